Background: an optimization exercise with open tools, aiming at small area and a short achievable clock period. Do not read the settings as production practice. Where RTL was checked, it was by simulation tests only, not by an equivalence proof against the original. The runs stand in the order in which they began. Some may have run side by side, so a run need not build on the results above it, and the first need not be the original design. Some runs may be left out. An edit can pass the tests and still lose a function that they never use. Function not checked in run 2: the RTL went through the layout flow alone. Power and IR drop assume default switching activity.

==> flow/design.v <==
module temp_converter(
input clk,
input reset,
input [7:0] upper,
input [7:0] lower,
input toggle,
output reg [11:0] BCD_celsius,
output reg [11:0] BCD_fahrenheit,
output reg [11:0] BCD_kelvin,
output reg [7:0] bcd_tenth_hundreth_c,
output reg [7:0] bcd_tenth_hundreth_f,
output reg [7:0] bcd_tenth_hundreth_k,
output reg [7:0] sign);
integer celsius;			 
reg [11:0] temp_bcd_celsius;	 
integer bcd_hundreth_c;		 
integer bcd_tenth_c;		 
integer fahrenheit;			 
reg [11:0] temp_bcd_fahrenheit; 
integer bcd_hundreth_f;		 
integer bcd_tenth_f;		 
integer kelvin;			 
reg [11:0] temp_bcd_kelvin;	 
integer bcd_hundreth_k;		 
integer bcd_tenth_k;		 
integer f_offset;			 
integer i;
reg [2:0] STATE;
parameter binary_temps = 0;	 
parameter shift = 1;		 
parameter shift_check = 2;	 
parameter add3 = 3;		 
parameter fractional_bcd = 5;	 
parameter set = 6;		 
always @(posedge clk) begin
if (!reset) begin	 
	STATE <= fractional_bcd;
	i <= 0;
	celsius <= 0;
	fahrenheit <= 0;
	kelvin <= 0;
	temp_bcd_celsius <= 12'h000;
	temp_bcd_fahrenheit <= 12'h000;
	temp_bcd_kelvin <= 12'h000;
	bcd_hundreth_c <= 0;
	bcd_tenth_c <= 0;
	bcd_hundreth_f <= 0;
	bcd_tenth_f <= 0;
	bcd_hundreth_k <= 0;
	bcd_tenth_k <= 0;
	f_offset <= 0;
	BCD_celsius <= 12'h000;
	BCD_fahrenheit <= 12'h000;
	BCD_kelvin <= 12'h000;
	bcd_tenth_hundreth_c <= 8'h00;
	bcd_tenth_hundreth_f <= 8'h00;
	bcd_tenth_hundreth_k <= 8'h00;
	sign <= 8'h00;
end
else begin
case (STATE) 
	fractional_bcd : begin	 
		bcd_tenth_c <= ((lower % 16) * 10) / 16;	 
		bcd_hundreth_c <= ((((lower % 16) * 10) % 16) * 10) / 16;  
		if ((((((lower % 16) * 10) % 16) * 10) / 16) + 4'b0101 >= 4'b1010) begin  
			bcd_hundreth_k <= (((((lower % 16) * 10) % 16) * 10) / 16) - 4'b0101; 
			if ((((lower % 16) * 10) / 16) + 4'b0010 >= 4'b1010) begin	 
				bcd_tenth_k <= (((lower % 16) * 10) / 16) - 4'b1000;	 
			end								 
			else begin							 
				bcd_tenth_k <= (((lower % 16) * 10) / 16) + 4'b0010;
			end
		end
		else if ((((((lower % 16) * 10) % 16) * 10) / 16) + 4'b0101 < 4'b1010) begin  
			bcd_hundreth_k[3:0] <= (((((lower % 16) * 10) % 16) * 10) / 16) + 4'b0101; 
			if((((lower % 16) * 10) / 16) + 4'b0001 >= 4'b1010) begin	 
				bcd_tenth_k <= (((lower % 16) * 10) / 16) - 4'b1001;	 
			end
			else begin							 
				bcd_tenth_k <= (((lower % 16) * 10) / 16) + 4'b0001;	 
			end
		end
		if (((((upper * 144) % 5) * 10) / 5) + ((((lower * 9) % 80) * 10) / 80) >= 4'b1010) begin  
			bcd_tenth_f <= ((((upper * 144) % 5) * 10) / 5) + ((((lower * 9) % 80) * 10) / 80) - 4'b1010; 
		end
		else if (((((upper * 144) % 5) * 10) / 5) + ((((lower * 9) % 80) * 10) / 80) < 4'b1010) begin
			bcd_tenth_f <= ((((upper * 144) % 5) * 10) / 5) + ((((lower * 9) % 80) * 10) / 80);
		end
		if (((((((upper * 144) % 5) * 10) % 5) * 10) / 5) + ((((((lower * 9) % 80) * 10) % 80) * 10) / 80) >= 4'b1010) begin 
			bcd_hundreth_f <= ((((((upper * 144) % 5) * 10) % 5) * 10) / 5) + ((((((lower * 9) % 80) * 10) % 80) * 10) / 80) - 4'b1010; 
		end
		else if (((((((upper * 144) % 5) * 10) % 5) * 10) / 5) + ((((((lower * 9) % 80) * 10) % 80) * 10) / 80) < 4'b1010) begin
			bcd_hundreth_f <= ((((((upper * 144) % 5) * 10) % 5) * 10) / 5) + ((((((lower * 9) % 80) * 10) % 80) * 10) / 80);
		end
		if ({bcd_tenth_c[3:0],bcd_hundreth_c[3:0]} <= 8'h11)
			f_offset <= 0;
		else if ({bcd_tenth_c[3:0],bcd_hundreth_c[3:0]} <= 8'h22)
			f_offset <= 1;
		else if ({bcd_tenth_c[3:0],bcd_hundreth_c[3:0]} <= 8'h33)
			f_offset <= 2;
		else if ({bcd_tenth_c[3:0],bcd_hundreth_c[3:0]} <= 8'h44)
			f_offset <= 3;
		else if ({bcd_tenth_c[3:0],bcd_hundreth_c[3:0]} <= 8'h55)
			f_offset <= 4;
		else if ({bcd_tenth_c[3:0],bcd_hundreth_c[3:0]} <= 8'h66)
			f_offset <= 5;
		else if ({bcd_tenth_c[3:0],bcd_hundreth_c[3:0]} <= 8'h77)
			f_offset <= 6;
		else if ({bcd_tenth_c[3:0],bcd_hundreth_c[3:0]} <= 8'h88)
			f_offset <= 7;
		else if ({bcd_tenth_c[3:0],bcd_hundreth_c[3:0]} <= 8'h99)
			f_offset <= 8;
		STATE <= binary_temps;
	end
	binary_temps : begin 
		temp_bcd_celsius <= 12'h000;  
		temp_bcd_fahrenheit <= 12'h000;
		temp_bcd_kelvin <= 12'h000;
		if (upper[4] == 1'b0) begin 
			celsius <= (upper * 16) + (lower / 16);
			fahrenheit <= ((((((upper * 16) + (lower / 16))) * 9) + f_offset) / 5) + 32; 
			if ({bcd_tenth_c[3:0],bcd_hundreth_c[3:0]} >= 8'h85) 
				kelvin <= ((upper * 16) + (lower / 16)) + 274;
			else
				kelvin <= ((upper * 16) + (lower / 16)) + 273;
			sign <= 8'hFE;	 
		end
		else begin 
			celsius <= (256 - (((upper * 8'h0F) * 16) + (lower / 16)));
			fahrenheit <= (((((256 - (((upper* 8'h0F) * 16) + (lower / 16)))) * 9) + f_offset) / 5) - 32; 
			sign <= 8'h2D;	 
			if (bcd_tenth_c >= 4'h1 && bcd_hundreth_c > 4'h5) 
				kelvin <= 272 - (256 - (((upper* 8'h0F) * 16) + (lower / 16)));
			else
				kelvin <= 273 - (256 - (((upper* 8'h0F) * 16) + (lower / 16)));
		end
		STATE <= shift;
	end
	shift : begin  
		if (i <= 7) begin 
			temp_bcd_celsius <= temp_bcd_celsius << 1;
			temp_bcd_celsius[0] <= celsius[7-i];
			temp_bcd_fahrenheit <= temp_bcd_fahrenheit << 1;
			temp_bcd_fahrenheit[0] <= fahrenheit[7-i];
		end 
		temp_bcd_kelvin <= temp_bcd_kelvin << 1;
		temp_bcd_kelvin[0] <= kelvin[8-i];
		STATE <= shift_check;
	end
	shift_check : begin 
		if (i <= 7) begin	 
			STATE <= add3;
			i <= i + 1;
		end
		else begin 
			STATE <= set;
			i <= 0;
		end
	end
	add3 : begin  
		if (i <= 7) begin 
			if (temp_bcd_celsius[3:0] > 4) begin  
				temp_bcd_celsius[3:0] <= temp_bcd_celsius[3:0] + 4'h3;
			end
			if (temp_bcd_celsius[7:4] > 4) begin
				temp_bcd_celsius[7:4] <= temp_bcd_celsius[7:4] + 4'h3; 
			end
			if (temp_bcd_celsius[11:8] > 4) begin
				temp_bcd_celsius[11:8] <= temp_bcd_celsius[11:8] + 4'h3; 
			end
			if (temp_bcd_fahrenheit[3:0] > 4) begin  
				temp_bcd_fahrenheit[3:0] <= temp_bcd_fahrenheit[3:0] + 4'h3;
			end
			if (temp_bcd_fahrenheit[7:4] > 4) begin
				temp_bcd_fahrenheit[7:4] <= temp_bcd_fahrenheit[7:4] + 4'h3;
			end
			if (temp_bcd_fahrenheit[11:8] > 4) begin
				temp_bcd_fahrenheit[11:8] <= temp_bcd_fahrenheit[11:8] + 4'h3;
			end
		end 
		if (temp_bcd_kelvin[3:0] > 4) begin  
			temp_bcd_kelvin[3:0] <= temp_bcd_kelvin[3:0] + 4'h3;
		end
		if (temp_bcd_kelvin[7:4] > 4) begin
			temp_bcd_kelvin[7:4] <= temp_bcd_kelvin[7:4] + 4'h3;
		end
		if (temp_bcd_kelvin[11:8] > 4) begin
			temp_bcd_kelvin[11:8] <= temp_bcd_kelvin[11:8] + 4'h3;
		end
		STATE <= shift;
	end
	set : begin 
		if (toggle == 1'b1) begin 
			bcd_tenth_hundreth_c [7:4] <= bcd_tenth_c;
			bcd_tenth_hundreth_c [3:0] <= bcd_hundreth_c;
			bcd_tenth_hundreth_f [7:4] <= bcd_tenth_f;
			bcd_tenth_hundreth_f [3:0] <= bcd_hundreth_f;
			bcd_tenth_hundreth_k [7:4] <= bcd_tenth_k;
			bcd_tenth_hundreth_k [3:0] <= bcd_hundreth_k;
			BCD_celsius <= temp_bcd_celsius;
			BCD_fahrenheit <= temp_bcd_fahrenheit;
			BCD_kelvin <= temp_bcd_kelvin;
		end
		STATE <= fractional_bcd;
	end
endcase
end
end
endmodule 
==> flow/run.sh <==
#!/bin/bash
# synth_recipe.tcl (not shown) runs the flow's synth.tcl, then flattens the netlist and writes it again
# the make line also repeats each setting of config.mk as NAME=value (left out here)
make -C /OpenROAD-flow-scripts/flow DESIGN_CONFIG=/design/flow/config.mk WORK_HOME=/design/flow/orfs CLKGATE_MAP_FILE= SYNTH_SCRIPT=/design/flow/synth_recipe.tcl finish
==> flow/config.mk <==
export PLATFORM = sky130hd
export DESIGN_NAME = temp_converter
export DESIGN_NICKNAME = temp_converter
export VERILOG_FILES = /design/flow/design.v
export SDC_FILE = /design/flow/constraint.sdc
export NUM_CORES = 4
export LEC_CHECK = 0
export CAP_MARGIN = 20
export CORE_MARGIN = 2
export CORE_UTILIZATION = 40
export SLEW_MARGIN = 20
==> flow/constraint.sdc <==
create_clock -name core_clock -period 150.0 [get_ports {clk}]
set_input_delay 30.0000 -clock core_clock [delete_from_list [all_inputs] [get_ports {clk}]]
set_output_delay 30.0000 -clock core_clock [all_outputs]
set_load 0.01 [all_outputs]
==> impl_metrics.tcl, run 1 <==
set metrics [dict create \
    regToRegStartpoint "f_offset[2]$_SDFFE_PN0P_" \
    hpwl_mm 276 \
    grt_usage_pct 25.4 \
    grt_antenna_before_repair 5 \
    grt_pass1_wl_mm 543 \
    crit_slowest_cell "nor4_1" \
    die_y_um 504 \
    yosys.area.top_type "xnor2_1" \
    grt_max_degree 112 \
    cts_root_buf "clkbuf_16" \
    utilization_pct 42.2 \
    gp_congestion 0.971 \
    synth_top_area_share_pct 8.30 \
    setup.worst_path.class "in2reg" \
    syn_inst 13400 \
    seq_area_frac_synth_pct 4.89 \
    synth_area_um2 99900 \
    r2r-end "fahrenheit[0]$_SDFFE_PN0P_" \
    clockBufferDepth 3 \
    clk_latency_ns 0.55 \
    drc 0 \
    hold_path.class "reg2reg" \
    async_reset_ff_share_pct 0 \
    io_buffers 86 \
    clk_pin_slew_worst_paths_ns 0.06 \
    cts_hold_buffers 0 \
    rows 183 \
    max_stage_delay_ns 0.80 \
    finalMaxSlewViolations 0 \
    yosys_register_bits 244 \
    worstPathArrival_ns 144.08 \
    cts_max_level 1 \
    die-area_um2 254000 \
    fin_skew_ns 0.0141 \
    drt-total-wl_mm 347 \
    num-nets-final 13900 \
    start_kind "input pin" \
    avgSynthCellArea_um2 7.47 \
    first_pass_iters 9 \
    place_ws_ns -1.70 \
    wl_met2_mm 158 \
    setup_violations 0 \
    syn_to_final_growth_pct 5.02 \
    io_pins 87 \
    vias_per_cell 6.29 \
    maxSlewHeadroom_pct 21.5 \
    initial_core_util_pct 40.2 \
    cts_tree "built" \
    setup_slack_ns 6.39 \
    reg2reg_depth 74 \
    hp-start "BCD_celsius[11]$_SDFFE_PN0P_" \
    min_path_cells 2 \
    tightest_slew_ns 1.17 \
    period_minus_slack_ns 143.61 \
    ant_nets 0 \
    drtIter0Drc 9550 \
    cts_buffers 25 \
    crit_top_cell "a21oi_1" \
    finalHoldViolCount 0 \
    yosys_warnings 1 \
    filler_cell_count 25700 \
    post_synth_num_cell_types 241 \
    fin_crit_sh_pct 95.7 \
    worstPathMaxFanout 35 \
    drv_cap 0 \
    synthTopCellsByArea "xnor2_1 (8.3%), ha_1 (6.0%), dfxtp_1 (4.9%)" \
    m1WireLength_mm 154 \
    top_layer "met4" \
    die_w_um 504 \
    min_to "BCD_celsius[11]$_SDFFE_PN0P_" \
    synth_edf_count 0 \
    coreArea_um2 248000 \
    grt_pass1_vias 95500 \
    ys.flop_type "dfxtp_1" \
    fmax_mhz 6.96 \
    drive_gt1_share_pct 17.4 \
    wl_met3_mm 20.2 \
    wire_per_inst_um 20.8 \
    grt_overflow 0 \
    hold_slack_ns 0.463 \
    vias 105000 \
    end_kind "register" \
    cts.sinks 244 \
    status "complete, no violations" \
    critical_path_required_ns 150.46 \
    timing.reg2reg.setup_slack_ns 132.11 \
]
==> worst max path at each step <==
stage                   from                        endpoint  slack, ns  cells after the start
floorplan           upper[1]  bcd_hundreth_f[3]$_SDFFE_PN0P_      19.78                    413
global placement    upper[5]  bcd_hundreth_f[2]$_SDFFE_PN0P_      -0.05                    389
detailed placement  upper[7]  bcd_hundreth_f[3]$_SDFFE_PN0P_      -1.70                    392
CTS                 upper[5]  bcd_hundreth_f[3]$_SDFFE_PN0P_       0.19                    393
global route        upper[1]  bcd_hundreth_f[3]$_SDFFE_PN0P_      -0.07                    401
finish              upper[1]  bcd_hundreth_f[3]$_SDFFE_PN0P_       6.39                    397
==> cells in the final DEF (no fill, tap or decap), drive strengths merged, types with 104 or more instances in the layout <==
| cell type | count |
|---|---|
| xor2 | 413 |
| nand2 | 1321 |
| or3 | 213 |
| a31oi | 177 |
| xnor2 | 1021 |
| ha | 479 |
| a21oi | 920 |
| o21ai | 675 |
| mux2i | 154 |
| a2111oi | 119 |
| nand4 | 231 |
| nor4 | 250 |
| nor2 | 1207 |
| buf | 378 |
| o31ai | 110 |
| o21bai | 186 |
| and3 | 171 |
| nand3 | 521 |
| inv | 489 |
| a21o | 126 |
| and2 | 239 |
| nor3 | 523 |
| o211ai | 174 |
| dfxtp | 244 |
| or2 | 152 |
| a211oi | 240 |
| nor2b | 104 |
| o21a | 116 |
| a21boi | 175 |
==> synthesized netlist by cell type (148+ instances only) <==
library cell / n
o21bai_1: 178
nor2_1: 1152
nand2_1: 1293
a21oi_1: 822
or3_1: 155
inv_1: 442
a21boi_0: 148
nor3_1: 451
nand3_1: 483
clkbuf_1: 160
a31oi_1: 157
dfxtp_1: 244
ha_1: 479
xnor2_1: 947
nor4_1: 205
xor2_1: 383
o21ai_0: 531
nand4_1: 212
a211oi_1: 188
==> per-layer routing <==
| metal | up-vias | track usage (%) |
|---|---|---|
| li1 | 50600 | - |
| met1 | 49800 | 34.4 |
| met2 | 3930 | 41.7 |
| met3 | 628 | 1.83 |
| met4 | 0 | 9.63 |
| met5 | - | 0 |
==> registers in the layout, summed over array words and instances (netlist names), 18 cells and up <==
register and count:
i 32, kelvin 32, celsius 18, fahrenheit 32
==> through the flow <==
step / setup TNS [ns] / instances / cell area [µm²]
final: 0 / 16700 / 105000
after global routing: -0.0709 / 16700 / 105000
after CTS: 0 / 16600 / 103000
after detailed placement: -5.04 / 16500 / 102000
after global placement: -0.135 / 16500 / 102000
after floorplan: 0 / 13400 / 100000
==> final cells by class <==
class                      count  area (µm²)  share of cell area (%)
multi-input combinational  12100       89100                    84.9
clock inverter                 8         169                   0.161
clock buffer                  33         716                   0.682
inverter                     500        2090                    1.99
sequential                   244        4890                    4.66
timing repair buffer         463        3760                    3.58
antenna                        5        12.5                  0.0119
tap                         3330        4170                    3.97
==> timing repair <==
action                                  in CTS  in global routing
resized for setup                            5                164
endpoints found under the setup margin       3                  4
pin swaps                                    5                 40
buffers inserted                             7                 76
gates cloned                                 2                  9
==> critical path, delay by kind of cell <==
kind / cells / cell delay [ns]
fa+ha+maj: 18 / 5.65
mux: 6 / 2.14
compound gates: 172 / 45.51
simple gates: 143 / 48.58
xor+xnor: 11 / 2.60
buf+inv: 47 / 9.16
==> cells by family after synthesis <==
| group | after synthesis | synth area share (%) |
|---|---|---|
| simple gates | 5594 | 31.2 |
| compound gates | 4228 | 33.3 |
| xor+xnor | 1435 | 13.5 |
| buf+inv | 1083 | 7.38 |
| fa+ha+maj | 540 | 6.89 |
| flops | 244 | 4.89 |
| mux | 241 | 2.85 |
| other cells | 1 | 0.00375 |
Power of run 1 is left out: the tool's default activity adds up to more than one toggle a clock period on the data nets, which glitch-free logic cannot reach.
==> run 2: changes to the inputs <==
==> flow/design.v (replaced) <==
module temp_converter(
input clk,
input reset,
input [7:0] upper,
input [7:0] lower,
input toggle,
output [11:0] BCD_celsius,
output [11:0] BCD_fahrenheit,
output [11:0] BCD_kelvin,
output [7:0] bcd_tenth_hundreth_c,
output [7:0] bcd_tenth_hundreth_f,
output [7:0] bcd_tenth_hundreth_k,
output [7:0] sign);
reg [11:0] r;       
reg valid;          
reg sign_pre, sign_on;
always @(posedge clk) begin
	if (!reset) begin
		r <= 12'd0;
		valid <= 1'b0;
		sign_pre <= 1'b0;
		sign_on <= 1'b0;
	end else begin
		if (toggle) begin
			r <= {upper[3:0], lower};
			valid <= 1'b1;
		end
		sign_pre <= 1'b1;
		sign_on <= sign_pre;
	end
end
assign sign = {{7{sign_on}}, 1'b0};
function [3:0] add3;
	input [3:0] d;
	begin
		add3[3] = d[3] | (d[2] & (d[1] | d[0]));
		add3[2] = (d[3] & d[0]) | (d[2] & ~d[1] & ~d[0]);
		add3[1] = (d[3] & ~d[0]) | (~d[2] & d[1]) | (d[1] & d[0]);
		add3[0] = (~d[3] & ~d[2] & d[0]) | (d[2] & d[1] & ~d[0]) | (d[3] & ~d[0]);
	end
endfunction
function [9:0] bcd8;
	input [7:0] b;
	reg [3:0] t0, t1, t2, t3, t4, o0, o1;
	begin
		t0 = add3({1'b0, b[7:5]});
		t1 = add3({t0[2:0], b[4]});
		t2 = add3({t1[2:0], b[3]});
		o0 = add3({1'b0, t0[3], t1[3], t2[3]});
		t3 = add3({t2[2:0], b[2]});
		o1 = add3({o0[2:0], t3[3]});
		t4 = add3({t3[2:0], b[1]});
		bcd8 = {o0[3], o1[3], o1[2:0], t4[3], t4[2:0], b[0]};
	end
endfunction
function [10:0] bcd9;
	input [8:0] b;
	reg [3:0] t0, t1, t2, t3, t4, t5, o0, o1, o2;
	begin
		t0 = add3({1'b0, b[8:6]});
		t1 = add3({t0[2:0], b[5]});
		t2 = add3({t1[2:0], b[4]});
		o0 = add3({1'b0, t0[3], t1[3], t2[3]});
		t3 = add3({t2[2:0], b[3]});
		o1 = add3({o0[2:0], t3[3]});
		t4 = add3({t3[2:0], b[2]});
		o2 = add3({o1[2:0], t4[3]});
		t5 = add3({t4[2:0], b[1]});
		bcd9 = {o0[3], o1[3], o2[3], o2[2:0], t5[3], t5[2:0], b[0]};
	end
endfunction
wire [7:0] c = r[11:4];    
wire [3:0] x = r[3:0];     
wire [3:0] u = r[11:8];
wire [7:0] l = r[7:0];
wire [7:0] x10 = {x, 3'b000} + {x, 1'b0};
wire [7:0] h10 = {x10[3:0], 3'b000} + {x10[3:0], 1'b0};
wire [3:0] tc = x10[7:4];
wire [3:0] hc = h10[7:4];
wire hcar = hc >= 4'd5;
wire [4:0] tk0 = tc + {3'd0, valid} + {3'd0, hcar};
wire [3:0] tk = (tk0 >= 5'd10) ? tk0 - 5'd10 : tk0;
wire [3:0] hk = valid ? (hcar ? hc - 4'd5 : hc + 4'd5) : 4'd0;
wire [3:0] d0 = add3({1'b0, c[7:5]});
wire [3:0] d1 = add3({d0[2:0], c[4]});
wire [3:0] d2 = add3({d1[2:0], c[3]});
wire [3:0] d3 = add3({d2[2:0], c[2]});
wire [3:0] d4 = add3({d3[2:0], c[1]});
wire [3:0] d5 = add3({d4[2:0], c[0]});
wire [5:0] a = {d0[3], d1[3], d2[3], d3[3], d4[3], d5[3]};
wire [2:0] b = d5[2:0];
wire [7:0] x9 = {x, 3'b000} + x;
wire [4:0] w = {b, 2'b00} + x9[7:4];
wire [2:0] e = (w >= 5'd20) ? 3'd4 : (w >= 5'd15) ? 3'd3 : (w >= 5'd10) ? 3'd2 : (w >= 5'd5) ? 3'd1 : 3'd0;
wire [7:0] fahr = {a, 3'b000} + a + b + e + {2'b00, valid, 5'd0};
wire [8:0] kel = {1'b0, c} + (valid ? 9'd273 : 9'd0) + (x[3] & x[2] & x[1]);
wire [2:0] m5 = (u == 4'd1 || u == 4'd6 || u == 4'd11) ? 3'd4 :
                (u == 4'd2 || u == 4'd7 || u == 4'd12) ? 3'd3 :
                (u == 4'd3 || u == 4'd8 || u == 4'd13) ? 3'd2 :
                (u == 4'd4 || u == 4'd9 || u == 4'd14) ? 3'd1 : 3'd0;
wire [8:0] tsum = l + l[7:3] + {m5, 1'b0};
wire [3:0] s0 = add3({1'b0, tsum[8:6]});
wire [3:0] s1 = add3({s0[2:0], tsum[5]});
wire [3:0] s2 = add3({s1[2:0], tsum[4]});
wire [3:0] s3 = add3({s2[2:0], tsum[3]});
wire [3:0] s4 = add3({s3[2:0], tsum[2]});
wire [3:0] s5 = add3({s4[2:0], tsum[1]});
wire [3:0] tf = {s5[2:0], tsum[0]};
wire [3:0] hf = {l[2] & l[1] & l[0], l[2] & ~(l[1] & l[0]),
                 (~l[2] & l[1]) | (l[2] & (l[1] ^ l[0])), l[2] ^ l[0]};
assign BCD_celsius = {2'b00, bcd8(c)};
assign BCD_fahrenheit = {2'b00, bcd8(fahr)};
assign BCD_kelvin = {1'b0, bcd9(kel)};
assign bcd_tenth_hundreth_c = {tc, hc};
assign bcd_tenth_hundreth_k = {tk, hk};
assign bcd_tenth_hundreth_f = {tf, hf};
endmodule
--- a/flow/config.mk
+++ b/flow/config.mk
@@ -6,4 +6,5 @@
 export NUM_CORES = 4
 export LEC_CHECK = 0
+export ABC_AREA = 1
 export CAP_MARGIN = 20
 export CORE_MARGIN = 2
==> run 2 against run 1 <==
Final cell count is 94% lower; design area decreased by 95%; critical path depth down 358; hold slack got worse by 0.036 ns; register-to-register slack gained 17 ns; critical path type is now reg2out; clock-buffer cell count shrank 30; wire length is 97% lower; synthesized cell count shrank 95%; highest routed layer unchanged; flip-flop and latch count is 229 lower; still clean; non-clock buffer count fell by 387; global-route usage fell by 6.6 points.
==> impl_metrics.tcl, run 2 <==
set metrics [dict create \
    status "complete, no violations" \
    yosys.area.top_type "nand2_1" \
    cts_tree "built" \
    die_w_um 107 \
    timing.reg2reg.setup_slack_ns 148.75 \
    initial_core_util_pct 41.2 \
    avgSynthCellArea_um2 5.90 \
    rsz0062_at_grt "no" \
    tightest_slew_ns 0.595 \
    vdd_ir_drop_max_mv 0.0458 \
    drc 0 \
    grt_antenna_before_repair 0 \
    grt_max_degree 24 \
    vias 4607 \
    grt_overflow 0 \
    yosys_register_bits 15 \
    reg2reg_depth 2 \
    coreArea_um2 10400 \
    drv_cap 0 \
    drtIter0Drc 192 \
    synth_area_um2 4270 \
    rows 37 \
    drive_gt1_share_pct 12.5 \
    ant_nets 0 \
    start_kind "register" \
    leakagePower_nw 2.68 \
    post_synth_num_cell_types 47 \
    grt_pass1_wl_mm 18.7 \
    end_kind "output port" \
    seq_area_frac_synth_pct 7.03 \
    n_antenna_cell 0 \
    synth_edf_count 0 \
    cts_root_buf "clkbuf_8" \
    period_minus_slack_ns 37.29 \
    largest-register "r" \
    first_pass_iters 5 \
    post-synth-top-count-cell "nand2_1" \
    yosys_warnings 1 \
    worstPathMaxFanout 10 \
    cts_max_level 1 \
    cts.sinks 15 \
    setup_violations 0 \
    p_per_area_nw_per_um2 21.3 \
    mostFrequentLayoutCells "nand2_1 (183), inv_1 (98), clkdlybuf4s50_1 (76)" \
    clk_latency_ns 0.25 \
    hpwl_mm 8.79 \
    clockBufferDepth 2 \
    finalHoldViolCount 0 \
    final_common_cell "nand2_1" \
    setup.worst_path.class "reg2out" \
    r2r-end "r[6]$_SDFFE_PN0P_" \
    worstPathArrival_ns 7.29 \
    crit_start "r[9]$_SDFFE_PN0P_" \
    fin_skew_ns 0.000127 \
    gp_congestion 0.857 \
    synth_top_area_share_pct 16.1 \
    clk_pin_slew_worst_paths_ns 0.07 \
    fin_crit_sh_pct 24.9 \
    grt_usage_pct 18.8 \
    max_stage_delay_ns 0.57 \
    syn_to_final_growth_pct 19.2 \
    maxSlewHeadroom_pct 59.9 \
    die_y_um 107 \
    wire_per_inst_um 11.3 \
    hold_path.class "reg2reg" \
    fmax_mhz 26.8 \
    postCtsSetupRepairBufs 0 \
    io_pins 87 \
    drt-total-wl_mm 10.4 \
    cts_hold_buffers 0 \
    synthTopCellsByArea "nand2_1 (16%), inv_1 (8.6%), nand3_1 (8.2%)" \
    critical_path_required_ns 120.00 \
    cp-endpoint "BCD_fahrenheit[6]" \
    largest_register_ffs 12 \
    synthTopCellsByCount "nand2_1 (183), inv_1 (98), nand3_1 (70)" \
    regToRegStartpoint "r[6]$_SDFFE_PN0P_" \
    vias_per_cell 5.01 \
    finalMaxSlewViolations 0 \
    hold_slack_ns 0.427 \
    finalSetupTns_ns 0 \
    num-nets-final 843 \
    ys.flop_type "dfxtp_1" \
    syn_inst 724 \
    crit_slowest_cell "dfxtp_1" \
    cts_resized 0 \
    die-area_um2 11500 \
    io_buffers 76 \
    cts_buffers 3 \
    grt_pass1_vias 4383 \
    async_reset_ff_share_pct 0 \
]
-- run 2: cell types whose count changed after synthesis, moves of 188 or more --
cell	previous run	this run
nand2_1	1293	183
nor2_1	1152	55
xnor2_1	947	3
a21oi_1	822	28
o21ai_0	531	29
ha_1	479	27
nor3_1	451	3
nand3_1	483	70
xor2_1	383	16
inv_1	442	98
dfxtp_1	244	15
nor4_1	205	0
a211oi_1	188	0
-- run 2: logic make-up after synthesis --
group                      synth area share (%)
adders and majority gates                  14.0
xor gates and xnor gates                   3.89
and+or+nand+nor                            45.0
other                                    0.0878
muxes                                     0.234
DFF                                        7.03
AOI/OAI and AO/OA                          15.1
buffers and inverters                      14.6
-- run 2: layout make-up --
class	instances	area, µm²
fillers	1076	5280
multi-input cells	570	3370
repair buffers	76	761
inverters	118	445
flip-flops and latches	15	300
well taps	136	170
clock buffers	3	41.3
clock inverters	1	7.51
-- run 2: critical path: cells and delay by family, from the launching register on --
family	cells	cell delay, ns
buffers and inverters	8	1.14
AOI/OAI and AO/OA	7	1.33
xor gates and xnor gates	1	0.19
adders and majority gates	5	1.65
DFF	1	0.57
and+or+nand+nor	18	2.15
-- run 2: worst min-delay path by stage --
stage | slack (ns) | cells past startpoint | start | endpoint
floorplan | 0.39 | 2 | sign_pre$_DFF_P_ | sign_on$_SDFF_PN0_
global placement | 0.40 | 2 | sign_pre$_DFF_P_ | sign_on$_SDFF_PN0_
detailed placement | 0.41 | 2 | sign_pre$_DFF_P_ | sign_on$_SDFF_PN0_
CTS | 0.42 | 2 | sign_pre$_DFF_P_ | sign_on$_SDFF_PN0_
global route | 0.43 | 2 | sign_pre$_DFF_P_ | sign_on$_SDFF_PN0_
finish | 0.43 | 2 | sign_pre$_DFF_P_ | sign_on$_SDFF_PN0_
-- run 2: per-layer routing --
| layer | global-route usage [%] | vias up | wire length (µm) |
|---|---|---|---|
| li1 | - | 2447 | - |
| met1 | 24.0 | 2081 | 4960 |
| met2 | 34.8 | 73 | 5010 |
| met3 | 1.27 | 6 | 387 |
| met4 | 3.39 | 0 | 73 |
| met5 | 0 | - | 0 |
-- run 2: through the flow --
step	worst slack (ns)	utilization [%]	std cells	total power, mW	area (µm²)
finish	112.71	49.1	919	0.108	5090
global route	111.87	49.1	919	0.121	5090
CTS	112.68	49.1	919	0.109	5090
detailed placement	113.00	48.6	915	0.105	5040
global placement	113.07	48.6	915	0.103	5040
floorplan	114.28	-	729	0.0723	4290
-- run 2: report_power, final --
part | internal (mW) | total (mW) | switching (mW)
clock | 0.00187 | 0.00349 | 0.00162
combinational | 0.0429 | 0.0998 | 0.0569
sequential | 0.00426 | 0.00498 | 0.000726
==> run 3: changes to the inputs <==
==> flow/design.v (replaced) <==
module temp_converter(
input clk,
input reset,
input [7:0] upper,
input [7:0] lower,
input toggle,
output [11:0] BCD_celsius,
output [11:0] BCD_fahrenheit,
output [11:0] BCD_kelvin,
output [7:0] bcd_tenth_hundreth_c,
output [7:0] bcd_tenth_hundreth_f,
output [7:0] bcd_tenth_hundreth_k,
output [7:0] sign);
reg [11:0] r;       
reg valid;          
reg sign_pre, sign_on;
always @(posedge clk) begin
	if (!reset) begin
		r <= 12'd0;
		valid <= 1'b0;
		sign_pre <= 1'b0;
		sign_on <= 1'b0;
	end else begin
		if (toggle) begin
			r <= {upper[3:0], lower};
			valid <= 1'b1;
		end
		sign_pre <= 1'b1;
		sign_on <= sign_pre;
	end
end
assign sign = {{7{sign_on}}, 1'b0};
function [3:0] div5;
	input [3:0] d;
	begin
		div5[3] = d[3] | (d[2] & (d[1] | d[0]));
		div5[2] = (d[3] & d[0]) | (d[2] & ~d[1] & ~d[0]);
		div5[1] = (d[3] & ~d[0]) | (~d[2] & d[1]) | (d[1] & d[0]);
		div5[0] = (~d[3] & ~d[2] & d[0]) | (d[2] & d[1] & ~d[0]) | (d[3] & ~d[0]);
	end
endfunction
function [9:0] bcd8;
	input [7:0] b;
	reg [3:0] t0, t1, t2, t3, t4, o0, o1;
	begin
		t0 = div5({1'b0, b[7:5]});
		t1 = div5({t0[2:0], b[4]});
		t2 = div5({t1[2:0], b[3]});
		o0 = div5({1'b0, t0[3], t1[3], t2[3]});
		t3 = div5({t2[2:0], b[2]});
		o1 = div5({o0[2:0], t3[3]});
		t4 = div5({t3[2:0], b[1]});
		bcd8 = {o0[3], o1[3], o1[2:0], t4[3], t4[2:0], b[0]};
	end
endfunction
wire [7:0] c = r[11:4];    
wire [3:0] x = r[3:0];     
wire [3:0] d0 = div5({1'b0, c[7:5]});
wire [3:0] d1 = div5({d0[2:0], c[4]});
wire [3:0] d2 = div5({d1[2:0], c[3]});
wire [3:0] d3 = div5({d2[2:0], c[2]});
wire [3:0] d4 = div5({d3[2:0], c[1]});
wire [4:0] q = {d0[3], d1[3], d2[3], d3[3], d4[3]};   
wire [3:0] o = {d4[2:0], c[0]};                       
wire [3:0] e0 = div5({1'b0, q[4:2]});
wire [3:0] e1 = div5({e0[2:0], q[1]});
wire [1:0] ch = {e0[3], e1[3]};                       
wire [3:0] ct = {e1[2:0], q[0]};                      
wire [7:0] x10 = x * 4'd10;
wire [7:0] h10 = x10[3:0] * 4'd10;
wire [3:0] tc = x10[7:4];
wire [3:0] hc = h10[7:4];
wire k1 = x[3] & x[2] & x[1];
wire [4:0] ko0 = o + {2'b00, valid, valid} + k1;
wire kc0 = ko0 >= 5'd10;
wire [3:0] ko = kc0 ? ko0 - 5'd10 : ko0;
wire [4:0] kt0 = ct + {2'b00, valid, valid, valid} + kc0;
wire kc1 = kt0 >= 5'd10;
wire [3:0] kt = kc1 ? kt0 - 5'd10 : kt0;
wire [2:0] kh = ch + {valid, 1'b0} + kc1;
wire kwrap = (kh == 3'd5) && (kt[1] || (kt[0] && ko >= 4'd2));
wire [3:0] kom2 = ko >= 4'd2 ? ko - 4'd2 : ko + 4'd8;
wire [11:0] kelvin = kwrap ? {8'h00, 3'b000, kt[1] & (ko >= 4'd2), kom2} : {1'b0, kh, kt, ko};
wire hcar = hc >= 4'd5;
wire [4:0] tk0 = tc + {3'd0, valid} + {3'd0, hcar};
wire [3:0] tk = (tk0 >= 5'd10) ? tk0 - 5'd10 : tk0;
wire [3:0] hk = valid ? (hcar ? hc - 4'd5 : hc + 4'd5) : 4'd0;
wire g = o >= 4'd5;
wire [2:0] om5 = g ? o - 4'd5 : o;
wire [7:0] x9 = x * 4'd9;
wire [4:0] w = {om5, 2'b00} + x9[7:4];
wire [2:0] e = (w >= 5'd20) ? 3'd4 : (w >= 5'd15) ? 3'd3 : (w >= 5'd10) ? 3'd2 : (w >= 5'd5) ? 3'd1 : 3'd0;
wire [4:0] s = o + {g, 2'b00} + e;
wire [7:0] fahr = {q[3:0], 4'b0000} + {q, 1'b0} + s + {2'b00, valid, 5'd0};
wire [3:0] u = r[11:8];
wire [7:0] l = r[7:0];
wire [2:0] m5 = ({2'b00, u, 2'b00} % 8'd5);
wire [8:0] tsum = l + l[7:3] + {m5, 1'b0};
wire [3:0] tf = tsum % 9'd10;
wire [6:0] hf10 = l[2:0] * 4'd10;
wire [3:0] hf = hf10[6:3];
assign BCD_celsius = {2'b00, ch, ct, o};
assign BCD_fahrenheit = {2'b00, bcd8(fahr)};
assign BCD_kelvin = kelvin;
assign bcd_tenth_hundreth_c = {tc, hc};
assign bcd_tenth_hundreth_k = {tk, hk};
assign bcd_tenth_hundreth_f = {tf, hf};
endmodule
==> run 3 against run 2 <==
Still clean on timing, DRC and antenna; flip-flop and latch count is the same; core utilization down 0.080 points; die area decreased by 2.0%; worst setup slack lost 1.0 ns; area after synthesis down 2.1%; sequential share of layout area increased by 0.090 points; critical path depth rose by 7; maximum frequency down 2.7%; design area decreased by 1.5%; synthesized cell count shrank 7.9%; final cell count shrank 6.0%; register-to-register slack improved by 0.28 ns; highest routed layer unchanged.
==> impl_metrics.tcl, run 3 <==
set metrics [dict create \
    grt_pass1_vias 3917 \
    end_kind "output port" \
    clk_latency_ns 0.26 \
    drc 0 \
    syn_to_final_growth_pct 19.9 \
    period_minus_slack_ns 38.32 \
    finalSetupTns_ns 0 \
    grt_antenna_before_repair 0 \
    ys.flop_type "dfxtp_1" \
    num-nets-final 816 \
    ant_nets 0 \
    vias 4211 \
    n_antenna_cell 0 \
    grt_overflow 0 \
    rsz0062_at_grt "no" \
    grt_max_degree 21 \
    vias_per_cell 4.87 \
    cts_buffers 3 \
    hp-start "sign_pre$_DFF_P_" \
    met2_usage_pct 32.5 \
    setup_slack_ns 111.69 \
    filler_cell_count 1021 \
    syn_inst 667 \
    clockBufferDepth 2 \
    synthTopCellsByCount "nand2_1 (154), inv_1 (110), nand3_1 (53)" \
    grt.met1_usage_pct 21.0 \
    seq_area_frac_synth_pct 7.18 \
    clk_pin_slew_worst_paths_ns 0.07 \
    worstPathMaxFanout 6 \
    first_pass_iters 4 \
    timing.reg2reg.setup_slack_ns 149.03 \
    critical_path_required_ns 120.00 \
    synthTopCellsByArea "ha_1 (15%), nand2_1 (14%), inv_1 (9.9%)" \
    reg2reg_depth 2 \
    place_ws_ns 111.98 \
    synth_top_area_share_pct 15.0 \
    avgSynthCellArea_um2 6.27 \
    grt_pass1_wl_mm 16.5 \
    post-synth-top-count-cell "nand2_1" \
    finalMaxSlewViolations 0 \
    drv_cap 0 \
    drtIter0Drc 171 \
    largest_register_ffs 12 \
    hpwl_mm 8.43 \
    initial_core_util_pct 40.9 \
    setup.worst_path.class "reg2out" \
    gp_congestion 0.817 \
    largest-register "r" \
    final_common_cell "nand2_1" \
    synth_area_um2 4180 \
    use_met3_pct 0.797 \
    die_w_um 106 \
    mostFrequentLayoutCells "nand2_1 (154), inv_1 (110), clkdlybuf4s50_1 (76)" \
    fin_skew_ns 0.0000228 \
    rows 37 \
    coreArea_um2 10200 \
    drive_gt1_share_pct 11.7 \
    hold_path.class "reg2reg" \
    finalHoldViolCount 0 \
    setup_violations 0 \
    max_stage_delay_ns 0.56 \
    yosys_warnings 1 \
    die-area_um2 11300 \
    yosys.area.top_type "ha_1" \
    min_path_cells 2 \
    regToRegStartpoint "r[2]$_SDFFE_PN0P_" \
    postCtsSetupRepairBufs 0 \
    crit_slowest_cell "fa_1" \
    synth_edf_count 0 \
    async_reset_ff_share_pct 0 \
    cts_resized 0 \
    cts_max_level 1 \
    busiest_layer "met2" \
    start_kind "register" \
    cts_hold_buffers 0 \
    fmax_mhz 26.1 \
    yosys_register_bits 15 \
    min_to "sign_on$_SDFF_PN0_" \
    io_buffers 76 \
    status "complete, no violations" \
    crit_top_cell "inv_1" \
    worstPathArrival_ns 8.32 \
    io_pins 87 \
    wire_per_inst_um 11.2 \
    cts_tree "built" \
    grt_usage_pct 17.0 \
    tightest_slew_ns 0.702 \
    post_synth_num_cell_types 47 \
    fin_crit_sh_pct 25.5 \
    r2r-end "r[2]$_SDFFE_PN0P_" \
    cts.sinks 15 \
    drt-total-wl_mm 9.64 \
    maxSlewHeadroom_pct 52.7 \
    die_y_um 106 \
    cts_root_buf "clkbuf_8" \
]
## run 3: per-stage QoR
stage	util [%]	hold slack (ns)	instances	instance area (µm²)
6_report	49.0	0.416	864	5010
5_1_grt	49.0	0.446	864	5010
4_1_cts	49.0	0.422	864	5010
3_5_place_dp	48.6	0.405	860	4970
3_3_place_gp	48.6	0.397	860	4970
2_1_floorplan	-	0.390	672	4200
## run 3: worst max-delay path by stage
stage / startpoint / end / slack, ns
floorplan: r[9]$_SDFFE_PN0P_ / BCD_fahrenheit[4] / 113.24
global placement: r[9]$_SDFFE_PN0P_ / BCD_fahrenheit[5] / 112.09
detailed placement: r[9]$_SDFFE_PN0P_ / BCD_fahrenheit[7] / 111.98
CTS: r[9]$_SDFFE_PN0P_ / BCD_fahrenheit[5] / 111.69
global route: r[10]$_SDFFE_PN0P_ / BCD_fahrenheit[5] / 110.88
finish: r[9]$_SDFFE_PN0P_ / BCD_fahrenheit[5] / 111.69
## run 3: layer usage
layer	wire [µm]	vias to the layer above	share of wire, %
met5	0	-	0
met4	97	0	1.0
met3	281	10	2.9
met2	4820	63	50
met1	4440	1923	46
li1	-	2215	-
## run 3: critical path: cells and delay by family (launching register included)
family / cells / cell delay [ns]
AO/OA/AOI/OAI: 6 / 1.31
flip-flops: 1 / 0.35
XOR/XNOR: 2 / 0.37
adder cells (fa/ha/maj): 7 / 2.40
AND/OR/NAND/NOR: 20 / 2.34
buffers and inverters: 11 / 1.28
## run 3: kinds of logic (layout without fill, tap and decap cells)
group	count (synthesis)	after routing	synth area share [%]
adders and majority gates	68	68	23.6
DFF	15	15	7.18
xor gates and xnor gates	20	20	4.37
AOI/OAI and AO/OA	91	91	12.9
and+or+nand+nor	319	319	36.0
buffers and inverters	151	207	15.4
muxes	2	2	0.478
other	1	6	0.0896
## run 3: area by class of cell
class	instances	area [µm²]	share of cell area (%)
Timing Repair Buffer	76	761	15.2
Clock buffer	3	41.3	0.823
Inverter	127	479	9.56
Tap cell	136	170	3.39
Clock inverter	1	5.00	0.0998
Multi-Input combinational cell	506	3260	65.0
Sequential cell	15	300	5.99
Power of run 3 is not shown: the default activity estimate is doubtful for this run.
==> run 4: changes to the inputs <==
--- a/flow/design.v
+++ b/flow/design.v
@@ -31,4 +31,18 @@
 end
 assign sign = {{7{sign_on}}, 1'b0};
+tc_decode dec(.r(r), .valid(valid),
+	.BCD_celsius(BCD_celsius), .BCD_fahrenheit(BCD_fahrenheit), .BCD_kelvin(BCD_kelvin),
+	.bcd_tenth_hundreth_c(bcd_tenth_hundreth_c), .bcd_tenth_hundreth_f(bcd_tenth_hundreth_f),
+	.bcd_tenth_hundreth_k(bcd_tenth_hundreth_k));
+endmodule
+module tc_decode(
+input [11:0] r,
+input valid,
+output [11:0] BCD_celsius,
+output [11:0] BCD_fahrenheit,
+output [11:0] BCD_kelvin,
+output [7:0] bcd_tenth_hundreth_c,
+output [7:0] bcd_tenth_hundreth_f,
+output [7:0] bcd_tenth_hundreth_k);
 function [3:0] div5;
 	input [3:0] d;
@@ -56,4 +70,6 @@
 wire [7:0] c = r[11:4];    
 wire [3:0] x = r[3:0];     
+wire [3:0] u = r[11:8];
+wire [7:0] l = r[7:0];
 wire [3:0] d0 = div5({1'b0, c[7:5]});
 wire [3:0] d1 = div5({d0[2:0], c[4]});
@@ -72,18 +88,18 @@
 wire [3:0] hc = h10[7:4];
 wire k1 = x[3] & x[2] & x[1];
-wire [4:0] ko0 = o + {2'b00, valid, valid} + k1;
-wire kc0 = ko0 >= 5'd10;
-wire [3:0] ko = kc0 ? ko0 - 5'd10 : ko0;
-wire [4:0] kt0 = ct + {2'b00, valid, valid, valid} + kc0;
-wire kc1 = kt0 >= 5'd10;
-wire [3:0] kt = kc1 ? kt0 - 5'd10 : kt0;
-wire [2:0] kh = ch + {valid, 1'b0} + kc1;
-wire kwrap = (kh == 3'd5) && (kt[1] || (kt[0] && ko >= 4'd2));
+wire c0 = (o >= 4'd7) | ((o == 4'd6) & k1);           
+wire [3:0] ko = c0 ? o - 4'd7 + k1 : o + 4'd3 + k1;
+wire c1 = (ct >= 4'd3) | ((ct == 4'd2) & c0);         
+wire [3:0] kt = c1 ? ct - 4'd3 + c0 : ct + 4'd7 + c0;
+wire [2:0] kh = ch + 3'd2 + c1;
+wire o9 = (o == 4'd9) | ((o == 4'd8) & k1);
+wire kwrap = ch[1] & ((ct >= 4'd4) | ((ct == 4'd3) & o9));
+wire [3:0] wt = (ct == 4'd5 || (ct == 4'd4 && o9)) ? 4'd1 : 4'd0;
 wire [3:0] kom2 = ko >= 4'd2 ? ko - 4'd2 : ko + 4'd8;
-wire [11:0] kelvin = kwrap ? {8'h00, 3'b000, kt[1] & (ko >= 4'd2), kom2} : {1'b0, kh, kt, ko};
+wire [11:0] kel = kwrap ? {4'h0, wt, kom2} : {1'b0, kh, kt, ko};
 wire hcar = hc >= 4'd5;
-wire [4:0] tk0 = tc + {3'd0, valid} + {3'd0, hcar};
+wire [4:0] tk0 = tc + 4'd1 + {3'd0, hcar};
 wire [3:0] tk = (tk0 >= 5'd10) ? tk0 - 5'd10 : tk0;
-wire [3:0] hk = valid ? (hcar ? hc - 4'd5 : hc + 4'd5) : 4'd0;
+wire [3:0] hk = hcar ? hc - 4'd5 : hc + 4'd5;
 wire g = o >= 4'd5;
 wire [2:0] om5 = g ? o - 4'd5 : o;
@@ -92,17 +108,18 @@
 wire [2:0] e = (w >= 5'd20) ? 3'd4 : (w >= 5'd15) ? 3'd3 : (w >= 5'd10) ? 3'd2 : (w >= 5'd5) ? 3'd1 : 3'd0;
 wire [4:0] s = o + {g, 2'b00} + e;
-wire [7:0] fahr = {q[3:0], 4'b0000} + {q, 1'b0} + s + {2'b00, valid, 5'd0};
-wire [3:0] u = r[11:8];
-wire [7:0] l = r[7:0];
-wire [2:0] m5 = ({2'b00, u, 2'b00} % 8'd5);
-wire [8:0] tsum = l + l[7:3] + {m5, 1'b0};
-wire [3:0] tf = tsum % 9'd10;
+wire [7:0] fahr = {q[3:0], 4'b0000} + {q, 1'b0} + s + 8'd32;
+wire [1:0] f4 = {1'b0, l[3]} + {1'b0, l[7]} + {1'b0, u[3]};   
+wire [1:0] f3 = {1'b0, l[4]} + {1'b0, u[0]};                  
+wire [4:0] fs = l[2:0] + l[6:5] + u[2:1] + {f4, 2'b00} + {f3, 1'b0} + f3;
+wire [2:0] t5 = fs % 5'd5;
+wire todd = t5[0] ^ l[0] ^ l[3];
+wire [3:0] tf = todd ? t5 + 4'd5 : {1'b0, t5};
 wire [6:0] hf10 = l[2:0] * 4'd10;
 wire [3:0] hf = hf10[6:3];
 assign BCD_celsius = {2'b00, ch, ct, o};
-assign BCD_fahrenheit = {2'b00, bcd8(fahr)};
-assign BCD_kelvin = kelvin;
+assign BCD_fahrenheit = {2'b00, bcd8(fahr)} & {6'b111111, valid, valid, 2'b11, valid, 1'b1};
+assign BCD_kelvin = kel & {2'b11, valid, 2'b11, valid, valid, valid, 2'b11, valid, valid};
 assign bcd_tenth_hundreth_c = {tc, hc};
-assign bcd_tenth_hundreth_k = {tk, hk};
+assign bcd_tenth_hundreth_k = {tk, hk} & {3'b111, valid, 1'b1, valid, 1'b1, valid};
 assign bcd_tenth_hundreth_f = {tf, hf};
 endmodule
==> flow/flow/run.sh (new file) <==
#!/bin/bash
# Layout flow for temp_converter.
#  1. the standard synthesis (standard.sh), unchanged.
#  2. The combinational logic of that netlist is re-mapped by ABC with a
#     stronger script (opt.abc); the registers are kept as they are, with
#     their names and cell types.
#  3. the standard layout from that netlist, with the smallest buffer
#     (buf_1) on every input and output port.
# Each step writes its full output to a log file of its own here.
set -euo pipefail
here=$(pwd)
res=$here/orfs/results/$FLOW_PLATFORM/temp_converter/base
lib=$FLOW_HOME/platforms/$FLOW_PLATFORM/lib/sky130_fd_sc_hd__tt_025C_1v80.lib
export BUFFER_PORTS_ARGS="-buffer_cell sky130_fd_sc_hd__buf_1"

bash standard.sh $res/1_2_yosys.v > log_1_standard_synth.txt 2>&1
cp $res/1_2_yosys.v std_netlist.v

# cells ABC may not use: the platform's DONT_USE_CELLS (lpflow and probe cells)
dont_use=$(grep -o 'cell *( *"\?sky130_fd_sc_hd__\(lpflow\|probe\)[a-z0-9_]*' $lib | sed 's/.*(\s*"\?//' | sort -u | sed 's/^/-dont_use /' | tr '\n' ' ')
seq_cells=$(grep -o 'sky130_fd_sc_hd__[a-z0-9_]*' std_netlist.v | sort -u | grep -E '__(df|edf|sdf|dl)' | tr '\n' ' ')
sed -e "s#@LIB@#$lib#g" -e "s#@IN@#$here/std_netlist.v#g" -e "s#@OUT@#$here/reopt_netlist.v#g" \
    -e "s#@SCRIPT@#$here/flow/opt.abc#g" -e "s#@DONTUSE@#$dont_use#g" -e "s#@SEQ@#$seq_cells#g" \
    flow/reopt.ys > reopt_run.ys
yosys -s reopt_run.ys > log_2_reopt.txt 2>&1
cp reopt_netlist.v $res/1_2_yosys.v

bash standard.sh > log_3_layout.txt 2>&1
==> flow/flow/opt.abc (new file) <==
strash
&get -n
&deepsyn -T 60
&put
dch -f
map -a
topo
stime
==> flow/flow/reopt.ys (new file) <==
# Re-map the combinational logic of the standard synthesis netlist.
read_liberty -ignore_miss_func @LIB@
blackbox @SEQ@
read_verilog @IN@
hierarchy -top temp_converter
flatten
opt_clean -purge
abc -script @SCRIPT@ -liberty @LIB@ @DONTUSE@
opt_clean -purge
hilomap -singleton -hicell sky130_fd_sc_hd__conb_1 HI -locell sky130_fd_sc_hd__conb_1 LO
insbuf -buf sky130_fd_sc_hd__buf_4 A X
opt_clean -purge
stat -liberty @LIB@
write_verilog -noattr -noexpr -nohex -nodec @OUT@
==> flow/standard.sh (new file) <==
#!/bin/bash
# synth_recipe.tcl (not shown) runs the flow's synth.tcl, then flattens the netlist and writes it again
# the make line also repeats each setting of config.mk as NAME=value (left out here)
make -C /OpenROAD-flow-scripts/flow DESIGN_CONFIG=/design/flow/config.mk WORK_HOME=/design/flow/orfs CLKGATE_MAP_FILE= SYNTH_SCRIPT=/design/flow/synth_recipe.tcl "${@:-finish}"
--- a/flow/config.mk
+++ b/flow/config.mk
@@ -6,5 +6,4 @@
 export NUM_CORES = 4
 export LEC_CHECK = 0
-export ABC_AREA = 1
 export CAP_MARGIN = 20
 export CORE_MARGIN = 2
removed: flow/run.sh
==> run 4 against run 3 <==
Clock skew rose by 0.00073 ns; area after synthesis fell by 42%; die area shrank 40%; final cell count fell by 29%; maximum frequency fell by 3.4%; core utilization fell by 2.1 points; non-clock buffer count rose by 1; via count shrank 26%; critical path depth increased by 6; register-to-register slack worse by 0.32 ns; critical path type unchanged.
==> impl_metrics.tcl, run 4 <==
set metrics [dict create \
    status "complete, no violations" \
    synth_area_um2 2440 \
    cts_max_level 1 \
    n_antenna_cell 0 \
    vias_per_cell 5.08 \
    gp_congestion 0.941 \
    io_pins 87 \
    initial_core_util_pct 41.2 \
    syn_inst 469 \
    cts_tree "built" \
    drive_gt1_share_pct 2.79 \
    die-area_um2 6740 \
    avgSynthCellArea_um2 5.20 \
    power_frac_comb_pct 82.9 \
    largest-register "r" \
    power_frac_clock_pct 7.1 \
    p_switching_mw 0.0276 \
    p_sw_share_pct 58.9 \
    clockBufferDepth 2 \
    use_met3_pct 1.20 \
    cts_hold_buffers 0 \
    syn_to_final_growth_pct 13.7 \
    grt.met1_usage_pct 26.9 \
    cts.sinks 15 \
    max_stage_delay_ns 0.70 \
    postCtsSetupRepairBufs 0 \
    drc 0 \
    start_kind "register" \
    critPathBufInv 11 \
    period_minus_slack_ns 39.66 \
    hpwl_mm 5.92 \
    fin_skew_ns 0.000755 \
    leakagePower_nw 1.11 \
    r2r-end "r[3]$_SDFFE_PN0P_" \
    regToRegStartpoint "r[3]$_SDFFE_PN0P_" \
    p_seq_share_pct 10.0 \
    setup_slack_ns 110.34 \
    setup.worst_path.class "reg2out" \
    tightest_slew_ns 0.845 \
    rows 28 \
    finalMaxSlewViolations 0 \
    cts_root_buf "clkbuf_8" \
    hp-start "sign_pre$_DFF_P_" \
    vdd_ir_drop_max_mv 0.0178 \
    worstPathArrival_ns 9.66 \
    min_path_cells 2 \
    die_w_um 82.1 \
    drtIter0Drc 184 \
    drt-total-wl_mm 7.18 \
    clk_pin_slew_worst_paths_ns 0.06 \
    end_kind "output port" \
    coreArea_um2 5920 \
    critical_path_required_ns 120.00 \
    finalSetupTns_ns 0 \
    grt_pass1_vias 2627 \
    maxSlewHeadroom_pct 43.1 \
    p_per_area_nw_per_um2 16.9 \
    finalHoldViolCount 0 \
    rsz0062_at_grt "no" \
    fin_crit_sh_pct 26.4 \
    setup_violations 0 \
    grt_antenna_before_repair 0 \
    die_y_um 82.1 \
    p_total_mw 0.0468 \
    drv_cap 0 \
    largest_register_ffs 12 \
    num-nets-final 558 \
    first_pass_iters 4 \
    io_buffers 76 \
    yosys_warnings 2 \
    critical_path.top_delay_family "simple AND/OR/NAND/NOR gates" \
    filler_cell_count 714 \
    busiest_layer "met2" \
    place_ws_ns 110.71 \
    fmax_mhz 25.2 \
    crit_top_cell "nand2_1" \
    reg2reg_depth 2 \
    crit_slowest_cell "o21ai_0" \
    worstPathMaxFanout 11 \
    cts_resized 0 \
    wire_per_inst_um 11.7 \
    cts_buffers 3 \
    mostFrequentLayoutCells "nor2_1 (100), nand2_1 (98), clkinv_1 (77)" \
    grt_overflow 0 \
    hold_path.class "reg2reg" \
    p_int_mw 0.0192 \
    grt_max_degree 16 \
    min_to "sign_on$_SDFF_PN0_" \
    timing.reg2reg.setup_slack_ns 148.71 \
    clk_latency_ns 0.25 \
    ant_nets 0 \
    vias 3114 \
    grt_pass1_wl_mm 11.3 \
    met2_usage_pct 37.6 \
    final_common_cell "nor2_1" \
    grt_usage_pct 20.9 \
]
## run 4: per-stage QoR
stage          area (µm²)  cells  hold slack [ns]  util, %
3_5_place_dp         2730    609            0.392     46.1
5_1_grt              2780    613            0.439     46.9
4_1_cts              2780    613            0.401     46.9
3_3_place_gp         2730    609            0.387     46.1
6_report             2780    613            0.400     46.9
2_1_floorplan        2460    474            0.383        -
## run 4: layout make-up
class / count / area, µm² / share of cell area (%)
Inverter: 77 / 289 / 10.4
Timing Repair Buffer: 77 / 293 / 10.5
Sequential cell: 15 / 300 / 10.8
Clock inverter: 1 / 5.00 / 0.180
Tap cell: 75 / 93.8 / 3.38
Multi-Input combinational cell: 365 / 1750 / 63.2
Clock buffer: 3 / 41.3 / 1.49
## run 4: how the worst max path moves through the flow
| stage | endpoint | from | cells after the start | slack (ns) |
|---|---|---|---|---|
| 2_1_floorplan | BCD_fahrenheit[2] | r[10]$_SDFFE_PN0P_ | 51 | 112.47 |
| 3_3_place_gp | BCD_fahrenheit[2] | r[10]$_SDFFE_PN0P_ | 50 | 110.92 |
| 3_5_place_dp | BCD_fahrenheit[2] | r[10]$_SDFFE_PN0P_ | 52 | 110.71 |
| 4_1_cts | BCD_fahrenheit[2] | r[10]$_SDFFE_PN0P_ | 52 | 110.42 |
| 5_1_grt | BCD_fahrenheit[2] | r[9]$_SDFFE_PN0P_ | 54 | 109.16 |
| 6_report | BCD_fahrenheit[2] | r[10]$_SDFFE_PN0P_ | 52 | 110.34 |
## run 4: worst register-to-register path: stages (launching register included)
cell and delay [ns]:
dfxtp_1 0.57, clkinv_1 0.40, o21ai_0 0.24
## run 4: power by group through the flow
stage	sequential (mW)	combinational, mW	clock, mW
3_3_place_gp	0.00478	0.0380	0
6_report	0.00469	0.0388	0.00331
5_1_grt	0.00474	0.0442	0.00345
2_1_floorplan	0.00462	0.0296	0
3_5_place_dp	0.00478	0.0387	0
4_1_cts	0.00469	0.0389	0.00334
## run 4: per-layer routing
| layer | share of wire, % | up-vias |
|---|---|---|
| met5 | 0 | - |
| met4 | 0.75 | 0 |
| met3 | 4.1 | 6 |
| met2 | 49 | 81 |
| met1 | 47 | 1375 |
| li1 | - | 1652 |
==> run 5: changes to the inputs <==
--- a/flow/design.v
+++ b/flow/design.v
@@ -70,6 +70,4 @@
 wire [7:0] c = r[11:4];    
 wire [3:0] x = r[3:0];     
-wire [3:0] u = r[11:8];
-wire [7:0] l = r[7:0];
 wire [3:0] d0 = div5({1'b0, c[7:5]});
 wire [3:0] d1 = div5({d0[2:0], c[4]});
@@ -109,11 +107,9 @@
 wire [4:0] s = o + {g, 2'b00} + e;
 wire [7:0] fahr = {q[3:0], 4'b0000} + {q, 1'b0} + s + 8'd32;
-wire [1:0] f4 = {1'b0, l[3]} + {1'b0, l[7]} + {1'b0, u[3]};   
-wire [1:0] f3 = {1'b0, l[4]} + {1'b0, u[0]};                  
-wire [4:0] fs = l[2:0] + l[6:5] + u[2:1] + {f4, 2'b00} + {f3, 1'b0} + f3;
-wire [2:0] t5 = fs % 5'd5;
-wire todd = t5[0] ^ l[0] ^ l[3];
+wire [4:0] tz = x + x[3] + {om5, 1'b0} + om5;
+wire [2:0] t5 = tz % 5'd5;
+wire todd = t5[0] ^ x[0] ^ x[3];
 wire [3:0] tf = todd ? t5 + 4'd5 : {1'b0, t5};
-wire [6:0] hf10 = l[2:0] * 4'd10;
+wire [6:0] hf10 = x[2:0] * 4'd10;
 wire [3:0] hf = hf10[6:3];
 assign BCD_celsius = {2'b00, ch, ct, o};
==> flow/flow/run.sh (replaced) <==
#!/bin/bash
# Layout flow for temp_converter.
#  1. the standard synthesis (standard.sh), unchanged.
#  3. the standard layout from that netlist, with the smallest buffer
#     (buf_1) on every input and output port.
# Each step writes its full output to a log file of its own here.
set -euo pipefail
here=$(pwd)
res=$here/orfs/results/$FLOW_PLATFORM/temp_converter/base
pdir=$FLOW_HOME/platforms/$FLOW_PLATFORM
export BUFFER_PORTS_ARGS="-buffer_cell sky130_fd_sc_hd__buf_1"

bash standard.sh $res/1_2_yosys.v > log_1_standard_synth.txt 2>&1
cp $res/1_2_yosys.v std_netlist.v

python3 flow/reopt.py $here/std_netlist.v $here/reopt_netlist.v \
    $pdir/lib/sky130_fd_sc_hd__tt_025C_1v80.lib $pdir/lef $FLOW_SDC 2 8 > log_2_reopt.txt 2>&1
cp reopt_netlist.v $res/1_2_yosys.v

bash standard.sh > log_3_layout.txt 2>&1
==> flow/flow/reopt.py (new file) <==
#!/usr/bin/env python3
"""Re-map the combinational logic of bench's standard synthesis netlist.

Each candidate reads the netlist with the library's cell functions, keeps the
registers (their instances, names and cell types) and re-maps everything else
with ABC (random-seeded &deepsyn, then standard-cell mapping). Every candidate
is timed with OpenSTA; the one with the smallest estimate of
(cell area + port buffers) * (clock period - setup slack) is kept, and the
next round starts from it. All tool output goes to reopt/*.log.
usage: reopt.py in.v out.v lib lefdir sdc rounds seeds
"""
import os, re, subprocess, sys, shutil
from concurrent.futures import ThreadPoolExecutor

inp, out, lib, lefdir, sdc, rounds, seeds = sys.argv[1:8]
rounds, seeds = int(rounds), int(seeds)
wd = os.path.abspath("reopt")
os.makedirs(wd, exist_ok=True)

libtxt = open(lib).read()
dont_use = sorted(set(re.findall(r'cell\s*\(\s*"?(sky130_fd_sc_hd__(?:lpflow|probe)\w*)', libtxt)))
du_args = " ".join("-dont_use " + c for c in dont_use)

def seq_cells(netlist):
    cells = set(re.findall(r'(sky130_fd_sc_hd__\w+)\s', open(netlist).read()))
    return sorted(c for c in cells if re.match(r'sky130_fd_sc_hd__(df|edf|sdf|dl)', c))

def abc_script(kind, seed):
    m = "map -D 5500" if kind == "d" else "map -a"
    return f"strash\n&get -n\n&deepsyn -T 30 -S {seed}\n&put\ndch -f\n{m}\ntopo\nstime\n"

def run_candidate(name, src, kind, seed):
    abc = f"{wd}/{name}.abc"
    open(abc, "w").write(abc_script(kind, seed))
    net = f"{wd}/{name}.v"
    ys = f"""read_liberty -ignore_miss_func {lib}
blackbox {' '.join(seq_cells(src))}
read_verilog {src}
hierarchy -top temp_converter
flatten
opt_clean -purge
abc -script {abc} -liberty {lib} {du_args}
opt_clean -purge
hilomap -singleton -hicell sky130_fd_sc_hd__conb_1 HI -locell sky130_fd_sc_hd__conb_1 LO
insbuf -buf sky130_fd_sc_hd__buf_4 A X
opt_clean -purge
tee -o {wd}/{name}.stat stat -liberty {lib}
write_verilog -noattr -noexpr -nohex -nodec {net}
"""
    open(f"{wd}/{name}.ys", "w").write(ys)
    with open(f"{wd}/{name}.yosys.log", "w") as lg:
        r = subprocess.run(["yosys", "-s", f"{wd}/{name}.ys"], stdout=lg, stderr=subprocess.STDOUT)
    if r.returncode != 0 or not os.path.exists(net):
        return None
    stat = open(f"{wd}/{name}.stat").read()
    area = float(re.search(r"Chip area for module .*?: ([\d.]+)", stat).group(1))
    buf4 = re.search(r"(\d+)\s+[\d.]+\s+sky130_fd_sc_hd__buf_4", stat)
    area -= 7.5072 * int(buf4.group(1)) if buf4 else 0.0
    tcl = f"""read_lef {lefdir}/sky130_fd_sc_hd.tlef
read_lef {lefdir}/sky130_fd_sc_hd_merged.lef
read_liberty {lib}
read_verilog {net}
link_design temp_converter
read_sdc {sdc}
puts "PERIOD [expr 150.0 - [sta::worst_slack_cmd max] * 1e9]"
"""
    open(f"{wd}/{name}.sta.tcl", "w").write(tcl)
    with open(f"{wd}/{name}.sta.log", "w") as lg:
        subprocess.run(["openroad", "-no_init", "-exit", f"{wd}/{name}.sta.tcl"], stdout=lg, stderr=subprocess.STDOUT)
    m = re.search(r"PERIOD ([\d.]+)", open(f"{wd}/{name}.sta.log").read())
    if not m:
        return None
    period = float(m.group(1))
    # port buffers and wires add about 285 um2 and 2.6 ns in the layout
    cost = (area + 285.0) * (period + 2.6)
    return (cost, area, period, net)

best_src = inp
best = None
log = open(f"{wd}/summary.log", "w")
for rnd in range(rounds):
    jobs = []
    with ThreadPoolExecutor(max_workers=int(os.environ.get("NUM_CORES", "4"))) as ex:
        for kind in ("d", "a"):
            for seed in range(seeds):
                name = f"r{rnd}_{kind}{seed}"
                jobs.append((name, ex.submit(run_candidate, name, best_src, kind, seed)))
    improved = False
    for name, fut in jobs:
        res = fut.result()
        log.write(f"{name}: {res}\n"); log.flush()
        if res and (best is None or res[0] < best[0]):
            best = res; improved = True
    log.write(f"round {rnd} best: {best}\n"); log.flush()
    if not improved:
        break
    best_src = best[3]
if best is None:
    sys.exit("no candidate")
shutil.copy(best[3], out)
log.write(f"chosen: {best}\n")
--- a/flow/config.mk
+++ b/flow/config.mk
@@ -6,4 +6,5 @@
 export NUM_CORES = 4
 export LEC_CHECK = 0
+export ABC_AREA = 1
 export CAP_MARGIN = 20
 export CORE_MARGIN = 2
removed: flow/flow/opt.abc
removed: flow/flow/reopt.ys
==> run 5 against run 4 <==
Register-to-register slack improved by 0.09 ns; non-clock buffer count fell by 1; flip-flop and latch count did not move; via count fell by 3.9%; design area fell by 6.5%; synthesized cell count fell by 8.7%; area after synthesis fell by 7.0%; sequential share of layout area rose by 0.76 points; final cell count fell by 7.3%; core utilization rose by 0.23 points; wire length fell by 5.2%; critical path type unchanged; highest routed layer unchanged.
==> impl_metrics.tcl, run 5 <==
set metrics [dict create \
    grt_max_degree 16 \
    hold_path.class "reg2reg" \
    place_ws_ns 109.01 \
    drtIter0Drc 198 \
    die_w_um 79.3 \
    yosys_warnings 2 \
    critical_path_required_ns 120.00 \
    coreArea_um2 5510 \
    cts_root_buf "clkbuf_8" \
    rsz0062_at_grt "no" \
    n_antenna_cell 0 \
    avgSynthCellArea_um2 5.31 \
    fin_skew_ns 0.0000506 \
    cts_resized 0 \
    worstPathMaxFanout 7 \
    cts_buffers 3 \
    finalHoldViolCount 0 \
    initial_core_util_pct 41.2 \
    largest_register_ffs 12 \
    clk_pin_slew_worst_paths_ns 0.06 \
    io_pins 87 \
    grt_pass1_wl_mm 11.6 \
    io_buffers 76 \
    mostFrequentLayoutCells "nor2_1 (101), buf_1 (76), clkinv_1 (64)" \
    vias 2994 \
    largest-register "r" \
    fin_crit_sh_pct 27.6 \
    finalSetupTns_ns 0 \
    drt-total-wl_mm 6.81 \
    first_pass_iters 4 \
    synth_area_um2 2270 \
    final_common_cell "nor2_1" \
    grt_overflow 0 \
    setup_violations 0 \
    drc 0 \
    gp_congestion 0.929 \
    worstPathArrival_ns 11.42 \
    clk_latency_ns 0.25 \
    rows 27 \
    status "complete, no violations" \
    grt_pass1_vias 2640 \
    vias_per_cell 5.27 \
    grt_antenna_before_repair 0 \
    wire_per_inst_um 12.0 \
    tightest_slew_ns 0.581 \
    max_stage_delay_ns 0.44 \
    cts_tree "built" \
    syn_to_final_growth_pct 14.3 \
    end_kind "output port" \
    num-nets-final 516 \
    die-area_um2 6300 \
    clockBufferDepth 2 \
    cts_hold_buffers 0 \
    grt_usage_pct 22.1 \
    syn_inst 428 \
    maxSlewHeadroom_pct 61.3 \
    crit_slowest_cell "a31oi_1" \
    cts.sinks 15 \
    die_y_um 79.3 \
    ant_nets 0 \
    utilization_pct 47.1 \
    fmax_mhz 24.1 \
    setup.worst_path.class "reg2out" \
    cts_max_level 1 \
    drv_cap 0 \
    period_minus_slack_ns 41.42 \
    finalMaxSlewViolations 0 \
    drive_gt1_share_pct 1.81 \
    setup_slack_ns 108.58 \
    hpwl_mm 5.57 \
    start_kind "register" \
    postCtsSetupRepairBufs 0 \
    crit_top_cell "nand2_1" \
]
## run 5: cell count changes in the layout (fill, tap and decap cells not counted), sizes merged, moves of 3 or more
cell / before / now
nand2: 98 / 59
or2: 6 / 3
clkinv: 78 / 65
a21oi: 25 / 39
o31ai: 4 / 0
xor2: 15 / 12
o21ai: 36 / 39
## run 5: per-stage QoR
step                area [µm²]  cells  hold slack, ns
floorplan                 2290    433           0.383
global placement          2550    564           0.388
detailed placement        2550    564           0.389
CTS                       2590    568           0.398
global route              2590    568           0.412
finish                    2590    568           0.396
## run 5: layout make-up
cell class              instances  area, µm²
fillers                       628       2910
multi-input cells             337       1630
flip-flops and latches         15        300
repair buffers                 76        285
inverters                      64        240
well taps                      72       90.1
clock buffers                   3       41.3
clock inverters                 1       5.00
## run 5: layer usage
layer | vias to the layer above | track usage, % | wire [µm]
li1 | 1550 | - | -
met1 | 1350 | 29.8 | 3240
met2 | 83 | 37.9 | 3160
met3 | 11 | 1.59 | 302
met4 | 0 | 5.86 | 102
met5 | - | 0 | 0
## run 5: worst max-delay path, delay by kind of cell, from the launching register on
kind            cells  cell delay (ns)
compound gates     20             3.59
simple gates       36             4.87
buf+inv            14             2.03
flops               1             0.40
xor+xnor            1             0.23
## run 5: worst paths after layout
check,slack (ns),depth (start not counted),from,end
hold / removal,0.40,2,sign_pre$_DFF_P_,sign_on$_SDFF_PN0_
setup / recovery,108.58,71,r[11]$_SDFFE_PN0P_,BCD_fahrenheit[1]
hold reg to reg,0.40,2,sign_pre$_DFF_P_,sign_on$_SDFF_PN0_
setup reg to reg,148.80,2,r[2]$_SDFFE_PN0P_,r[2]$_SDFFE_PN0P_
Power of run 5 is not shown: the default activity estimate is doubtful for this run.
==> run 6: changes to the inputs <==
--- a/flow/flow/run.sh
+++ b/flow/flow/run.sh
@@ -15,5 +15,5 @@
 
 python3 flow/reopt.py $here/std_netlist.v $here/reopt_netlist.v \
-    $pdir/lib/sky130_fd_sc_hd__tt_025C_1v80.lib $pdir/lef $FLOW_SDC 2 8 > log_2_reopt.txt 2>&1
+    $pdir/lib/sky130_fd_sc_hd__tt_025C_1v80.lib $pdir/lef $FLOW_SDC 1 6 > log_2_reopt.txt 2>&1
 cp reopt_netlist.v $res/1_2_yosys.v
 
--- a/flow/flow/reopt.py
+++ b/flow/flow/reopt.py
@@ -27,5 +27,5 @@
 
 def abc_script(kind, seed):
-    m = "map -D 5500" if kind == "d" else "map -a"
+    m = "map -a" if kind == "a" else "map -D " + kind[1:]
     return f"strash\n&get -n\n&deepsyn -T 30 -S {seed}\n&put\ndch -f\n{m}\ntopo\nstime\n"
 
@@ -82,5 +82,5 @@
     jobs = []
     with ThreadPoolExecutor(max_workers=int(os.environ.get("NUM_CORES", "4"))) as ex:
-        for kind in ("d", "a"):
+        for kind in ("d5500", "d4500", "a"):
             for seed in range(seeds):
                 name = f"r{rnd}_{kind}{seed}"
==> run 6 against run 5 <==
Clock skew barely moved; first-iteration DRC count down 53%; design area is 3.7% higher; global-route usage down 3.1 points; area after synthesis rose by 3.9%; largest cell class unchanged.
==> impl_metrics.tcl, run 6 <==
set metrics [dict create \
    status "complete, no violations" \
    vias 2945 \
    n_antenna_cell 0 \
    first_pass_iters 6 \
    initial_core_util_pct 42.1 \
    io_pins 87 \
    grt_pass1_wl_mm 10.4 \
    period_minus_slack_ns 40.03 \
    worstPathMaxFanout 8 \
    grt_max_degree 26 \
    hold_path.class "reg2reg" \
    setup.worst_path.class "reg2out" \
    finalMaxSlewViolations 0 \
    synth_area_um2 2360 \
    mostFrequentLayoutCells "nand2_1 (113), nor2_1 (80), buf_1 (76)" \
    cts_root_buf "clkbuf_8" \
    maxSlewHeadroom_pct 53.8 \
    final_common_cell "nand2_1" \
    wire_per_inst_um 10.4 \
    syn_inst 449 \
    io_buffers 76 \
    drc 0 \
    hpwl_mm 5.15 \
    cts.sinks 15 \
    cts_max_level 1 \
    avgSynthCellArea_um2 5.26 \
    fin_skew_ns 0.0000272 \
    rsz0062_at_grt "no" \
    rows 27 \
    max_stage_delay_ns 0.66 \
    cts_resized 0 \
    tightest_slew_ns 0.687 \
    postCtsSetupRepairBufs 0 \
    clk_latency_ns 0.25 \
    drtIter0Drc 94 \
    grt_pass1_vias 2502 \
    finalSetupTns_ns 0 \
    largest_register_ffs 12 \
    critical_path_required_ns 120.00 \
    cts_hold_buffers 0 \
    grt_overflow 0 \
    drive_gt1_share_pct 2.50 \
    coreArea_um2 5610 \
    syn_to_final_growth_pct 14.1 \
    grt_usage_pct 19.0 \
    cts_tree "built" \
    vias_per_cell 4.98 \
    gp_congestion 0.882 \
    grt_antenna_before_repair 0 \
    yosys_warnings 2 \
    die_w_um 80.8 \
    fmax_mhz 25.0 \
    cts_buffers 3 \
    drv_cap 0 \
    crit_slowest_cell "o31ai_1" \
    finalHoldViolCount 0 \
    crit_top_cell "nand2_1" \
    ant_nets 0 \
    clockBufferDepth 2 \
    setup_violations 0 \
    num-nets-final 539 \
    start_kind "register" \
    die_y_um 80.8 \
    die-area_um2 6530 \
    worstPathArrival_ns 10.03 \
    drt-total-wl_mm 6.12 \
    end_kind "output port" \
    clk_pin_slew_worst_paths_ns 0.06 \
    fin_crit_sh_pct 26.7 \
    largest-register "r" \
]
## run 6: through the flow
stage / hold slack, ns / utilization (%) / setup WS [ns] / cells / instance area, µm²
6_report: 0.401 / 48.0 / 109.97 / 591 / 2690
5_1_grt: 0.415 / 48.0 / 108.53 / 591 / 2690
4_1_cts: 0.401 / 48.0 / 110.00 / 591 / 2690
3_5_place_dp: 0.389 / 47.2 / 110.29 / 587 / 2650
3_3_place_gp: 0.388 / 47.2 / 110.48 / 587 / 2650
2_1_floorplan: 0.383 / - / 111.71 / 454 / 2380
## run 6: cell type report
type	count	area (µm²)
Sequential cell	15	300
Clock inverter	1	5.00
Multi-Input combinational cell	358	1720
Inverter	66	248
Timing Repair Buffer	76	285
Fill cell	644	2920
Clock buffer	3	41.3
Tap cell	72	90.1
## run 6: layer usage
metal / wire length [µm] / global-route usage (%) / vias up
met4: 80 / 5.08 / 0
met2: 2850 / 34.5 / 56
met1: 2980 / 23.9 / 1282
met5: 0 / 0 / -
li1: - / - / 1601
met3: 212 / 1.44 / 6
## run 6: critical path, delay by kind of cell, from the launching register on
family          cells  cell delay [ns]
compound gates     14             3.55
xor+xnor            1             0.22
simple gates       30             4.43
flops               1             0.35
buf+inv             8             1.22
## run 6: worst paths after layout
check,from,endpoint,slack [ns],cells past startpoint
setup / recovery,r[11]$_SDFFE_PN0P_,BCD_fahrenheit[9],109.97,53
hold reg to reg,sign_pre$_DFF_P_,sign_on$_SDFF_PN0_,0.40,2
setup reg to reg,r[2]$_SDFFE_PN0P_,r[2]$_SDFFE_PN0P_,148.80,2
hold / removal,sign_pre$_DFF_P_,sign_on$_SDFF_PN0_,0.40,2
Power of run 6 is not shown: the default activity estimate is doubtful for this run.
==> run 7: changes to the inputs <==
--- a/flow/design.v
+++ b/flow/design.v
@@ -105,6 +105,6 @@
 wire [4:0] w = {om5, 2'b00} + x9[7:4];
 wire [2:0] e = (w >= 5'd20) ? 3'd4 : (w >= 5'd15) ? 3'd3 : (w >= 5'd10) ? 3'd2 : (w >= 5'd5) ? 3'd1 : 3'd0;
-wire [4:0] s = o + {g, 2'b00} + e;
-wire [7:0] fahr = {q[3:0], 4'b0000} + {q, 1'b0} + s + 8'd32;
+wire [3:0] z = {1'b0, g, 2'b00} + e;
+wire [7:0] fahr = c + {q, 3'b000} + z + 8'd32;
 wire [4:0] tz = x + x[3] + {om5, 1'b0} + om5;
 wire [2:0] t5 = tz % 5'd5;
--- a/flow/flow/run.sh
+++ b/flow/flow/run.sh
@@ -10,4 +10,5 @@
 pdir=$FLOW_HOME/platforms/$FLOW_PLATFORM
 export BUFFER_PORTS_ARGS="-buffer_cell sky130_fd_sc_hd__buf_1"
+export REOPT_KINDS="nf d5500 a"
 
 bash standard.sh $res/1_2_yosys.v > log_1_standard_synth.txt 2>&1
@@ -15,5 +16,5 @@
 
 python3 flow/reopt.py $here/std_netlist.v $here/reopt_netlist.v \
-    $pdir/lib/sky130_fd_sc_hd__tt_025C_1v80.lib $pdir/lef $FLOW_SDC 1 6 > log_2_reopt.txt 2>&1
+    $pdir/lib/sky130_fd_sc_hd__tt_025C_1v80.lib $pdir/lef $FLOW_SDC 1 3 > log_2_reopt.txt 2>&1
 cp reopt_netlist.v $res/1_2_yosys.v
 
--- a/flow/flow/reopt.py
+++ b/flow/flow/reopt.py
@@ -27,4 +27,10 @@
 
 def abc_script(kind, seed):
+    if kind == "nf":
+        return f"strash\n&get -n\n&deepsyn -T 30 -S {seed}\n&st\n&dch -f\n&nf -R 1000\n&put\ntopo\nstime\n"
+    if kind == "nfa":
+        return f"strash\n&get -n\n&deepsyn -T 30 -S {seed}\n&st\n&dch -f\n&nf -a -R 1000\n&put\ntopo\nstime\n"
+    if kind == "t60":
+        return f"strash\n&get -n\n&deepsyn -T 60 -S {seed}\n&put\ndch -f\nmap -a\ntopo\nstime\n"
     m = "map -a" if kind == "a" else "map -D " + kind[1:]
     return f"strash\n&get -n\n&deepsyn -T 30 -S {seed}\n&put\ndch -f\n{m}\ntopo\nstime\n"
@@ -82,5 +88,5 @@
     jobs = []
     with ThreadPoolExecutor(max_workers=int(os.environ.get("NUM_CORES", "4"))) as ex:
-        for kind in ("d5500", "d4500", "a"):
+        for kind in os.environ.get("REOPT_KINDS", "d5500 d4500 a").split():
             for seed in range(seeds):
                 name = f"r{rnd}_{kind}{seed}"
==> run 7 against run 6 <==
Worst setup slack lost 1.6 ns; highest routed layer unchanged; area after synthesis shrank 6.0%; critical endpoint is now BCD_fahrenheit[5]; maximum frequency fell by 3.8%; register-to-register slack better by 0.09 ns; first-iteration DRC count grew 14%; clock-buffer cell count rose by 1; still clean on timing, DRC and antenna; non-clock buffer count stayed put; design area is 5.6% lower; hold slack hardly changed; sequential share of layout area up 0.67 points.
==> impl_metrics.tcl, run 7 <==
set metrics [dict create \
    rows 27 \
    cts_root_buf "clkbuf_8" \
    vias 2868 \
    grt_max_degree 16 \
    filler_cell_count 619 \
    power_frac_comb_pct 82.0 \
    drv_cap 0 \
    vias_per_cell 5.10 \
    utilization_pct 46.7 \
    period_minus_slack_ns 41.61 \
    clk_latency_ns 0.24 \
    reg2reg_depth 2 \
    critical_path.top_delay_family "compound AO/OA/AOI/OAI gates" \
    multi_input_comb_area_um2 1560 \
    hpwl_mm 5.29 \
    die_w_um 78.5 \
    cts_tree "built" \
    power_frac_clock_pct 7.3 \
    start_kind "register" \
    ant_nets 0 \
    worstPathArrival_ns 11.61 \
    drive_gt1_share_pct 1.22 \
    status "complete, no violations" \
    drc 0 \
    postCtsSetupRepairBufs 0 \
    p_seq_share_pct 10.7 \
    die_y_um 78.5 \
    fmax_mhz 24.0 \
    max_stage_delay_ns 0.77 \
    finalHoldViolCount 0 \
    syn_to_final_growth_pct 14.6 \
    post-route-cell-area_um2 2540 \
    syn_inst 422 \
    avgSynthCellArea_um2 5.25 \
    cts_buffers 3 \
    grt_pass1_wl_mm 11.0 \
    fin_skew_ns 0.0000266 \
    cts_hold_buffers 0 \
    p_per_area_nw_per_um2 17.0 \
    vdd_ir_drop_max_mv 0.00961 \
    place_ws_ns 108.90 \
    critPathBufInv 9 \
    cts_max_level 1 \
    rsz0062_at_grt "no" \
    timing.reg2reg.setup_slack_ns 148.89 \
    tightest_slew_ns 0.977 \
    die-area_um2 6150 \
    io_pins 87 \
    setup.worst_path.class "reg2out" \
    p_total_mw 0.0431 \
    finalMaxSlewViolations 0 \
    clk_pin_slew_worst_paths_ns 0.06 \
    critical_path_required_ns 120.00 \
    synth_area_um2 2220 \
    largest_register_ffs 12 \
    mostFrequentLayoutCells "nor2_1 (110), buf_1 (76), clkinv_1 (69)" \
    grt_usage_pct 21.1 \
    worstPathMaxFanout 8 \
    crit_top_cell "nor2_1" \
    maxSlewHeadroom_pct 34.2 \
    crit_slowest_cell "o21ai_0" \
    drt-total-wl_mm 6.48 \
    drtIter0Drc 107 \
    seq_area_um2 300 \
    finalSetupTns_ns 0 \
    cts.sinks 15 \
    gp_congestion 0.860 \
    min_path_cells 2 \
    setup_slack_ns 108.39 \
    io_buffers 76 \
    grt_overflow 0 \
    p_int_mw 0.0174 \
    initial_core_util_pct 40.8 \
    hp-start "sign_pre$_DFF_P_" \
    end_kind "output port" \
    final_common_cell "nor2_1" \
    dpl_cell_area_um2 2490 \
    wire_per_inst_um 11.5 \
    cp_num_cells 65 \
    hold_path.class "reg2reg" \
    leakagePower_nw 0.964 \
    grt_antenna_before_repair 0 \
    grt_pass1_vias 2471 \
    p_sw_share_pct 59.7 \
    num-nets-final 510 \
    r2r-end "r[2]$_SDFFE_PN0P_" \
    cts_resized 0 \
    crit_start "r[11]$_SDFFE_PN0P_" \
    first_pass_iters 4 \
    p_switching_mw 0.0257 \
    regToRegStartpoint "r[2]$_SDFFE_PN0P_" \
    fin_crit_sh_pct 27.7 \
    n_antenna_cell 0 \
    yosys_warnings 2 \
    setup_violations 0 \
    min_to "sign_on$_SDFF_PN0_" \
    coreArea_um2 5440 \
    largest-register "r" \
    clockBufferDepth 2 \
]
run 7: changes by cell type in the layout (fill, tap and decap cells not counted), sizes merged, moves of 4 or more:
cell,delta
nand2,-62
nor2,+30
a211oi,-10
o21ai,+9
a21oi,+7
a31oi,+4
run 7: tightest hold or removal path, cell delays in order (launching register included):
cell      delay (ns)
dfxtp_1         0.30
clkinv_1        0.04
nor2_1          0.03
run 7: per-stage QoR:
| step | hold slack [ns] | std cells |
|---|---|---|
| 2_1_floorplan | 0.383 | 427 |
| 3_3_place_gp | 0.397 | 558 |
| 3_5_place_dp | 0.395 | 558 |
| 4_1_cts | 0.404 | 562 |
| 5_1_grt | 0.414 | 562 |
| 6_report | 0.401 | 562 |
run 7: power by group through the flow:
stage | logic (mW) | registers [mW] | clock network, mW
3_5_place_dp | 0.0348 | 0.00470 | 0
2_1_floorplan | 0.0267 | 0.00457 | 0
5_1_grt | 0.0404 | 0.00465 | 0.00348
3_3_place_gp | 0.0345 | 0.00469 | 0
4_1_cts | 0.0349 | 0.00461 | 0.00322
6_report | 0.0353 | 0.00461 | 0.00315
run 7: metal layers:
layer / track usage, % / vias up / share of wire [%]
met4: 2.98 / 0 / 0.062
met3: 1.26 / 2 / 7.2
met1: 30.3 / 1236 / 48
met5: 0 / - / 0
li1: - / 1522 / -
met2: 35.3 / 108 / 44
run 7: layout make-up:
cell class	instances	share of cell area, %
inverter	69	10.2
timing repair buffer	76	11.2
sequential	15	11.8
clock buffer	4	1.77
multi-input combinational	326	61.4
tap	72	3.55
run 7: worst max path at each step:
stage / slack (ns) / end
after floorplan: 110.54 / BCD_fahrenheit[5]
after global placement: 108.97 / BCD_fahrenheit[5]
after detailed placement: 108.90 / BCD_fahrenheit[5]
after CTS: 108.61 / BCD_fahrenheit[5]
after global routing: 106.98 / BCD_fahrenheit[5]
final: 108.39 / BCD_fahrenheit[5]
==> run 8: changes to the inputs <==
--- a/flow/config.mk
+++ b/flow/config.mk
@@ -10,3 +10,4 @@
 export CORE_MARGIN = 2
 export CORE_UTILIZATION = 40
+export CTS_BUF_LIST = sky130_fd_sc_hd__clkbuf_4
 export SLEW_MARGIN = 20
==> run 8 against run 7 <==
Maximum frequency down 0.10%; non-clock buffer count unchanged; final cell count unchanged; via count down 0.14%; clock skew barely moved; combinational power about the same; register-to-register slack got worse by 0.02 ns; worst setup slack worse by 0.043 ns; design area decreased by 0.59%; global-route usage about the same; highest routed layer is now met3; sequential power about the same; critical path depth stayed put; critical path type unchanged.
==> impl_metrics.tcl, run 8 <==
set metrics [dict create \
    end_kind "output port" \
    place_ws_ns 108.90 \
    n_antenna_cell 0 \
    io_pins 87 \
    status "complete, no violations" \
    num-nets-final 510 \
    largest-register "r" \
    crit_top_cell "nor2_1" \
    critical_path_required_ns 120.00 \
    clk_pin_slew_worst_paths_ns 0.08 \
    postCtsSetupRepairBufs 0 \
    avgSynthCellArea_um2 5.25 \
    first_pass_iters 4 \
    grt_overflow 0 \
    setup_slack_ns 108.35 \
    worstPathMaxFanout 8 \
    finalHoldViolCount 0 \
    tightest_slew_ns 0.977 \
    clockBufferDepth 2 \
    cts_buffers 3 \
    mostFrequentLayoutCells "nor2_1 (110), buf_1 (76), clkinv_1 (69)" \
    initial_core_util_pct 40.8 \
    finalSetupTns_ns 0 \
    drt-total-wl_mm 6.49 \
    syn_to_final_growth_pct 13.9 \
    drv_cap 0 \
    cts_tree "built" \
    largest_register_ffs 12 \
    synth_area_um2 2220 \
    grt_max_degree 16 \
    start_kind "register" \
    crit_slowest_cell "o21ai_0" \
    fmax_mhz 24.0 \
    grt_pass1_wl_mm 11.0 \
    vdd_ir_drop_max_mv 0.00960 \
    die-area_um2 6150 \
    drc 0 \
    cts_root_buf "clkbuf_4" \
    cts_resized 0 \
    setup.worst_path.class "reg2out" \
    worstPathArrival_ns 11.65 \
    grt_pass1_vias 2478 \
    finalMaxSlewViolations 0 \
    setup_violations 0 \
    critical_path.top_delay_family "compound AO/OA/AOI/OAI gates" \
    drtIter0Drc 124 \
    p_per_area_nw_per_um2 16.8 \
    hpwl_mm 5.29 \
    ant_nets 0 \
    rsz0062_at_grt "no" \
    critPathBufInv 9 \
    vias_per_cell 5.10 \
    maxSlewHeadroom_pct 34.2 \
    die_w_um 78.5 \
    io_buffers 76 \
    cts_hold_buffers 0 \
    grt_usage_pct 21.0 \
    vias 2864 \
    drive_gt1_share_pct 1.43 \
    clk_latency_ns 0.27 \
    period_minus_slack_ns 41.65 \
    grt_antenna_before_repair 0 \
    wire_per_inst_um 11.5 \
    coreArea_um2 5440 \
    die_y_um 78.5 \
    gp_congestion 0.860 \
    hold_path.class "reg2reg" \
    fin_crit_sh_pct 27.8 \
    yosys_warnings 2 \
    rows 27 \
    final_common_cell "nor2_1" \
    cts_max_level 1 \
    leakagePower_nw 0.960 \
    fin_skew_ns 0.0000266 \
    cts.sinks 15 \
    syn_inst 422 \
    max_stage_delay_ns 0.77 \
]
## run 8: routing by layer
layer / vias to the layer above / GRT usage [%] / share of wire [%]
met5: - / 0 / 0
met4: 0 / 2.46 / 0
met3: 0 / 1.26 / 7.1
met2: 113 / 35.5 / 44
met1: 1233 / 30.2 / 49
li1: 1518 / - / -
## run 8: final timing paths
check,depth (start not counted),startpoint,slack (ns),to
worst max-delay path,65,r[11]$_SDFFE_PN0P_,108.35,BCD_fahrenheit[5]
worst min-delay path,2,sign_pre$_DFF_P_,0.41,sign_on$_SDFF_PN0_
worst max register to register,2,r[2]$_SDFFE_PN0P_,148.87,r[2]$_SDFFE_PN0P_
worst min register to register,2,sign_pre$_DFF_P_,0.41,sign_on$_SDFF_PN0_
## run 8: power breakdown
group	total (mW)	leakage [nW]	switching [mW]	internal, mW
Combinational	0.0353	0.817	0.0240	0.0113
Sequential	0.00460	0.124	0.000382	0.00422
Clock	0.00243	0.0184	0.00122	0.00121
## run 8: layout make-up
cell class                 count  area [µm²]
fill                         619        2910
multi-input combinational    326        1560
sequential                    15         300
timing repair buffer          76         285
inverter                      69         259
tap                           72        90.1
clock buffer                   4        30.0
## run 8: tightest hold or removal path, stage by stage, from the launching register on
cell	delay, ns
dfxtp_1	0.31
clkinv_1	0.04
nor2_1	0.03
## run 8: metrics by stage
step | instance area [µm²] | instances | power [mW] | utilization (%) | hold slack [ns]
floorplan | 2240 | 427 | 0.0313 | - | 0.383
global placement | 2490 | 558 | 0.0391 | 45.9 | 0.397
detailed placement | 2490 | 558 | 0.0395 | 45.9 | 0.395
CTS | 2520 | 562 | 0.0420 | 46.4 | 0.408
global route | 2520 | 562 | 0.0478 | 46.4 | 0.419
finish | 2520 | 562 | 0.0423 | 46.4 | 0.406
==> run 9: changes to the inputs <==
--- a/flow/flow/run.sh
+++ b/flow/flow/run.sh
@@ -11,4 +11,5 @@
 export BUFFER_PORTS_ARGS="-buffer_cell sky130_fd_sc_hd__buf_1"
 export REOPT_KINDS="nf d5500 a"
+export SKIP_REPAIR_TIE_FANOUT=1
 
 bash standard.sh $res/1_2_yosys.v > log_1_standard_synth.txt 2>&1
--- a/flow/config.mk
+++ b/flow/config.mk
@@ -11,3 +11,4 @@
 export CORE_UTILIZATION = 40
 export CTS_BUF_LIST = sky130_fd_sc_hd__clkbuf_4
+export CTS_CLUSTER_SIZE = 30
 export SLEW_MARGIN = 20
==> run 9 against run 8 <==
Maximum frequency rose by 1.6%; clock-buffer cell count did not move; via count rose by 1.8%; area after synthesis did not move; die area did not move; hold slack got worse by 0.0024 ns; worst setup slack improved by 0.64 ns; sequential share of layout area rose by 0.053 points; design area fell by 0.45%; register-to-register slack barely moved.
==> impl_metrics.tcl, run 9 <==
set metrics [dict create \
    period_minus_slack_ns 41.01 \
    reg2reg_depth 2 \
    crit_slowest_cell "nor3_1" \
    yosys_warnings 2 \
    filler_cell_count 642 \
    grt_pass1_wl_mm 11.1 \
    vias 2916 \
    place_ws_ns 109.47 \
    setup.worst_path.class "reg2out" \
    critical_path_required_ns 120.00 \
    p_int_mw 0.0168 \
    hpwl_mm 5.36 \
    clockBufferDepth 2 \
    n_antenna_cell 0 \
    syn_inst 422 \
    p_total_mw 0.0422 \
    vdd_ir_drop_max_mv 0.0132 \
    cts_buffers 3 \
    rsz0062_at_grt "no" \
    wire_per_inst_um 11.8 \
    cp-endpoint "BCD_fahrenheit[5]" \
    io_buffers 76 \
    die_y_um 78.5 \
    dp_cells 554 \
    io_pins 87 \
    vias_per_cell 5.23 \
    fmax_mhz 24.4 \
    first_pass_iters 5 \
    finalSetupTns_ns 0 \
    drt-total-wl_mm 6.57 \
    coreArea_um2 5440 \
    clk_pin_slew_worst_paths_ns 0.09 \
    r2r-end "valid$_SDFFE_PN0P_" \
    postCtsSetupRepairBufs 0 \
    grt_usage_pct 21.1 \
    status "complete, no violations" \
    die_w_um 78.5 \
    setup_violations 0 \
    grt_overflow 0 \
    critPathBufInv 8 \
    num-nets-final 506 \
    dpl_cell_area_um2 2480 \
    drtIter0Drc 159 \
    p_per_area_nw_per_um2 16.8 \
    instances_no_fill 558 \
    p_seq_share_pct 10.9 \
    mostFrequentLayoutCells "nor2_1 (110), buf_1 (76), clkinv_1 (69)" \
    largest_register_ffs 12 \
    finalHoldViolCount 0 \
    cts_max_level 1 \
    fin_crit_sh_pct 27.3 \
    setup_slack_ns 108.99 \
    largest-register "r" \
    post-route-cell-area_um2 2510 \
    tightest_slew_ns 0.770 \
    p_sw_share_pct 60.1 \
    hp-start "sign_pre$_DFF_P_" \
    initial_core_util_pct 40.8 \
    power_frac_comb_pct 83.1 \
    leakagePower_nw 0.948 \
    drive_gt1_share_pct 1.65 \
    worstPathMaxFanout 8 \
    crit_top_cell "nor2_1" \
    die-area_um2 6150 \
    cts_hold_buffers 0 \
    avgSynthCellArea_um2 5.25 \
    cts_resized 0 \
    rows 27 \
    max_stage_delay_ns 0.57 \
    cts_root_buf "clkbuf_4" \
    synth_area_um2 2220 \
    drc 0 \
    crit_start "r[11]$_SDFFE_PN0P_" \
    power_frac_clock_pct 5.9 \
    regToRegStartpoint "valid$_SDFFE_PN0P_" \
    finalMaxSlewViolations 0 \
    fin_skew_ns 0.0000580 \
    clk_latency_ns 0.28 \
    final_common_cell "nor2_1" \
    cts.sinks 15 \
    ant_nets 0 \
    critical_path.top_delay_family "simple AND/OR/NAND/NOR gates" \
    cp_num_cells 61 \
    gp_congestion 0.897 \
    hold_path.class "reg2reg" \
    syn_to_final_growth_pct 13.4 \
    grt_antenna_before_repair 0 \
    end_kind "output port" \
    start_kind "register" \
    cts_tree "built" \
    grt_max_degree 16 \
    p_switching_mw 0.0253 \
    timing.reg2reg.setup_slack_ns 148.88 \
    drv_cap 0 \
    worstPathArrival_ns 11.01 \
    maxSlewHeadroom_pct 48.3 \
    grt_pass1_vias 2537 \
]
-- run 9: cell count changes in the layout (fill, tap and decap cells not counted), sizes merged --
cell,delta
conb,-5
buf,+1
-- run 9: how the worst min path moves through the flow --
stage	endpoint	depth (start not counted)	slack, ns
final	sign_on$_SDFF_PN0_	2	0.40
after detailed placement	sign_on$_SDFF_PN0_	2	0.39
after global routing	sign_on$_SDFF_PN0_	2	0.44
after floorplan	sign_on$_SDFF_PN0_	2	0.38
after global placement	sign_on$_SDFF_PN0_	2	0.39
after CTS	sign_on$_SDFF_PN0_	2	0.41
-- run 9: per-layer routing --
metal  wire [µm]  track usage (%)  share of wire (%)
met3         431             1.84                6.6
met5           0                0                  0
met1        3170             29.0                 48
met2        2940             36.8                 45
met4          27             2.81               0.41
-- run 9: power by group through the flow --
stage	sequential (mW)	clock, mW	combinational (mW)
2_1_floorplan	0.00457	0	0.0267
3_3_place_gp	0.00470	0	0.0342
3_5_place_dp	0.00470	0	0.0347
4_1_cts	0.00460	0.00256	0.0348
5_1_grt	0.00467	0.00277	0.0402
6_report	0.00461	0.00250	0.0350
-- run 9: cell type report --
type	count	area, µm²	share of cell area, %
Clock buffer	4	30.0	1.19
Inverter	69	259	10.3
Multi-Input combinational cell	321	1540	61.3
Sequential cell	15	300	11.9
Tap cell	72	90.1	3.58
Timing Repair Buffer	77	293	11.6
-- run 9: worst register-to-register path, cell delays in order (launching register included) --
cell and delay, ns:
dfxtp_1 0.51, clkinv_1 0.35, a21oi_1 0.20
-- run 9: through the flow --
step / hold slack, ns / util [%]
finish: 0.404 / 46.2
global route: 0.443 / 46.2
CTS: 0.407 / 46.2
detailed placement: 0.392 / 45.7
global placement: 0.389 / 45.7
floorplan: 0.383 / -
==> run 10: changes to the inputs <==
--- a/flow/flow/run.sh
+++ b/flow/flow/run.sh
@@ -10,5 +10,6 @@
 pdir=$FLOW_HOME/platforms/$FLOW_PLATFORM
 export BUFFER_PORTS_ARGS="-buffer_cell sky130_fd_sc_hd__buf_1"
-export REOPT_KINDS="nf d5500 a"
+export REOPT_KINDS="nf:6 d5500:3 a:3"
+# one tie cell for all constant outputs
 export SKIP_REPAIR_TIE_FANOUT=1
 
--- a/flow/flow/reopt.py
+++ b/flow/flow/reopt.py
@@ -9,4 +9,5 @@
 next round starts from it. All tool output goes to reopt/*.log.
 usage: reopt.py in.v out.v lib lefdir sdc rounds seeds
+REOPT_KINDS lists the ABC scripts to try, each optionally as kind:seeds.
 """
 import os, re, subprocess, sys, shutil
@@ -88,6 +89,7 @@
     jobs = []
     with ThreadPoolExecutor(max_workers=int(os.environ.get("NUM_CORES", "4"))) as ex:
-        for kind in os.environ.get("REOPT_KINDS", "d5500 d4500 a").split():
-            for seed in range(seeds):
+        for spec in os.environ.get("REOPT_KINDS", "d5500 d4500 a").split():
+            kind, _, n = spec.partition(":")
+            for seed in range(int(n) if n else seeds):
                 name = f"r{rnd}_{kind}{seed}"
                 jobs.append((name, ex.submit(run_candidate, name, best_src, kind, seed)))
==> run 10 against run 9 <==
Still clean on timing, DRC and antenna; combinational power is essentially flat; design area stayed put; core utilization is the same; critical path depth unchanged; area after synthesis unchanged; clock skew is the same; maximum frequency did not move; sequential power about the same; die area stayed put; hold slack unchanged; wire length stayed put; register-to-register slack barely moved.
==> impl_metrics.tcl, run 10 <==
set metrics [dict create \
    cts_root_buf "clkbuf_4" \
    dpl_cell_area_um2 2480 \
    grt_pass1_wl_mm 11.1 \
    ant_nets 0 \
    setup_violations 0 \
    hpwl_mm 5.36 \
    postCtsSetupRepairBufs 0 \
    reg2reg_depth 2 \
    vias 2916 \
    fin_skew_ns 0.0000580 \
    tightest_slew_ns 0.770 \
    grt_antenna_before_repair 0 \
    drc 0 \
    vdd_ir_drop_max_mv 0.0132 \
    setup.worst_path.class "reg2out" \
    fmax_mhz 24.4 \
    final_common_cell "nor2_1" \
    start_kind "register" \
    maxSlewHeadroom_pct 48.3 \
    timing.reg2reg.setup_slack_ns 148.88 \
    grt_overflow 0 \
    io_pins 87 \
    cts_tree "built" \
    cts.sinks 15 \
    cts_max_level 1 \
    syn_inst 422 \
    post-route-cell-area_um2 2510 \
    n_antenna_cell 0 \
    num-nets-final 506 \
    finalMaxSlewViolations 0 \
    cts_resized 0 \
    crit_slowest_cell "nor3_1" \
    period_minus_slack_ns 41.01 \
    utilization_pct 46.2 \
    cp-endpoint "BCD_fahrenheit[5]" \
    hold_path.class "reg2reg" \
    die-area_um2 6150 \
    avgSynthCellArea_um2 5.25 \
    regToRegStartpoint "valid$_SDFFE_PN0P_" \
    synth_area_um2 2220 \
    rows 27 \
    crit_top_cell "nor2_1" \
    clk_pin_slew_worst_paths_ns 0.09 \
    critical_path_required_ns 120.00 \
    finalHoldViolCount 0 \
    drtIter0Drc 159 \
    fin_crit_sh_pct 27.3 \
    cts_buffers 3 \
    wire_per_inst_um 11.8 \
    grt_usage_pct 21.1 \
    hold_slack_ns 0.404 \
    first_pass_iters 5 \
    drv_cap 0 \
    largest_register_ffs 12 \
    die_y_um 78.5 \
    p_per_area_nw_per_um2 16.8 \
    syn_to_final_growth_pct 13.4 \
    initial_core_util_pct 40.8 \
    largest-register "r" \
    gp_congestion 0.897 \
    leakagePower_nw 0.948 \
    yosys_warnings 2 \
    vias_per_cell 5.23 \
    end_kind "output port" \
    clockBufferDepth 2 \
    max_stage_delay_ns 0.57 \
    cts_hold_buffers 0 \
    drive_gt1_share_pct 1.65 \
    setup_slack_ns 108.99 \
    r2r-end "valid$_SDFFE_PN0P_" \
    cp_num_cells 61 \
    mostFrequentLayoutCells "nor2_1 (110), buf_1 (76), clkinv_1 (69)" \
    finalSetupTns_ns 0 \
    status "complete, no violations" \
    critical_path.top_delay_family "simple AND/OR/NAND/NOR gates" \
    die_w_um 78.5 \
    coreArea_um2 5440 \
    worstPathArrival_ns 11.01 \
    rsz0062_at_grt "no" \
    drt-total-wl_mm 6.57 \
    crit_start "r[11]$_SDFFE_PN0P_" \
    worstPathMaxFanout 8 \
    io_buffers 76 \
    critPathBufInv 8 \
    clk_latency_ns 0.28 \
    place_ws_ns 109.47 \
    grt_max_degree 16 \
    grt_pass1_vias 2537 \
]
[run 10: report_power, final]
part / internal, mW / switching [mW] / total (mW)
combinational: 0.0114 / 0.0237 / 0.0350
sequential: 0.00422 / 0.000387 / 0.00461
clock: 0.00121 / 0.00129 / 0.00250
[run 10: worst min path at each step]
stage                startpoint            endpoint  slack (ns)  depth (start not counted)
3_5_place_dp   sign_pre$_DFF_P_  sign_on$_SDFF_PN0_        0.39                          2
5_1_grt        sign_pre$_DFF_P_  sign_on$_SDFF_PN0_        0.44                          2
3_3_place_gp   sign_pre$_DFF_P_  sign_on$_SDFF_PN0_        0.39                          2
6_report       sign_pre$_DFF_P_  sign_on$_SDFF_PN0_        0.40                          2
2_1_floorplan  sign_pre$_DFF_P_  sign_on$_SDFF_PN0_        0.38                          2
4_1_cts        sign_pre$_DFF_P_  sign_on$_SDFF_PN0_        0.41                          2
[run 10: worst register-to-register path, delay by kind of cell, from the launching register on]
| kind | cells | cell delay [ns] |
|---|---|---|
| AO/OA/AOI/OAI | 1 | 0.20 |
| flip-flops | 1 | 0.51 |
| buffers and inverters | 1 | 0.35 |
[run 10: layer usage]
metal | GRT usage, % | routed length (µm) | vias up
met5 | 0 | 0 | -
met4 | 2.81 | 27 | 0
met3 | 1.84 | 431 | 4
met2 | 36.8 | 2940 | 118
met1 | 29.0 | 3170 | 1276
li1 | - | - | 1518
[run 10: layout make-up]
type / instances / area, µm²
Clock buffer: 4 / 30.0
Timing Repair Buffer: 77 / 293
Tap cell: 72 / 90.1
Fill cell: 642 / 2930
Inverter: 69 / 259
Multi-Input combinational cell: 321 / 1540
Sequential cell: 15 / 300
[run 10: through the flow]
| stage | total power, mW | instances |
|---|---|---|
| 2_1_floorplan | 0.0313 | 422 |
| 3_3_place_gp | 0.0389 | 554 |
| 3_5_place_dp | 0.0394 | 554 |
| 4_1_cts | 0.0420 | 558 |
| 5_1_grt | 0.0476 | 558 |
| 6_report | 0.0422 | 558 |
==> run 11: changes to the inputs <==
--- a/flow/design.v
+++ b/flow/design.v
@@ -13,19 +13,16 @@
 output [7:0] sign);
 reg [11:0] r;       
-reg valid;          
-reg sign_pre, sign_on;
+reg sign_on, sign_wait;
+wire valid = sign_on & ~sign_wait;
 always @(posedge clk) begin
 	if (!reset) begin
 		r <= 12'd0;
-		valid <= 1'b0;
-		sign_pre <= 1'b0;
 		sign_on <= 1'b0;
+		sign_wait <= 1'b0;
 	end else begin
-		if (toggle) begin
+		if (toggle)
 			r <= {upper[3:0], lower};
-			valid <= 1'b1;
-		end
-		sign_pre <= 1'b1;
-		sign_on <= sign_pre;
+		sign_on <= sign_on | sign_wait;
+		sign_wait <= ~sign_on | (sign_wait & ~toggle);
 	end
 end
--- a/flow/flow/run.sh
+++ b/flow/flow/run.sh
@@ -10,5 +10,5 @@
 pdir=$FLOW_HOME/platforms/$FLOW_PLATFORM
 export BUFFER_PORTS_ARGS="-buffer_cell sky130_fd_sc_hd__buf_1"
-export REOPT_KINDS="nf:6 d5500:3 a:3"
+export REOPT_KINDS="nf:10 d5500:3 a:3"
 # one tie cell for all constant outputs
 export SKIP_REPAIR_TIE_FANOUT=1
==> run 11 against run 10 <==
Die area decreased by 6.3%; combinational power increased by 2%; clock-buffer cell count down 1; design area decreased by 6.1%; flip-flop and latch count down 1; first-iteration DRC count decreased by 62%; sequential power hardly changed.
==> impl_metrics.tcl, run 11 <==
set metrics [dict create \
    status "complete, no violations" \
    p_int_mw 0.0187 \
    ant_nets 0 \
    syn_inst 320 \
    die-area_um2 5770 \
    synth_area_um2 2070 \
    mostFrequentLayoutCells "buf_1 (76), nor2_1 (54), nand2_1 (40)" \
    final_common_cell "buf_1" \
    gp_congestion 0.866 \
    leakagePower_nw 0.915 \
    coreArea_um2 5040 \
    die_y_um 76.0 \
    power_frac_clock_pct 5.0 \
    worstPathMaxFanout 13 \
    wire_per_inst_um 11.9 \
    yosys_warnings 2 \
    initial_core_util_pct 41.1 \
    worstPathArrival_ns 12.64 \
    io_pins 87 \
    n_antenna_cell 0 \
    cts_root_buf "clkbuf_4" \
    cts_hold_buffers 0 \
    postCtsSetupRepairBufs 0 \
    clk_pin_slew_worst_paths_ns 0.07 \
    drt-total-wl_mm 5.44 \
    p_total_mw 0.0423 \
    p_sw_share_pct 55.9 \
    finalSetupTns_ns 0 \
    rows 26 \
    utilization_pct 46.8 \
    grt_overflow 0 \
    maxSlewHeadroom_pct 49.5 \
    fmax_mhz 23.4 \
    drv_cap 0 \
    hold_slack_ns 0.460 \
    cts_buffers 3 \
    cts_tree "built" \
    crit_top_cell "o21ai_0" \
    num-nets-final 405 \
    largest-register "r" \
    syn_to_final_growth_pct 14.0 \
    max_stage_delay_ns 0.61 \
    grt_pass1_vias 2055 \
    crit_slowest_cell "o21ai_0" \
    instances_no_fill 455 \
    clockBufferDepth 2 \
    finalHoldViolCount 0 \
    p_seq_share_pct 10.9 \
    clk_latency_ns 0.27 \
    grt_antenna_before_repair 0 \
    tightest_slew_ns 0.750 \
    avgSynthCellArea_um2 6.47 \
    rsz0062_at_grt "no" \
    io_buffers 76 \
    hold_path.class "reg2reg" \
    grt_max_degree 18 \
    end_kind "output port" \
    cts_max_level 1 \
    dp_cells 451 \
    period_minus_slack_ns 42.64 \
    fin_crit_sh_pct 28.4 \
    drtIter0Drc 61 \
    vias 2439 \
    vdd_ir_drop_max_mv 0.0116 \
    first_pass_iters 4 \
    top_regs "r (12), sign_on (1), sign_wait (1)" \
    start_kind "register" \
    critical_path_required_ns 120.00 \
    fin_skew_ns 0.00000186 \
    drive_gt1_share_pct 0.779 \
    cts.sinks 14 \
    grt_usage_pct 18.1 \
    setup_violations 0 \
    p_per_area_nw_per_um2 17.9 \
    setup.worst_path.class "reg2out" \
    power_frac_comb_pct 84.1 \
    drc 0 \
    hpwl_mm 4.32 \
    p_switching_mw 0.0237 \
    cts_resized 0 \
    vias_per_cell 5.36 \
    die_w_um 76.0 \
    finalMaxSlewViolations 0 \
    largest_register_ffs 12 \
    grt_pass1_wl_mm 9.16 \
]
==> run 11: metal layers <==
layer	global-route usage, %	vias to the layer above	share of wire [%]
li1	-	1266	-
met1	25.8	1093	51
met2	30.0	78	44
met3	2.02	2	5.6
met4	3.09	0	0.26
met5	0	-	0
==> run 11: area by class of cell <==
class | instances | area, µm²
sequential | 14 | 280
fill | 547 | 2680
clock inverter | 1 | 3.75
tap | 70 | 87.6
multi-input combinational | 282 | 1650
timing repair buffer | 76 | 285
clock buffer | 3 | 22.5
inverter | 9 | 33.8
==> run 11: through the flow <==
step,area [µm²],setup slack (ns)
5_1_grt,2360,105.62
4_1_cts,2360,107.42
3_3_place_gp,2330,107.90
3_5_place_dp,2330,107.76
6_report,2360,107.36
2_1_floorplan,2070,109.48
==> run 11: power by group through the flow <==
stage | Sequential (mW) | Combinational [mW] | Clock [mW]
after floorplan | 0.00452 | 0.0279 | 0
final | 0.00463 | 0.0356 | 0.00211
after global placement | 0.00470 | 0.0351 | 0
after CTS | 0.00463 | 0.0357 | 0.00216
after global routing | 0.00472 | 0.0403 | 0.00230
after detailed placement | 0.00471 | 0.0355 | 0
==> run 11: worst max-delay path: cells and delay by family, from the launching register on <==
| kind | cells | cell delay (ns) |
|---|---|---|
| simple gates | 22 | 3.39 |
| flops | 1 | 0.58 |
| compound gates | 26 | 6.12 |
| fa+ha+maj | 1 | 0.39 |
| xor+xnor | 4 | 0.82 |
| buf+inv | 4 | 0.83 |
| mux | 1 | 0.24 |
==> run 11: path summary, 6_finish.rpt <==
path                         from                    to  slack [ns]  cells past startpoint
max             r[9]$_SDFFE_PN0P_     BCD_fahrenheit[5]      107.36                     58
min          sign_wait$_SDFF_PN0_    sign_on$_SDFF_PN0_        0.46                      1
max reg2reg    sign_on$_SDFF_PN0_  sign_wait$_SDFF_PN0_      148.80                      3
min reg2reg  sign_wait$_SDFF_PN0_    sign_on$_SDFF_PN0_        0.46                      1
==> run 12: changes to the inputs <==
--- a/flow/design.v
+++ b/flow/design.v
@@ -12,21 +12,47 @@
 output [7:0] bcd_tenth_hundreth_k,
 output [7:0] sign);
-reg [11:0] r;       
-reg sign_on, sign_wait;
-wire valid = sign_on & ~sign_wait;
+wire [7:0] c = {upper[3:0], lower[7:4]};
+function [3:0] div5;
+	input [3:0] d;
+	begin
+		div5[3] = d[3] | (d[2] & (d[1] | d[0]));
+		div5[2] = (d[3] & d[0]) | (d[2] & ~d[1] & ~d[0]);
+		div5[1] = (d[3] & ~d[0]) | (~d[2] & d[1]) | (d[1] & d[0]);
+		div5[0] = (~d[3] & ~d[2] & d[0]) | (d[2] & d[1] & ~d[0]) | (d[3] & ~d[0]);
+	end
+endfunction
+wire [3:0] d0 = div5({1'b0, c[7:5]});
+wire [3:0] d1 = div5({d0[2:0], c[4]});
+wire [3:0] d2 = div5({d1[2:0], c[3]});
+wire [3:0] d3 = div5({d2[2:0], c[2]});
+wire [3:0] d4 = div5({d3[2:0], c[1]});
+wire [4:0] cq = {d0[3], d1[3], d2[3], d3[3], d4[3]};   
+wire [3:0] co = {d4[2:0], c[0]};                      
+reg [4:0] q;        
+reg [3:0] o;        
+reg [3:0] x;        
+reg valid;          
+reg sign_pre, sign_on;
 always @(posedge clk) begin
 	if (!reset) begin
-		r <= 12'd0;
+		q <= 5'd0;
+		o <= 4'd0;
+		x <= 4'd0;
+		valid <= 1'b0;
+		sign_pre <= 1'b0;
 		sign_on <= 1'b0;
-		sign_wait <= 1'b0;
 	end else begin
-		if (toggle)
-			r <= {upper[3:0], lower};
-		sign_on <= sign_on | sign_wait;
-		sign_wait <= ~sign_on | (sign_wait & ~toggle);
+		if (toggle) begin
+			q <= cq;
+			o <= co;
+			x <= lower[3:0];
+			valid <= 1'b1;
+		end
+		sign_pre <= 1'b1;
+		sign_on <= sign_pre;
 	end
 end
 assign sign = {{7{sign_on}}, 1'b0};
-tc_decode dec(.r(r), .valid(valid),
+tc_decode dec(.q(q), .o(o), .x(x), .valid(valid),
 	.BCD_celsius(BCD_celsius), .BCD_fahrenheit(BCD_fahrenheit), .BCD_kelvin(BCD_kelvin),
 	.bcd_tenth_hundreth_c(bcd_tenth_hundreth_c), .bcd_tenth_hundreth_f(bcd_tenth_hundreth_f),
@@ -34,5 +60,7 @@
 endmodule
 module tc_decode(
-input [11:0] r,
+input [4:0] q,
+input [3:0] o,
+input [3:0] x,
 input valid,
 output [11:0] BCD_celsius,
@@ -65,13 +93,4 @@
 	end
 endfunction
-wire [7:0] c = r[11:4];    
-wire [3:0] x = r[3:0];     
-wire [3:0] d0 = div5({1'b0, c[7:5]});
-wire [3:0] d1 = div5({d0[2:0], c[4]});
-wire [3:0] d2 = div5({d1[2:0], c[3]});
-wire [3:0] d3 = div5({d2[2:0], c[2]});
-wire [3:0] d4 = div5({d3[2:0], c[1]});
-wire [4:0] q = {d0[3], d1[3], d2[3], d3[3], d4[3]};   
-wire [3:0] o = {d4[2:0], c[0]};                       
 wire [3:0] e0 = div5({1'b0, q[4:2]});
 wire [3:0] e1 = div5({e0[2:0], q[1]});
@@ -102,6 +121,6 @@
 wire [4:0] w = {om5, 2'b00} + x9[7:4];
 wire [2:0] e = (w >= 5'd20) ? 3'd4 : (w >= 5'd15) ? 3'd3 : (w >= 5'd10) ? 3'd2 : (w >= 5'd5) ? 3'd1 : 3'd0;
-wire [3:0] z = {1'b0, g, 2'b00} + e;
-wire [7:0] fahr = c + {q, 3'b000} + z + 8'd32;
+wire [4:0] s = o + {g, 2'b00} + e;
+wire [7:0] fahr = {q[3:0], 4'b0000} + {q, 1'b0} + s + 8'd32;
 wire [4:0] tz = x + x[3] + {om5, 1'b0} + om5;
 wire [2:0] t5 = tz % 5'd5;
==> run 12 against run 11 <==
Still clean on timing, DRC and antenna; die area increased by 17%; hold slack got worse by 0.022 ns; final cell count increased by 11%; area after synthesis increased by 18%; sequential share of layout area about the same.
==> impl_metrics.tcl, run 12 <==
set metrics [dict create \
    status "complete, no violations" \
    fin_crit_sh_pct 25.3 \
    place_ws_ns 112.41 \
    maxSlewHeadroom_pct 55.3 \
    setup_slack_ns 112.08 \
    yosys_warnings 2 \
    min_path_cells 1 \
    worstPathMaxFanout 9 \
    leakagePower_nw 0.995 \
    instances_no_fill 507 \
    timing.reg2reg.setup_slack_ns 149.02 \
    rsz0062_at_grt "no" \
    finalMaxSlewViolations 0 \
    setup.worst_path.class "reg2out" \
    finalHoldViolCount 0 \
    fin_skew_ns 0.0000179 \
    rows 28 \
    crit_slowest_cell "o21ai_0" \
    start_kind "register" \
    initial_core_util_pct 41.2 \
    grt_max_degree 18 \
    largest-register "q" \
    hpwl_mm 4.51 \
    grt_pass1_wl_mm 9.09 \
    min_to "sign_on$_SDFF_PN0_" \
    largest_register_ffs 5 \
    hp-start "sign_pre$_DFF_P_" \
    io_pins 87 \
    vias 2643 \
    clk_latency_ns 0.28 \
    vdd_ir_drop_max_mv 0.0152 \
    critical_path_required_ns 120.00 \
    end_kind "output port" \
    cts_buffers 3 \
    grt_usage_pct 16.4 \
    die-area_um2 6740 \
    first_pass_iters 4 \
    gp_congestion 0.830 \
    tightest_slew_ns 0.663 \
    p_per_area_nw_per_um2 14.6 \
    r2r-end "x[3]$_SDFFE_PN0P_" \
    grt_overflow 0 \
    cts_resized 0 \
    mostFrequentLayoutCells "buf_1 (76), nand2_1 (42), nor2_1 (35)" \
    fmax_mhz 26.4 \
    cts_root_buf "clkbuf_4" \
    grt_pass1_vias 2179 \
    drtIter0Drc 73 \
    drt-total-wl_mm 5.56 \
    cp_num_cells 34 \
    reg2reg_depth 1 \
    drc 0 \
    cts.sinks 16 \
    critical_path.top_delay_family "compound AO/OA/AOI/OAI gates" \
    ant_nets 0 \
    cts_max_level 1 \
    cts_hold_buffers 0 \
    die_w_um 82.1 \
    grt_antenna_before_repair 0 \
    setup_violations 0 \
    period_minus_slack_ns 37.92 \
    top_regs "q (5), o (4), x (4)" \
    num-nets-final 452 \
    drv_cap 0 \
    regToRegStartpoint "x[3]$_SDFFE_PN0P_" \
    utilization_pct 45.7 \
    wire_per_inst_um 11.0 \
    finalSetupTns_ns 0 \
    syn_inst 371 \
    cts_tree "built" \
    die_y_um 82.1 \
    hold_path.class "reg2reg" \
    final_common_cell "buf_1" \
    postCtsSetupRepairBufs 0 \
    clk_pin_slew_worst_paths_ns 0.09 \
    max_stage_delay_ns 0.48 \
    io_buffers 76 \
    syn_to_final_growth_pct 10.9 \
    worstPathArrival_ns 7.92 \
    vias_per_cell 5.21 \
    avgSynthCellArea_um2 6.58 \
    dp_cells 503 \
    synth_area_um2 2440 \
    n_antenna_cell 0 \
    clockBufferDepth 2 \
    critPathBufInv 2 \
    drive_gt1_share_pct 0.694 \
    coreArea_um2 5920 \
]
==> run 12: report_power, final <==
part,internal [mW],leakage (nW),switching (mW),total (mW)
logic,0.0124,0.847,0.0194,0.0318
registers,0.00456,0.133,0.000916,0.00548
clock network,0.000965,0.0154,0.00126,0.00223
total,0.0180,0.995,0.0216,0.0395
==> run 12: cell type report <==
class | count | area [µm²]
flip-flops and latches | 16 | 320
well taps | 75 | 93.8
clock inverters | 1 | 3.75
multi-input cells | 318 | 1910
repair buffers | 76 | 285
fillers | 656 | 3210
clock buffers | 3 | 22.5
inverters | 18 | 67.6
==> run 12: metal layers <==
layer / routed length, µm / global-route usage [%]
met3: 102 / 1.09
met1: 2570 / 19.7
met5: 0 / 0
met4: 34 / 3.17
met2: 2860 / 32.0
==> run 12: how the worst max path moves through the flow <==
| stage | from | endpoint | slack, ns |
|---|---|---|---|
| floorplan | o[1]$_SDFFE_PN0P_ | BCD_fahrenheit[1] | 113.48 |
| global placement | o[1]$_SDFFE_PN0P_ | BCD_fahrenheit[1] | 112.54 |
| detailed placement | o[0]$_SDFFE_PN0P_ | BCD_fahrenheit[1] | 112.41 |
| CTS | o[1]$_SDFFE_PN0P_ | BCD_fahrenheit[1] | 112.06 |
| global route | o[0]$_SDFFE_PN0P_ | BCD_fahrenheit[1] | 111.09 |
| finish | o[0]$_SDFFE_PN0P_ | BCD_fahrenheit[1] | 112.08 |
==> run 12: metrics by stage <==
stage | power [mW] | area (µm²) | hold slack [ns]
CTS | 0.0399 | 2710 | 0.444
global placement | 0.0369 | 2680 | 0.420
detailed placement | 0.0375 | 2680 | 0.423
global route | 0.0446 | 2710 | 0.461
finish | 0.0395 | 2710 | 0.438
floorplan | 0.0307 | 2440 | 0.413
==> run 13: changes to the inputs <==
==> flow/design.v: back to that of run 11 <==
--- a/flow/flow/run.sh
+++ b/flow/flow/run.sh
@@ -10,5 +10,5 @@
 pdir=$FLOW_HOME/platforms/$FLOW_PLATFORM
 export BUFFER_PORTS_ARGS="-buffer_cell sky130_fd_sc_hd__buf_1"
-export REOPT_KINDS="nf:10 d5500:3 a:3"
+export REOPT_KINDS="nf:20 nfR1000:8 d5500:2 a:2"
 # one tie cell for all constant outputs
 export SKIP_REPAIR_TIE_FANOUT=1
--- a/flow/flow/reopt.py
+++ b/flow/flow/reopt.py
@@ -32,4 +32,6 @@
     if kind == "nfa":
         return f"strash\n&get -n\n&deepsyn -T 30 -S {seed}\n&st\n&dch -f\n&nf -a -R 1000\n&put\ntopo\nstime\n"
+    if kind.startswith("nfR"):
+        return f"strash\n&get -n\n&deepsyn -T 30 -S {seed}\n&st\n&dch -f\n&nf -p -R {kind[3:]}\n&put\ntopo\nstime\n"
     if kind == "t60":
         return f"strash\n&get -n\n&deepsyn -T 60 -S {seed}\n&put\ndch -f\nmap -a\ntopo\nstime\n"
==> run 13 against run 12 <==
Still clean on timing, DRC and antenna; wire length shrank 2.3%; combinational power grew 12%; area after synthesis shrank 15%; final cell count shrank 10%; first-iteration DRC count shrank 16%; global-route usage grew 1.7 points; via count shrank 7.7%; hold slack gained 0.022 ns; flip-flop and latch count shrank 2; clock power shrank 5%; largest cell class unchanged.
==> impl_metrics.tcl, run 13 <==
set metrics [dict create \
    cts_hold_buffers 0 \
    filler_cell_count 547 \
    grt_max_degree 18 \
    die_w_um 76.0 \
    postCtsSetupRepairBufs 0 \
    vias_per_cell 5.36 \
    hold_path.class "reg2reg" \
    dp_cells 451 \
    avgSynthCellArea_um2 6.47 \
    top_regs "r (12), sign_on (1), sign_wait (1)" \
    clk_pin_slew_worst_paths_ns 0.07 \
    min_path_cells 1 \
    rsz0062_at_grt "no" \
    drv_cap 0 \
    rows 26 \
    grt_usage_pct 18.1 \
    ant_nets 0 \
    first_pass_iters 4 \
    coreArea_um2 5040 \
    status "complete, no violations" \
    finalMaxSlewViolations 0 \
    gp_congestion 0.866 \
    min_to "sign_on$_SDFF_PN0_" \
    p_per_area_nw_per_um2 17.9 \
    synth_area_um2 2070 \
    grt_overflow 0 \
    maxSlewHeadroom_pct 49.5 \
    final_common_cell "buf_1" \
    n_antenna_cell 0 \
    critical_path.top_delay_family "compound AO/OA/AOI/OAI gates" \
    drive_gt1_share_pct 0.779 \
    post-route-cell-area_um2 2360 \
    end_kind "output port" \
    crit_top_cell "o21ai_0" \
    clockBufferDepth 2 \
    drtIter0Drc 61 \
    hp-start "sign_wait$_SDFF_PN0_" \
    crit_slowest_cell "o21ai_0" \
    grt_pass1_wl_mm 9.16 \
    fin_crit_sh_pct 28.4 \
    dpl_cell_area_um2 2330 \
    r2r-end "sign_wait$_SDFF_PN0_" \
    max_stage_delay_ns 0.61 \
    finalHoldViolCount 0 \
    worstPathArrival_ns 12.64 \
    worstPathMaxFanout 13 \
    die-area_um2 5770 \
    finalSetupTns_ns 0 \
    hpwl_mm 4.32 \
    drc 0 \
    setup_violations 0 \
    cts.sinks 14 \
    grt_antenna_before_repair 0 \
    die_y_um 76.0 \
    cts_buffers 3 \
    cts_root_buf "clkbuf_4" \
    io_pins 87 \
    clk_latency_ns 0.27 \
    largest-register "r" \
    instances_no_fill 455 \
    syn_inst 320 \
    vias 2439 \
    vdd_ir_drop_max_mv 0.0116 \
    cts_max_level 1 \
    yosys_warnings 2 \
    regToRegStartpoint "sign_on$_SDFF_PN0_" \
    initial_core_util_pct 41.1 \
    fin_skew_ns 0.00000186 \
    cts_tree "built" \
    start_kind "register" \
    drt-total-wl_mm 5.44 \
    tightest_slew_ns 0.750 \
    critical_path_required_ns 120.00 \
    cts_resized 0 \
    grt_pass1_vias 2055 \
    setup.worst_path.class "reg2out" \
    num-nets-final 405 \
    largest_register_ffs 12 \
    period_minus_slack_ns 42.64 \
    wire_per_inst_um 11.9 \
    fmax_mhz 23.4 \
    mostFrequentLayoutCells "buf_1 (76), nor2_1 (54), nand2_1 (40)" \
    leakagePower_nw 0.915 \
    critPathBufInv 4 \
    io_buffers 76 \
    timing.reg2reg.setup_slack_ns 148.80 \
    reg2reg_depth 3 \
    syn_to_final_growth_pct 14.0 \
]
==> run 13: layout make-up <==
type                       instances  area [µm²]  share of cell area [%]
multi-input combinational        282        1650                    69.8
tap                               70        87.6                    3.71
sequential                        14         280                    11.9
clock inverter                     1        3.75                   0.159
clock buffer                       3        22.5                   0.954
timing repair buffer              76         285                    12.1
inverter                           9        33.8                    1.43
==> run 13: per-stage QoR <==
step | hold WS (ns) | power, mW | setup slack, ns | util (%)
after global placement | 0.447 | 0.0398 | 107.90 | 46.3
after floorplan | 0.432 | 0.0324 | 109.48 | -
after global routing | 0.484 | 0.0473 | 105.62 | 46.8
final | 0.460 | 0.0423 | 107.36 | 46.8
after CTS | 0.467 | 0.0425 | 107.42 | 46.8
after detailed placement | 0.448 | 0.0402 | 107.76 | 46.3
==> run 13: how the worst max path moves through the flow <==
stage,slack [ns],cells past startpoint,startpoint,to
floorplan,109.48,59,r[9]$_SDFFE_PN0P_,BCD_fahrenheit[5]
global placement,107.90,58,r[9]$_SDFFE_PN0P_,BCD_fahrenheit[5]
detailed placement,107.76,58,r[9]$_SDFFE_PN0P_,BCD_fahrenheit[5]
CTS,107.42,58,r[9]$_SDFFE_PN0P_,BCD_fahrenheit[5]
global route,105.62,58,r[9]$_SDFFE_PN0P_,BCD_fahrenheit[5]
finish,107.36,58,r[9]$_SDFFE_PN0P_,BCD_fahrenheit[5]
==> run 13: metal layers <==
layer	vias up	wire (µm)	track usage, %
li1	1266	-	-
met2	78	2370	30.0
met1	1093	2750	25.8
met3	2	302	2.02
met4	0	14	3.09
met5	-	0	0
==> run 13: where the power goes <==
group	total (mW)	internal (mW)	switching [mW]
registers	0.00463	0.00396	0.000672
clock network	0.00211	0.000965	0.00114
logic	0.0356	0.0138	0.0218
total	0.0423	0.0187	0.0237
==> run 14: changes to the inputs <==
--- a/flow/design.v
+++ b/flow/design.v
@@ -21,5 +21,5 @@
 		sign_wait <= 1'b0;
 	end else begin
-		if (toggle)
+		if (toggle & sign_on)
 			r <= {upper[3:0], lower};
 		sign_on <= sign_on | sign_wait;
==> run 14 against run 13 <==
Still clean; largest cell class unchanged; maximum frequency up 5.3%; die area increased by 3.1%; final cell count up 3.1%; register-to-register slack worse by 0.03 ns; highest routed layer unchanged.
==> impl_metrics.tcl, run 14 <==
set metrics [dict create \
    status "complete, no violations" \
    drive_gt1_share_pct 1.00 \
    top_regs "r (12), sign_on (1), sign_wait (1)" \
    finalSetupTns_ns 0 \
    fin_skew_ns 0.00166 \
    cts_max_level 1 \
    instances_no_fill 469 \
    clk_pin_slew_worst_paths_ns 0.08 \
    fin_crit_sh_pct 27.0 \
    largest-register "r" \
    hpwl_mm 4.28 \
    synth_area_um2 2140 \
    hold_path.class "reg2reg" \
    grt_usage_pct 18.4 \
    syn_inst 333 \
    drt-total-wl_mm 5.42 \
    period_minus_slack_ns 40.49 \
    finalHoldViolCount 0 \
    first_pass_iters 4 \
    syn_to_final_growth_pct 13.9 \
    regToRegStartpoint "sign_on$_SDFF_PN0_" \
    n_antenna_cell 0 \
    cp-endpoint "BCD_fahrenheit[7]" \
    grt_overflow 0 \
    finalMaxSlewViolations 0 \
    cts_hold_buffers 0 \
    yosys_warnings 2 \
    initial_core_util_pct 41.6 \
    cts_tree "built" \
    grt_pass1_vias 2127 \
    worstPathArrival_ns 10.49 \
    worstPathMaxFanout 11 \
    rows 26 \
    grt_antenna_before_repair 0 \
    fmax_mhz 24.7 \
    max_stage_delay_ns 0.63 \
    grt_pass1_wl_mm 9.47 \
    maxSlewHeadroom_pct 48.9 \
    avgSynthCellArea_um2 6.42 \
    crit_slowest_cell "o21bai_1" \
    drtIter0Drc 69 \
    vias 2434 \
    die_y_um 77.1 \
    largest_register_ffs 12 \
    filler_cell_count 609 \
    grt_max_degree 16 \
    end_kind "output port" \
    crit_start "r[10]$_SDFFE_PN0P_" \
    cts_resized 0 \
    reg2reg_depth 2 \
    postCtsSetupRepairBufs 0 \
    dp_cells 465 \
    ant_nets 0 \
    clockBufferDepth 2 \
    cts_buffers 3 \
    clk_latency_ns 0.27 \
    timing.reg2reg.setup_slack_ns 148.77 \
    drc 0 \
    io_buffers 76 \
    die-area_um2 5950 \
    vias_per_cell 5.19 \
    r2r-end "r[11]$_SDFFE_PN0P_" \
    die_w_um 77.1 \
    drv_cap 0 \
    rsz0062_at_grt "no" \
    wire_per_inst_um 11.5 \
    num-nets-final 419 \
    gp_congestion 0.806 \
    critical_path_required_ns 120.00 \
    tightest_slew_ns 0.764 \
    utilization_pct 47.4 \
    start_kind "register" \
    cts.sinks 14 \
    cts_root_buf "clkbuf_4" \
    setup_violations 0 \
    coreArea_um2 5140 \
    final_common_cell "buf_1" \
    setup.worst_path.class "reg2out" \
    io_pins 87 \
    mostFrequentLayoutCells "buf_1 (76), nor2_1 (52), nand2_1 (44)" \
]
==> run 14: final cells by class <==
| cell class | count | area, µm² | share of cell area, % |
|---|---|---|---|
| timing repair buffer | 77 | 293 | 12.0 |
| tap | 70 | 87.6 | 3.60 |
| inverter | 18 | 67.6 | 2.77 |
| clock inverter | 1 | 3.75 | 0.154 |
| multi-input combinational | 286 | 1680 | 69.0 |
| clock buffer | 3 | 22.5 | 0.924 |
| sequential | 14 | 280 | 11.5 |
==> run 14: per-stage QoR <==
| stage | instance area [µm²] | setup slack (ns) | hold WS, ns |
|---|---|---|---|
| 6_report | 2440 | 109.52 | 0.471 |
| 5_1_grt | 2440 | 108.28 | 0.512 |
| 4_1_cts | 2440 | 109.48 | 0.471 |
| 3_5_place_dp | 2410 | 109.86 | 0.452 |
| 3_3_place_gp | 2410 | 109.97 | 0.445 |
| 2_1_floorplan | 2140 | 111.22 | 0.432 |
==> run 14: worst min path at each step <==
stage	start	endpoint	slack (ns)	cells past startpoint
2_1_floorplan	sign_wait$_SDFF_PN0_	sign_on$_SDFF_PN0_	0.43	1
3_3_place_gp	sign_wait$_SDFF_PN0_	sign_on$_SDFF_PN0_	0.45	1
3_5_place_dp	sign_wait$_SDFF_PN0_	sign_on$_SDFF_PN0_	0.45	1
4_1_cts	sign_wait$_SDFF_PN0_	sign_on$_SDFF_PN0_	0.47	1
5_1_grt	sign_wait$_SDFF_PN0_	sign_on$_SDFF_PN0_	0.51	1
6_report	sign_wait$_SDFF_PN0_	sign_on$_SDFF_PN0_	0.47	1
==> run 14: critical path, delay by kind of cell, from the launching register on <==
family | cells | cell delay, ns
compound gates | 15 | 3.88
xor+xnor | 6 | 1.54
fa+ha+maj | 1 | 0.33
buf+inv | 3 | 0.57
flops | 1 | 0.47
mux | 1 | 0.22
simple gates | 18 | 3.20
==> run 14: per-layer routing <==
layer / GRT usage (%) / up-vias / wire, µm
met5: 0 / - / 0
met1: 26.9 / 1063 / 2730
li1: - / 1291 / -
met2: 29.9 / 78 / 2340
met3: 1.29 / 2 / 323
met4: 3.39 / 0 / 15
Power of run 14 is not shown: the default activity estimate is doubtful for this run.
==> run 15: changes to the inputs <==
--- a/flow/design.v
+++ b/flow/design.v
@@ -12,15 +12,39 @@
 output [7:0] bcd_tenth_hundreth_k,
 output [7:0] sign);
-reg [11:0] r;       
+wire [7:0] c = {upper[3:0], lower[7:4]};
+function [3:0] div5;
+	input [3:0] d;
+	begin
+		div5[3] = d[3] | (d[2] & (d[1] | d[0]));
+		div5[2] = (d[3] & d[0]) | (d[2] & ~d[1] & ~d[0]);
+		div5[1] = (d[3] & ~d[0]) | (~d[2] & d[1]) | (d[1] & d[0]);
+		div5[0] = (~d[3] & ~d[2] & d[0]) | (d[2] & d[1] & ~d[0]) | (d[3] & ~d[0]);
+	end
+endfunction
+wire [3:0] d0 = div5({1'b0, c[7:5]});
+wire [3:0] d1 = div5({d0[2:0], c[4]});
+wire [3:0] d2 = div5({d1[2:0], c[3]});
+wire [3:0] d3 = div5({d2[2:0], c[2]});
+wire [3:0] d4 = div5({d3[2:0], c[1]});
+wire [4:0] cq = {d0[3], d1[3], d2[3], d3[3], d4[3]};   
+wire [3:0] co = {d4[2:0], c[0]};                      
+reg [4:0] q;        
+reg [3:0] o;        
+reg [3:0] x;        
 reg sign_on, sign_wait;
 wire valid = sign_on & ~sign_wait;
 always @(posedge clk) begin
 	if (!reset) begin
-		r <= 12'd0;
+		q <= 5'd0;
+		o <= 4'd0;
+		x <= 4'd0;
 		sign_on <= 1'b0;
 		sign_wait <= 1'b0;
 	end else begin
-		if (toggle & sign_on)
-			r <= {upper[3:0], lower};
+		if (toggle & sign_on) begin
+			q <= cq;
+			o <= co;
+			x <= lower[3:0];
+		end
 		sign_on <= sign_on | sign_wait;
 		sign_wait <= ~sign_on | (sign_wait & ~toggle);
@@ -28,5 +52,5 @@
 end
 assign sign = {{7{sign_on}}, 1'b0};
-tc_decode dec(.r(r), .valid(valid),
+tc_decode dec(.q(q), .o(o), .x(x), .valid(valid),
 	.BCD_celsius(BCD_celsius), .BCD_fahrenheit(BCD_fahrenheit), .BCD_kelvin(BCD_kelvin),
 	.bcd_tenth_hundreth_c(bcd_tenth_hundreth_c), .bcd_tenth_hundreth_f(bcd_tenth_hundreth_f),
@@ -34,5 +58,7 @@
 endmodule
 module tc_decode(
-input [11:0] r,
+input [4:0] q,
+input [3:0] o,
+input [3:0] x,
 input valid,
 output [11:0] BCD_celsius,
@@ -65,13 +91,4 @@
 	end
 endfunction
-wire [7:0] c = r[11:4];    
-wire [3:0] x = r[3:0];     
-wire [3:0] d0 = div5({1'b0, c[7:5]});
-wire [3:0] d1 = div5({d0[2:0], c[4]});
-wire [3:0] d2 = div5({d1[2:0], c[3]});
-wire [3:0] d3 = div5({d2[2:0], c[2]});
-wire [3:0] d4 = div5({d3[2:0], c[1]});
-wire [4:0] q = {d0[3], d1[3], d2[3], d3[3], d4[3]};   
-wire [3:0] o = {d4[2:0], c[0]};                       
 wire [3:0] e0 = div5({1'b0, q[4:2]});
 wire [3:0] e1 = div5({e0[2:0], q[1]});
@@ -102,6 +119,6 @@
 wire [4:0] w = {om5, 2'b00} + x9[7:4];
 wire [2:0] e = (w >= 5'd20) ? 3'd4 : (w >= 5'd15) ? 3'd3 : (w >= 5'd10) ? 3'd2 : (w >= 5'd5) ? 3'd1 : 3'd0;
-wire [3:0] z = {1'b0, g, 2'b00} + e;
-wire [7:0] fahr = c + {q, 3'b000} + z + 8'd32;
+wire [4:0] s = o + {g, 2'b00} + e;
+wire [7:0] fahr = {q[3:0], 4'b0000} + {q, 1'b0} + s + 8'd32;
 wire [4:0] tz = x + x[3] + {om5, 1'b0} + om5;
 wire [2:0] t5 = tz % 5'd5;
==> run 15 against run 14 <==
Still clean; design area rose by 11%; first-iteration DRC count down 8.7%; die area rose by 13%; non-clock buffer count fell by 1; clock skew rose by 0.0028 ns; critical path type unchanged; critical endpoint is now BCD_fahrenheit[4]; highest routed layer unchanged.
==> impl_metrics.tcl, run 15 <==
set metrics [dict create \
    status "complete, no violations" \
    top_regs "q (5), o (4), x (4)" \
    setup_violations 0 \
    clk_latency_ns 0.28 \
    vias 2588 \
    grt_usage_pct 16.6 \
    drv_cap 0 \
    hpwl_mm 4.54 \
    use_met3_pct 1.21 \
    cts_resized 0 \
    hold_path.class "reg2reg" \
    fin_skew_ns 0.00448 \
    end_kind "output port" \
    initial_core_util_pct 41.3 \
    synth_area_um2 2430 \
    io_buffers 76 \
    first_pass_iters 4 \
    wire_per_inst_um 10.9 \
    crit_top_cell "o21ai_0" \
    gp_congestion 0.747 \
    num-nets-final 458 \
    mostFrequentLayoutCells "buf_1 (76), nor2_1 (49), a21oi_1 (38)" \
    cts.sinks 15 \
    leakagePower_nw 1.00 \
    avgSynthCellArea_um2 6.46 \
    period_minus_slack_ns 37.08 \
    start_kind "register" \
    largest-register "q" \
    ant_nets 0 \
    n_antenna_cell 0 \
    finalHoldViolCount 0 \
    drt-total-wl_mm 5.57 \
    die_y_um 82 \
    grt.met1_usage_pct 21.1 \
    p_sw_share_pct 52.6 \
    cts_tree "built" \
    syn_to_final_growth_pct 11.0 \
    fin_crit_sh_pct 24.7 \
    grt_overflow 0 \
    critical_path_required_ns 120.00 \
    grt_pass1_vias 2198 \
    rows 28 \
    finalMaxSlewViolations 0 \
    postCtsSetupRepairBufs 0 \
    tightest_slew_ns 0.631 \
    grt_antenna_before_repair 0 \
    fmax_mhz 27.0 \
    rsz0062_at_grt "no" \
    dpl_cell_area_um2 2670 \
    p_per_area_nw_per_um2 10.7 \
    yosys_warnings 2 \
    grt_pass1_wl_mm 9.19 \
    p_seq_share_pct 17.1 \
    post-route-cell-area_um2 2700 \
    setup.worst_path.class "reg2out" \
    final_common_cell "buf_1" \
    coreArea_um2 5890 \
    worstPathMaxFanout 9 \
    maxSlewHeadroom_pct 57.9 \
    vdd_ir_drop_max_mv 0.00774 \
    largest_register_ffs 5 \
    hold_slack_ns 0.502 \
    max_stage_delay_ns 0.55 \
    p_int_mw 0.0137 \
    vias_per_cell 5.04 \
    drc 0 \
    die_w_um 82 \
    io_pins 87 \
    cts_buffers 3 \
    grt_max_degree 19 \
    crit_slowest_cell "dfxtp_1" \
    drtIter0Drc 63 \
    finalSetupTns_ns 0 \
    met2_usage_pct 30.6 \
    drive_gt1_share_pct 0.913 \
    clockBufferDepth 2 \
    worstPathArrival_ns 7.08 \
    clk_pin_slew_worst_paths_ns 0.09 \
    p_switching_mw 0.0153 \
    power_frac_clock_pct 7.9 \
    busiest_layer "met2" \
    cts_root_buf "clkbuf_4" \
    cts_hold_buffers 0 \
    syn_inst 377 \
    cts_max_level 1 \
    power_frac_comb_pct 75.0 \
    die-area_um2 6720 \
]
[run 15: changes by cell type in the layout (fill, tap and decap cells not counted), sizes merged, moves of 6 or more]
cell	before	now
maj3	1	7
nor2b	5	14
a22o	12	6
a21oi	29	38
nand2	44	36
xnor2	28	35
[run 15: cell type report]
class / instances / area, µm²
multi-input cells: 320 / 1910
fillers: 658 / 3180
flip-flops and latches: 15 / 300
repair buffers: 76 / 285
inverters: 23 / 86.3
well taps: 75 / 93.8
clock buffers: 3 / 22.5
clock inverters: 1 / 5.00
[run 15: power by group through the flow]
stage                     combinational [mW]  clock (mW)  sequential [mW]
after floorplan                       0.0176           0          0.00484
after global placement                0.0216           0          0.00504
after detailed placement              0.0219           0          0.00505
after CTS                             0.0220     0.00241          0.00496
after global routing                  0.0249     0.00255          0.00506
final                                 0.0218     0.00230          0.00495
[run 15: per-layer routing]
metal | share of wire (%) | up-vias
met5 | 0 | -
met4 | 0.61 | 0
met2 | 49 | 30
li1 | - | 1411
met3 | 2.5 | 4
met1 | 47 | 1143
[run 15: path summary, 6_finish.rpt]
kind,startpoint,end,slack (ns),depth (start not counted)
max,o[0]$_SDFFE_PN0P_,BCD_fahrenheit[4],112.92,31
min,sign_wait$_SDFF_PN0_,sign_on$_SDFF_PN0_,0.50,1
max reg2reg,sign_on$_SDFF_PN0_,o[1]$_SDFFE_PN0P_,148.42,4
min reg2reg,sign_wait$_SDFF_PN0_,sign_on$_SDFF_PN0_,0.50,1
[run 15: per-stage QoR]
step	worst slack [ns]	total power, mW	std cells	util [%]
floorplan	114.11	0.0224	377	-
global placement	113.27	0.0267	509	45.4
detailed placement	113.24	0.0269	509	45.4
CTS	112.90	0.0293	513	45.9
global route	112.03	0.0325	513	45.9
finish	112.92	0.0290	513	45.9
[run 15: critical path, delay by kind of cell (launching register included)]
| kind | cells | cell delay, ns |
|---|---|---|
| buffers and inverters | 3 | 0.36 |
| DFF | 1 | 0.55 |
| and+or+nand+nor | 11 | 1.78 |
| xor gates and xnor gates | 5 | 1.38 |
| AOI/OAI and AO/OA | 11 | 2.36 |
| adders and majority gates | 1 | 0.39 |
==> run 16: changes to the inputs <==
==> flow/design.v: back to that of run 14 <==
--- a/flow/flow/run.sh
+++ b/flow/flow/run.sh
@@ -10,5 +10,5 @@
 pdir=$FLOW_HOME/platforms/$FLOW_PLATFORM
 export BUFFER_PORTS_ARGS="-buffer_cell sky130_fd_sc_hd__buf_1"
-export REOPT_KINDS="nf:20 nfR1000:8 d5500:2 a:2"
+export REOPT_KINDS="nf:20 nfd:8 nfs:8 d5500:2 a:2"
 # one tie cell for all constant outputs
 export SKIP_REPAIR_TIE_FANOUT=1
--- a/flow/flow/reopt.py
+++ b/flow/flow/reopt.py
@@ -34,4 +34,8 @@
     if kind.startswith("nfR"):
         return f"strash\n&get -n\n&deepsyn -T 30 -S {seed}\n&st\n&dch -f\n&nf -p -R {kind[3:]}\n&put\ntopo\nstime\n"
+    if kind == "nfd":
+        return f"strash\ndc2\n&get -n\n&deepsyn -T 30 -S {seed}\n&st\n&dch -f\n&nf -R 1000\n&put\ntopo\nstime\n"
+    if kind == "nfs":
+        return f"strash\n&get -n\n&synch2\n&deepsyn -T 30 -S {seed}\n&st\n&dch -f\n&nf -R 1000\n&put\ntopo\nstime\n"
     if kind == "t60":
         return f"strash\n&get -n\n&deepsyn -T 60 -S {seed}\n&put\ndch -f\nmap -a\ntopo\nstime\n"
==> run 16 against run 15 <==
First-iteration DRC count rose by 9.5%; flip-flop and latch count fell by 1; area after synthesis fell by 12%; register-to-register slack improved by 0.35 ns; still clean on timing, DRC and antenna; die area fell by 12%; critical endpoint is now BCD_fahrenheit[7]; critical path depth rose by 13; clock skew fell by 0.0028 ns; maximum frequency fell by 8.4%; global-route usage rose by 1.8 points; hold slack got worse by 0.031 ns; core utilization rose by 1.5 points.
==> impl_metrics.tcl, run 16 <==
set metrics [dict create \
    cts_hold_buffers 0 \
    grt.met1_usage_pct 26.9 \
    finalHoldViolCount 0 \
    finalMaxSlewViolations 0 \
    place_ws_ns 109.86 \
    tightest_slew_ns 0.764 \
    fmax_mhz 24.7 \
    grt_max_degree 16 \
    drc 0 \
    status "complete, no violations" \
    setup_violations 0 \
    cts_tree "built" \
    grt_pass1_vias 2127 \
    largest_register_ffs 12 \
    avgSynthCellArea_um2 6.42 \
    vias_per_cell 5.19 \
    hpwl_mm 4.28 \
    period_minus_slack_ns 40.49 \
    finalSetupTns_ns 0 \
    gp_congestion 0.806 \
    use_met3_pct 1.29 \
    busiest_layer "met2" \
    max_stage_delay_ns 0.63 \
    syn_to_final_growth_pct 13.9 \
    clockBufferDepth 2 \
    fin_crit_sh_pct 27.0 \
    n_antenna_cell 0 \
    grt_antenna_before_repair 0 \
    fin_skew_ns 0.00166 \
    clk_pin_slew_worst_paths_ns 0.08 \
    postCtsSetupRepairBufs 0 \
    synth_area_um2 2140 \
    syn_inst 333 \
    critical_path_required_ns 120.00 \
    final_common_cell "buf_1" \
    setup.worst_path.class "reg2out" \
    io_pins 87 \
    coreArea_um2 5140 \
    hold_path.class "reg2reg" \
    dp_cells 465 \
    maxSlewHeadroom_pct 48.9 \
    cts_buffers 3 \
    drive_gt1_share_pct 1.00 \
    end_kind "output port" \
    rows 26 \
    drtIter0Drc 69 \
    crit_slowest_cell "o21bai_1" \
    num-nets-final 419 \
    drv_cap 0 \
    die_w_um 77.1 \
    clk_latency_ns 0.27 \
    start_kind "register" \
    largest-register "r" \
    die_y_um 77.1 \
    first_pass_iters 4 \
    met2_usage_pct 29.9 \
    instances_no_fill 469 \
    ant_nets 0 \
    mostFrequentLayoutCells "buf_1 (76), nor2_1 (52), nand2_1 (44)" \
    wire_per_inst_um 11.5 \
    cts_max_level 1 \
    io_buffers 76 \
    worstPathArrival_ns 10.49 \
    top_regs "r (12), sign_on (1), sign_wait (1)" \
    die-area_um2 5950 \
    cts.sinks 14 \
    grt_pass1_wl_mm 9.47 \
    grt_usage_pct 18.4 \
    initial_core_util_pct 41.6 \
    setup_slack_ns 109.52 \
    cts_root_buf "clkbuf_4" \
    worstPathMaxFanout 11 \
    cts_resized 0 \
    vias 2434 \
    grt_overflow 0 \
    filler_cell_count 609 \
    rsz0062_at_grt "no" \
    drt-total-wl_mm 5.42 \
    yosys_warnings 2 \
]
run 16: critical path, delay by kind of cell (launching register included):
family / cells / cell delay [ns]
AO/OA/AOI/OAI: 15 / 3.88
XOR/XNOR: 6 / 1.54
adder cells (fa/ha/maj): 1 / 0.33
buffers and inverters: 3 / 0.57
flip-flops: 1 / 0.47
multiplexers: 1 / 0.22
AND/OR/NAND/NOR: 18 / 3.20
run 16: per-layer routing:
metal  vias to the layer above  wire (µm)  share of wire, %
met5                         -          0                 0
met4                         0         15              0.28
met3                         2        323               6.0
met2                        78       2340                43
met1                      1063       2730                50
li1                       1291          -                 -
run 16: area by class of cell:
cell class | instances | area (µm²) | area share [%]
clock buffers | 3 | 22.5 | 0.924
clock inverters | 1 | 3.75 | 0.154
inverters | 18 | 67.6 | 2.77
multi-input cells | 286 | 1680 | 69.0
flip-flops and latches | 14 | 280 | 11.5
well taps | 70 | 87.6 | 3.60
repair buffers | 77 | 293 | 12.0
run 16: path summary, 6_finish.rpt:
kind,from,endpoint,slack [ns],cells past startpoint
max,r[10]$_SDFFE_PN0P_,BCD_fahrenheit[7],109.52,44
min,sign_wait$_SDFF_PN0_,sign_on$_SDFF_PN0_,0.47,1
max reg2reg,sign_on$_SDFF_PN0_,r[11]$_SDFFE_PN0P_,148.77,2
min reg2reg,sign_wait$_SDFF_PN0_,sign_on$_SDFF_PN0_,0.47,1
run 16: stage by stage:
step	hold WS, ns	instance area [µm²]	util [%]
finish	0.471	2440	47.4
global placement	0.445	2410	46.9
detailed placement	0.452	2410	46.9
CTS	0.471	2440	47.4
global route	0.512	2440	47.4
floorplan	0.432	2140	-
Power of run 16 is not shown: the default activity estimate is doubtful for this run.
==> run 17: changes to the inputs <==
--- a/flow/flow/run.sh
+++ b/flow/flow/run.sh
@@ -10,5 +10,5 @@
 pdir=$FLOW_HOME/platforms/$FLOW_PLATFORM
 export BUFFER_PORTS_ARGS="-buffer_cell sky130_fd_sc_hd__buf_1"
-export REOPT_KINDS="nf:20 nfd:8 nfs:8 d5500:2 a:2"
+export REOPT_KINDS="nf:40 nfs:6 d5500:2"
 # one tie cell for all constant outputs
 export SKIP_REPAIR_TIE_FANOUT=1
==> run 17 against run 16 <==
Still clean on timing, DRC and antenna; final cell count is 2.6% lower; clock skew is 0.0031 ns higher; area after synthesis is 2.8% lower; first-iteration DRC count is 55% higher; flip-flop and latch count stayed put; design area is 2.4% lower; hold slack better by 0.029 ns; largest cell class unchanged; highest routed layer unchanged.
==> impl_metrics.tcl, run 17 <==
set metrics [dict create \
    cts_resized 0 \
    die_w_um 76.1 \
    tightest_slew_ns 1.00 \
    setup.worst_path.class "reg2out" \
    hpwl_mm 4.41 \
    clockBufferDepth 2 \
    cts_buffers 3 \
    clk_latency_ns 0.27 \
    hold_path.class "reg2reg" \
    p_int_mw 0.0151 \
    largest_register_ffs 12 \
    finalHoldViolCount 0 \
    cts_root_buf "clkbuf_4" \
    fmax_mhz 24.7 \
    gp_congestion 0.850 \
    avgSynthCellArea_um2 6.48 \
    p_sw_share_pct 55.3 \
    top_regs "r (12), sign_on (1), sign_wait (1)" \
    largest-register "r" \
    ant_nets 0 \
    p_seq_share_pct 13.3 \
    vias_per_cell 5.28 \
    rows 26 \
    vias 2413 \
    p_switching_mw 0.0186 \
    grt_max_degree 18 \
    grt_overflow 0 \
    drv_cap 0 \
    syn_inst 321 \
    end_kind "output port" \
    wire_per_inst_um 12.1 \
    setup_violations 0 \
    grt_usage_pct 18.7 \
    p_total_mw 0.0337 \
    drive_gt1_share_pct 1.03 \
    filler_cell_count 566 \
    initial_core_util_pct 41.0 \
    finalMaxSlewViolations 0 \
    clk_pin_slew_worst_paths_ns 0.07 \
    coreArea_um2 5070 \
    cts_hold_buffers 0 \
    die_y_um 76.1 \
    start_kind "register" \
    n_antenna_cell 0 \
    power_frac_comb_pct 80.5 \
    num-nets-final 407 \
    period_minus_slack_ns 40.56 \
    worstPathMaxFanout 17 \
    cts.sinks 14 \
    status "complete, no violations" \
    p_per_area_nw_per_um2 14.2 \
    cts_max_level 1 \
    synth_area_um2 2080 \
    grt_pass1_wl_mm 9.45 \
    fin_crit_sh_pct 27.0 \
    worstPathArrival_ns 10.56 \
    finalSetupTns_ns 0 \
    postCtsSetupRepairBufs 0 \
    io_pins 87 \
    grt_pass1_vias 2123 \
    leakagePower_nw 0.886 \
    io_buffers 76 \
    mostFrequentLayoutCells "buf_1 (76), nor2_1 (49), nand2_1 (37)" \
    maxSlewHeadroom_pct 32.7 \
    first_pass_iters 4 \
    power_frac_clock_pct 6.2 \
    grt_antenna_before_repair 0 \
    vdd_ir_drop_max_mv 0.00901 \
    critical_path_required_ns 120.00 \
    yosys_warnings 2 \
    rsz0062_at_grt "no" \
    max_stage_delay_ns 0.67 \
    final_common_cell "buf_1" \
    syn_to_final_growth_pct 14.3 \
    crit_slowest_cell "dfxtp_1" \
    die-area_um2 5790 \
    cts_tree "built" \
    drtIter0Drc 107 \
    drt-total-wl_mm 5.55 \
    drc 0 \
    fin_skew_ns 0.00474 \
]
-- run 17: changes by cell type in the layout (fill, tap and decap cells not counted), sizes merged, moves of 4 or more --
cell / before / now
a211oi: 1 / 5
a31oi: 1 / 5
clkinv: 19 / 14
nand2: 44 / 37
nor2b: 5 / 9
xnor2: 28 / 22
xor2: 12 / 7
-- run 17: final cells by class --
class	count	area [µm²]	area share, %
Clock buffer	3	22.5	0.947
Timing Repair Buffer	77	293	12.3
Inverter	13	48.8	2.05
Clock inverter	1	3.75	0.158
Tap cell	70	87.6	3.68
Multi-Input combinational cell	279	1640	69.1
Sequential cell	14	280	11.8
-- run 17: stage by stage --
step | hold WS [ns] | instances | setup slack, ns | utilization (%) | instance area [µm²]
after floorplan | 0.455 | 321 | 110.92 | - | 2080
after global placement | 0.476 | 453 | 109.89 | 46.3 | 2350
after detailed placement | 0.478 | 453 | 109.79 | 46.3 | 2350
after CTS | 0.506 | 457 | 109.44 | 46.8 | 2380
after global routing | 0.535 | 457 | 107.97 | 46.8 | 2380
final | 0.500 | 457 | 109.44 | 46.8 | 2380
-- run 17: worst paths after layout --
kind / startpoint / end / slack [ns] / cells past startpoint
max reg2reg: sign_on$_SDFF_PN0_ / r[11]$_SDFFE_PN0P_ / 148.79 / 2
min: sign_wait$_SDFF_PN0_ / sign_on$_SDFF_PN0_ / 0.50 / 1
max: r[10]$_SDFFE_PN0P_ / BCD_fahrenheit[9] / 109.44 / 43
min reg2reg: sign_wait$_SDFF_PN0_ / sign_on$_SDFF_PN0_ / 0.50 / 1
-- run 17: power by group through the flow --
stage	sequential (mW)	clock, mW	combinational, mW
3_3_place_gp	0.00456	0	0.0268
5_1_grt	0.00457	0.00238	0.0305
3_5_place_dp	0.00457	0	0.0271
6_report	0.00448	0.00209	0.0271
4_1_cts	0.00448	0.00216	0.0272
2_1_floorplan	0.00441	0	0.0213
-- run 17: per-layer routing --
metal / share of wire (%) / global-route usage, % / vias up
li1: - / - / 1281
met1: 50 / 25.8 / 1047
met2: 43 / 31.9 / 81
met3: 6.2 / 1.66 / 4
met4: 0.47 / 3.64 / 0
met5: 0 / 0 / -
-- run 17: worst max-delay path, delay by kind of cell (launching register included) --
family,cells,cell delay (ns)
muxes,1,0.25
AOI/OAI and AO/OA,17,4.45
xor gates and xnor gates,3,0.65
DFF,1,0.67
and+or+nand+nor,17,3.21
buffers and inverters,4,0.60
adders and majority gates,1,0.41
==> run 18: changes to the inputs <==
--- a/flow/flow/run.sh
+++ b/flow/flow/run.sh
@@ -10,5 +10,5 @@
 pdir=$FLOW_HOME/platforms/$FLOW_PLATFORM
 export BUFFER_PORTS_ARGS="-buffer_cell sky130_fd_sc_hd__buf_1"
-export REOPT_KINDS="nf:40 nfs:6 d5500:2"
+export REOPT_KINDS="nf:72"
 # one tie cell for all constant outputs
 export SKIP_REPAIR_TIE_FANOUT=1
==> run 18 against run 17 <==
Still clean on timing, DRC and antenna; final cell count unchanged; critical path depth did not move; core utilization unchanged; clock power barely moved; largest cell class unchanged.
==> impl_metrics.tcl, run 18 <==
set metrics [dict create \
    clk_latency_ns 0.27 \
    largest-register "r" \
    rows 26 \
    finalSetupTns_ns 0 \
    wl_met2_mm 2.41 \
    power_frac_comb_pct 80.5 \
    cts_resized 0 \
    filler_cell_count 566 \
    clockBufferDepth 2 \
    rsz0062_at_grt "no" \
    hold_path.class "reg2reg" \
    num-nets-final 407 \
    grt_antenna_before_repair 0 \
    min_to "sign_on$_SDFF_PN0_" \
    cts_max_level 1 \
    regToRegStartpoint "sign_on$_SDFF_PN0_" \
    coreArea_um2 5070 \
    setup.worst_path.class "reg2out" \
    seq_area_um2 280 \
    io_pins 87 \
    fin_crit_sh_pct 27.0 \
    top_regs "r (12), sign_on (1), sign_wait (1)" \
    leakagePower_nw 0.886 \
    syn_to_final_growth_pct 14.3 \
    drc 0 \
    first_pass_iters 4 \
    critical_path_required_ns 120.00 \
    final_common_cell "buf_1" \
    finalHoldViolCount 0 \
    vias_per_cell 5.28 \
    worstPathMaxFanout 17 \
    hpwl_mm 4.41 \
    power_frac_clock_pct 6.2 \
    p_sw_share_pct 55.3 \
    hp-start "sign_wait$_SDFF_PN0_" \
    end_kind "output port" \
    drive_gt1_share_pct 1.03 \
    mostFrequentLayoutCells "buf_1 (76), nor2_1 (49), nand2_1 (37)" \
    cts_hold_buffers 0 \
    clk_pin_slew_worst_paths_ns 0.07 \
    wire_per_inst_um 12.1 \
    worstPathArrival_ns 10.56 \
    postCtsSetupRepairBufs 0 \
    drtIter0Drc 107 \
    r2r-end "r[11]$_SDFFE_PN0P_" \
    grt_overflow 0 \
    multi_input_comb_area_um2 1640 \
    grt_max_degree 18 \
    vias 2413 \
    finalMaxSlewViolations 0 \
    reg2reg_depth 2 \
    fin_skew_ns 0.00474 \
    min_path_cells 1 \
    die-area_um2 5790 \
    max_stage_delay_ns 0.67 \
    grt_usage_pct 18.7 \
    vdd_ir_drop_max_mv 0.00901 \
    grt_pass1_vias 2123 \
    status "complete, no violations" \
    dpl_cell_area_um2 2350 \
    cts_buffers 3 \
    period_minus_slack_ns 40.56 \
    io_buffers 76 \
    top_layer "met4" \
    initial_core_util_pct 41.0 \
    ant_nets 0 \
    die_y_um 76.1 \
    cts.sinks 14 \
    setup_violations 0 \
    avgSynthCellArea_um2 6.48 \
    wl_met3_um 342 \
    start_kind "register" \
    fmax_mhz 24.7 \
    synth_area_um2 2080 \
    tightest_slew_ns 1.00 \
    p_switching_mw 0.0186 \
    p_int_mw 0.0151 \
    grt_pass1_wl_mm 9.45 \
    drv_cap 0 \
    n_antenna_cell 0 \
    die_w_um 76.1 \
    maxSlewHeadroom_pct 32.7 \
    utilization_pct 46.8 \
    timing.reg2reg.setup_slack_ns 148.79 \
    post-route-cell-area_um2 2380 \
    drt-total-wl_mm 5.55 \
    cts_root_buf "clkbuf_4" \
    syn_inst 321 \
    cts_tree "built" \
    crit_slowest_cell "dfxtp_1" \
    p_seq_share_pct 13.3 \
    m1WireLength_mm 2.77 \
    critical_path.top_delay_family "compound AO/OA/AOI/OAI gates" \
    gp_congestion 0.850 \
    critPathBufInv 4 \
    p_per_area_nw_per_um2 14.2 \
    largest_register_ffs 12 \
    yosys_warnings 2 \
]
## run 18: worst max path at each step
| stage | slack, ns | end | from | cells past startpoint |
|---|---|---|---|---|
| detailed placement | 109.79 | BCD_fahrenheit[9] | r[10]$_SDFFE_PN0P_ | 43 |
| finish | 109.44 | BCD_fahrenheit[9] | r[10]$_SDFFE_PN0P_ | 43 |
| CTS | 109.44 | BCD_fahrenheit[6] | r[10]$_SDFFE_PN0P_ | 43 |
| global route | 107.97 | BCD_fahrenheit[9] | r[10]$_SDFFE_PN0P_ | 43 |
| global placement | 109.89 | BCD_fahrenheit[6] | r[10]$_SDFFE_PN0P_ | 43 |
| floorplan | 110.92 | BCD_fahrenheit[9] | r[10]$_SDFFE_PN0P_ | 42 |
## run 18: power by group through the flow
stage / Sequential, mW / Combinational, mW / Clock, mW
after CTS: 0.00448 / 0.0272 / 0.00216
after detailed placement: 0.00457 / 0.0271 / 0
after global routing: 0.00457 / 0.0305 / 0.00238
after global placement: 0.00456 / 0.0268 / 0
final: 0.00448 / 0.0271 / 0.00209
after floorplan: 0.00441 / 0.0213 / 0
## run 18: layout make-up
| type | count | area share, % |
|---|---|---|
| inverters | 13 | 2.05 |
| well taps | 70 | 3.68 |
| clock inverters | 1 | 0.158 |
| multi-input cells | 279 | 69.1 |
| repair buffers | 77 | 12.3 |
| clock buffers | 3 | 0.947 |
| flip-flops and latches | 14 | 11.8 |
## run 18: layer usage
metal	track usage (%)	vias up
li1	-	1281
met4	3.64	0
met2	31.9	81
met3	1.66	4
met1	25.8	1047
met5	0	-
## run 18: through the flow
step	setup WS [ns]	cells	total power [mW]	hold WS [ns]
detailed placement	109.79	453	0.0316	0.478
global route	107.97	457	0.0375	0.535
CTS	109.44	457	0.0338	0.506
finish	109.44	457	0.0337	0.500
global placement	109.89	453	0.0314	0.476
floorplan	110.92	321	0.0257	0.455

[separate check: timing with driven ports]
Ports are ideal in the flow. The routed layouts listed here were re-timed in OpenROAD.
Step 1: set_driving_cell puts a clkbuf_16 on clk and a buf_2 on each other input, an assumption about the parent block.
Step 2 adds t to the input delays and takes it off the output delays; t is the mean of the earliest and latest rising clock arrival at the registers after step 1. Input paths then give back, and output paths get back, about the clock's delay inside the block.
a / b / c = ideal ports / drivers / drivers and shift; a / b = the first two.
| run | t (ns) | slack for setup (ns) | worst register clock-pin slew, ns | worst slew at a driven data input, ns |
|---|---|---|---|---|
| run 1 | 0.582 | 6.386 / 6.404 / 5.822 | 0.07 / 0.07 | 0.17 |
| run 2 | 0.277 | 112.714 / 112.689 / 112.966 | 0.07 / 0.07 | 0.05 |
| run 3 | 0.280 | 111.685 / 111.660 / 111.940 | 0.07 / 0.07 | 0.04 |
| run 4 | 0.275 | 110.339 / 110.312 / 110.587 | 0.06 / 0.06 | 0.04 |
| run 5 | 0.271 | 108.582 / 108.558 / 108.829 | 0.06 / 0.06 | 0.03 |
| run 6 | 0.271 | 109.972 / 109.946 / 110.217 | 0.06 / 0.06 | 0.04 |
| run 7 | 0.260 | 108.389 / 108.368 / 108.628 | 0.06 / 0.06 | 0.03 |
| run 8 | 0.289 | 108.346 / 108.330 / 108.620 | 0.09 / 0.09 | 0.03 |
| run 9 | 0.299 | 108.987 / 108.968 / 109.267 | 0.09 / 0.09 | 0.04 |
| run 10 | 0.299 | 108.987 / 108.968 / 109.267 | 0.09 / 0.09 | 0.04 |
| run 11 | 0.290 | 107.356 / 107.340 / 107.630 | 0.08 / 0.08 | 0.04 |
| run 12 | 0.299 | 112.076 / 112.055 / 112.355 | 0.09 / 0.09 | 0.03 |
| run 13 | 0.290 | 107.356 / 107.340 / 107.630 | 0.08 / 0.08 | 0.04 |
| run 14 | 0.288 | 109.515 / 109.494 / 109.783 | 0.08 / 0.08 | 0.04 |
| run 15 | 0.303 | 112.917 / 112.896 / 113.199 | 0.09 / 0.09 | 0.04 |
| run 16 | 0.288 | 109.515 / 109.494 / 109.783 | 0.08 / 0.08 | 0.04 |
| run 17 | 0.288 | 109.437 / 109.420 / 109.709 | 0.08 / 0.08 | 0.04 |
| run 18 | 0.288 | 109.437 / 109.420 / 109.709 | 0.08 / 0.08 | 0.04 |
After both steps every run listed still meets setup and hold. For run 1, which loses most, drivers alone change the setup slack by +0.018 ns; drivers and shift together by -0.564 ns.
